From an optimization exercise on the open Yosys and OpenROAD flow, aimed at small area; shortcuts taken in it are not production practice.
The RTL was checked by simulation tests, not by an equivalence proof against the original design.
Order is by start time. A run may have started before the one above it ended, and the first run may already hold edits.
The series may have gaps, and a smaller design here may also do less where the tests do not look.
Power figures rest on the tool's default switching activity, not on a simulated workload.

<file path="design/flow/design.v">
module eve_pe
#(
parameter WORD_SZ = 32,
parameter GENE_SZ = 64,
parameter ATTR_SZ = 8
)(
input clk,
input rst,
input setup,
input state,
input [GENE_SZ - 1: 0]  data_in1,
input [GENE_SZ - 1: 0]  data_in2,
input [GENE_SZ - 1: 0]  gene_in1,
input [GENE_SZ - 1: 0]  gene_in2,
input [GENE_SZ - 1: 0]  random_num_pack,
output [GENE_SZ - 1: 0]  gene_out1,
output [GENE_SZ - 1: 0]  gene_out2,
output [GENE_SZ - 1: 0]  gene_out3,
output [2 : 0]  out_valid
);
reg  [ATTR_SZ - 1: 0]   node_del_prob_reg;
reg  [ATTR_SZ - 1: 0]   conn_del_prob_reg;
reg  [ATTR_SZ - 1: 0]   node_add_prob_reg;
reg  [ATTR_SZ - 1: 0]   conn_add_prob_reg;
reg setup_stage1;     
reg setup_stage2;     
reg setup_d1;
reg setup_d2;
reg setup_d3;
reg setup_d4;
wire stage2_bypass_n;
wire setup_stage0_out;
wire inst_node_max_rst;
wire [GENE_SZ - 1: 0]   stage1_gene_in;
wire [GENE_SZ - 1: 0]   stage2_gene_in;
wire [ATTR_SZ - 1: 0]   genome_id;
wire [ATTR_SZ - 1: 0]   hidden_node_max_state0;
wire [ATTR_SZ - 1: 0]   hidden_node_max_state1;
wire [ATTR_SZ - 1: 0]   hidden_node_max_reg;
wire [64 - 1: 0]   tie_low;
wire [64 - 1: 0]   tie_high;
assign tie_low  = 64'b0;
assign tie_high = 64'hFFFF_FFFF_FFFF_FFFF;
assign hidden_node_max_reg = (state == 1'b0) ? hidden_node_max_state0 : hidden_node_max_state1;
always @(posedge clk, posedge rst)
begin
    if(rst == 1'b1)
    begin
        node_del_prob_reg <= tie_low[ATTR_SZ - 1: 0];
        node_add_prob_reg <= tie_low[ATTR_SZ - 1: 0];
        conn_del_prob_reg <= tie_low[ATTR_SZ - 1: 0];
        conn_add_prob_reg <= tie_low[ATTR_SZ - 1: 0];
    end
    else
    begin
        if(setup == 1'b1)
        begin
            node_add_prob_reg <= data_in2[2* ATTR_SZ - 1: ATTR_SZ];
            node_del_prob_reg <= data_in2[3* ATTR_SZ - 1: 2* ATTR_SZ];
            conn_add_prob_reg <= data_in2[4* ATTR_SZ - 1: 3* ATTR_SZ];
            conn_del_prob_reg <= data_in2[5* ATTR_SZ - 1: 4* ATTR_SZ];
        end
    end
end
always @(posedge clk, posedge rst)
begin
    if(rst == 1'b1)
    begin
        setup_stage1 <= 1'b0;
        setup_stage2 <= 1'b0;
        setup_d1 <= 1'b0;
        setup_d2 <= 1'b0;
        setup_d3 <= 1'b0;
        setup_d4 <= 1'b0;
    end
    else
    begin
        setup_stage1 <= setup_stage0_out;
        setup_stage2 <= setup_stage1;
        setup_d1 <= setup;
        setup_d2 <= setup_d1;
        setup_d3 <= setup_d2;
        setup_d4 <= setup_d3;
    end
end
wire bubble;
wire bias_ext;
wire [GENE_SZ - 1: 0] gene1_stg0;
wire [GENE_SZ - 1: 0] gene2_stg0;
pe_front_end #(
    .GENE_SZ(GENE_SZ),
    .ATTR_SZ(ATTR_SZ)
) front_end(
    .clk(clk),
    .rst(rst),
    .gene1_in(gene_in1),
    .gene2_in(gene_in2),
    .bubble(bubble),
    .bias(bias_ext),
    .gene1_out(gene1_stg0),
    .gene2_out(gene2_stg0)
);
crossover_perturb #(
    .WORD_SZ(WORD_SZ),
    .GENE_SZ(GENE_SZ),
    .ATTR_SZ(ATTR_SZ)
) stage0(
    .clk(clk),
    .rst(rst),
    .setup(setup),
    .bubble(bubble),
    .bias_ext(bias_ext),
    .data_in1(data_in1),
    .data_in2(data_in2),
    .gene1_in(gene1_stg0),
    .gene2_in(gene2_stg0),
    .random_num_pack(random_num_pack[WORD_SZ -1 : 0]),
    .setup_out(setup_stage0_out),
    .child_genome_id(genome_id),
    .child_gene(stage1_gene_in)
);
assign inst_node_max_rst = setup;
lane_stage0 #(
    .GENE_SZ(GENE_SZ),
    .ATTR_SZ(ATTR_SZ)
) inst_node_max(
    .clk(clk),
    .rst(rst),
    .clear(inst_node_max_rst),
    .state(state),
    .gene_in(stage1_gene_in),
    .hidden_node_max(hidden_node_max_state0)
);
del_node_conn #(
    .GENE_SZ(GENE_SZ),
    .ATTR_SZ(ATTR_SZ),
    .LIM_DEL_NODE(GENE_SZ / ATTR_SZ)
) stage1(
    .clk(clk),
    .rst(rst),
    .state(state),
    .setup(setup_d3),
    .bubble(setup_stage1),
    .gene_in(stage1_gene_in),
    .node_del_prob(node_del_prob_reg),
    .conn_del_prob(conn_del_prob_reg),
    .random(random_num_pack[(WORD_SZ + ATTR_SZ) - 1: WORD_SZ]),
    .gene_out(stage2_gene_in),
    .out_valid(stage2_bypass_n)
);
add_node_conn #(
    .GENE_SZ(GENE_SZ),
    .ATTR_SZ(ATTR_SZ)
) stage2(
    .clk(clk),
    .rst(rst),
    .state(state),
    .setup(setup_d4),
    .bubble(~stage2_bypass_n),
    .gene_in(stage2_gene_in),
    .node_add_prob(node_add_prob_reg),
    .conn_add_prob(conn_add_prob_reg),
    .random(random_num_pack[(2 * ATTR_SZ + WORD_SZ) - 1: (ATTR_SZ + WORD_SZ)]),
    .genome_id(genome_id),
    .global_hidden_node_max(hidden_node_max_reg),
    .hidden_node_max(hidden_node_max_state1),
    .gene_out1(gene_out1),
    .gene_out2(gene_out2),
    .gene_out3(gene_out3),
    .out_valid(out_valid)
);
endmodule
module pe_front_end
#(
parameter GENE_SZ = 64,
parameter ATTR_SZ = 8
)(
input clk,
input rst,
output reg bubble,
output reg bias,
input [GENE_SZ -1: 0] gene1_in,
input [GENE_SZ -1: 0] gene2_in,
output reg [GENE_SZ -1: 0] gene1_out,
output reg [GENE_SZ -1: 0] gene2_out
);
wire [GENE_SZ - 1: 0] tie_low;
reg gene1_rd;
wire gene1_wr;
wire [GENE_SZ -1: 0] gene1_q_out;
reg gene2_rd;
wire gene2_wr;
wire [GENE_SZ -1: 0] gene2_q_out;
wire [ATTR_SZ -1: 0] gene1_src1;
wire [ATTR_SZ -1: 0] gene1_src2;
wire [ATTR_SZ -1: 0] gene2_src1;
wire [ATTR_SZ -1: 0] gene2_src2;
assign tie_low = 0;
assign gene1_wr = 1'b1;          
circ_q #(
    .WORD_SZ(GENE_SZ)
) 
gene1_q(
    .clk(clk),
    .rst(rst),
    .rd(gene1_rd),
    .wr(gene1_wr),
    .data_in(gene1_in),
    .data_out(gene1_q_out)
    );
assign gene2_wr = 1'b1;          
circ_q #(
    .WORD_SZ(GENE_SZ)
) 
gene2_q(
    .clk(clk),
    .rst(rst),
    .rd(gene2_rd),
    .wr(gene2_wr),
    .data_in(gene2_in),
    .data_out(gene2_q_out)
    );
assign gene1_src1 = gene1_q_out[6 * ATTR_SZ - 1 : 5 * ATTR_SZ];
assign gene1_src2 = gene1_q_out[5 * ATTR_SZ - 1 : 4 * ATTR_SZ];
assign gene2_src1 = gene2_q_out[6 * ATTR_SZ - 1 : 5 * ATTR_SZ];
assign gene2_src2 = gene2_q_out[5 * ATTR_SZ - 1 : 4 * ATTR_SZ];
always @(posedge clk)
begin 
    if(rst == 1'b1)
    begin
        gene1_out <= tie_low;
        gene2_out <= tie_low;
        gene1_rd <= 1'b1;
        gene2_rd <= 1'b1;
        bubble <= 1'b1;
        bias <= 1'b0;
    end
    begin
        if (gene1_src1 == gene2_src1)
        begin
            if (gene1_src2 == gene2_src2)
            begin
                gene1_out <= gene1_q_out;
                gene2_out <= gene2_q_out;
                bubble <= 1'b0;
                bias <= 1'b0;
                gene1_rd <= 1'b1;
                gene2_rd <= 1'b1;
            end
            else if (gene1_src2 < gene2_src2)
            begin
                gene1_out <= gene1_q_out;
                gene2_out <= tie_low;
                bubble <= 1'b0;
                bias <= 1'b1;
                gene1_rd <= 1'b1;
                gene2_rd <= 1'b0;
            end
            else
            begin
                gene2_out <= tie_low;
                gene1_out <= tie_low;
                bubble <= 1'b1;
                bias <= 1'b0;
                gene2_rd <= 1'b1;
                gene1_rd <= 1'b0;
            end
        end
        else if (gene1_src1 < gene2_src1)
        begin
            gene1_out <= gene1_q_out;
            gene2_out <= tie_low;
            bubble <= 1'b0;
            bias <= 1'b1;
            gene1_rd <= 1'b1;
            gene2_rd <= 1'b0;
        end
        else
        begin
            gene1_out <= tie_low;
            gene2_out <= tie_low;
            bubble <= 1'b1;
            bias <= 1'b0;
            gene1_rd <= 1'b0;
            gene2_rd <= 1'b1;
        end
    end
end
endmodule
module circ_q
#(
parameter DEPTH = 2,   
parameter WORD_SZ = 32
)(
input clk,
input rst,
input rd,
input wr,
output reg full,
output reg empty,
input [WORD_SZ - 1: 0] data_in,
output reg [WORD_SZ - 1: 0] data_out
);
always @(posedge clk, posedge rst)
begin
    if(rst == 1'b1)
    begin
        full     <= 1'b0;
        empty    <= 1'b1;
        data_out <= {WORD_SZ{1'b0}};
    end
    else
    begin
        full  <= 1'b0;
        empty <= ~wr;
        if(wr == 1'b1)
            data_out <= data_in;
    end
end
endmodule
module crossover_perturb
#(
parameter WORD_SZ = 32,
parameter GENE_SZ = 64,
parameter ATTR_SZ = 8
)(
input clk,
input rst,
input setup,
input bubble,
input bias_ext,
input [GENE_SZ - 1: 0] data_in1,
input [GENE_SZ - 1: 0] data_in2,
input [GENE_SZ - 1: 0] gene1_in,
input [GENE_SZ - 1: 0] gene2_in,
input [WORD_SZ - 1: 0] random_num_pack,      
output setup_out,
output reg [ATTR_SZ - 1: 0] child_genome_id,
output reg [GENE_SZ - 1: 0] child_gene
);
reg [GENE_SZ  -1 : 0]   gene1;                   
reg [GENE_SZ  -1 : 0]   gene2;                   
reg [4*ATTR_SZ - 1 : 0] res_crossover;           
reg skip_crossover;
reg bias_reg;                                    
reg gene_type_reg;                               
reg [3*ATTR_SZ - 1 : 0] res_key;                 
reg skip_mutate;
reg [7:0] parent1_fitness;
reg [7:0] parent2_fitness;
reg [7:0] mutation_prob_node_bias;
reg [7:0] mutation_prob_node_response;
reg [7:0] mutation_prob_node_activation;
reg [7:0] mutation_prob_node_aggregation;
reg [7:0] mutation_prob_conn_weight;
reg [7:0] mutation_prob_conn_enable;
reg [7:0] random0;
reg [7:0] random1;
reg [7:0] random2;
reg [7:0] random3;
wire gene_type;
wire crossover_sel_bias;                            
wire sel_attr0;
wire sel_attr1;
wire sel_attr2;
wire sel_attr3;
wire mutation_sel0;
wire mutation_sel1;
wire mutation_sel2;
wire mutation_sel3;
wire [7:0] mutation_prob_attr0;
wire [7:0] mutation_prob_attr1;
wire [7:0] mutation_prob_attr2;
wire [7:0] mutation_prob_attr3;
wire [7:0] mutated_val_attr0;
wire [7:0] mutated_val_attr1;
wire [7:0] mutated_val_attr2;
wire [7:0] mutated_val_attr3;
wire [127:0] tie_low;
assign tie_low = 128'b0;
always @(posedge clk, posedge rst)
begin
    if(rst == 1'b1)
    begin
        parent1_fitness         <= tie_low[ATTR_SZ - 1: 0];
        parent2_fitness         <= tie_low[ATTR_SZ - 1: 0];
        child_genome_id         <= tie_low[ATTR_SZ - 1: 0];
        mutation_prob_node_bias         <= tie_low[ATTR_SZ - 1: 0];
        mutation_prob_node_response     <= tie_low[ATTR_SZ - 1: 0];
        mutation_prob_node_activation   <= tie_low[ATTR_SZ - 1: 0];
        mutation_prob_node_aggregation  <= tie_low[ATTR_SZ - 1: 0];
        mutation_prob_conn_weight       <= tie_low[ATTR_SZ - 1: 0];
        mutation_prob_conn_enable       <= tie_low[ATTR_SZ - 1: 0];
        gene1   <= tie_low[GENE_SZ - 1: 0];
        gene2   <= tie_low[GENE_SZ - 1: 0];
        bias_reg <= 1'b0;
    end
    else
    begin
        if(setup == 1'b1)
        begin
            parent1_fitness                 <= data_in1[8*ATTR_SZ - 1: 7*ATTR_SZ];
            parent2_fitness                 <= data_in1[7*ATTR_SZ - 1: 6*ATTR_SZ];
            mutation_prob_node_bias         <= data_in1[6*ATTR_SZ - 1: 5*ATTR_SZ];
            mutation_prob_node_response     <= data_in1[5*ATTR_SZ - 1: 4*ATTR_SZ];
            mutation_prob_node_activation   <= data_in1[4*ATTR_SZ - 1: 3*ATTR_SZ];
            mutation_prob_node_aggregation  <= data_in1[3*ATTR_SZ - 1: 2*ATTR_SZ];
            mutation_prob_conn_weight       <= data_in1[2*ATTR_SZ - 1: ATTR_SZ];
            mutation_prob_conn_enable       <= data_in1[ATTR_SZ - 1 : 0];
            child_genome_id                 <= data_in2[ATTR_SZ - 1 : 0];
        end
        else
        begin
            gene1 <= gene1_in;
            gene2 <= gene2_in;
            bias_reg <= bias_ext;
        end
    end
end
wire bubble_insertion;
assign bubble_insertion = setup | bubble;
always @(posedge clk, posedge rst)
begin
    if(rst == 1'b1)
    begin
        skip_crossover  <= 1'b1;
        skip_mutate     <= 1'b1;
    end
    else
    begin
        skip_crossover <= bubble_insertion;
        skip_mutate    <= skip_crossover;
    end
end
assign setup_out = skip_mutate;
always @(posedge clk, posedge rst)
begin
    if(rst == 1'b1)
    begin
        random0 <= tie_low[ATTR_SZ - 1: 0];
        random1 <= tie_low[ATTR_SZ - 1: 0];
        random2 <= tie_low[ATTR_SZ - 1: 0];
        random3 <= tie_low[ATTR_SZ - 1: 0];
    end
    else
    begin
        random0 <= random_num_pack[ATTR_SZ - 1: 0]; 
        random1 <= random_num_pack[2* ATTR_SZ - 1: ATTR_SZ]; 
        random2 <= random_num_pack[3* ATTR_SZ - 1: 2* ATTR_SZ]; 
        random3 <= random_num_pack[4* ATTR_SZ - 1: 3* ATTR_SZ]; 
    end
end
assign crossover_sel_bias = (bias_reg == 1'b0) && (parent2_fitness > parent1_fitness);
crossover_sel_gen sel0_gen( .bias(bias_reg),
                            .random(random0),
                            .gene1_key(gene1[7*ATTR_SZ - 1: 5*ATTR_SZ]),
                            .gene2_key(gene2[7*ATTR_SZ - 1: 5*ATTR_SZ]),
                            .sel(sel_attr0));
crossover_sel_gen sel1_gen( .bias(bias_reg),
                            .random(random1),
                            .gene1_key(gene1[7*ATTR_SZ - 1: 5*ATTR_SZ]),
                            .gene2_key(gene2[7*ATTR_SZ - 1: 5*ATTR_SZ]),
                            .sel(sel_attr1));
crossover_sel_gen sel2_gen( .bias(bias_reg),
                            .random(random2),
                            .gene1_key(gene1[7*ATTR_SZ - 1: 5*ATTR_SZ]),
                            .gene2_key(gene2[7*ATTR_SZ - 1: 5*ATTR_SZ]),
                            .sel(sel_attr2));
crossover_sel_gen sel3_gen( .bias(bias_reg),
                            .random(random3),
                            .gene1_key(gene1[7*ATTR_SZ - 1: 5*ATTR_SZ]),
                            .gene2_key(gene2[7*ATTR_SZ - 1: 5*ATTR_SZ]),
                            .sel(sel_attr3));
always@(posedge clk, posedge rst)
begin
    if(rst == 1'b1)
    begin
        res_crossover[4*ATTR_SZ - 1: 0] <= tie_low[4 * ATTR_SZ - 1 : 0];
        res_key       <= tie_low[3 * ATTR_SZ - 1 : 0];
        gene_type_reg <= 1'b0;
    end
    else
    begin
        if(skip_crossover == 1'b1)
        begin
            res_crossover[4*ATTR_SZ - 1: 0] <= tie_low[4 * ATTR_SZ - 1 : 0];
            res_key       <= tie_low[3 * ATTR_SZ - 1 : 0];
            gene_type_reg <= 1'b0;
        end
        else
        begin
            gene_type_reg <= gene_type;
            if(crossover_sel_bias == 1'b0)
                res_key <= gene1[7*ATTR_SZ - 1: 4*ATTR_SZ];
            else
                res_key <= gene2[7*ATTR_SZ - 1: 4*ATTR_SZ];
            if(sel_attr0 == 1'b0)
                res_crossover[ATTR_SZ - 1: 0] <= gene1[ATTR_SZ - 1: 0];
            else
                res_crossover[ATTR_SZ - 1: 0] <= gene2[ATTR_SZ - 1: 0];
            if(sel_attr1 == 1'b0)
                res_crossover[2*ATTR_SZ - 1: ATTR_SZ] <= gene1[2*ATTR_SZ - 1: ATTR_SZ];
            else
                res_crossover[2*ATTR_SZ - 1: ATTR_SZ] <= gene2[2*ATTR_SZ - 1: ATTR_SZ];
            if(sel_attr2 == 1'b0)
                res_crossover[3*ATTR_SZ - 1: 2* ATTR_SZ] <= gene1[3*ATTR_SZ - 1: 2* ATTR_SZ];
            else
                res_crossover[3*ATTR_SZ - 1: 2* ATTR_SZ] <= gene2[3*ATTR_SZ - 1: 2* ATTR_SZ];
            if(sel_attr3 == 1'b0)
                res_crossover[4*ATTR_SZ - 1: 3* ATTR_SZ] <= gene1[4*ATTR_SZ - 1: 3* ATTR_SZ];
            else
                res_crossover[4*ATTR_SZ - 1: 3* ATTR_SZ] <= gene2[4*ATTR_SZ - 1: 3* ATTR_SZ];
        end
    end
end
assign gene_type = (crossover_sel_bias == 1'b0)? gene1[GENE_SZ - ATTR_SZ -1] :gene2[GENE_SZ - ATTR_SZ -1];  
assign mutation_prob_attr0 = (gene_type_reg == 1'b0)? mutation_prob_node_bias : mutation_prob_conn_weight;
assign mutation_prob_attr1 = (gene_type_reg == 1'b0)? mutation_prob_node_response : mutation_prob_conn_enable;
assign mutation_prob_attr2 = (gene_type_reg == 1'b0)? mutation_prob_node_activation : tie_low[ATTR_SZ -1];
assign mutation_prob_attr3 = (gene_type_reg == 1'b0)? mutation_prob_node_aggregation: tie_low[ATTR_SZ -1];
mutation_sel_gen mutation_sel_gen0( .random(random0),
                                    .mutation_prob(mutation_prob_attr0),
                                    .sel(mutation_sel0));
mutation_sel_gen mutation_sel_gen1( .random(random1),
                                    .mutation_prob(mutation_prob_attr1),
                                    .sel(mutation_sel1));
mutation_sel_gen mutation_sel_gen2( .random(random2),
                                    .mutation_prob(mutation_prob_attr2),
                                    .sel(mutation_sel2));
mutation_sel_gen mutation_sel_gen3( .random(random3),
                                    .mutation_prob(mutation_prob_attr3),
                                    .sel(mutation_sel3));
assign mutated_val_attr0 = random0;
mutate_val_gen_attr1 mval_gen1( .random(random1),
                                .gene_type(gene_type_reg),
                                .mutated_val(mutated_val_attr1)
);
mutate_val_gen_attr2 mval_gen2( .random(random2),
                                .gene_type(gene_type_reg),
                                .mutated_val(mutated_val_attr2)
);
mutate_val_gen_attr3 mval_gen3( .random(random3),
                                .gene_type(gene_type_reg),
                                .mutated_val(mutated_val_attr3)
);
always @(posedge clk, posedge rst)
begin
    if(rst == 1'b1)
    begin 
        child_gene <= tie_low[8*ATTR_SZ - 1 : 0];
    end
    else
    begin
        if(skip_mutate == 1'b1)
        begin
            child_gene <= tie_low[8*ATTR_SZ - 1 : 0];
        end
        else
        begin
            if(mutation_sel0 == 1'b1)
                child_gene[ATTR_SZ - 1 : 0] <= mutated_val_attr0;
            else
                child_gene[ATTR_SZ - 1 : 0] <= res_crossover[ATTR_SZ - 1: 0];
            if(mutation_sel1 == 1'b1)
                child_gene[2*ATTR_SZ - 1 : ATTR_SZ] <= mutated_val_attr1;
            else
                child_gene[2*ATTR_SZ - 1 : ATTR_SZ] <= res_crossover[2*ATTR_SZ - 1: ATTR_SZ];
            if(mutation_sel2 == 1'b1)
                child_gene[3*ATTR_SZ - 1 : 2* ATTR_SZ] <= mutated_val_attr2;
            else
                child_gene[3*ATTR_SZ - 1 : 2* ATTR_SZ] <= res_crossover[3*ATTR_SZ - 1: 2* ATTR_SZ];
            if(mutation_sel3 == 1'b1)
                child_gene[4*ATTR_SZ - 1 : 3* ATTR_SZ] <= mutated_val_attr3;
            else
                child_gene[4*ATTR_SZ - 1 : 3* ATTR_SZ] <= res_crossover[4*ATTR_SZ - 1: 3* ATTR_SZ];
            child_gene[7*ATTR_SZ - 1: 4*ATTR_SZ] <= res_key;
            child_gene[8*ATTR_SZ - 1: 7*ATTR_SZ] <= child_genome_id;
        end
    end
end
endmodule
module crossover_sel_gen(
    input bias,
    input [7:0]  random,
    input [15:0] gene1_key,
    input [15:0] gene2_key,
    output reg sel
);
    wire [7:0] half;
    assign half = 8'b0100_0000;      
    always @(*)
    begin
        if(bias == 1'b0)
        begin 
            if(random > half)
                sel = 1'b1;
            else
                sel = 1'b0;
        end
        else
            sel = 1'b0;
    end
endmodule
module mutation_sel_gen(
    input [7:0] random,
    input [7:0] mutation_prob,
    output reg sel
);
    always @(*)
    begin
        if(random > mutation_prob)
            sel = 1'b1;
        else
            sel = 1'b0;
    end
endmodule
module mutate_val_gen_attr1(
    input   [7:0]   random,
    input           gene_type,
    output reg [7:0]   mutated_val
);
    always @*
    begin
        if(gene_type == 1'b0)                        
            mutated_val = random;                    
        else                                         
            mutated_val = 8'b0000_0001 & random;     
    end
endmodule
module mutate_val_gen_attr2(
    input       [7:0]   random,
    input               gene_type,
    output reg  [7:0]   mutated_val
);
    always @*
    begin
        if(gene_type == 1'b0)                        
            mutated_val = 8'b0000_1111 & random;     
        else                                         
            mutated_val = 8'b0000_0000;              
    end
endmodule
module mutate_val_gen_attr3(
    input       [7:0]   random,
    input               gene_type,
    output reg  [7:0]   mutated_val
);
    always @*
    begin
        if(gene_type == 1'b0)                        
            mutated_val = 8'b0000_0111 & random;     
        else                                         
            mutated_val = 8'b0000_0000;              
    end
endmodule
module lane_stage0
#(
parameter GENE_SZ = 64,
parameter ATTR_SZ = 8
)(
input clk,
input rst,
input clear,
input state,
input [GENE_SZ - 1 : 0] gene_in,
output reg [ATTR_SZ - 1 : 0] hidden_node_max
);
wire [63 : 0] tie_low;
wire [63 : 0] tie_high;
wire [ATTR_SZ - 1 : 0] node_id;
wire [1:0] layer;         
assign tie_high = 64'hFFFF_FFFF_FFFF_FFFF;
assign tie_low  = 64'b0;
assign node_id = gene_in[6* ATTR_SZ - 1: 5* ATTR_SZ];
assign layer   = gene_in[7* ATTR_SZ - 2: 7* ATTR_SZ - 3];
always @(posedge clk, posedge rst)
begin
    if(rst == 1'b1)
    begin 
        hidden_node_max <= tie_low[ATTR_SZ - 1: 0];
    end
    else if(clear == 1'b1)
    begin 
        hidden_node_max <= tie_low[ATTR_SZ - 1: 0];
    end
    else
    begin
        if(state == 1'b0)
        begin
            if(layer == 2'b00)
            begin
                if(node_id > hidden_node_max)
                    hidden_node_max <= node_id; 
            end
        end
    end
end
endmodule
module del_node_conn
#(
parameter GENE_SZ = 64,
parameter ATTR_SZ = 8,
parameter LIM_DEL_NODE = 8  
)(
input clk,
input rst,
input state,
input setup,
input bubble,
input [GENE_SZ - 1 : 0] gene_in,
input [ATTR_SZ - 1 : 0] node_del_prob,
input [ATTR_SZ - 1 : 0] conn_del_prob,
input [ATTR_SZ - 1 : 0] random,
output reg [GENE_SZ - 1 : 0] gene_out,
output reg out_valid
);
wire [63 : 0] tie_low;
wire [63 : 0] tie_high;
assign tie_low  = 64'b0;
assign tie_high = 64'hFFFF_FFFF_FFFF_FFFF;
wire del_node_match;
wire [1:0] node_type;
wire [ATTR_SZ - 1 : 0] node_id;          
wire [ATTR_SZ - 1 : 0] src_node_id;      
wire [ATTR_SZ - 1 : 0] dest_node_id;     
reg [ATTR_SZ - 1: 0] node_del_prob_reg;
reg [ATTR_SZ - 1: 0] conn_del_prob_reg;
reg [ATTR_SZ - 1: 0] del_node_ctr;
reg [GENE_SZ - 1: 0] del_node_list;
assign src_node_id  = gene_in[6* ATTR_SZ - 1: 5* ATTR_SZ];
assign dest_node_id = gene_in[5* ATTR_SZ - 1: 4* ATTR_SZ];
assign node_id      = gene_in[6* ATTR_SZ - 1: 5* ATTR_SZ];
assign node_type    = gene_in[7* ATTR_SZ - 2: 7* ATTR_SZ - 3];
del_list_node_match#(.GENE_SZ(GENE_SZ),
                     .ATTR_SZ(ATTR_SZ)
                   )
                    match_logic(.src_node(src_node_id),
                                .dest_node(dest_node_id),
                                .del_node_list(del_node_list),
                                .del_node_ctr(del_node_ctr),
                                .match(del_node_match)
                    );
always @(posedge clk, posedge rst)
begin
    if(rst == 1'b1)
    begin
        node_del_prob_reg <= tie_low[ATTR_SZ - 1: 0];
        conn_del_prob_reg <= tie_low[ATTR_SZ - 1: 0];
    end
    else
    begin
        if(setup == 1'b1)
        begin
            node_del_prob_reg <= node_del_prob;
            conn_del_prob_reg <= conn_del_prob;
        end
    end
end
always @(posedge clk, posedge rst)
begin
    if(rst == 1'b1)
    begin
        gene_out        <= tie_low[GENE_SZ - 1: 0];
        del_node_list   <= tie_low[GENE_SZ - 1: 0];
        del_node_ctr    <= tie_low[ATTR_SZ - 1: 0];
        out_valid       <= tie_low[0];
    end
    else if(setup == 1'b1)
    begin
        gene_out        <= tie_low[GENE_SZ - 1: 0];
        del_node_list   <= tie_low[GENE_SZ - 1: 0];
        del_node_ctr    <= tie_low[ATTR_SZ - 1: 0];
        out_valid       <= tie_low[0];
    end
    else if(bubble == 1'b1)
    begin
        gene_out        <= tie_low[GENE_SZ - 1: 0];
        out_valid       <= tie_low[0];
    end
    else
    begin
        if(state == 1'b0)
        begin
            if((random > node_del_prob_reg) && (del_node_ctr < LIM_DEL_NODE) && (node_type == 2'b00))
            begin
                gene_out    <= tie_low[GENE_SZ - 1: 0];
                out_valid   <= tie_low[0];
                del_node_ctr <= del_node_ctr + 1;
                case(del_node_ctr)
                    8'h7: del_node_list[8* ATTR_SZ - 1: 7* ATTR_SZ] <= node_id;   
                    8'h6: del_node_list[7* ATTR_SZ - 1: 6* ATTR_SZ] <= node_id;   
                    8'h5: del_node_list[6* ATTR_SZ - 1: 5* ATTR_SZ] <= node_id;   
                    8'h4: del_node_list[5* ATTR_SZ - 1: 4* ATTR_SZ] <= node_id;   
                    8'h3: del_node_list[4* ATTR_SZ - 1: 3* ATTR_SZ] <= node_id;   
                    8'h2: del_node_list[3* ATTR_SZ - 1: 2* ATTR_SZ] <= node_id;   
                    8'h1: del_node_list[2* ATTR_SZ - 1: 1* ATTR_SZ] <= node_id;   
                    8'h0: del_node_list[   ATTR_SZ - 1:          0] <= node_id;   
                endcase
            end
            else
            begin
                gene_out <= gene_in;
                out_valid <= tie_high[0];
            end
        end
        else if(state == 1'b1)
        begin
            if((del_node_match == 1'b1) || (random > conn_del_prob_reg))
            begin
                gene_out    <= tie_low[GENE_SZ - 1: 0];
                out_valid   <= tie_low[0];
            end
            else
            begin
                gene_out <= gene_in;
                out_valid <= tie_high[0];
            end
        end
    end
end
endmodule
module add_node_conn
#(
parameter GENE_SZ = 64,
parameter ATTR_SZ = 8
)(
input clk,
input rst,
input state,
input setup,
input bubble,
input [GENE_SZ - 1 : 0] gene_in,
input [ATTR_SZ - 1 : 0] node_add_prob,
input [ATTR_SZ - 1 : 0] conn_add_prob,
input [ATTR_SZ - 1 : 0] random,
input [ATTR_SZ - 1 : 0] genome_id,
input [ATTR_SZ - 1 : 0] global_hidden_node_max,
output reg [ATTR_SZ - 1 : 0] hidden_node_max,
output reg [GENE_SZ - 1 : 0] gene_out1,
output reg [GENE_SZ - 1 : 0] gene_out2,
output reg [GENE_SZ - 1 : 0] gene_out3,
output reg [2 : 0] out_valid
);
reg next_flag;
reg [ATTR_SZ - 1: 0] src_reg;
reg [ATTR_SZ - 1: 0] node_add_prob_reg;
reg [ATTR_SZ - 1: 0] conn_add_prob_reg;
wire [63 : 0] tie_low;
wire [63 : 0] tie_high;
wire [GENE_SZ - 1 : 0] new_node_gene;
wire [GENE_SZ - 1 : 0] new_conn1_gene;
wire [GENE_SZ - 1 : 0] new_conn2_gene;
wire [GENE_SZ - 1 : 0] new_conn_gene;
wire [ATTR_SZ - 1 : 0] src;
wire [ATTR_SZ - 1 : 0] dest;
assign tie_high = 64'hFFFF_FFFF_FFFF_FFFF;
assign tie_low  = 64'b0;
add_node_mutation #(.GENE_SZ(GENE_SZ),
                    .ATTR_SZ(ATTR_SZ)
                    )
                    add_node_block(.max_node_id(global_hidden_node_max),
                                   .gene_in(gene_in),
                                   .node_gene_out(new_node_gene),
                                   .conn1_gene_out(new_conn1_gene),
                                   .conn2_gene_out(new_conn2_gene)
                    );
assign src  = gene_in[6* ATTR_SZ - 1: 5* ATTR_SZ];
assign dest = gene_in[5* ATTR_SZ - 1: 4* ATTR_SZ];
assign new_conn_gene[8* ATTR_SZ - 1: 7* ATTR_SZ] = genome_id;
assign new_conn_gene[7* ATTR_SZ - 1: 6* ATTR_SZ] = {1'b1, tie_low[ATTR_SZ -2: 0]};
assign new_conn_gene[6* ATTR_SZ - 1: 5* ATTR_SZ] = src_reg; 
assign new_conn_gene[5* ATTR_SZ - 1: 4* ATTR_SZ] = dest; 
assign new_conn_gene[4* ATTR_SZ - 1: 3* ATTR_SZ] = {tie_low[ATTR_SZ -2:0], 1'b1}; 
assign new_conn_gene[3* ATTR_SZ - 1: 2* ATTR_SZ] = {tie_low[ATTR_SZ -2:0], 1'b1}; 
assign new_conn_gene[2* ATTR_SZ - 1:    ATTR_SZ] = tie_low[ATTR_SZ -1:0]; 
assign new_conn_gene[   ATTR_SZ - 1:          0] = tie_low[ATTR_SZ -1:0]; 
always @(posedge clk, posedge rst)
begin
    if(rst == 1'b1)
    begin
        node_add_prob_reg <= tie_low[ATTR_SZ - 1: 0];
        conn_add_prob_reg <= tie_low[ATTR_SZ - 1: 0];
    end
    else
    begin
        if(setup == 1'b1)
        begin
            node_add_prob_reg <= node_add_prob;
            conn_add_prob_reg <= conn_add_prob;
        end
    end
end
always @(posedge clk, posedge rst)
begin
    if(rst == 1'b1)
    begin
        out_valid       <= tie_low[2:0];
        gene_out1       <= tie_low[GENE_SZ - 1: 0];
        gene_out2       <= tie_low[GENE_SZ - 1: 0];
        gene_out3       <= tie_low[GENE_SZ - 1: 0];
        src_reg         <= tie_low[ATTR_SZ - 1: 0];
        hidden_node_max <= tie_low[ATTR_SZ - 1: 0];
        next_flag       <= 1'b0;
    end
    else if(setup == 1'b1)
    begin
        out_valid       <= tie_low[2:0];
        gene_out1       <= tie_low[GENE_SZ - 1: 0];
        gene_out2       <= tie_low[GENE_SZ - 1: 0];
        gene_out3       <= tie_low[GENE_SZ - 1: 0];
        src_reg         <= tie_low[ATTR_SZ - 1: 0];
        hidden_node_max <= tie_low[ATTR_SZ - 1: 0];
        next_flag       <= 1'b0;
    end
    else if(bubble == 1'b1)
    begin
        out_valid       <= tie_low[2:0];
        gene_out1       <= tie_low[GENE_SZ - 1: 0];
        gene_out2       <= tie_low[GENE_SZ - 1: 0];
        gene_out3       <= tie_low[GENE_SZ - 1: 0];
    end
    else
    begin
        if(state == 1'b0)
        begin
            hidden_node_max <= global_hidden_node_max;
            gene_out1       <= gene_in;
            gene_out2       <= tie_low[GENE_SZ - 1: 0];
            gene_out3       <= tie_low[GENE_SZ - 1: 0];
            out_valid       <= 3'b001;
        end
        else if(state == 1'b1)
        begin
            if(random > node_add_prob_reg)
            begin
                hidden_node_max <= new_node_gene[6* ATTR_SZ - 1: 5* ATTR_SZ];
                gene_out1       <= new_node_gene;
                gene_out2       <= new_conn1_gene;
                gene_out3       <= new_conn2_gene;
                out_valid       <= 3'b111;
            end
            else if((random > conn_add_prob_reg) && (next_flag == 1'b0))
            begin
                hidden_node_max <= global_hidden_node_max;
                gene_out1       <= gene_in;
                gene_out2       <= tie_low[GENE_SZ - 1: 0];
                out_valid       <= 3'b001;
                src_reg         <= src;
                next_flag       <= 1'b1; 
            end
            else
            begin
                hidden_node_max <= global_hidden_node_max;
                gene_out1       <= gene_in;
                if(next_flag == 1'b1)
                begin
                    gene_out2   <= new_conn_gene;
                    out_valid   <= 3'b011;
                    next_flag   <= 1'b0;
                end
                else
                begin
                    gene_out2       <= tie_low[GENE_SZ - 1: 0];
                    out_valid       <= 3'b001;
                end
                gene_out3       <= tie_low[GENE_SZ - 1: 0];
            end
        end
    end
end
endmodule
module add_node_mutation
#(
parameter ATTR_SZ = 8,
parameter GENE_SZ = 64
)(
input [ATTR_SZ - 1 : 0] max_node_id,
input [GENE_SZ - 1 : 0] gene_in,
output reg [GENE_SZ - 1 : 0] node_gene_out,
output reg [GENE_SZ - 1 : 0] conn1_gene_out,
output reg [GENE_SZ - 1 : 0] conn2_gene_out
);
wire [63 : 0] tie_low;
wire [ATTR_SZ - 1 : 0] genome_id;
wire [ATTR_SZ - 1 : 0] default_bias;
wire [ATTR_SZ - 1 : 0] default_response;
wire [ATTR_SZ - 1 : 0] default_activation;
wire [ATTR_SZ - 1 : 0] default_aggregation;
wire [ATTR_SZ - 1 : 0] default_weight;
wire [ATTR_SZ - 1 : 0] default_enable;
wire [ATTR_SZ  -1 : 0] node_id; 
wire [ATTR_SZ  -1 : 0] node_gene_identifier;
wire [ATTR_SZ  -1 : 0] conn_gene_identifier;
assign tie_low = 64'b0;
assign genome_id            = gene_in[GENE_SZ - 1: (GENE_SZ - ATTR_SZ)];
assign node_gene_identifier = tie_low[ATTR_SZ - 1:0];
assign conn_gene_identifier = {1'b1, tie_low[ATTR_SZ - 2 : 0]};
assign  node_id              = max_node_id + 1;   
assign  default_bias         = 8'b0000_0001;
assign  default_response     = 8'b0000_0001;
assign  default_activation   = 8'b0000_0001;
assign  default_aggregation  = 8'b0000_0001;
assign  default_weight       = 8'b0000_0001;
assign  default_enable       = 8'b0000_0001;
always @(*)
begin
    node_gene_out[GENE_SZ - 1: (GENE_SZ - ATTR_SZ)] = genome_id;
    node_gene_out[7* ATTR_SZ - 1: 6* ATTR_SZ]       = node_gene_identifier;
    node_gene_out[6* ATTR_SZ - 1: 5* ATTR_SZ]       = node_id;
    node_gene_out[5* ATTR_SZ - 1: 4* ATTR_SZ]       = tie_low[ATTR_SZ -1: 0];
    node_gene_out[4* ATTR_SZ - 1: 3* ATTR_SZ]       = default_bias;
    node_gene_out[3* ATTR_SZ - 1: 2* ATTR_SZ]       = default_response;
    node_gene_out[2* ATTR_SZ - 1:    ATTR_SZ]       = default_activation;
    node_gene_out[   ATTR_SZ - 1:          0]       = default_aggregation;
    conn1_gene_out[GENE_SZ - 1: (GENE_SZ - ATTR_SZ)]    = genome_id;
    conn1_gene_out[7* ATTR_SZ - 1: 6* ATTR_SZ]          = conn_gene_identifier;
    conn1_gene_out[6* ATTR_SZ - 1: 5* ATTR_SZ]          = gene_in[6* ATTR_SZ - 1: 5* ATTR_SZ];
    conn1_gene_out[5* ATTR_SZ - 1: 4* ATTR_SZ]          = node_id;
    conn1_gene_out[4* ATTR_SZ - 1: 3* ATTR_SZ]          = gene_in[4* ATTR_SZ - 1: 3* ATTR_SZ];
    conn1_gene_out[3* ATTR_SZ - 1: 2* ATTR_SZ]          = gene_in[3* ATTR_SZ - 1: 2* ATTR_SZ];
    conn1_gene_out[2* ATTR_SZ - 1: 1* ATTR_SZ]          = gene_in[2* ATTR_SZ - 1: 1* ATTR_SZ];
    conn1_gene_out[   ATTR_SZ - 1:          0]          = gene_in[   ATTR_SZ - 1:          0];
    conn2_gene_out[GENE_SZ - 1: (GENE_SZ - ATTR_SZ)]    = genome_id;
    conn2_gene_out[7* ATTR_SZ - 1: 6* ATTR_SZ]          = conn_gene_identifier;
    conn2_gene_out[6* ATTR_SZ - 1: 5* ATTR_SZ]          = node_id;
    conn2_gene_out[5* ATTR_SZ - 1: 4* ATTR_SZ]          = gene_in[5* ATTR_SZ - 1: 4* ATTR_SZ];
    conn2_gene_out[4* ATTR_SZ - 1: 3* ATTR_SZ]          = default_weight;
    conn2_gene_out[3* ATTR_SZ - 1: 2* ATTR_SZ]          = default_enable;
    conn2_gene_out[2* ATTR_SZ - 1: 1* ATTR_SZ]          = tie_low[ATTR_SZ - 1: 0];
    conn2_gene_out[   ATTR_SZ - 1:          0]          = tie_low[ATTR_SZ - 1: 0];
end
endmodule
module del_list_node_match
#(
parameter GENE_SZ = 64,
parameter ATTR_SZ = 8
)(
input [ATTR_SZ - 1: 0] src_node,
input [ATTR_SZ - 1: 0] dest_node,
input [GENE_SZ - 1: 0] del_node_list,
input [ATTR_SZ - 1: 0] del_node_ctr,
output match
);
wire [(GENE_SZ / ATTR_SZ) - 1: 0] match_bits_src;
wire [(GENE_SZ / ATTR_SZ) - 1: 0] match_bits_dest;
genvar i;
generate
    for(i = 0; i < (GENE_SZ / ATTR_SZ); i = i+1)
    begin
        assign match_bits_src[i] = (del_node_ctr > i) && (src_node == del_node_list[(i+1) * ATTR_SZ - 1: i* ATTR_SZ]);
    end
endgenerate
genvar j;
generate
    for(j = 0; j < (GENE_SZ / ATTR_SZ); j = j+1)
    begin
        assign match_bits_dest[j] = (del_node_ctr > j) && (dest_node == del_node_list[(j+1) * ATTR_SZ - 1: j* ATTR_SZ]);
    end
endgenerate
assign match = |{match_bits_src, match_bits_dest};
endmodule
module add_conn_mutation
#(
parameter GENE_SZ = 64,
parameter ATTR_SZ = 8
)(
input [ATTR_SZ - 1 : 0] genome_id,
output reg [GENE_SZ - 1 : 0] new_node_gene,
output reg [GENE_SZ - 1 : 0] new_conn1_gene,
output reg [GENE_SZ - 1 : 0] new_conn2_gene
);
wire [ATTR_SZ - 1: 0] src;
wire [ATTR_SZ - 1: 0] dest;
endmodule
</file>
<file path="design/flow/config.mk">
export PLATFORM = sky130hd
export DESIGN_NAME = eve_pe
export DESIGN_NICKNAME = eve_pe
export VERILOG_FILES = /design/flow/design.v
export SDC_FILE = /design/flow/constraint.sdc
export NUM_CORES = 4
export LEC_CHECK = 0
export CAP_MARGIN = 20
export CORE_MARGIN = 2
export CORE_UTILIZATION = 40
export SLEW_MARGIN = 20
</file>
<file path="design/flow/constraint.sdc">
create_clock -name core_clock -period 4.5 [get_ports {clk}]
set_input_delay 0.9000 -clock core_clock [delete_from_list [all_inputs] [get_ports {clk}]]
set_output_delay 0.9000 -clock core_clock [all_outputs]
set_load 0.01 [all_outputs]
</file>
<file path="design/flow/run.sh">
#!/bin/bash
# synth_recipe.tcl (not shown) runs the flow's synth.tcl, then flattens the netlist and writes it again
# the make line also repeats each setting of config.mk as NAME=value (left out here)
make -C /OpenROAD-flow-scripts/flow DESIGN_CONFIG=/design/flow/config.mk WORK_HOME=/design/flow/orfs CLKGATE_MAP_FILE= SYNTH_SCRIPT=/design/flow/synth_recipe.tcl finish
</file>
==> results of run 1 <==
==> worst paths after layout <==
path | end | depth (start not counted)
hold / removal | setup_d3 | 0
setup reg to reg | stage1.gene_out[13] | 8
min in group asynchronous | stage0.parent2_fitness[0] | 2
hold reg to reg | setup_d3 | 0
setup / recovery | stage1.gene_out[13] | 10
max in group asynchronous | stage2.gene_out1[17] | 4
==> cell usage in the layout (no fill, tap or decap), types with 7 or more instances in the layout <==
cell	Yosys	routed
and2_1	256	256
nand3_1	9	9
nand4_1	38	38
dfxtp_1	114	114
nor2_1	193	193
nand3b_1	19	19
clkbuf_8	0	29
nand2_1	83	83
a21o_1	34	34
xnor2_1	85	85
xor2_1	50	50
o21a_1	10	10
conb_1	1	44
nor2b_1	54	53
nor4_1	16	16
mux2i_1	158	158
ha_1	103	103
inv_1	84	83
a22o_1	35	35
o21ai_0	53	53
nand2b_1	35	35
buf_4	50	41
bufinv_16	0	7
buf_12	0	16
dfrtp_1	828	826
clkbuf_1	93	25
mux2_2	216	216
clkbuf_16	0	104
a21oi_1	54	53
clkinv_2	0	16
clkdlybuf4s50_1	0	417
==> stage by stage <==
stage          hold WS (ns)  std cells  area, um^2  TNS (ns)  total power, W
2_1_floorplan         0.331       2832       36500  -6466.44          0.0102
3_3_place_gp          0.334       4299       41900         0          0.0108
3_5_place_dp          0.338       4299       41900         0          0.0109
4_1_cts               0.343       4486       45400         0          0.0194
5_1_grt               0.352       4489       45400         0          0.0199
6_report              0.342       4489       45400         0          0.0191
==> where the power goes <==
group          switching (W)  total, W  internal (W)
Clock                0.00328   0.00840       0.00512
Sequential          0.000224   0.00909       0.00886
Combinational       0.000832   0.00160      0.000770
Total                0.00434    0.0191        0.0148
==> layout make-up <==
class,count,area (um^2),area share [%]
sequential,944,23100,50.8
multi-input combinational,1620,12200,27.0
timing repair buffer,475,4820,10.6
clock buffer,158,3100,6.82
tap,1176,1470,3.24
clock inverter,29,375,0.827
inverter,84,319,0.703
antenna,3,7.51,0.0165
==> per-layer routing <==
metal | track usage [%] | wire, um | part of all wire [%] | vias to the layer above
li1 | - | - | - | 10100
met1 | 24.7 | 37700 | 43 | 10900
met2 | 31.6 | 42500 | 49 | 476
met3 | 3.73 | 4300 | 4.9 | 137
met4 | 6.19 | 2400 | 2.8 | 10
met5 | 0 | 61 | 0.070 | -
==> logic make-up after synthesis <==
group / Yosys count / share of synthesized area, %
DFF: 944 / 63.5
and+or+nand+nor: 728 / 10.8
muxes: 374 / 11.1
buffers and inverters: 268 / 3.40
AOI/OAI and AO/OA: 236 / 4.42
xor gates and xnor gates: 135 / 3.26
adders and majority gates: 103 / 3.55
other: 1 / 0.0103
==> run notes, run 1 <==
nets 3651; DR vias approximately 22000; required time worst endpoint 5.07 ns; Tmin final roughly 3.4 ns; clk buf depth 3; final worst slack 1.09 ns; largest net degree at the start of global routing between 100 and 150; clk root buf clkbuf_16; Cell Pwr Density 421 nW/um^2; CP delay by family, top compound AO/OA/AOI/OAI gates; chip height 305 um; R2R Setup Slk about 1.4 ns; Max-cap violations 0; CTS buffer count 99; drt first pass iters 5; #FFs+latches synth 944; Synth Cell Area 36300 um^2; Least-Margin Pin Slew 1.09 ns; clk sinks 944; DP Worst Slack 0.419 ns; leakage 21.1 nW; maximum vdd drop 0.298 mV; asr flop ratio synth between 80 and 90%; slowest stage cell on the critical path o31ai_4; Iter 0 DRT Violations 1063; Die W 305 um; grt ovf 0; r2r startpoint stage0.child_gene[47]; dominant cells by area after synthesis dfrtp_1, mux2_2, dfxtp_1; post-layout utilization of the core 50.4%; antenna-violating nets left 0; Max Freq 0.293 GHz; fin crit share approximately 76%; Final Max Slew Viols 0; I/O pin cnt 519; Wirelength per Cell 19.4 um; Post-DP HPWL 61700 um; core area about 90000 um^2; launch point of the worst path random_num_pack[34]; Yosys top cell area share 57.1%; Via-to-Cell Ratio ~4.8; DRC viols 0; kind of critical path input port to flip-flop; RePlAce Congestion 0.863; area delta synth->final 25.0%; Worst Clk Skew 0.0251 ns; CP peak stage delay 0.50 ns; vias in the first global route 23100; PortBufs between 400 and 500; Worst Setup End Kind flip-flop; # rows 110; setup violators final 0; final WL approximately 87000 um; unrepaired setup endpoints after global routing false; register area share after synthesis 63.5%; Hold WC Path Type flip-flop to flip-flop; synthesized instance count 2789; clock transition at the registers of the reported paths 0.06 ns; CTS tree done; die area 93200 um^2; GRT Util Overall 18.9%; Worst-Skew Late Latency between 0.6 and 0.7 ns; Worst Hold Launch setup_d2; YS warnings 13; Worst slew margin 27.5%; Yosys top cell by area dfrtp_1; Synth Flop Type dfrtp_1; status timing/DRC/antenna clean; worst-path fanout max 58; # hold bufs at CTS 0; buffers plus inverters on the worst setup path 2; Critical Path AT 3.98 ns; initial antenna violation count 13; CP cell instances clkdlybuf4s50_1, ha_1, a21o_1, a2bb2oi_1, a21oi_1, o31ai_1, o2111ai_1, o31ai_4, buf_12, and2_1; post_cts resized 0; synthesized area per cell 13.0 um^2; Setup crit start kind input port; Hold Fails Final Rpt 0; top cells by count, synth dfrtp_1, and2_1, mux2_2; Starting Density 40.3%; FILL cells 7872; number of synthesized flops with an enable pin 0; Synth cell types 63; Post-CTS Setup Inserts 0; htree depth 3; cell with the most instances after synthesis dfrtp_1; first-pass GRT wire length 136000 um; share of cells above drive strength 1 13.9%
==> run 2, diff against run 1 <==
==> design/flow/design.v (replaced) <==
module eve_pe
#(
parameter WORD_SZ = 32,
parameter GENE_SZ = 64,
parameter ATTR_SZ = 8
)(
input clk,
input rst,
input setup,
input state,
input [GENE_SZ - 1: 0]  data_in1,
input [GENE_SZ - 1: 0]  data_in2,
input [GENE_SZ - 1: 0]  gene_in1,
input [GENE_SZ - 1: 0]  gene_in2,
input [GENE_SZ - 1: 0]  random_num_pack,
output [GENE_SZ - 1: 0]  gene_out1,
output [GENE_SZ - 1: 0]  gene_out2,
output [GENE_SZ - 1: 0]  gene_out3,
output reg [2 : 0]  out_valid
);
reg        fit_gt;           
reg  [7:0] mp_node_bias;
reg  [7:0] mp_node_resp;
reg  [7:0] mp_node_act;
reg  [7:0] mp_node_agg;
reg  [7:0] mp_conn_weight;
reg  [7:0] mp_conn_enable;
reg  [7:0] child_genome_id;
reg  [7:0] node_add_prob;
reg  [7:0] node_del_prob;
reg  [7:0] conn_add_prob;
reg  [7:0] conn_del_prob;
reg  [7:0] del_node_prob;    
reg  [7:0] del_conn_prob;
reg  [7:0] add_node_prob;    
reg  [7:0] add_conn_prob;
reg setup_d1, setup_d2, setup_d3, setup_d4;
wire fit_gt_in = data_in1[55:48] > data_in1[63:56];
wire fit_gt_nx = setup ? fit_gt_in : fit_gt;
wire [7:0] mp_node_bias_nx   = setup ? data_in1[47:40] : mp_node_bias;
wire [7:0] mp_node_resp_nx   = setup ? data_in1[39:32] : mp_node_resp;
wire [7:0] mp_node_act_nx    = setup ? data_in1[31:24] : mp_node_act;
wire [7:0] mp_node_agg_nx    = setup ? data_in1[23:16] : mp_node_agg;
wire [7:0] mp_conn_weight_nx = setup ? data_in1[15:8]  : mp_conn_weight;
wire [7:0] mp_conn_enable_nx = setup ? data_in1[7:0]   : mp_conn_enable;
always @(posedge clk, posedge rst)
begin
    if (rst) begin
        fit_gt          <= 1'b0;
        mp_node_bias    <= 8'd0;
        mp_node_resp    <= 8'd0;
        mp_node_act     <= 8'd0;
        mp_node_agg     <= 8'd0;
        mp_conn_weight  <= 8'd0;
        mp_conn_enable  <= 8'd0;
        child_genome_id <= 8'd0;
        node_add_prob   <= 8'd0;
        node_del_prob   <= 8'd0;
        conn_add_prob   <= 8'd0;
        conn_del_prob   <= 8'd0;
    end else begin
        fit_gt         <= fit_gt_nx;
        mp_node_bias   <= mp_node_bias_nx;
        mp_node_resp   <= mp_node_resp_nx;
        mp_node_act    <= mp_node_act_nx;
        mp_node_agg    <= mp_node_agg_nx;
        mp_conn_weight <= mp_conn_weight_nx;
        mp_conn_enable <= mp_conn_enable_nx;
        if (setup) begin
            child_genome_id <= data_in2[7:0];
            node_add_prob   <= data_in2[15:8];
            node_del_prob   <= data_in2[23:16];
            conn_add_prob   <= data_in2[31:24];
            conn_del_prob   <= data_in2[39:32];
        end
    end
end
always @(posedge clk, posedge rst)
begin
    if (rst) begin
        setup_d1 <= 1'b0;
        setup_d2 <= 1'b0;
        setup_d3 <= 1'b0;
        setup_d4 <= 1'b0;
        del_node_prob <= 8'd0;
        del_conn_prob <= 8'd0;
        add_node_prob <= 8'd0;
        add_conn_prob <= 8'd0;
    end else begin
        setup_d1 <= setup;
        setup_d2 <= setup_d1;
        setup_d3 <= setup_d2;
        setup_d4 <= setup_d3;
        if (setup_d3) begin
            del_node_prob <= node_del_prob;
            del_conn_prob <= conn_del_prob;
        end
        if (setup_d4) begin
            add_node_prob <= node_add_prob;
            add_conn_prob <= conn_add_prob;
        end
    end
end
wire [15:0] key1 = gene_in1[47:32];
wire [15:0] key2 = gene_in2[47:32];
reg  [55:0] a_g1;            
reg  [7:0]  a_g2_type;       
reg  [31:0] a_g2_attr;       
reg         a_bubble;        
reg         a_bias;          
always @(posedge clk, posedge rst)
begin
    if (rst) begin
        a_g1      <= 56'd0;
        a_g2_type <= 8'd0;
        a_g2_attr <= 32'd0;
        a_bubble  <= 1'b0;
        a_bias    <= 1'b0;
    end else begin
        a_g1      <= gene_in1[55:0];
        a_g2_type <= gene_in2[55:48];
        a_g2_attr <= gene_in2[31:0];
        a_bubble  <= key1 > key2;
        a_bias    <= key1 < key2;
    end
end
reg  [15:0] b_key;
reg  [7:0]  b_type;
reg  [31:0] b_g1_attr;
reg  [31:0] b_g2_attr;
reg         b_bubble;
reg         b_bias;
always @(posedge clk)
begin
    b_key     <= a_g1[47:32];
    b_type    <= (!a_bias && fit_gt_nx) ? a_g2_type : a_g1[55:48];
    b_g1_attr <= a_g1[31:0];
    b_g2_attr <= a_g2_attr;
    b_bubble  <= a_bubble;
    b_bias    <= a_bias;
end
reg         c_skip;
reg  [15:0] c_key;
reg  [7:0]  c_type;
reg  [31:0] c_attr;
wire [3:0] xsel;
genvar gi;
generate
    for (gi = 0; gi < 4; gi = gi + 1) begin : g_xsel
        assign xsel[gi] = !b_bias && (random_num_pack[8*gi+7:8*gi] > 8'h40);
    end
endgenerate
always @(posedge clk, posedge rst)
begin
    if (rst)
        c_skip <= 1'b1;
    else
        c_skip <= setup | b_bubble;
end
always @(posedge clk)
begin
    c_key  <= b_key;
    c_type <= b_type;
    c_attr[7:0]   <= xsel[0] ? b_g2_attr[7:0]   : b_g1_attr[7:0];
    c_attr[15:8]  <= xsel[1] ? b_g2_attr[15:8]  : b_g1_attr[15:8];
    c_attr[23:16] <= xsel[2] ? b_g2_attr[23:16] : b_g1_attr[23:16];
    c_attr[31:24] <= xsel[3] ? b_g2_attr[31:24] : b_g1_attr[31:24];
end
reg         d_skip;
reg  [15:0] d_key;
reg  [7:0]  d_type;
reg  [31:0] d_attr;
wire       gtype = c_type[7];
wire [7:0] r0 = random_num_pack[7:0];
wire [7:0] r1 = random_num_pack[15:8];
wire [7:0] r2 = random_num_pack[23:16];
wire [7:0] r3 = random_num_pack[31:24];
wire [7:0] th0 = gtype ? mp_conn_weight_nx : mp_node_bias_nx;
wire [7:0] th1 = gtype ? mp_conn_enable_nx : mp_node_resp_nx;
wire [7:0] th2 = gtype ? 8'd0 : mp_node_act_nx;
wire [7:0] th3 = gtype ? 8'd0 : mp_node_agg_nx;
wire [7:0] mv1 = gtype ? {7'd0, r1[0]} : r1;
wire [7:0] mv2 = gtype ? 8'd0 : {4'd0, r2[3:0]};
wire [7:0] mv3 = gtype ? 8'd0 : {5'd0, r3[2:0]};
always @(posedge clk, posedge rst)
begin
    if (rst)
        d_skip <= 1'b1;
    else
        d_skip <= c_skip;
end
always @(posedge clk)
begin
    d_key  <= c_key;
    d_type <= c_type;
    d_attr[7:0]   <= (r0 > th0) ? r0  : c_attr[7:0];
    d_attr[15:8]  <= (r1 > th1) ? mv1 : c_attr[15:8];
    d_attr[23:16] <= (r2 > th2) ? mv2 : c_attr[23:16];
    d_attr[31:24] <= (r3 > th3) ? mv3 : c_attr[31:24];
end
reg  [63:0] e_gene;
reg         e_bubble;
always @(posedge clk, posedge rst)
begin
    if (rst) begin
        e_gene   <= 64'd0;
        e_bubble <= 1'b0;
    end else begin
        e_gene   <= {child_genome_id, d_type, d_key, d_attr};
        e_bubble <= d_skip;
    end
end
wire [7:0] e_src  = e_gene[47:40];
wire [7:0] e_dst  = e_gene[39:32];
wire       e_hidden = (e_gene[54:53] == 2'b00);
reg  [7:0] hidden_max0;
always @(posedge clk, posedge rst)
begin
    if (rst)
        hidden_max0 <= 8'd0;
    else if (setup)
        hidden_max0 <= 8'd0;
    else if (!state && !e_bubble && e_hidden && (e_src > hidden_max0))
        hidden_max0 <= e_src;
end
wire [7:0] r5 = random_num_pack[39:32];
reg  [63:0] f_gene;
reg         f_valid;
reg  [3:0]  del_ctr;
reg  [63:0] del_list;            
wire [7:0] del_hit;
generate
    for (gi = 0; gi < 8; gi = gi + 1) begin : g_match
        assign del_hit[gi] = (del_ctr > gi) && ((e_src == del_list[8*gi+7:8*gi]) || (e_dst == del_list[8*gi+7:8*gi]));
    end
endgenerate
wire del_node = !setup_d3 && !e_bubble && !state && (r5 > del_node_prob) && !del_ctr[3] && e_hidden;
always @(posedge clk, posedge rst)
begin
    if (rst) begin
        f_valid <= 1'b0;
        del_ctr <= 4'd0;
    end else if (setup_d3) begin
        f_valid <= 1'b0;
        del_ctr <= 4'd0;
    end else if (e_bubble) begin
        f_valid <= 1'b0;
    end else if (!state) begin
        if (del_node) begin
            f_valid <= 1'b0;
            del_ctr <= del_ctr + 4'd1;
        end else begin
            f_valid <= 1'b1;
        end
    end else begin
        f_valid <= !((|del_hit) || (r5 > del_conn_prob));
    end
end
always @(posedge clk)
begin
    f_gene <= e_gene;
    if (del_node)
        del_list <= {del_list[55:0], e_src};
end
wire [7:0] r6 = random_num_pack[47:40];
reg  [63:0] g_gene;
reg  [7:0]  g_genome_id;
reg  [7:0]  src_reg;
reg  [7:0]  hidden_max1;
reg         next_flag;
always @(posedge clk, posedge rst)
begin
    if (rst) begin
        out_valid   <= 3'b000;
        hidden_max1 <= 8'd0;
        next_flag   <= 1'b0;
    end else if (setup_d4) begin
        out_valid   <= 3'b000;
        hidden_max1 <= 8'd0;
        next_flag   <= 1'b0;
    end else if (!f_valid) begin
        out_valid   <= 3'b000;
    end else if (!state) begin
        hidden_max1 <= hidden_max0;
        out_valid   <= 3'b001;
    end else if (r6 > add_node_prob) begin
        hidden_max1 <= hidden_max1 + 8'd1;
        out_valid   <= 3'b111;
    end else if ((r6 > add_conn_prob) && !next_flag) begin
        out_valid   <= 3'b001;
        next_flag   <= 1'b1;
    end else if (next_flag) begin
        out_valid   <= 3'b011;
        next_flag   <= 1'b0;
    end else begin
        out_valid   <= 3'b001;
    end
end
wire rec_src = !setup_d4 && f_valid && state && !(r6 > add_node_prob) && (r6 > add_conn_prob) && !next_flag;
always @(posedge clk)
begin
    g_gene      <= f_gene;
    g_genome_id <= child_genome_id;
    if (rec_src)
        src_reg <= f_gene[47:40];
end
wire split = out_valid[2];
assign gene_out1 = split ? {g_gene[63:56], 8'h00, hidden_max1, 8'h00, 32'h01010101}
                         : g_gene;
assign gene_out2 = split ? {g_gene[63:56], 8'h80, g_gene[47:40], hidden_max1, g_gene[31:0]}
                         : {g_genome_id, 8'h80, src_reg, g_gene[39:32], 32'h01010000};
assign gene_out3 = {g_gene[63:56], 8'h80, hidden_max1, g_gene[39:32], 32'h01010000};
endmodule
==> run notes, run 2 <==
status timing/DRC/antenna clean (unchanged); Hold Fails Final Rpt 0 (unchanged); #FFs+latches synth 725 (was 944); drt first pass iters 4 (was 5); most frequent cells in the layout clkdlybuf4s50_1, dfxtp_1, dfrtp_1 (was dfrtp_1, clkdlybuf4s50_1, and2_1); nets 2706 (was 3651); Tmin final 3.67 ns (was 3.41 ns); core area 63000 um^2 (was 90000 um^2); Max-cap violations 0 (unchanged); initial antenna violation count 11 (was 13); combinational share of power 9.5% (was 8.4%); Synth Flop Type dfxtp_1 (was dfrtp_1); clk buf depth 3 (unchanged); CTS tree done (unchanged); post-layout utilization of the core 52.2% (was 50.4%); Setup crit start kind flip-flop (was input port); worst-path fanout max 65 (was 58); DR vias 14600 (was 21600); Worst slew margin 43.7% (was 27.5%); required time worst endpoint 3.60 ns (was 5.07 ns); leading cell type in the layout, fill and taps excluded clkdlybuf4s50_1 (was dfrtp_1); chip height 256 um (was 305 um); vias in the first global route 15800 (was 23100); RePlAce Congestion 0.827 (was 0.863); Worst Clk Skew 0.0189 ns (was 0.0251 ns); cell with the most instances after synthesis dfxtp_1 (was dfrtp_1); net switching share of the total power 22.2% (was 22.7%); share of cells above drive strength 1 14.4% (was 13.9%); synthesized instance count 1861 (was 2789); post_cts resized 0 (unchanged); Least-Margin Pin Slew 0.844 ns (was 1.09 ns); kind of critical path flip-flop to output port (was input port to flip-flop); setup violators final 0 (unchanged); Post-DP Area 30200 um^2 (was 41900 um^2); Die W 256 um (was 305 um); Synth cell types 56 (was 63); dominant cells by area after synthesis dfrtp_1, dfxtp_1, edfxtp_1 (was dfrtp_1, mux2_2, dfxtp_1); synthesized area per cell 13.7 um^2 (was 13.0 um^2); first-pass GRT wire length 90800 um (was 136000 um); Cell Pwr Density 468 nW/um^2 (was 421 nW/um^2); unrepaired setup endpoints after global routing false (unchanged); FILL cells 5304 (was 7872); Worst Setup End Kind output port (was flip-flop); maximum vdd drop 0.286 mV (was 0.298 mV); CTS buffer count 74 (was 99); DRC viols 0 (unchanged); Hold WC Path Type flip-flop to flip-flop (unchanged); Synth Cell Area 25400 um^2 (was 36300 um^2); clk sinks 725 (was 944); Final Max Slew Viols 0 (unchanged); Int Power 0.0120 W (was 0.0148 W); YS warnings 1 (was 13); Max Freq 0.273 GHz (was 0.293 GHz); asr flop ratio synth 43.4% (was 87.9%); largest net degree at the start of global routing 120 (was 105); register area share after synthesis 66.1% (was 63.5%); Wirelength per Cell 18.6 um (was 19.4 um); Via-to-Cell Ratio 4.58 (was 4.81); GRT Util Overall 18.1% (was 18.9%); Starting Density 40.4% (was 40.3%); Clock Power Share 42.4% (was 44.0%); # hold bufs at CTS 0 (unchanged); die area 65600 um^2 (was 93200 um^2); htree depth 3 (unchanged); # rows 92 (was 110); top cells by count, synth dfxtp_1, dfrtp_1, mux2_2 (was dfrtp_1, and2_1, mux2_2); Post-DP HPWL 43100 um (was 61700 um); Iter 0 DRT Violations 544 (was 1063); PortBufs 414 (was 418); grt ovf 0 (unchanged); final WL 59200 um (was 86900 um); Yosys top cell by area dfrtp_1 (unchanged); I/O pin cnt 519 (unchanged); number of synthesized flops with an enable pin 72 (was 0); fin crit share 81.5% (was 75.7%); Psw 0.00341 W (was 0.00434 W); Post-CTS Setup Inserts 0 (unchanged); sequential share of power 48.1% (was 47.6%); leakage 13.7 nW (was 21.1 nW); antenna-violating nets left 0 (unchanged); clock transition at the registers of the reported paths 0.06 ns (about the same); area delta synth->final 29.2% (was 25.0%); Yosys top cell area share 30.8% (was 57.1%); Critical Path AT 2.77 ns (was 3.98 ns); Post-Layout Inst Area 32900 um^2 (was 45400 um^2); clk root buf clkbuf_16 (unchanged); Worst-Skew Late Latency 0.61 ns (was 0.65 ns)
run 2: cell types whose count changed in the layout (fill, tap and decap cells not counted), moves of 18 or more:
cell / change
nor2b_1: +30
a22o_1: -35
edfxtp_1: +72
nand3b_1: -18
nor2_1: -159
clkbuf_16: -26
dfrtp_1: -514
nand2_1: -25
and2_1: -226
mux2i_1: -131
a21oi_1: -21
dfxtp_1: +223
buf_4: -28
mux2_2: -50
run 2: worst max-delay path, cell delays in order, from the launching register on:
cell	delay, ns
dfrtp_4	0.95
buf_12	0.31
mux2_2	0.36
clkdlybuf4s50_1	0.50
run 2: cells by family (layout without fill, tap and decap cells):
kind of cell | after synthesis | count (layout) | share of synthesized area, %
flops | 725 | 725 | 66.1
compound gates | 159 | 159 | 3.83
simple gates | 324 | 324 | 7.10
xor+xnor | 130 | 130 | 4.48
other cells | 2 | 52 | 0.0295
fa+ha+maj | 102 | 102 | 5.02
buf+inv | 218 | 653 | 4.58
mux | 201 | 201 | 8.88
run 2: per-layer routing:
| layer | share of wire (%) | global-route usage, % |
|---|---|---|
| met5 | 0.14 | 0 |
| met4 | 2.5 | 5.91 |
| met3 | 5.5 | 4.90 |
| met2 | 49 | 30.8 |
| met1 | 43 | 22.3 |
run 2: cell type report:
| class | count | area [um^2] | area share (%) |
|---|---|---|---|
| Antenna cell | 4 | 10.0 | 0.0305 |
| Clock buffer | 106 | 2240 | 6.81 |
| Clock inverter | 32 | 443 | 1.35 |
| Inverter | 84 | 319 | 0.971 |
| Multi-Input combinational cell | 964 | 7650 | 23.3 |
| Sequential cell | 725 | 16800 | 51.2 |
| Tap cell | 846 | 1060 | 3.22 |
| Timing Repair Buffer | 431 | 4330 | 13.2 |
run 2: final timing paths:
path                               from                  to  slack, ns  cells after the start
setup reg to reg              c_type[7]          d_attr[16]       1.61                      9
max in group asynchronous           rst              c_skip       2.59                      4
hold / removal                f_gene[8]           g_gene[8]       0.31                      0
min in group asynchronous           rst  child_genome_id[3]       0.76                      2
hold reg to reg               f_gene[8]           g_gene[8]       0.31                      0
setup / recovery           out_valid[2]       gene_out2[57]       0.83                      3
run 2: power groups by stage:
| stage | logic [W] | registers [W] | clock network [W] |
|---|---|---|---|
| after floorplan | 0.000899 | 0.00737 | 0 |
| after detailed placement | 0.00147 | 0.00754 | 0 |
| final | 0.00146 | 0.00740 | 0.00652 |
| after global placement | 0.00145 | 0.00752 | 0 |
| after CTS | 0.00148 | 0.00741 | 0.00670 |
| after global routing | 0.00161 | 0.00746 | 0.00696 |
run 2: metrics by stage:
stage	worst slack (ns)	setup TNS (ns)	power (W)	std cells	hold slack [ns]
floorplan	-0.595	-186.31	0.00827	1907	0.310
global placement	0.727	0	0.00896	3050	0.310
detailed placement	0.715	0	0.00901	3050	0.312
CTS	0.714	0	0.0156	3188	0.310
global route	0.643	0	0.0160	3191	0.318
finish	0.831	0	0.0154	3192	0.311
==> run 3, diff against run 2 <==
--- a/design/flow/config.mk
+++ b/design/flow/config.mk
@@ -5,6 +5,7 @@
 export SDC_FILE = /design/flow/constraint.sdc
 export NUM_CORES = 4
 export LEC_CHECK = 0
+export ABC_AREA = 1
 export CAP_MARGIN = 20
 export CORE_MARGIN = 2
 export CORE_UTILIZATION = 40
==> run notes, run 3 <==
placed cell count 3643 (was 3050); chip height 258 um (was 256 um); Iter 0 DRT Violations 879 (was 544); clk buf depth 3 (unchanged); Die W 258 um (was 256 um); DR vias 17000 (was 14600); sequential share of power 49.3% (was 48.1%); R2R Setup Slk 1.23 ns (was 1.61 ns); r2r worst-path depth 8 (was 9); fin crit share 83.6% (was 81.5%); # hold bufs at CTS 0 (unchanged); Max-cap violations 0 (unchanged); WHS Path Cells 0 (unchanged); synthesized area per cell 10.5 um^2 (was 13.7 um^2); Cell Pwr Density 456 nW/um^2 (was 468 nW/um^2); grt ovf 0 (unchanged); antenna-violating nets left 0 (unchanged); top cells by count, synth nand2_1, dfxtp_1, dfrtp_1 (was dfxtp_1, dfrtp_1, mux2_2); Final Max Slew Viols 0 (unchanged); synthesized instance count 2450 (was 1861); net switching share of the total power 23.4% (was 22.2%); maximum vdd drop 0.287 mV (was 0.286 mV); fin cells 3789 (was 3192); area delta synth->final 27.9% (was 29.2%); # rows 93 (was 92); number of synthesized flops with an enable pin 72 (unchanged); share of cells above drive strength 1 6.80% (was 14.4%); asr flop ratio synth 43.4% (unchanged); clock transition at the registers of the reported paths 0.06 ns (about the same); r2r startpoint c_type[7] (unchanged); final WL 60300 um (was 59200 um); combinational share of power 10.1% (was 9.5%); vias in the first global route 17400 (was 15800); dominant cells by area after synthesis dfrtp_1, dfxtp_1, nand2_1 (was dfrtp_1, dfxtp_1, edfxtp_1); Yosys top cell area share 30.3% (was 30.8%); CTS buffer count 75 (was 74); Setup crit start kind flip-flop (unchanged); Tmin final 3.76 ns (was 3.67 ns); R2R Path End d_attr[0] (was d_attr[16]); largest net degree at the start of global routing 94 (was 120); Yosys top cell by area dfrtp_1 (unchanged); #FFs+latches synth 725 (unchanged); CTS tree done (unchanged); DRC viols 0 (unchanged); Post-Layout Inst Area 33100 um^2 (was 32900 um^2); Max Freq 0.266 GHz (was 0.273 GHz); I/O pin cnt 519 (unchanged); Synth Flop Type dfxtp_1 (unchanged); Tot Pwr 0.0151 W (was 0.0154 W); htree depth 3 (unchanged); initial antenna violation count 14 (was 11); Post-DP Area 30500 um^2 (was 30200 um^2); setup violators final 0 (unchanged); Synth Cell Area 25800 um^2 (was 25400 um^2); GRT Util Overall 18.1% (about the same); Wirelength per Cell 15.9 um (was 18.6 um); leading cell type in the layout, fill and taps excluded nand2_1 (was clkdlybuf4s50_1); worst-path fanout max 79 (was 65); RePlAce Congestion 0.851 (was 0.827); Hold WC Path Type flip-flop to flip-flop (unchanged); Critical Path AT 2.86 ns (was 2.77 ns); YS warnings 1 (unchanged); register area share after synthesis 65.1% (was 66.1%); status timing/DRC/antenna clean (unchanged); Worst-Skew Late Latency 0.61 ns (about the same); Worst Clk Skew 0.0259 ns (was 0.0189 ns); required time worst endpoint 3.60 ns (about the same); Least-Margin Pin Slew 1.02 ns (was 0.844 ns); Worst slew margin 31.6% (was 43.7%); cell with the most instances after synthesis nand2_1 (was dfxtp_1); die area 66600 um^2 (was 65600 um^2); PortBufs 414 (unchanged); Int Power 0.0116 W (was 0.0120 W); Psw 0.00353 W (was 0.00341 W); most frequent cells in the layout nand2_1, clkdlybuf4s50_1, dfxtp_1 (was clkdlybuf4s50_1, dfxtp_1, dfrtp_1); first-pass GRT wire length 93600 um (was 90800 um); kind of critical path flip-flop to output port (unchanged); Hold Fails Final Rpt 0 (unchanged); hold path endpoint e_gene[39] (was g_gene[8]); launch point of the worst path out_valid[2] (unchanged); Post-DP HPWL 44800 um (was 43100 um); Starting Density 40.3% (was 40.4%); unrepaired setup endpoints after global routing false (unchanged); Post-CTS Setup Inserts 0 (unchanged); nets 3291 (was 2706); clk root buf clkbuf_16 (unchanged); clk sinks 725 (unchanged); leakage 15.1 nW (was 13.7 nW); post_cts resized 0 (unchanged); Synth cell types 47 (was 56); Via-to-Cell Ratio 4.49 (was 4.58); core area 64100 um^2 (was 63000 um^2); Worst Setup End Kind output port (unchanged); Clock Power Share 40.6% (was 42.4%); drt first pass iters 5 (was 4); Worst Hold Launch d_key[7] (was f_gene[8])
-- run 3: cell count changes after synthesis, moves of 27 or more --
| cell | before | now |
|---|---|---|
| and2_1 | 30 | 0 |
| inv_1 | 84 | 239 |
| mux2_2 | 166 | 32 |
| mux2i_1 | 27 | 0 |
| nand2_1 | 58 | 676 |
| nand2b_1 | 36 | 0 |
| nand3_1 | 5 | 58 |
| nand4_1 | 45 | 8 |
| nor2_1 | 34 | 123 |
| nor2b_1 | 83 | 0 |
| o21ai_0 | 63 | 122 |
| xor2_1 | 33 | 3 |
-- run 3: cells by family after synthesis --
group / after synthesis / synth area share, %
XOR/XNOR: 98 / 3.32
other: 2 / 0.0291
AO/OA/AOI/OAI: 223 / 4.83
buffers and inverters: 382 / 6.96
flip-flops: 725 / 65.1
multiplexers: 32 / 1.39
AND/OR/NAND/NOR: 886 / 13.5
adder cells (fa/ha/maj): 102 / 4.94
-- run 3: metal layers --
layer  track usage [%]  vias up  part of all wire (%)
li1                  -     8430                     -
met1              21.2     8023                    40
met4              7.19       14                   3.3
met5                 0        -                  0.15
met2              31.7      421                    50
met3              4.79      131                   5.8
-- run 3: area by class of cell --
cell class	count	area, um^2
clock buffer	109	2200
tap	855	1070
timing repair buffer	430	4320
clock inverter	30	310
antenna	7	17.5
inverter	244	921
fill	5640	31100
multi-input combinational	1389	7400
sequential	725	16800
-- run 3: how the worst max path moves through the flow --
stage	cells after the start	slack (ns)	to
after floorplan	1	-0.60	a_bias
after global placement	12	0.84	d_attr[5]
after detailed placement	12	0.80	d_attr[5]
after CTS	4	0.68	gene_out2[59]
after global routing	4	0.48	gene_out2[59]
final	4	0.74	gene_out2[59]
-- run 3: metrics by stage --
step | setup TNS [ns] | hold WS [ns] | setup WS [ns] | utilization (%)
after floorplan | -186.31 | 0.310 | -0.595 | -
after global placement | 0 | 0.310 | 0.841 | 47.6
after detailed placement | 0 | 0.312 | 0.804 | 47.6
after CTS | 0 | 0.303 | 0.680 | 51.5
after global routing | 0 | 0.317 | 0.483 | 51.6
final | 0 | 0.307 | 0.739 | 51.6
-- run 3: power by group through the flow --
stage | combinational, W | clock [W] | sequential (W)
after floorplan | 0.000893 | 0 | 0.00743
after detailed placement | 0.00153 | 0 | 0.00757
after global placement | 0.00150 | 0 | 0.00755
after global routing | 0.00170 | 0.00658 | 0.00750
after CTS | 0.00154 | 0.00630 | 0.00745
final | 0.00152 | 0.00613 | 0.00744
-- run 3: critical path: stages (launching register included) --
cell             delay (ns)
dfrtp_4                0.61
buf_4                  0.76
nand2_1                0.10
nand2_1                0.19
clkdlybuf4s50_1        0.57
==> run 4, diff against run 3 <==
--- a/design/flow/design.v
+++ b/design/flow/design.v
@@ -54,10 +54,6 @@
         mp_conn_weight  <= 8'd0;
         mp_conn_enable  <= 8'd0;
         child_genome_id <= 8'd0;
-        node_add_prob   <= 8'd0;
-        node_del_prob   <= 8'd0;
-        conn_add_prob   <= 8'd0;
-        conn_del_prob   <= 8'd0;
     end else begin
         fit_gt         <= fit_gt_nx;
         mp_node_bias   <= mp_node_bias_nx;
@@ -66,13 +62,17 @@
         mp_node_agg    <= mp_node_agg_nx;
         mp_conn_weight <= mp_conn_weight_nx;
         mp_conn_enable <= mp_conn_enable_nx;
-        if (setup) begin
+        if (setup)
             child_genome_id <= data_in2[7:0];
-            node_add_prob   <= data_in2[15:8];
-            node_del_prob   <= data_in2[23:16];
-            conn_add_prob   <= data_in2[31:24];
-            conn_del_prob   <= data_in2[39:32];
-        end
+    end
+end
+always @(posedge clk)
+begin
+    if (setup) begin
+        node_add_prob <= data_in2[15:8];
+        node_del_prob <= data_in2[23:16];
+        conn_add_prob <= data_in2[31:24];
+        conn_del_prob <= data_in2[39:32];
     end
 end
 always @(posedge clk, posedge rst)
@@ -108,28 +108,32 @@
 reg  [31:0] a_g2_attr;       
 reg         a_bubble;        
 reg         a_bias;          
+reg         a_zero;          
 always @(posedge clk, posedge rst)
 begin
     if (rst) begin
-        a_g1      <= 56'd0;
-        a_g2_type <= 8'd0;
-        a_g2_attr <= 32'd0;
         a_bubble  <= 1'b0;
         a_bias    <= 1'b0;
+        a_zero    <= 1'b1;
     end else begin
-        a_g1      <= gene_in1[55:0];
-        a_g2_type <= gene_in2[55:48];
-        a_g2_attr <= gene_in2[31:0];
         a_bubble  <= key1 > key2;
         a_bias    <= key1 < key2;
+        a_zero    <= 1'b0;
     end
 end
+always @(posedge clk)
+begin
+    a_g1      <= gene_in1[55:0];
+    a_g2_type <= gene_in2[55:48];
+    a_g2_attr <= gene_in2[31:0];
+end
 reg  [15:0] b_key;
 reg  [7:0]  b_type;
 reg  [31:0] b_g1_attr;
 reg  [31:0] b_g2_attr;
 reg         b_bubble;
 reg         b_bias;
+reg         b_zero;
 always @(posedge clk)
 begin
     b_key     <= a_g1[47:32];
@@ -138,6 +142,7 @@
     b_g2_attr <= a_g2_attr;
     b_bubble  <= a_bubble;
     b_bias    <= a_bias;
+    b_zero    <= a_zero;
 end
 reg         c_skip;
 reg  [15:0] c_key;
@@ -159,12 +164,12 @@
 end
 always @(posedge clk)
 begin
-    c_key  <= b_key;
-    c_type <= b_type;
-    c_attr[7:0]   <= xsel[0] ? b_g2_attr[7:0]   : b_g1_attr[7:0];
-    c_attr[15:8]  <= xsel[1] ? b_g2_attr[15:8]  : b_g1_attr[15:8];
-    c_attr[23:16] <= xsel[2] ? b_g2_attr[23:16] : b_g1_attr[23:16];
-    c_attr[31:24] <= xsel[3] ? b_g2_attr[31:24] : b_g1_attr[31:24];
+    c_key  <= b_zero ? 16'd0 : b_key;
+    c_type <= b_zero ? 8'd0  : b_type;
+    c_attr[7:0]   <= b_zero ? 8'd0 : xsel[0] ? b_g2_attr[7:0]   : b_g1_attr[7:0];
+    c_attr[15:8]  <= b_zero ? 8'd0 : xsel[1] ? b_g2_attr[15:8]  : b_g1_attr[15:8];
+    c_attr[23:16] <= b_zero ? 8'd0 : xsel[2] ? b_g2_attr[23:16] : b_g1_attr[23:16];
+    c_attr[31:24] <= b_zero ? 8'd0 : xsel[3] ? b_g2_attr[31:24] : b_g1_attr[31:24];
 end
 reg         d_skip;
 reg  [15:0] d_key;
--- a/design/flow/config.mk
+++ b/design/flow/config.mk
@@ -5,7 +5,6 @@
 export SDC_FILE = /design/flow/constraint.sdc
 export NUM_CORES = 4
 export LEC_CHECK = 0
-export ABC_AREA = 1
 export CAP_MARGIN = 20
 export CORE_MARGIN = 2
 export CORE_UTILIZATION = 40
==> run notes, run 4 <==
post_cts resized 0 (unchanged); dominant cells by area after synthesis dfxtp_1, dfrtp_1, edfxtp_1 (was dfrtp_1, dfxtp_1, nand2_1); Tmin final 3.83 ns (was 3.76 ns); antenna-violating nets left 0 (unchanged); Yosys top cell area share 34.8% (was 30.3%); largest net degree at the start of global routing 88 (was 94); top cells by count, synth dfxtp_1, dfrtp_1, xnor2_1 (was nand2_1, dfxtp_1, dfrtp_1); R2R Setup Slk 1.65 ns (was 1.23 ns); DR vias 14400 (was 17000); final setup TNS 0 ns (unchanged); Critical Path AT 2.93 ns (was 2.86 ns); Worst slew margin 36.6% (was 31.6%); htree depth 3 (unchanged); # hold bufs at CTS 0 (unchanged); synthesized area per cell 13.3 um^2 (was 10.5 um^2); maximum vdd drop 0.275 mV (was 0.287 mV); R2R Path End d_attr[26] (was d_attr[0]); Synth cell types 56 (was 47); CP endpoint gene_out2[12] (was gene_out2[59]); Worst Clk Skew 0.0289 ns (was 0.0259 ns); most frequent cells in the layout dfxtp_1, clkdlybuf4s50_1, dfrtp_1 (was nand2_1, clkdlybuf4s50_1, dfxtp_1); Wirelength per Cell 17.2 um (was 15.9 um); CTS buffer count 78 (was 75); Hold WC Path Type flip-flop to flip-flop (unchanged); Starting Density 40.5% (was 40.3%); leading cell type in the layout, fill and taps excluded dfxtp_1 (was nand2_1); grt ovf 0 (unchanged); kind of critical path flip-flop to output port (unchanged); PortBufs 414 (unchanged); GRT Util Overall 17.0% (was 18.1%); synthesized instance count 1888 (was 2450); required time worst endpoint 3.60 ns (about the same); Setup crit start kind flip-flop (unchanged); area delta synth->final 29.4% (was 27.9%); launch point of the worst path out_valid[2] (unchanged); drt first pass iters 5 (unchanged); Max-cap violations 0 (unchanged); initial antenna violation count 18 (was 14); fin crit share 85.1% (was 83.6%); Synth Flop Type dfxtp_1 (unchanged); Synth Cell Area 25100 um^2 (was 25800 um^2); RePlAce Congestion 0.859 (was 0.851); Least-Margin Pin Slew 0.947 ns (was 1.02 ns); CTS tree done (unchanged); setup violators final 0 (unchanged); clk buf depth 3 (unchanged); leakage 13.3 nW (was 15.1 nW); combinational share of power 8.8% (was 10.1%); Worst Setup End Kind output port (unchanged); Post-DP HPWL 40100 um (was 44800 um); Worst-Skew Late Latency 0.61 ns (about the same); Die W 254 um (was 258 um); asr flop ratio synth 25.9% (was 43.4%); Yosys top cell by area dfxtp_1 (was dfrtp_1); cell with the most instances after synthesis dfxtp_1 (was nand2_1); #FFs+latches synth 727 (was 725); die area 64600 um^2 (was 66600 um^2); register area share after synthesis 66.0% (was 65.1%); worst-path fanout max 67 (was 79); YS warnings 1 (unchanged); Hold Fails Final Rpt 0 (unchanged); chip height 254 um (was 258 um); Iter 0 DRT Violations 638 (was 879); Int Power 0.0118 W (was 0.0116 W); share of cells above drive strength 1 11.5% (was 6.80%); Cell Pwr Density 467 nW/um^2 (was 456 nW/um^2); Tot Pwr 0.0152 W (was 0.0151 W); core area 61800 um^2 (was 64100 um^2); unrepaired setup endpoints after global routing false (unchanged); Final Max Slew Viols 0 (unchanged); Hold WS 0.314 ns (was 0.307 ns); vias in the first global route 15000 (was 17400); sequential share of power 48.5% (was 49.3%); Clock Power Share 42.7% (was 40.6%); nets 2736 (was 3291); final WL 55300 um (was 60300 um); FILL cells 5279 (was 5640); Max Freq 0.261 GHz (was 0.266 GHz); # rows 91 (was 93); Post-CTS Setup Inserts 0 (unchanged); number of synthesized flops with an enable pin 104 (was 72); I/O pin cnt 519 (unchanged); clock transition at the registers of the reported paths 0.06 ns (about the same); Psw 0.00338 W (was 0.00353 W); clk sinks 727 (was 725); first-pass GRT wire length 83400 um (was 93600 um); DRC viols 0 (unchanged); status timing/DRC/antenna clean (unchanged); Via-to-Cell Ratio 4.49 (about the same); r2r startpoint c_type[7] (unchanged); clk root buf clkbuf_16 (unchanged); net switching share of the total power 22.3% (was 23.4%); r2r worst-path depth 9 (was 8)
-- run 4: cell count changes after synthesis, moves of 32 or more --
cell	delta
nor2_1	-54
mux2_2	+78
nand4_1	+42
dfxtp_1	+97
nand2_1	-617
mux2i_1	+58
edfxtp_1	+32
nor2b_1	+104
inv_1	-156
dfrtp_1	-128
nand3_1	-52
o21ai_0	-65
-- run 4: metal layers --
layer	track usage (%)	routed length [um]	up-vias
li1	-	-	7098
met1	19.2	21500	6858
met3	6.26	4120	123
met5	0	149	-
met2	29.4	28100	336
met4	6.00	1480	26
-- run 4: critical path, cell delays in order (launching register included) --
cell             delay [ns]
dfrtp_4                0.95
buf_4                  0.50
and2_1                 0.21
clkdlybuf4s50_1        0.53
-- run 4: metrics by stage --
stage	instance area [um^2]	util (%)	worst slack [ns]	std cells
global placement	29700	48.1	0.763	3067
CTS	32400	52.4	0.613	3209
finish	32400	52.4	0.669	3214
floorplan	25200	-	0.428	1935
global route	32400	52.4	0.492	3211
detailed placement	29700	48.1	0.736	3067
-- run 4: how the worst min path moves through the flow --
stage	startpoint	end	slack [ns]	cells past startpoint
finish	f_gene[3]	g_gene[3]	0.31	0
global route	f_gene[3]	g_gene[3]	0.32	0
CTS	f_gene[3]	g_gene[3]	0.32	0
detailed placement	f_gene[1]	g_gene[1]	0.31	0
global placement	a_g1[24]	b_g1_attr[24]	0.31	0
floorplan	a_g1[0]	b_g1_attr[0]	0.31	0
-- run 4: power by group through the flow --
stage,clock [W],combinational [W],sequential (W)
global route,0.00692,0.00148,0.00740
global placement,0,0.00132,0.00748
CTS,0.00666,0.00136,0.00736
finish,0.00647,0.00133,0.00735
detailed placement,0,0.00135,0.00749
floorplan,0,0.000830,0.00736
-- run 4: cell families after synthesis --
family | after synthesis | synth area share, %
muxes | 168 | 7.26
xor gates and xnor gates | 129 | 4.51
and+or+nand+nor | 374 | 8.10
DFF | 727 | 66.0
other | 2 | 0.0300
AOI/OAI and AO/OA | 167 | 4.24
adders and majority gates | 102 | 5.09
buffers and inverters | 219 | 4.75
-- run 4: final cells by class --
cell class              count  area [um^2]  area share, %
diodes                      5         12.5         0.0386
clock buffers             114         2310           7.13
clock inverters            28          364           1.12
inverters                  83          315          0.973
multi-input cells         989         7510           23.2
flip-flops and latches    727        16500           51.0
well taps                 837         1050           3.23
repair buffers            431         4310           13.3
==> run 5, diff against run 4 <==
--- a/design/flow/design.v
+++ b/design/flow/design.v
@@ -18,6 +18,30 @@
 output [GENE_SZ - 1: 0]  gene_out3,
 output reg [2 : 0]  out_valid
 );
+function gt8;
+    input [7:0] a;
+    input [7:0] b;
+    integer i;
+    reg g;
+    begin
+        g = 1'b0;
+        for (i = 0; i < 8; i = i + 1)
+            g = (a[i] & ~b[i]) | ((a[i] | ~b[i]) & g);
+        gt8 = g;
+    end
+endfunction
+function gt16;
+    input [15:0] a;
+    input [15:0] b;
+    integer i;
+    reg g;
+    begin
+        g = 1'b0;
+        for (i = 0; i < 16; i = i + 1)
+            g = (a[i] & ~b[i]) | ((a[i] | ~b[i]) & g);
+        gt16 = g;
+    end
+endfunction
 reg        fit_gt;           
 reg  [7:0] mp_node_bias;
 reg  [7:0] mp_node_resp;
@@ -35,7 +59,7 @@
 reg  [7:0] add_node_prob;    
 reg  [7:0] add_conn_prob;
 reg setup_d1, setup_d2, setup_d3, setup_d4;
-wire fit_gt_in = data_in1[55:48] > data_in1[63:56];
+wire fit_gt_in = gt8(data_in1[55:48], data_in1[63:56]);
 wire fit_gt_nx = setup ? fit_gt_in : fit_gt;
 wire [7:0] mp_node_bias_nx   = setup ? data_in1[47:40] : mp_node_bias;
 wire [7:0] mp_node_resp_nx   = setup ? data_in1[39:32] : mp_node_resp;
@@ -116,8 +140,8 @@
         a_bias    <= 1'b0;
         a_zero    <= 1'b1;
     end else begin
-        a_bubble  <= key1 > key2;
-        a_bias    <= key1 < key2;
+        a_bubble  <= gt16(key1, key2);
+        a_bias    <= gt16(key2, key1);
         a_zero    <= 1'b0;
     end
 end
@@ -198,10 +222,10 @@
 begin
     d_key  <= c_key;
     d_type <= c_type;
-    d_attr[7:0]   <= (r0 > th0) ? r0  : c_attr[7:0];
-    d_attr[15:8]  <= (r1 > th1) ? mv1 : c_attr[15:8];
-    d_attr[23:16] <= (r2 > th2) ? mv2 : c_attr[23:16];
-    d_attr[31:24] <= (r3 > th3) ? mv3 : c_attr[31:24];
+    d_attr[7:0]   <= gt8(r0, th0) ? r0  : c_attr[7:0];
+    d_attr[15:8]  <= gt8(r1, th1) ? mv1 : c_attr[15:8];
+    d_attr[23:16] <= gt8(r2, th2) ? mv2 : c_attr[23:16];
+    d_attr[31:24] <= gt8(r3, th3) ? mv3 : c_attr[31:24];
 end
 reg  [63:0] e_gene;
 reg         e_bubble;
@@ -225,7 +249,7 @@
         hidden_max0 <= 8'd0;
     else if (setup)
         hidden_max0 <= 8'd0;
-    else if (!state && !e_bubble && e_hidden && (e_src > hidden_max0))
+    else if (!state && !e_bubble && e_hidden && gt8(e_src, hidden_max0))
         hidden_max0 <= e_src;
 end
 wire [7:0] r5 = random_num_pack[39:32];
@@ -239,7 +263,7 @@
         assign del_hit[gi] = (del_ctr > gi) && ((e_src == del_list[8*gi+7:8*gi]) || (e_dst == del_list[8*gi+7:8*gi]));
     end
 endgenerate
-wire del_node = !setup_d3 && !e_bubble && !state && (r5 > del_node_prob) && !del_ctr[3] && e_hidden;
+wire del_node = !setup_d3 && !e_bubble && !state && gt8(r5, del_node_prob) && !del_ctr[3] && e_hidden;
 always @(posedge clk, posedge rst)
 begin
     if (rst) begin
@@ -258,7 +282,7 @@
             f_valid <= 1'b1;
         end
     end else begin
-        f_valid <= !((|del_hit) || (r5 > del_conn_prob));
+        f_valid <= !((|del_hit) || gt8(r5, del_conn_prob));
     end
 end
 always @(posedge clk)
@@ -288,10 +312,10 @@
     end else if (!state) begin
         hidden_max1 <= hidden_max0;
         out_valid   <= 3'b001;
-    end else if (r6 > add_node_prob) begin
+    end else if (gt8(r6, add_node_prob)) begin
         hidden_max1 <= hidden_max1 + 8'd1;
         out_valid   <= 3'b111;
-    end else if ((r6 > add_conn_prob) && !next_flag) begin
+    end else if (gt8(r6, add_conn_prob) && !next_flag) begin
         out_valid   <= 3'b001;
         next_flag   <= 1'b1;
     end else if (next_flag) begin
@@ -301,7 +325,7 @@
         out_valid   <= 3'b001;
     end
 end
-wire rec_src = !setup_d4 && f_valid && state && !(r6 > add_node_prob) && (r6 > add_conn_prob) && !next_flag;
+wire rec_src = !setup_d4 && f_valid && state && !gt8(r6, add_node_prob) && gt8(r6, add_conn_prob) && !next_flag;
 always @(posedge clk)
 begin
     g_gene      <= f_gene;
--- a/design/flow/config.mk
+++ b/design/flow/config.mk
@@ -8,4 +8,7 @@
 export CAP_MARGIN = 20
 export CORE_MARGIN = 2
 export CORE_UTILIZATION = 40
+export CTS_BUF_LIST = sky130_fd_sc_hd__clkbuf_4 sky130_fd_sc_hd__clkbuf_8
+export CTS_CLUSTER_DIAMETER = 40
+export CTS_CLUSTER_SIZE = 10
 export SLEW_MARGIN = 20
==> run notes, run 5 <==
status timing/DRC/antenna clean (unchanged); Via-to-Cell Ratio 4.69 (was 4.49); number of synthesized flops with an enable pin 104 (unchanged); PortBufs 414 (unchanged); initial antenna violation count 18 (unchanged); area of the multi-input gates 7080 um^2 (was 7510 um^2); Post-DP Area 29300 um^2 (was 29700 um^2); chip height 252 um (was 254 um); maximum vdd drop 0.296 mV (was 0.275 mV); Worst slew margin 24.0% (was 36.6%); Yosys top cell area share 35.5% (was 34.8%); nets 2664 (was 2736); FILL cells 5105 (was 5279); Synth cell types 72 (was 56); clock transition at the registers of the reported paths 0.07 ns (was 0.06 ns); first-pass GRT wire length 88700 um (was 83400 um); post_cts resized 0 (unchanged); Cell Pwr Density 464 nW/um^2 (was 467 nW/um^2); DR vias 15000 (was 14400); #FFs+latches synth 727 (unchanged); kind of critical path input port to flip-flop (was flip-flop to output port); Hold WC Path Type flip-flop to flip-flop (unchanged); Critical Path AT 3.95 ns (was 2.93 ns); Synth Cell Area 24600 um^2 (was 25100 um^2); required time worst endpoint 4.83 ns (was 3.60 ns); share of cells above drive strength 1 14.5% (was 11.5%); largest net degree at the start of global routing 110 (was 88); final setup TNS 0 ns (unchanged); fin crit share 80.3% (was 85.1%); clk sinks 727 (unchanged); Hold Fails Final Rpt 0 (unchanged); leading cell type in the layout, fill and taps excluded dfxtp_1 (unchanged); register area 16500 um^2 (about the same); Wirelength per Cell 18.1 um (was 17.2 um); top cells by count, synth dfxtp_1, dfrtp_1, edfxtp_1 (was dfxtp_1, dfrtp_1, xnor2_1); htree depth 3 (unchanged); synthesized area per cell 13.1 um^2 (was 13.3 um^2); GRT Util Overall 18.3% (was 17.0%); RePlAce Congestion 0.857 (was 0.859); unrepaired setup endpoints after global routing false (unchanged); # hold bufs at CTS 0 (unchanged); # rows 90 (was 91); grt ovf 0 (unchanged); core area 60500 um^2 (was 61800 um^2); die area 63400 um^2 (was 64600 um^2); Post-CTS Setup Inserts 0 (unchanged); cell with the most instances after synthesis dfxtp_1 (unchanged); Tmin final 3.62 ns (was 3.83 ns); Max Freq 0.277 GHz (was 0.261 GHz); Yosys top cell by area dfxtp_1 (unchanged); worst-path fanout max 8 (was 67); Iter 0 DRT Violations 673 (was 638); setup violators final 0 (unchanged); Least-Margin Pin Slew 1.14 ns (was 0.947 ns); most frequent cells in the layout dfxtp_1, clkdlybuf4s50_1, dfrtp_1 (unchanged); Tot Pwr 0.0148 W (was 0.0152 W); Synth Flop Type dfxtp_1 (unchanged); YS warnings 1 (unchanged); Die W 252 um (was 254 um); Setup crit start kind input port (was flip-flop); dominant cells by area after synthesis dfxtp_1, dfrtp_1, edfxtp_1 (unchanged); drt first pass iters 5 (unchanged); Worst-Skew Late Latency 0.71 ns (was 0.61 ns); clk buf depth 3 (unchanged); Post-DP HPWL 42300 um (was 40100 um); Worst Setup End Kind flip-flop (was output port); I/O pin cnt 519 (unchanged); CTS buffer count 104 (was 78); Max-cap violations 0 (unchanged); antenna-violating nets left 0 (unchanged); vias in the first global route 15800 (was 15000); register area share after synthesis 67.4% (was 66.0%); area delta synth->final 29.8% (was 29.4%); Post-Layout Inst Area 31900 um^2 (was 32400 um^2); clk root buf clkbuf_8 (was clkbuf_16); Starting Density 40.6% (was 40.5%); CTS tree done (unchanged); Worst Clk Skew 0.0481 ns (was 0.0289 ns); leakage 13.1 nW (was 13.3 nW); asr flop ratio synth 25.9% (unchanged); Final Max Slew Viols 0 (unchanged); synthesized instance count 1873 (was 1888); DRC viols 0 (unchanged); final WL 58100 um (was 55300 um)
[run 5: cell count changes in the layout (fill, tap and decap cells not counted), sizes merged, moves of 17 or more]
cell / before / now
a21o: 18 / 1
clkbuf: 114 / 151
ha: 102 / 5
maj3: 0 / 37
nand4: 51 / 13
nor4: 9 / 27
xnor2: 112 / 48
xor2: 17 / 80
[run 5: final timing paths]
check	start	endpoint	slack [ns]	cells past startpoint
min in group asynchronous	rst	child_genome_id[1]	0.71	2
setup / recovery	random_num_pack[40]	src_reg[3]	0.88	10
hold reg to reg	f_gene[61]	g_gene[61]	0.31	0
hold / removal	f_gene[61]	g_gene[61]	0.31	0
setup reg to reg	c_type[7]	d_attr[1]	1.04	10
max in group asynchronous	rst	a_bias	2.70	3
[run 5: cells by family after synthesis]
family	count (synthesis)	share of synthesized area, %
multiplexers	164	7.91
other	2	0.0306
adder cells (fa/ha/maj)	42	1.80
flip-flops	727	67.4
AO/OA/AOI/OAI	200	5.34
buffers and inverters	221	4.57
AND/OR/NAND/NOR	389	8.40
XOR/XNOR	128	4.57
[run 5: final cells by class]
cell class / count / area share (%)
Antenna cell: 4 / 0.0314
Clock buffer: 150 / 5.95
Clock inverter: 43 / 2.01
Inverter: 93 / 1.11
Multi-Input combinational cell: 972 / 22.2
Sequential cell: 727 / 51.9
Tap cell: 782 / 3.07
Timing Repair Buffer: 437 / 13.7
[run 5: per-stage QoR]
| stage | cells | worst slack, ns | util [%] | hold slack [ns] |
|---|---|---|---|---|
| after floorplan | 1920 | 0.0857 | - | 0.310 |
| after global placement | 3010 | 0.201 | 48.5 | 0.310 |
| after detailed placement | 3010 | 0.205 | 48.5 | 0.312 |
| after CTS | 3203 | 0.920 | 52.7 | 0.286 |
| after global routing | 3207 | 0.814 | 52.7 | 0.294 |
| final | 3208 | 0.885 | 52.7 | 0.306 |
[run 5: critical path: stages]
cell,delay [ns]
clkdlybuf4s50_1,0.42
nor2b_1,0.14
maj3_1,0.35
maj3_1,0.37
maj3_1,0.37
maj3_1,0.40
maj3_1,0.36
o31a_1,0.27
nand3_1,0.10
inv_1,0.27
[run 5: power breakdown]
group	internal (W)	switching, W	leakage (nW)
clock	0.00352	0.00255	1.29
combinational	0.000745	0.000584	4.86
sequential	0.00712	0.000246	6.93
[run 5: layer usage]
metal / part of all wire [%] / track usage, %
met5: 0.29 / 0
met4: 2.4 / 5.92
met3: 5.9 / 5.21
met2: 51 / 32.5
met1: 40 / 21.1
==> run 6, diff against run 5 <==
--- a/design/flow/config.mk
+++ b/design/flow/config.mk
@@ -8,7 +8,7 @@
 export CAP_MARGIN = 20
 export CORE_MARGIN = 2
 export CORE_UTILIZATION = 40
-export CTS_BUF_LIST = sky130_fd_sc_hd__clkbuf_4 sky130_fd_sc_hd__clkbuf_8
-export CTS_CLUSTER_DIAMETER = 40
-export CTS_CLUSTER_SIZE = 10
+export CTS_BUF_LIST = sky130_fd_sc_hd__clkbuf_8
+export CTS_CLUSTER_DIAMETER = 50
+export CTS_CLUSTER_SIZE = 16
 export SLEW_MARGIN = 20
==> run notes, run 6 <==
number of synthesized flops with an enable pin 104 (unchanged); Hold Fails Final Rpt 0 (unchanged); Worst Setup End Kind flip-flop (unchanged); RePlAce Congestion 0.857 (unchanged); Tot Pwr 0.0131 W (was 0.0148 W); Via-to-Cell Ratio 4.72 (was 4.69); FILL cells 5207 (was 5105); clock transition at the registers of the reported paths 0.09 ns (was 0.07 ns); Met2 Wirelength 29200 um (was 29800 um); share of cells above drive strength 1 11.7% (was 14.5%); #FFs+latches synth 727 (unchanged); top cells by count, synth dfxtp_1, dfrtp_1, edfxtp_1 (unchanged); clk sinks 727 (unchanged); Tmin final 3.63 ns (was 3.62 ns); status timing/DRC/antenna clean (unchanged); worst-path fanout max 8 (unchanged); Iter 0 DRT Violations 768 (was 673); WHS Path Cells 0 (unchanged); Psw 0.00322 W (was 0.00338 W); r2r startpoint c_type[7] (unchanged); leakage 12.6 nW (was 13.1 nW); Least-Margin Pin Slew 1.15 ns (was 1.14 ns); register area share after synthesis 67.4% (unchanged); core area 60500 um^2 (unchanged); kind of critical path input port to flip-flop (unchanged); register area 16500 um^2 (unchanged); placed cell count 3010 (unchanged); Post-DP HPWL 42300 um (unchanged); Setup crit start kind input port (unchanged); GRT Util Overall 18.0% (was 18.3%); dominant cells by area after synthesis dfxtp_1, dfrtp_1, edfxtp_1 (unchanged); r2r worst-path depth 10 (unchanged); combinational share of power 10.2% (was 9.0%); met3 WL 3590 um (was 3450 um); Cell Pwr Density 423 nW/um^2 (was 464 nW/um^2); DR vias 14900 (was 15000); Worst Clk Skew 0.0350 ns (was 0.0481 ns); chip height 252 um (unchanged); Hold WC Path Type flip-flop to flip-flop (unchanged); leading cell type in the layout, fill and taps excluded dfxtp_1 (unchanged); antenna-violating nets left 0 (unchanged); Synth cell types 72 (unchanged); Worst Hold Launch d_key[8] (was f_gene[61]); Synth Flop Type dfxtp_1 (unchanged); final WL 57200 um (was 58100 um); Max-cap violations 0 (unchanged); vias in the first global route 15400 (was 15800); Int Power 0.00986 W (was 0.0114 W); grt ovf 0 (unchanged); Synth Cell Area 24600 um^2 (unchanged); R2R Setup Slk 0.99 ns (was 1.04 ns); post_cts resized 0 (unchanged); CTS buffer count 71 (was 104); # rows 90 (unchanged); drt first pass iters 5 (unchanged); Wirelength per Cell 18.2 um (was 18.1 um); most frequent cells in the layout dfxtp_1, clkdlybuf4s50_1, dfrtp_1 (unchanged); area of the multi-input gates 7080 um^2 (unchanged); cell with the most instances after synthesis dfxtp_1 (unchanged); # hold bufs at CTS 0 (unchanged); Clock Power Share 33.6% (was 41.1%); area delta synth->final 25.9% (was 29.8%); nets 2631 (was 2664); clk root buf clkbuf_8 (unchanged); Post-CTS Setup Inserts 0 (unchanged); fin cells 3144 (was 3208); Worst slew margin 23.6% (was 24.0%); maximum vdd drop 0.267 mV (was 0.296 mV); Die W 252 um (unchanged); sequential share of power 56.3% (was 49.9%); htree depth 3 (unchanged); unrepaired setup endpoints after global routing false (unchanged); synthesized instance count 1873 (unchanged); I/O pin cnt 519 (unchanged); Post-DP Area 29300 um^2 (unchanged); fin crit share 80.6% (was 80.3%); Worst-Skew Late Latency 0.66 ns (was 0.71 ns); synthesized area per cell 13.1 um^2 (unchanged); setup violators final 0 (unchanged); first-pass GRT wire length 87300 um (was 88700 um); YS warnings 1 (unchanged); die area 63400 um^2 (unchanged); DRC viols 0 (unchanged); R2R Path End d_attr[1] (unchanged); uppermost layer routed met5 (unchanged); clk buf depth 3 (unchanged); M1 WL 23000 um (was 23300 um); Final Max Slew Viols 0 (unchanged); CTS tree done (unchanged); initial antenna violation count 17 (was 18); asr flop ratio synth 25.9% (unchanged); required time worst endpoint 4.81 ns (was 4.83 ns); largest net degree at the start of global routing 110 (unchanged); PortBufs 414 (unchanged); Post-Layout Inst Area 30900 um^2 (was 31900 um^2); final setup TNS 0 ns (unchanged); Yosys top cell area share 35.5% (unchanged); net switching share of the total power 24.6% (was 22.9%); Starting Density 40.6% (unchanged); Yosys top cell by area dfxtp_1 (unchanged); hold path endpoint e_gene[40] (was g_gene[61]); Max Freq 0.276 GHz (was 0.277 GHz); Critical Path AT 3.94 ns (was 3.95 ns)
## run 6: layout make-up
class,instances,share of cell area [%]
well taps,782,3.17
diodes,5,0.0405
multi-input cells,972,22.9
inverters,93,1.14
repair buffers,437,14.1
flip-flops and latches,727,53.5
clock buffers,77,3.43
clock inverters,51,1.66
## run 6: critical path, cell delays in order
cell	delay, ns
clkdlybuf4s50_1	0.42
nor2b_1	0.14
maj3_1	0.36
maj3_1	0.36
maj3_1	0.36
maj3_1	0.39
maj3_1	0.36
o31a_1	0.27
nand3_1	0.10
inv_1	0.26
## run 6: power groups by stage
stage          Sequential, W  Combinational, W  Clock, W
4_1_cts              0.00737           0.00134   0.00456
3_3_place_gp         0.00750           0.00131         0
5_1_grt              0.00742           0.00144   0.00483
6_report             0.00736           0.00133   0.00439
2_1_floorplan        0.00737          0.000796         0
3_5_place_dp         0.00751           0.00134         0
## run 6: stage by stage
step	setup slack [ns]	hold WS [ns]	utilization, %
6_report	0.872	0.314	51.1
5_1_grt	0.787	0.307	51.1
4_1_cts	0.917	0.315	51.1
3_5_place_dp	0.205	0.312	48.5
3_3_place_gp	0.201	0.310	48.5
2_1_floorplan	0.0857	0.310	-
## run 6: logic make-up after synthesis
logic type      Yosys count  share of synthesized area, %
flops                   727                          67.4
mux                     164                          7.91
compound gates          200                          5.34
buf+inv                 221                          4.57
other cells               2                        0.0306
xor+xnor                128                          4.57
fa+ha+maj                42                          1.80
simple gates            389                          8.40
## run 6: worst max-delay path by stage
stage / from / endpoint / cells after the start
final: random_num_pack[40] / src_reg[3] / 10
after global routing: c_type[7] / d_attr[0] / 10
after CTS: random_num_pack[40] / src_reg[5] / 10
after detailed placement: random_num_pack[40] / src_reg[2] / 10
after global placement: random_num_pack[40] / src_reg[2] / 10
after floorplan: random_num_pack[34] / del_ctr[2] / 9
## run 6: metal layers
layer / vias up / GRT usage [%]
met5: - / 0
met4: 24 / 5.49
met3: 111 / 4.99
met2: 397 / 31.8
met1: 7220 / 21.4
li1: 7098 / -
==> run 7, diff against run 6 <==
--- a/design/flow/config.mk
+++ b/design/flow/config.mk
@@ -7,7 +7,7 @@
 export LEC_CHECK = 0
 export CAP_MARGIN = 20
 export CORE_MARGIN = 2
-export CORE_UTILIZATION = 40
+export CORE_UTILIZATION = 60
 export CTS_BUF_LIST = sky130_fd_sc_hd__clkbuf_8
 export CTS_CLUSTER_DIAMETER = 50
 export CTS_CLUSTER_SIZE = 16
==> run notes, run 7 <==
Yosys top cell by area dfxtp_1 (unchanged); Psw 0.00285 W (was 0.00322 W); Post-DP Area 29000 um^2 (was 29300 um^2); final WL 50900 um (was 57200 um); net switching share of the total power 23.4% (was 24.6%); number of synthesized flops with an enable pin 104 (unchanged); Cell Pwr Density 405 nW/um^2 (was 423 nW/um^2); leakage 12.4 nW (was 12.6 nW); area delta synth->final 22.6% (was 25.9%); worst-path fanout max 68 (was 8); clk sinks 727 (unchanged); clock transition at the registers of the reported paths 0.10 ns (was 0.09 ns); combinational share of power 10.7% (was 10.2%); die area 42600 um^2 (was 63400 um^2); share of cells above drive strength 1 9.97% (was 11.7%); Worst Setup End Kind output port (was flip-flop); initial antenna violation count 11 (was 17); CTS buffer count 56 (was 71); nets 2609 (was 2631); antenna-violating nets left 0 (unchanged); required time worst endpoint 3.60 ns (was 4.81 ns); Worst Clk Skew 0.0264 ns (was 0.0350 ns); top cells by count, synth dfxtp_1, dfrtp_1, edfxtp_1 (unchanged); Iter 0 DRT Violations 760 (was 768); fin crit share 82.2% (was 80.6%); Post-CTS Setup Inserts 0 (unchanged); Critical Path AT 2.80 ns (was 3.94 ns); Worst-Skew Late Latency 0.67 ns (was 0.66 ns); Die W 206 um (was 252 um); sequential share of power 60.4% (was 56.3%); unrepaired setup endpoints after global routing false (unchanged); R2R Setup Slk 1.37 ns (was 0.99 ns); DRC viols 0 (unchanged); drt first pass iters 5 (unchanged); Least-Margin Pin Slew 1.09 ns (was 1.15 ns); dominant cells by area after synthesis dfxtp_1, dfrtp_1, edfxtp_1 (unchanged); # hold bufs at CTS 0 (unchanged); clk root buf clkbuf_8 (unchanged); Yosys top cell area share 35.5% (unchanged); DR vias 14700 (was 14900); final setup TNS 0 ns (unchanged); first-pass GRT wire length 77200 um (was 87300 um); core area 40600 um^2 (was 60500 um^2); Hold WC Path Type flip-flop to flip-flop (unchanged); status timing/DRC/antenna clean (unchanged); r2r worst-path depth 9 (was 10); launch point of the worst path out_valid[2] (was random_num_pack[40]); Max-cap violations 0 (unchanged); R2R Path End src_reg[5] (was d_attr[1]); PortBufs 414 (unchanged); RePlAce Congestion 0.861 (was 0.857); vias in the first global route 14600 (was 15400); largest net degree at the start of global routing 80 (was 110); htree depth 2 (was 3); Post-Layout Inst Area 30100 um^2 (was 30900 um^2); chip height 206 um (was 252 um); Hold Fails Final Rpt 0 (unchanged); most frequent cells in the layout dfxtp_1, clkdlybuf4s50_1, dfrtp_1 (unchanged); #FFs+latches synth 727 (unchanged); Max Freq 0.270 GHz (was 0.276 GHz); post_cts resized 0 (unchanged); I/O pin cnt 519 (unchanged); synthesized area per cell 13.1 um^2 (unchanged); kind of critical path flip-flop to output port (was input port to flip-flop); area of the multi-input gates 7080 um^2 (unchanged); cell with the most instances after synthesis dfxtp_1 (unchanged); Via-to-Cell Ratio 5.14 (was 4.72); register area share after synthesis 67.4% (unchanged); Worst slew margin 27.1% (was 23.6%); asr flop ratio synth 25.9% (unchanged); grt ovf 0 (unchanged); synthesized instance count 1873 (unchanged); Wirelength per Cell 17.8 um (was 18.2 um); CP endpoint gene_out2[27] (was src_reg[3]); Final Max Slew Viols 0 (unchanged); Synth Cell Area 24600 um^2 (unchanged); setup violators final 0 (unchanged); Clock Power Share 29.0% (was 33.6%); Setup crit start kind flip-flop (was input port); Tmin final 3.70 ns (was 3.63 ns); Synth Flop Type dfxtp_1 (unchanged); CTS tree done (unchanged); FILL cells 2737 (was 5207); leading cell type in the layout, fill and taps excluded dfxtp_1 (unchanged); # rows 74 (was 90); Worst Hold Launch c_type[0] (was d_key[8]); maximum vdd drop 0.314 mV (was 0.267 mV); Starting Density 60.4% (was 40.6%); Int Power 0.00933 W (was 0.00986 W); post-layout utilization of the core 74.1% (was 51.1%); register area 16500 um^2 (about the same); Post-DP HPWL 37000 um (was 42300 um); GRT Util Overall 23.8% (was 18.0%); clk buf depth 3 (unchanged); r2r startpoint add_conn_prob[0] (was c_type[7]); Synth cell types 72 (unchanged); YS warnings 1 (unchanged)
-- run 7: cell counts after synthesis --
Identical to the previous run, type by type.
-- run 7: per-stage QoR --
stage	hold WS [ns]	total power [W]	cells	setup slack, ns
final	0.313	0.0122	2861	0.800
after global routing	0.315	0.0127	2859	0.647
after CTS	0.311	0.0123	2858	0.713
after detailed placement	0.312	0.00880	2754	0.325
after global placement	0.310	0.00875	2754	0.327
after floorplan	0.310	0.00817	1920	0.0857
-- run 7: cells by family (layout without fill, tap and decap cells) --
kind of cell    Yosys count  in the layout  share of synthesized area (%)
flops                   727            727                           67.4
simple gates            389            389                           8.40
buf+inv                 221            627                           4.57
compound gates          200            200                           5.34
mux                     164            164                           7.91
xor+xnor                128            128                           4.57
fa+ha+maj                42             42                           1.80
other cells               2             52                         0.0306
-- run 7: power by group through the flow --
| stage | logic [W] | registers [W] | clock network [W] |
|---|---|---|---|
| floorplan | 0.000796 | 0.00737 | 0 |
| global placement | 0.00127 | 0.00748 | 0 |
| detailed placement | 0.00130 | 0.00751 | 0 |
| CTS | 0.00131 | 0.00736 | 0.00363 |
| global route | 0.00141 | 0.00741 | 0.00387 |
| finish | 0.00130 | 0.00735 | 0.00353 |
-- run 7: cell type report --
type / instances / share of cell area (%)
tap: 532 / 2.21
clock buffer: 62 / 2.83
inverter: 93 / 1.17
multi-input combinational: 972 / 23.5
antenna: 3 / 0.0249
timing repair buffer: 430 / 14.3
sequential: 727 / 55.0
clock inverter: 42 / 0.968
-- run 7: worst max-delay path, stage by stage (launching register included) --
cell,delay [ns]
dfrtp_4,0.96
buf_4,0.42
and2_1,0.18
clkdlybuf4s50_1,0.53
-- run 7: routing by layer --
metal / up-vias / global-route usage, % / part of all wire (%)
met4: 12 / 7.65 / 2.4
met2: 454 / 41.4 / 50
met3: 102 / 6.05 / 7.2
met5: - / 0 / 0.16
met1: 7103 / 28.9 / 40
li1: 7025 / - / -
-- run 7: how the worst min path moves through the flow --
stage | to | cells past startpoint | slack, ns
floorplan | b_g1_attr[0] | 0 | 0.31
global placement | g_gene[49] | 0 | 0.31
detailed placement | b_g1_attr[13] | 0 | 0.31
CTS | d_type[0] | 0 | 0.31
global route | b_g2_attr[18] | 0 | 0.32
finish | d_type[0] | 0 | 0.31
==> run 8, diff against run 7 <==
==> design/flow/flow/run.sh (new file) <==
#!/bin/bash
# The standard layout (standard.sh: standard synthesis, floorplan,
# placement, CTS, routing), with two changes:
#  - the port buffers that placement puts on every input and output are the
#    platform's smallest buffer, sky130_fd_sc_hd__buf_1;
#  - CTS inserts no dummy loads.
# make's full output goes to standard.log in the folder this runs in.
set -euo pipefail
export BUFFER_PORTS_ARGS="-buffer_cell sky130_fd_sc_hd__buf_1"
export CTS_ARGS="-sink_clustering_enable -repair_clock_nets -sink_clustering_size 16 -sink_clustering_max_diameter 50 -buf_list sky130_fd_sc_hd__clkbuf_8 -dont_use_dummy_load"
bash standard.sh > standard.log 2>&1
==> design/flow/standard.sh (new file) <==
#!/bin/bash
# synth_recipe.tcl (not shown) runs the flow's synth.tcl, then flattens the netlist and writes it again
# the make line also repeats each setting of config.mk as NAME=value (left out here)
make -C /OpenROAD-flow-scripts/flow DESIGN_CONFIG=/design/flow/config.mk WORK_HOME=/design/flow/orfs CLKGATE_MAP_FILE= SYNTH_SCRIPT=/design/flow/synth_recipe.tcl "${@:-finish}"
--- a/design/flow/config.mk
+++ b/design/flow/config.mk
@@ -7,7 +7,7 @@
 export LEC_CHECK = 0
 export CAP_MARGIN = 20
 export CORE_MARGIN = 2
-export CORE_UTILIZATION = 60
+export CORE_UTILIZATION = 40
 export CTS_BUF_LIST = sky130_fd_sc_hd__clkbuf_8
 export CTS_CLUSTER_DIAMETER = 50
 export CTS_CLUSTER_SIZE = 16
removed: design/flow/run.sh
==> run notes, run 8 <==
Starting Density 40.6% (was 60.4%); Synth Area in Simple Gates 8.40% (unchanged); Hold Fails Final Rpt 0 (unchanged); Setup crit start kind flip-flop (unchanged); kind of critical path flip-flop to flip-flop (was flip-flop to output port); number of synthesized flops with an enable pin 104 (unchanged); Worst slew margin 30.8% (was 27.1%); register area share after synthesis 67.4% (unchanged); CTS buffer count 69 (was 56); fin cells 3083 (was 2861); clk root buf clkbuf_8 (unchanged); Critical Path AT 4.04 ns (was 2.80 ns); area of the multi-input gates 7080 um^2 (unchanged); dominant cells by area after synthesis dfxtp_1, dfrtp_1, edfxtp_1 (unchanged); Post-DP HPWL 39700 um (was 37000 um); placed cell count 3009 (was 2754); synthesized area per cell 13.1 um^2 (unchanged); fraction of synthesized area in multiplexers 7.91% (unchanged); clk buf depth 3 (unchanged); drt first pass iters 4 (was 5); clock transition at the registers of the reported paths 0.09 ns (was 0.10 ns); leakage 11.2 nW (was 12.4 nW); Least-Margin Pin Slew 1.04 ns (was 1.09 ns); Post-Layout Inst Area 27700 um^2 (was 30100 um^2); synthesized instance count 1873 (unchanged); initial antenna violation count 17 (was 11); Worst Clk Skew 0.0580 ns (was 0.0264 ns); asr flop ratio synth 25.9% (unchanged); Synth Cell Area 24600 um^2 (unchanged); leading cell type in the layout, fill and taps excluded dfxtp_1 (unchanged); DRC viols 0 (unchanged); Post-CTS Setup Inserts 0 (unchanged); largest net degree at the start of global routing 89 (was 80); unrepaired setup endpoints after global routing false (unchanged); fin crit share 78.9% (was 82.2%); #FFs+latches synth 727 (unchanged); die area 63400 um^2 (was 42600 um^2); top cells by count, synth dfxtp_1, dfrtp_1, edfxtp_1 (unchanged); YS warnings 1 (unchanged); Hold WS 0.291 ns (was 0.313 ns); xor and xnor area share after synthesis 4.57% (unchanged); Cell Pwr Density 423 nW/um^2 (was 405 nW/um^2); share of cells above drive strength 1 9.89% (was 9.97%); Die W 252 um (was 206 um); htree depth 3 (was 2); Max Freq 0.282 GHz (was 0.270 GHz); Via-to-Cell Ratio 4.73 (was 5.14); Wirelength per Cell 17.4 um (was 17.8 um); first-pass GRT wire length 80700 um (was 77200 um); Post-DP Area 26700 um^2 (was 29000 um^2); adder-cell share of the synthesized area 1.80% (unchanged); DR vias 14600 (was 14700); slowest stage cell on the critical path dfxtp_1 (was dfrtp_4); Yosys top cell area share 35.5% (unchanged); status timing/DRC/antenna clean (unchanged); clk sinks 727 (unchanged); vias in the first global route 14500 (was 14600); required time worst endpoint 4.99 ns (was 3.60 ns); RePlAce Congestion 0.855 (was 0.861); Synth cell types 72 (unchanged); FILL cells 5511 (was 2737); grt ovf 0 (unchanged); nets 2627 (was 2609); CP peak stage delay 0.79 ns (was 0.96 ns); Worst-Skew Late Latency 0.65 ns (was 0.67 ns); I/O pin cnt 519 (unchanged); maximum vdd drop 0.311 mV (was 0.314 mV); CTS tree done (unchanged); most frequent cells in the layout dfxtp_1, buf_1, dfrtp_1 (was dfxtp_1, clkdlybuf4s50_1, dfrtp_1); chip height 252 um (was 206 um); compound-cell area share of the yosys netlist 5.34% (unchanged); Hold WC Path Type flip-flop to flip-flop (unchanged); antenna-violating nets left 0 (unchanged); # hold bufs at CTS 0 (unchanged); register area 16500 um^2 (about the same); setup violators final 0 (unchanged); largest family of logic cells by synthesized area simple AND/OR/NAND/NOR gates (unchanged); Synth Flop Type dfxtp_1 (unchanged); final setup TNS 0 ns (unchanged); Worst Setup End Kind flip-flop (was output port); Yosys top cell by area dfxtp_1 (unchanged); Final Max Slew Viols 0 (unchanged); core area 60500 um^2 (was 40600 um^2); Tmin final 3.55 ns (was 3.70 ns); worst-path fanout max 17 (was 68); CP cell instances buf_4, mux4_1, a211oi_1, o21ai_0, a22oi_1, maj3_1, o21ai_1, a21oi_1, maj3_2, mux2_2 (was buf_4, and2_1, clkdlybuf4s50_1); Max-cap violations 0 (unchanged); area delta synth->final 12.7% (was 22.6%); final WL 53700 um (was 50900 um); post_cts resized 0 (unchanged); GRT Util Overall 16.8% (was 23.8%); cell with the most instances after synthesis dfxtp_1 (unchanged); # rows 90 (was 74); PortBufs 414 (unchanged); Iter 0 DRT Violations 960 (was 760)
[run 8: cell counts after synthesis]
No cell type changed its count.
[run 8: power by group]
group / total (W) / switching [W] / internal [W] / leakage [nW]
combinational: 0.00105 / 0.000575 / 0.000479 / 3.76
sequential: 0.00735 / 0.000237 / 0.00712 / 6.93
clock: 0.00331 / 0.00194 / 0.00137 / 0.496
[run 8: critical path: cells and delay by family (launching register included)]
| kind | cells | cell delay (ns) |
|---|---|---|
| AOI/OAI and AO/OA | 5 | 0.97 |
| adders and majority gates | 2 | 0.58 |
| buffers and inverters | 1 | 0.33 |
| DFF | 1 | 0.79 |
| muxes | 2 | 0.73 |
[run 8: per-layer routing]
metal	track usage, %	part of all wire [%]	vias to the layer above
met3	4.58	6.4	125
met5	0	0.33	-
met1	20.0	41	7010
li1	-	-	7026
met4	6.58	2.9	28
met2	28.7	50	380
[run 8: layout make-up]
class                           instances  area share, %
Clock buffer                           69           3.43
Tap cell                              782           3.53
Multi-Input combinational cell        972           25.6
Timing Repair Buffer                  435           6.38
Inverter                               93           1.27
Antenna cell                            5         0.0452
Sequential cell                       727           59.8
[run 8: path summary, 6_finish.rpt]
kind | cells past startpoint | from | slack, ns | to
worst min-delay path | 0 | c_key[6] | 0.29 | d_key[6]
worst max register to register | 10 | c_type[7] | 0.95 | d_attr[4]
min in group asynchronous | 2 | rst | 0.39 | del_conn_prob[5]
worst min register to register | 0 | c_key[6] | 0.29 | d_key[6]
max in group asynchronous | 3 | rst | 3.13 | mp_node_act[0]
worst max-delay path | 10 | c_type[7] | 0.95 | d_attr[4]
[run 8: cells by family after synthesis]
family                     count (synthesis)
xor gates and xnor gates                 128
adders and majority gates                 42
and+or+nand+nor                          389
muxes                                    164
DFF                                      727
AOI/OAI and AO/OA                        200
buffers and inverters                    221
other                                      2
[run 8: stage by stage]
stage	worst slack, ns	power [W]	util (%)
after floorplan	0.0857	0.00817	-
after global placement	0.480	0.00853	44.2
after detailed placement	0.411	0.00857	44.2
after CTS	0.925	0.0119	45.8
after global routing	0.665	0.0123	45.8
final	0.950	0.0117	45.8
==> run 9, diff against run 8 <==
==> design/flow/run.sh (new file) <==
#!/bin/bash
# synth_recipe.tcl (not shown) runs the flow's synth.tcl, then flattens the netlist and writes it again
# the make line also repeats each setting of config.mk as NAME=value (left out here)
make -C /OpenROAD-flow-scripts/flow DESIGN_CONFIG=/design/flow/config.mk WORK_HOME=/design/flow/orfs CLKGATE_MAP_FILE= SYNTH_SCRIPT=/design/flow/synth_recipe.tcl finish
--- a/design/flow/config.mk
+++ b/design/flow/config.mk
@@ -7,8 +7,8 @@
 export LEC_CHECK = 0
 export CAP_MARGIN = 20
 export CORE_MARGIN = 2
-export CORE_UTILIZATION = 40
+export CORE_UTILIZATION = 70
 export CTS_BUF_LIST = sky130_fd_sc_hd__clkbuf_8
 export CTS_CLUSTER_DIAMETER = 50
-export CTS_CLUSTER_SIZE = 16
+export CTS_CLUSTER_SIZE = 18
 export SLEW_MARGIN = 20
removed: design/flow/flow/run.sh
removed: design/flow/standard.sh
==> run notes, run 9 <==
status timing/DRC/antenna clean (unchanged); hold path endpoint d_key[8] (was d_key[6]); Worst Clk Skew 0.0339 ns (was 0.0580 ns); Least-Margin Pin Slew 1.06 ns (was 1.04 ns); CP most frequent cell maj3_1; Worst Setup End Kind flip-flop (unchanged); GRT Util Overall 27.7% (was 16.8%); antenna-violating nets left 0 (unchanged); register area 16500 um^2 (about the same); Synth cell types 72 (unchanged); post_cts resized 0 (unchanged); Psw 0.00277 W (was 0.00275 W); Post-DP Area 28800 um^2 (was 26700 um^2); most frequent cells in the layout dfxtp_1, clkdlybuf4s50_1, dfrtp_1 (was dfxtp_1, buf_1, dfrtp_1); WHS Path Cells 0 (unchanged); sequential share of power 62.4% (was 62.8%); Synth Cell Area 24600 um^2 (unchanged); final WL 51600 um (was 53700 um); buffers plus inverters on the worst setup path 2 (was 1); asr flop ratio synth 25.9% (unchanged); CP cell instances clkdlybuf4s50_1, nor2b_1, maj3_1, maj3_1, maj3_1, maj3_1, maj3_1, o31a_1, nand3_1, inv_1 (was buf_4, mux4_1, a211oi_1, o21ai_0, a22oi_1, maj3_1, o21ai_1, a21oi_1, maj3_2, mux2_2); Worst-Skew Late Latency 0.61 ns (was 0.65 ns); top cells by count, synth dfxtp_1, dfrtp_1, edfxtp_1 (unchanged); leading cell type in the layout, fill and taps excluded dfxtp_1 (unchanged); Post-DP HPWL 37000 um (was 39700 um); M2 GR Usage 50.3% (was 28.7%); r2r worst-path depth 9 (was 10); register area share after synthesis 67.4% (unchanged); met3 Track Usage GR 4.44% (was 4.58%); die area 36600 um^2 (was 63400 um^2); area of the multi-input gates 7080 um^2 (about the same); launch point of the worst path random_num_pack[40] (was c_type[7]); Tmin final 3.67 ns (was 3.55 ns); vias in the first global route 15300 (was 14500); kind of critical path input port to flip-flop (was flip-flop to flip-flop); Iter 0 DRT Violations 1034 (was 960); clk root buf clkbuf_8 (unchanged); Setup crit start kind input port (was flip-flop); initial antenna violation count 0 (was 17); Max-cap violations 0 (unchanged); net switching share of the total power 23.4% (was 23.5%); slowest stage cell on the critical path clkdlybuf4s50_1 (was dfxtp_1); # hold bufs at CTS 0 (unchanged); Cell Pwr Density 396 nW/um^2 (was 423 nW/um^2); Tot Pwr 0.0118 W (was 0.0117 W); clock transition at the registers of the reported paths 0.10 ns (was 0.09 ns); number of synthesized flops with an enable pin 104 (unchanged); fin crit share 81.5% (was 78.9%); Worst slew margin 29.3% (was 30.8%); I/O pin cnt 519 (unchanged); DRC viols 0 (unchanged); leakage 12.3 nW (was 11.2 nW); Critical Path AT 3.98 ns (was 4.04 ns); Hold Fails Final Rpt 0 (unchanged); Wirelength per Cell 18.6 um (was 17.4 um); Clock Power Share 26.6% (was 28.3%); Yosys top cell area share 35.5% (unchanged); synthesized area per cell 13.1 um^2 (unchanged); share of cells above drive strength 1 9.32% (was 9.89%); CTS buffer count 49 (was 69); worst-path fanout max 8 (was 17); chip height 191 um (was 252 um); area delta synth->final 21.4% (was 12.7%); htree depth 2 (was 3); final setup TNS 0 ns (unchanged); Starting Density 71.1% (was 40.6%); R2R Setup Slk 1.04 ns (was 0.95 ns); clk buf depth 3 (unchanged); RePlAce Congestion 0.830 (was 0.855); CP peak stage delay 0.41 ns (was 0.79 ns); Post-CTS Setup Inserts 0 (unchanged); PortBufs 414 (unchanged); CTS tree done (unchanged); synthesized instance count 1873 (unchanged); Hold WC Path Type flip-flop to flip-flop (unchanged); grt ovf 0 (unchanged); combinational share of power 11.0% (was 9.0%); core area 34500 um^2 (was 60500 um^2); nets 2598 (was 2627); Via-to-Cell Ratio 5.39 (was 4.73); DR vias 14900 (was 14600); #FFs+latches synth 727 (unchanged); r2r startpoint c_type[7] (unchanged); YS warnings 1 (unchanged); Final Max Slew Viols 0 (unchanged); maximum vdd drop 0.326 mV (was 0.311 mV); required time worst endpoint 4.81 ns (was 4.99 ns); clk sinks 727 (unchanged); Post-Layout Inst Area 29800 um^2 (was 27700 um^2); GR Util met1 33.4% (was 20.0%); # rows 68 (was 90); dominant cells by area after synthesis dfxtp_1, dfrtp_1, edfxtp_1 (unchanged); critical path depth in cells 10 (unchanged); CP delay by family, top adder cells (was compound AO/OA/AOI/OAI gates); Synth Flop Type dfxtp_1 (unchanged); FILL cells 1687 (was 5511); GR peak layer met2 (unchanged); Max Freq 0.273 GHz (was 0.282 GHz); Worst Hold Launch c_key[8] (was c_key[6]); setup violators final 0 (unchanged); first-pass GRT wire length 78400 um (was 80700 um); cell with the most instances after synthesis dfxtp_1 (unchanged); Int Power 0.00905 W (was 0.00896 W); largest net degree at the start of global routing 108 (was 89); post-layout utilization of the core 86.3% (was 45.8%); R2R Path End d_attr[13] (was d_attr[4]); unrepaired setup endpoints after global routing false (unchanged); Die W 191 um (was 252 um); Yosys top cell by area dfxtp_1 (unchanged); drt first pass iters 7 (was 4)
run 9: cell counts after synthesis:
No cell type changed its count.
run 9: power by group through the flow:
stage | Clock (W) | Sequential, W | Combinational (W)
4_1_cts | 0.00319 | 0.00738 | 0.00130
5_1_grt | 0.00344 | 0.00742 | 0.00140
6_report | 0.00314 | 0.00738 | 0.00130
3_5_place_dp | 0 | 0.00752 | 0.00129
2_1_floorplan | 0 | 0.00737 | 0.000796
3_3_place_gp | 0 | 0.00748 | 0.00123
run 9: kinds of logic after synthesis:
group	count (synthesis)	share of synthesized area (%)
AO/OA/AOI/OAI	200	5.34
XOR/XNOR	128	4.57
adder cells (fa/ha/maj)	42	1.80
buffers and inverters	221	4.57
flip-flops	727	67.4
multiplexers	164	7.91
other	2	0.0306
AND/OR/NAND/NOR	389	8.40
run 9: cell type report:
| class | instances | area share (%) |
|---|---|---|
| flip-flops and latches | 727 | 55.5 |
| multi-input cells | 972 | 23.8 |
| repair buffers | 426 | 14.4 |
| clock buffers | 54 | 2.49 |
| well taps | 455 | 1.91 |
| inverters | 93 | 1.18 |
| clock inverters | 36 | 0.663 |
| diodes | 5 | 0.0420 |
run 9: worst reg2reg max path: cells and delay by family (launching register included):
| family | cells | cell delay, ns |
|---|---|---|
| compound gates | 1 | 0.24 |
| fa+ha+maj | 3 | 1.06 |
| buf+inv | 1 | 0.44 |
| flops | 1 | 0.87 |
| mux | 2 | 0.60 |
| simple gates | 2 | 0.15 |
run 9: metrics by stage:
stage               std cells  worst slack (ns)  hold slack (ns)
CTS                      2762             0.775            0.314
finish                   2768             0.831            0.309
floorplan                1920            0.0857            0.310
detailed placement       2672             0.275            0.312
global route             2763             0.800            0.322
global placement         2672             0.317            0.311
run 9: worst max path at each step:
stage                     to  slack [ns]
2_1_floorplan     del_ctr[2]        0.09
3_3_place_gp      src_reg[5]        0.32
3_5_place_dp      src_reg[4]        0.28
4_1_cts        gene_out2[40]        0.78
5_1_grt           src_reg[3]        0.80
6_report          src_reg[6]        0.83
run 9: metal layers:
layer	part of all wire, %	wire length, um	up-vias
met3	6.1	3140	97
met4	2.8	1430	0
met1	38	19600	7244
li1	-	-	7010
met2	53	27400	563
met5	0	0	-
==> run 10, diff against run 9 <==
--- a/design/flow/design.v
+++ b/design/flow/design.v
@@ -213,32 +213,32 @@
 wire [7:0] mv3 = gtype ? 8'd0 : {5'd0, r3[2:0]};
 always @(posedge clk, posedge rst)
 begin
-    if (rst)
+    if (rst) begin
         d_skip <= 1'b1;
-    else
+        d_key  <= 16'd0;
+        d_type <= 8'd0;
+        d_attr <= 32'd0;
+    end else begin
         d_skip <= c_skip;
-end
-always @(posedge clk)
-begin
-    d_key  <= c_key;
-    d_type <= c_type;
-    d_attr[7:0]   <= gt8(r0, th0) ? r0  : c_attr[7:0];
-    d_attr[15:8]  <= gt8(r1, th1) ? mv1 : c_attr[15:8];
-    d_attr[23:16] <= gt8(r2, th2) ? mv2 : c_attr[23:16];
-    d_attr[31:24] <= gt8(r3, th3) ? mv3 : c_attr[31:24];
+        d_key  <= c_key;
+        d_type <= c_type;
+        d_attr[7:0]   <= gt8(r0, th0) ? r0  : c_attr[7:0];
+        d_attr[15:8]  <= gt8(r1, th1) ? mv1 : c_attr[15:8];
+        d_attr[23:16] <= gt8(r2, th2) ? mv2 : c_attr[23:16];
+        d_attr[31:24] <= gt8(r3, th3) ? mv3 : c_attr[31:24];
+    end
 end
 reg  [63:0] e_gene;
 reg         e_bubble;
 always @(posedge clk, posedge rst)
 begin
-    if (rst) begin
-        e_gene   <= 64'd0;
+    if (rst)
         e_bubble <= 1'b0;
-    end else begin
-        e_gene   <= {child_genome_id, d_type, d_key, d_attr};
+    else
         e_bubble <= d_skip;
-    end
 end
+always @(posedge clk)
+    e_gene <= {child_genome_id, d_type, d_key, d_attr};
 wire [7:0] e_src  = e_gene[47:40];
 wire [7:0] e_dst  = e_gene[39:32];
 wire       e_hidden = (e_gene[54:53] == 2'b00);
==> design/flow/flow/run.sh (new file) <==
#!/bin/bash
# The standard layout (standard.sh: standard synthesis, floorplan,
# placement, CTS, routing), with two changes:
#  - the port buffers that placement puts on every input and output are the
#    platform's smallest buffer, sky130_fd_sc_hd__buf_1;
#  - CTS inserts no dummy loads.
# make's full output goes to standard.log in the folder this runs in.
set -euo pipefail
export BUFFER_PORTS_ARGS="-buffer_cell sky130_fd_sc_hd__buf_1"
export CTS_ARGS="-sink_clustering_enable -repair_clock_nets -sink_clustering_size 10 -sink_clustering_max_diameter 35 -buf_list sky130_fd_sc_hd__clkbuf_4 -dont_use_dummy_load"
bash standard.sh > standard.log 2>&1
==> design/flow/standard.sh (new file) <==
#!/bin/bash
# synth_recipe.tcl (not shown) runs the flow's synth.tcl, then flattens the netlist and writes it again
# the make line also repeats each setting of config.mk as NAME=value (left out here)
make -C /OpenROAD-flow-scripts/flow DESIGN_CONFIG=/design/flow/config.mk WORK_HOME=/design/flow/orfs CLKGATE_MAP_FILE= SYNTH_SCRIPT=/design/flow/synth_recipe.tcl "${@:-finish}"
--- a/design/flow/config.mk
+++ b/design/flow/config.mk
@@ -8,7 +8,4 @@
 export CAP_MARGIN = 20
 export CORE_MARGIN = 2
 export CORE_UTILIZATION = 70
-export CTS_BUF_LIST = sky130_fd_sc_hd__clkbuf_8
-export CTS_CLUSTER_DIAMETER = 50
-export CTS_CLUSTER_SIZE = 18
 export SLEW_MARGIN = 20
removed: design/flow/run.sh
==> run notes, run 10 <==
area delta synth->final 9.96% (was 21.4%); CP delay by family, top flip-flops (was adder cells); Final Max Slew Viols 0 (unchanged); met3 Track Usage GR 6.65% (was 4.44%); largest net degree at the start of global routing 120 (was 108); Synth Flop Type dfxtp_1 (unchanged); die area 36500 um^2 (was 36600 um^2); antenna-violating nets left 0 (unchanged); biggest regs del_list (64), f_gene (64), g_gene (64); DRC viols 0 (unchanged); fraction of synthesized area in multiplexers 8.09% (was 7.91%); post-layout utilization of the core 78.1% (was 86.3%); PortBufs 414 (unchanged); Post-DP HPWL 36200 um (was 37000 um); Worst Setup End Kind output port (was flip-flop); I/O pin cnt 519 (unchanged); CTS tree done (unchanged); Yosys top cell by area dfxtp_1 (unchanged); Critical Path AT 2.62 ns (was 3.98 ns); Synth Area in Simple Gates 8.21% (was 8.40%); DR vias 15000 (was 14900); unrepaired setup endpoints after global routing false (unchanged); CTS buffer count 94 (was 49); Wirelength per Cell 17.9 um (was 18.6 um); worst-path fanout max 45 (was 8); nets 2642 (was 2598); core area 34500 um^2 (unchanged); Post-CTS Setup Inserts 0 (unchanged); htree depth 3 (was 2); dominant cells by area after synthesis dfxtp_1, dfrtp_1, edfxtp_1 (unchanged); GR peak layer met2 (unchanged); clock transition at the registers of the reported paths 0.10 ns (about the same); placed cell count 2672 (unchanged); Tmin final 3.52 ns (was 3.67 ns); Post-DP Area 26200 um^2 (was 28800 um^2); asr flop ratio synth 25.0% (was 25.9%); drt first pass iters 7 (unchanged); leakage 10.9 nW (was 12.3 nW); required time worst endpoint 3.60 ns (was 4.81 ns); CP peak stage delay 0.82 ns (was 0.41 ns); RePlAce Congestion 0.893 (was 0.830); Max Freq 0.284 GHz (was 0.273 GHz); grt ovf 0 (unchanged); buffers plus inverters on the worst setup path 2 (unchanged); compound-cell area share of the yosys netlist 5.97% (was 5.34%); Iter 0 DRT Violations 779 (was 1034); largest family of logic cells by synthesized area simple AND/OR/NAND/NOR gates (unchanged); synthesized instance count 1869 (was 1873); Max-cap violations 0 (unchanged); cell with the most instances after synthesis dfxtp_1 (unchanged); Post-Layout Inst Area 27000 um^2 (was 29800 um^2); register area share after synthesis 66.6% (was 67.4%); final setup TNS 0 ns (unchanged); #FFs+latches synth 719 (was 727); xor and xnor area share after synthesis 4.61% (was 4.57%); Via-to-Cell Ratio 5.41 (was 5.39); status timing/DRC/antenna clean (unchanged); Yosys top cell area share 35.5% (about the same); final WL 49600 um (was 51600 um); synthesized area per cell 13.1 um^2 (about the same); Synth Cell Area 24500 um^2 (was 24600 um^2); slowest stage cell on the critical path dfrtp_4 (was clkdlybuf4s50_1); Worst slew margin 29.4% (was 29.3%); adder-cell share of the synthesized area 1.77% (was 1.80%); Cell Pwr Density 415 nW/um^2 (was 396 nW/um^2); Starting Density 71.0% (was 71.1%); Synth cell types 76 (was 72); Hold WC Path Type input port to flip-flop (was flip-flop to flip-flop); chip height 191 um (about the same); M2 GR Usage 45.7% (was 50.3%); clk sinks 719 (was 727); top cells by count, synth dfxtp_1, dfrtp_1, edfxtp_1 (unchanged); setup violators final 0 (unchanged); share of cells above drive strength 1 11.2% (was 9.32%); GR Util met1 33.7% (was 33.4%); # hold bufs at CTS 0 (unchanged); most frequent cells in the layout dfxtp_1, buf_1, dfrtp_1 (was dfxtp_1, clkdlybuf4s50_1, dfrtp_1); Hold Fails Final Rpt 0 (unchanged); clk root buf clkbuf_4 (was clkbuf_8); # rows 68 (unchanged); kind of critical path flip-flop to output port (was input port to flip-flop); first-pass GRT wire length 75700 um (was 78400 um); Worst Clk Skew 0.0678 ns (was 0.0339 ns); GRT Util Overall 27.1% (was 27.7%); CP cell instances buf_4, mux2_2, buf_1 (was clkdlybuf4s50_1, nor2b_1, maj3_1, maj3_1, maj3_1, maj3_1, maj3_1, o31a_1, nand3_1, inv_1); Die W 191 um (about the same); number of synthesized flops with an enable pin 104 (unchanged); clk buf depth 3 (unchanged); fin cells 2770 (was 2768); Worst-Skew Late Latency 0.81 ns (was 0.61 ns); YS warnings 1 (unchanged); fin crit share 78.2% (was 81.5%); initial antenna violation count 5 (was 0); Setup crit start kind flip-flop (was input port); vias in the first global route 14700 (was 15300); leading cell type in the layout, fill and taps excluded dfxtp_1 (unchanged); post_cts resized 0 (unchanged); maximum vdd drop 0.354 mV (was 0.326 mV); Least-Margin Pin Slew 1.06 ns (about the same)
## run 10: changes by cell type after synthesis, sizes merged, moves of 9 or more
cell / previous run / this run
and2: 44 / 35
xnor2: 48 / 65
nor4: 27 / 17
o21ai: 55 / 44
a21oi: 43 / 33
xor2: 80 / 64
nand3b: 1 / 10
nand2: 65 / 52
## run 10: cell families after synthesis
group / Yosys count
compound gates: 210
xor+xnor: 129
fa+ha+maj: 41
buf+inv: 224
flops: 719
mux: 171
other cells: 2
simple gates: 373
## run 10: cell type report
type                    count  area, um^2
repair buffers            432        1740
diodes                      4        10.0
inverters                  93         353
fillers                  2289        7580
flip-flops and latches    719       16300
well taps                 455         569
multi-input cells         973        7240
clock buffers              94         706
## run 10: power by group
group | internal, W | leakage, nW | switching, W
sequential | 0.00705 | 6.83 | 0.000249
clock | 0.000959 | 0.432 | 0.00184
combinational | 0.000505 | 3.65 | 0.000594
total | 0.00851 | 10.9 | 0.00268
## run 10: worst paths after layout
path,from,to,slack (ns),cells past startpoint
setup / recovery,out_valid[2],gene_out2[58],0.98,3
hold / removal,gene_in2[2],a_g2_attr[2],0.17,1
setup reg to reg,add_conn_prob[0],src_reg[7],1.37,8
hold reg to reg,c_key[3],d_key[3],0.30,0
max in group asynchronous,rst,d_key[2],3.63,3
min in group asynchronous,rst,del_node_prob[0],0.24,3
## run 10: per-stage QoR
stage / total power, W / setup slack, ns / hold WS (ns)
floorplan: 0.00814 / 0.346 / 0.310
global placement: 0.00848 / 0.522 / 0.310
detailed placement: 0.00854 / 0.474 / 0.312
CTS: 0.0113 / 0.918 / 0.0950
global route: 0.0117 / 0.827 / 0.0964
finish: 0.0112 / 0.981 / 0.173
## run 10: per-layer routing
layer	wire length, um	part of all wire, %
met1	19900	40
met2	24700	50
met3	3440	6.9
met4	1630	3.3
met5	11	0.022
==> run 11, diff against run 10 <==
--- a/design/flow/flow/run.sh
+++ b/design/flow/flow/run.sh
@@ -7,5 +7,5 @@
 # make's full output goes to standard.log in the folder this runs in.
 set -euo pipefail
 export BUFFER_PORTS_ARGS="-buffer_cell sky130_fd_sc_hd__buf_1"
-export CTS_ARGS="-sink_clustering_enable -repair_clock_nets -sink_clustering_size 10 -sink_clustering_max_diameter 35 -buf_list sky130_fd_sc_hd__clkbuf_4 -dont_use_dummy_load"
+export CTS_ARGS="-sink_clustering_enable -repair_clock_nets -sink_clustering_size 20 -sink_clustering_max_diameter 50 -buf_list sky130_fd_sc_hd__clkbuf_8 -dont_use_dummy_load"
 bash standard.sh > standard.log 2>&1
==> run notes, run 11 <==
status timing/DRC/antenna clean (unchanged); final worst slack 1.12 ns (was 0.981 ns); final WL 49400 um (was 49600 um); area delta synth->final 9.81% (was 9.96%); Yosys top cell by area dfxtp_1 (unchanged); DRC viols 0 (unchanged); core area 34500 um^2 (unchanged); Worst Setup End Kind output port (unchanged); final setup TNS 0 ns (unchanged); drt first pass iters 5 (was 7); Post-CTS Setup Inserts 0 (unchanged); Synth Flop Type dfxtp_1 (unchanged); fin cells 2723 (was 2770); synthesized area per cell 13.1 um^2 (unchanged); asr flop ratio synth 25.0% (unchanged); launch point of the worst path out_valid[2] (unchanged); clk buf depth 3 (unchanged); Critical Path AT 2.48 ns (was 2.62 ns); dominant cells by area after synthesis dfxtp_1, dfrtp_1, edfxtp_1 (unchanged); Least-Margin Pin Slew 1.04 ns (was 1.06 ns); Synth cell types 76 (unchanged); CTS tree done (unchanged); initial antenna violation count 3 (was 5); antenna-violating nets left 0 (unchanged); placed cell count 2672 (unchanged); Via-to-Cell Ratio 5.39 (was 5.41); first-pass GRT wire length 75000 um (was 75700 um); share of cells above drive strength 1 9.40% (was 11.2%); YS warnings 1 (unchanged); Cell Pwr Density 414 nW/um^2 (was 415 nW/um^2); r2r worst-path depth 8 (unchanged); worst-path fanout max 45 (unchanged); number of synthesized flops with an enable pin 104 (unchanged); cell with the most instances after synthesis dfxtp_1 (unchanged); most frequent cells in the layout dfxtp_1, buf_1, dfrtp_1 (unchanged); grt ovf 0 (unchanged); Hold Fails Final Rpt 0 (unchanged); clock transition at the registers of the reported paths 0.11 ns (was 0.10 ns); CP endpoint gene_out2[58] (unchanged); PortBufs 414 (unchanged); # rows 68 (unchanged); Iter 0 DRT Violations 849 (was 779); DP Worst Slack 0.474 ns (unchanged); synthesized instance count 1869 (unchanged); register area share after synthesis 66.6% (unchanged); Max Freq 0.296 GHz (was 0.284 GHz); Post-DP HPWL 36200 um (unchanged); CTS buffer count 49 (was 94); R2R Setup Slk 1.35 ns (was 1.37 ns); unrepaired setup endpoints after global routing false (unchanged); Worst Clk Skew 0.0719 ns (was 0.0678 ns); nets 2597 (was 2642); kind of critical path flip-flop to output port (unchanged); # hold bufs at CTS 0 (unchanged); fin crit share 75.2% (was 78.2%); GRT Util Overall 26.9% (was 27.1%); Post-Layout Inst Area 26900 um^2 (was 27000 um^2); post_cts resized 0 (unchanged); #FFs+latches synth 719 (unchanged); Final Max Slew Viols 0 (unchanged); clk root buf clkbuf_8 (was clkbuf_4); die area 36500 um^2 (unchanged); leading cell type in the layout, fill and taps excluded dfxtp_1 (unchanged); htree depth 2 (was 3); largest net degree at the start of global routing 120 (unchanged); top cells by count, synth dfxtp_1, dfrtp_1, edfxtp_1 (unchanged); RePlAce Congestion 0.893 (unchanged); Hold WC Path Type flip-flop to flip-flop (was input port to flip-flop); Post-DP Area 26200 um^2 (unchanged); biggest regs del_list (64), f_gene (64), g_gene (64) (unchanged); leakage 10.8 nW (was 10.9 nW); DR vias 14700 (was 15000); required time worst endpoint 3.60 ns (about the same); chip height 191 um (unchanged); Worst slew margin 30.6% (was 29.4%); r2r startpoint add_conn_prob[0] (unchanged); clk sinks 719 (unchanged); Setup crit start kind flip-flop (unchanged); Worst-Skew Late Latency 0.65 ns (was 0.81 ns); Synth Cell Area 24500 um^2 (unchanged); setup violators final 0 (unchanged); Die W 191 um (unchanged); maximum vdd drop 0.414 mV (was 0.354 mV); vias in the first global route 14400 (was 14700); Tot Pwr 0.0111 W (was 0.0112 W); Wirelength per Cell 18.1 um (was 17.9 um); Tmin final 3.38 ns (was 3.52 ns); R2R Path End src_reg[7] (unchanged); I/O pin cnt 519 (unchanged); Max-cap violations 0 (unchanged); Starting Density 71.0% (unchanged); Yosys top cell area share 35.5% (unchanged)
[run 11: cell count changes in the layout (fill, tap and decap cells not counted)]
| cell | before | now |
|---|---|---|
| diode_2 | 4 | 2 |
| clkbuf_4 | 95 | 1 |
| clkbuf_8 | 0 | 49 |
[run 11: per-layer routing]
metal | track usage (%) | up-vias | share of wire (%)
met5 | 0 | - | 0.022
met4 | 9.76 | 2 | 3.5
met3 | 5.91 | 115 | 6.7
met2 | 46.0 | 513 | 50
met1 | 33.7 | 7065 | 40
li1 | - | 6994 | -
[run 11: cells by family after synthesis]
family	after synthesis	synth area share, %
DFF	719	66.6
AOI/OAI and AO/OA	210	5.97
buffers and inverters	224	4.69
xor gates and xnor gates	129	4.61
and+or+nand+nor	373	8.21
adders and majority gates	41	1.77
other	2	0.0306
muxes	171	8.09
[run 11: worst max-delay path, stage by stage, from the launching register on]
cell	delay [ns]
dfrtp_4	0.82
buf_4	0.46
mux2_2	0.40
buf_1	0.13
[run 11: worst min path at each step]
stage / start / endpoint / cells after the start
global placement: f_gene[63] / g_gene[63] / 0
global route: gene_in2[26] / a_g2_attr[26] / 1
floorplan: a_g1[0] / b_g1_attr[0] / 0
finish: c_type[3] / d_type[3] / 0
detailed placement: a_g1[18] / b_g1_attr[18] / 0
CTS: gene_in1[26] / a_g1[26] / 1
[run 11: where the power goes]
part / switching [W] / leakage [nW] / internal, W
sequential: 0.000249 / 6.83 / 0.00705
combinational: 0.000593 / 3.65 / 0.000505
clock: 0.00177 / 0.352 / 0.000979
total: 0.00261 / 10.8 / 0.00853
[run 11: layout make-up]
cell class	instances	area (um^2)
multi-input combinational	973	7240
inverter	93	353
antenna	2	5.00
sequential	719	16300
timing repair buffer	432	1740
tap	455	569
fill	2252	7610
clock buffer	49	674
[run 11: per-stage QoR]
step	util, %	hold WS, ns
final	78.0	0.281
after global routing	78.0	0.274
after CTS	77.9	0.278
after detailed placement	76.0	0.312
after global placement	76.0	0.310
after floorplan	-	0.310
==> run 12, diff against run 11 <==
==> design/flow/config.mk (replaced) <==
export PLATFORM = sky130hd
export DESIGN_NAME = eve_pe
export DESIGN_NICKNAME = eve_pe
export VERILOG_FILES = /design/flow/design.v
export SDC_FILE = /design/flow/constraint.sdc
export NUM_CORES = 4
export LEC_CHECK = 0
export CAP_MARGIN = 0
export CORE_MARGIN = 2
export CORE_UTILIZATION = 80
export SLEW_MARGIN = 0
==> run notes, run 12 <==
Post-DP Area 26100 um^2 (was 26200 um^2); Setup crit start kind input port (was flip-flop); Critical Path AT 4.13 ns (was 2.48 ns); DR vias 15300 (was 14700); die area 32100 um^2 (was 36500 um^2); r2r worst-path depth 8 (unchanged); PortBufs 414 (unchanged); Worst Clk Skew 0.0486 ns (was 0.0719 ns); Cell Pwr Density 417 nW/um^2 (was 414 nW/um^2); CTS tree done (unchanged); top cells by count, synth dfxtp_1, dfrtp_1, edfxtp_1 (unchanged); Final Max Slew Viols 0 (unchanged); biggest regs del_list (64), f_gene (64), g_gene (64) (unchanged); kind of critical path input port to flip-flop (was flip-flop to output port); unrepaired setup endpoints after global routing false (unchanged); met3 WL 4280 um (was 3330 um); launch point of the worst path setup (was out_valid[2]); Int Power 0.00849 W (was 0.00853 W); Post-CTS Setup Inserts 0 (unchanged); M1 WL 20000 um (was 19800 um); Worst slew margin 11.0% (was 30.6%); fin crit share 79.4% (was 75.2%); final setup TNS 0 ns (unchanged); Hold Fails Final Rpt 0 (unchanged); clock transition at the registers of the reported paths 0.11 ns (about the same); maximum vdd drop 0.339 mV (was 0.414 mV); cell with the most instances after synthesis dfxtp_1 (unchanged); r2r startpoint add_conn_prob[0] (unchanged); nets 2591 (was 2597); clk sinks 719 (unchanged); dominant cells by area after synthesis dfxtp_1, dfrtp_1, edfxtp_1 (unchanged); synthesized area per cell 13.1 um^2 (unchanged); R2R Setup Slk 1.05 ns (was 1.35 ns); leakage 10.8 nW (about the same); #FFs+latches synth 719 (unchanged); Yosys top cell area share 35.5% (unchanged); worst-path fanout max 34 (was 45); I/O pin cnt 519 (unchanged); final WL 54100 um (was 49400 um); status timing/DRC/antenna clean (unchanged); setup violators final 0 (unchanged); Post-Layout Inst Area 26800 um^2 (was 26900 um^2); Post-DP HPWL 38300 um (was 36200 um); grt ovf 0 (unchanged); vias in the first global route 15300 (was 14400); # hold bufs at CTS 0 (unchanged); number of synthesized flops with an enable pin 104 (unchanged); Met2 Wirelength 27500 um (was 24500 um); uppermost layer routed met5 (unchanged); most frequent cells in the layout dfxtp_1, buf_1, dfrtp_1 (unchanged); # rows 64 (was 68); RePlAce Congestion 0.876 (was 0.893); Wirelength per Cell 20.3 um (was 18.1 um); Hold WC Path Type input port to async pin (was flip-flop to flip-flop); Synth Cell Area 24500 um^2 (unchanged); required time worst endpoint 5.06 ns (was 3.60 ns); Yosys top cell by area dfxtp_1 (unchanged); Starting Density 80.8% (was 71.0%); first-pass GRT wire length 80500 um (was 75000 um); R2R Path End src_reg[3] (was src_reg[7]); clk buf depth 3 (unchanged); Synth Flop Type dfxtp_1 (unchanged); Least-Margin Pin Slew 1.34 ns (was 1.04 ns); Tmin final 3.57 ns (was 3.38 ns); Die W 179 um (was 191 um); clk root buf clkbuf_8 (unchanged); largest net degree at the start of global routing 114 (was 120); area delta synth->final 9.19% (was 9.81%); Clock Power Share 24.3% (was 24.7%); Max-cap violations 0 (unchanged); combinational share of power 10.0% (was 9.9%); Max Freq 0.280 GHz (was 0.296 GHz); leading cell type in the layout, fill and taps excluded dfxtp_1 (unchanged); core area 30300 um^2 (was 34500 um^2); drt first pass iters 6 (was 5); Worst-Skew Late Latency 0.61 ns (was 0.65 ns); asr flop ratio synth 25.0% (unchanged); initial antenna violation count 6 (was 3); Iter 0 DRT Violations 972 (was 849); net switching share of the total power 23.9% (was 23.4%); antenna-violating nets left 0 (unchanged); Synth cell types 76 (unchanged); GRT Util Overall 33.2% (was 26.9%); register area share after synthesis 66.6% (unchanged); YS warnings 1 (unchanged); htree depth 2 (unchanged); Psw 0.00267 W (was 0.00261 W); CP endpoint d_attr[17] (was gene_out2[58]); sequential share of power 65.7% (was 65.5%); share of cells above drive strength 1 9.12% (was 9.40%); DRC viols 0 (unchanged); CTS buffer count 47 (was 49); post_cts resized 0 (unchanged); Worst Setup End Kind flip-flop (was output port); Via-to-Cell Ratio 5.75 (was 5.39); synthesized instance count 1869 (unchanged); chip height 179 um (was 191 um); Tot Pwr 0.0112 W (was 0.0111 W)
run 12: cell counts after synthesis:
Identical to the previous run, type by type.
run 12: worst min path at each step:
stage	from	end
2_1_floorplan	a_g1[0]	b_g1_attr[0]
3_3_place_gp	f_gene[63]	g_gene[63]
3_5_place_dp	a_g1[23]	b_g1_attr[23]
4_1_cts	rst	del_conn_prob[3]
5_1_grt	rst	del_conn_prob[3]
6_report	rst	del_conn_prob[3]
run 12: cell type report:
cell class              instances  area (um^2)
repair buffers                428         1700
flip-flops and latches        719        16300
well taps                     396          495
inverters                      93          353
clock buffers                  47          647
fillers                      1440         3570
multi-input cells             973         7220
diodes                          5         12.5
run 12: per-layer routing:
metal	vias up	GRT usage, %
met3	166	7.57
li1	6991	-
met1	7434	39.9
met5	-	0
met4	4	14.9
met2	703	57.2
run 12: cells by family (layout without fill, tap and decap cells):
logic type / after synthesis / count (layout) / synth area share, %
flops: 719 / 719 / 66.6
simple gates: 373 / 373 / 8.21
buf+inv: 224 / 568 / 4.69
compound gates: 210 / 210 / 5.97
mux: 171 / 171 / 8.09
xor+xnor: 129 / 129 / 4.61
fa+ha+maj: 41 / 41 / 1.77
other cells: 2 / 54 / 0.0306
run 12: power groups by stage:
stage | Sequential [W] | Combinational, W | Clock, W
floorplan | 0.00730 | 0.000841 | 0
global placement | 0.00743 | 0.00104 | 0
detailed placement | 0.00747 | 0.00109 | 0
CTS | 0.00733 | 0.00111 | 0.00274
global route | 0.00738 | 0.00122 | 0.00298
finish | 0.00733 | 0.00112 | 0.00271
run 12: worst max-delay path, stage by stage:
cell and delay [ns]:
clkbuf_4 0.45, buf_4 0.35, mux2i_1 0.31, a31oi_1 0.20, o211ai_1 0.25, a22oi_1 0.14, a41oi_1 0.38, o21a_1 0.17
o221ai_1 0.15, a211oi_1 0.57, a22o_1 0.22
run 12: stage by stage:
step / instances / hold WS (ns) / utilization (%) / worst slack, ns
2_1_floorplan: 1916 / 0.310 / - / 0.346
3_3_place_gp: 2609 / 0.310 / 86.1 / 0.582
3_5_place_dp: 2609 / 0.312 / 86.1 / 0.395
4_1_cts: 2656 / 0.181 / 88.2 / 1.00
5_1_grt: 2660 / 0.176 / 88.2 / 0.596
6_report: 2661 / 0.205 / 88.2 / 0.929
==> run 13, diff against run 12 <==
==> design/flow/run.sh (new file) <==
#!/bin/bash
# synth_recipe.tcl (not shown) runs the flow's synth.tcl, then flattens the netlist and writes it again
# the make line also repeats each setting of config.mk as NAME=value (left out here)
make -C /OpenROAD-flow-scripts/flow DESIGN_CONFIG=/design/flow/config.mk WORK_HOME=/design/flow/orfs CLKGATE_MAP_FILE= SYNTH_SCRIPT=/design/flow/synth_recipe.tcl finish
--- a/design/flow/config.mk
+++ b/design/flow/config.mk
@@ -8,4 +8,7 @@
 export CAP_MARGIN = 0
 export CORE_MARGIN = 2
 export CORE_UTILIZATION = 80
+export CTS_BUF_LIST = sky130_fd_sc_hd__clkbuf_8
+export CTS_CLUSTER_DIAMETER = 50
+export CTS_CLUSTER_SIZE = 18
 export SLEW_MARGIN = 0
removed: design/flow/flow/run.sh
removed: design/flow/standard.sh
==> run notes, run 13 <==
asr flop ratio synth 25.0% (unchanged); Yosys top cell area share 35.5% (unchanged); Die W 179 um (unchanged); Stopped at clock tree synthesis; post_cts resized 0 (unchanged); RePlAce Congestion 0.913 (was 0.876); clk root buf clkbuf_8 (unchanged); register area share after synthesis 66.6% (unchanged); Synth Cell Area 24500 um^2 (unchanged); synthesized area per cell 13.1 um^2 (unchanged); Starting Density 80.8% (unchanged); synthesized instance count 1869 (unchanged); clk buf depth 3 (unchanged); number of synthesized flops with an enable pin 104 (unchanged); YS warnings 1 (unchanged); tool error [ERROR DPL-0033] detailed placement checks failed during check placement.; htree depth 2 (unchanged); Yosys top cell by area dfxtp_1 (unchanged); status aborted with a tool error (was timing/DRC/antenna clean); # hold bufs at CTS 0 (unchanged); #FFs+latches synth 719 (unchanged); clk sinks 719 (unchanged); chip height 179 um (unchanged); I/O pin cnt 519 (unchanged); Synth cell types 76 (unchanged); PortBufs 414 (unchanged); # rows 64 (unchanged); Post-DP HPWL 48800 um (was 38300 um); Post-CTS Setup Inserts 0 (unchanged); dominant cells by area after synthesis dfxtp_1, dfrtp_1, edfxtp_1 (unchanged); cell with the most instances after synthesis dfxtp_1 (unchanged); Synth Flop Type dfxtp_1 (unchanged); CTS buffer count 48 (was 47); top cells by count, synth dfxtp_1, dfrtp_1, edfxtp_1 (unchanged); Post-DP Area 28800 um^2 (was 26100 um^2)
-- run 13: cell counts after synthesis --
Identical to the previous run, type by type.
-- run 13: cell families after synthesis --
group           count (synthesis)  synth area share, %
other cells                     2               0.0306
compound gates                210                 5.97
flops                         719                 66.6
mux                           171                 8.09
xor+xnor                      129                 4.61
simple gates                  373                 8.21
fa+ha+maj                      41                 1.77
buf+inv                       224                 4.69
-- run 13: worst min path at each step --
stage,startpoint,to,depth (start not counted)
3_3_place_gp,e_gene[18],f_gene[18],0
3_5_place_dp,e_gene[26],f_gene[26],0
2_1_floorplan,a_g1[0],b_g1_attr[0],0
-- run 13: stage by stage --
step	cells	worst slack (ns)
floorplan	1916	0.346
global placement	2614	0.216
detailed placement	2614	0.0278
-- run 13: power groups by stage --
| stage | Sequential (W) | Combinational, W | Clock [W] |
|---|---|---|---|
| after floorplan | 0.00730 | 0.000841 | 0 |
| after global placement | 0.00742 | 0.00132 | 0 |
| after detailed placement | 0.00748 | 0.00143 | 0 |
==> run 14, diff against run 13 <==
==> design/flow/flow/run.sh (new file) <==
#!/bin/bash
# The standard layout (standard.sh: ORFS synthesis with the standard flow's
# synthesis script, floorplan, placement, CTS, routing), with three changes:
#  - synthesis maps the logic with ABC's area-oriented mapper (flow/abc_area.script
#    in place of ORFS's abc_speed.script); registers are mapped as before;
#  - the port buffers that placement puts on every input and output are the
#    platform's smallest buffer, sky130_fd_sc_hd__buf_1;
#  - CTS inserts no dummy loads.
# make's full output goes to standard.log in the folder this runs in.
set -euo pipefail
here=$(pwd)
rm -rf "$here/scripts"
cp -r "$FLOW_HOME/scripts" "$here/scripts"
cp "$here/flow/abc_area.script" "$here/scripts/abc_speed.script"
export BUFFER_PORTS_ARGS="-buffer_cell sky130_fd_sc_hd__buf_1"
export CTS_ARGS="-sink_clustering_enable -repair_clock_nets -sink_clustering_size 20 -sink_clustering_max_diameter 50 -buf_list sky130_fd_sc_hd__clkbuf_8 -dont_use_dummy_load"
bash standard.sh SCRIPTS_DIR="$here/scripts" finish > standard.log 2>&1
==> design/flow/flow/abc_area.script (new file) <==
strash
dch -f
map -a
topo
mfs2 -a
strash
dch -f
map -a
topo
buffer -c
upsize -c
dnsize -c
==> design/flow/standard.sh (new file) <==
#!/bin/bash
# synth_recipe.tcl (not shown) runs the flow's synth.tcl, then flattens the netlist and writes it again
# the make line also repeats each setting of config.mk as NAME=value (left out here)
make -C /OpenROAD-flow-scripts/flow DESIGN_CONFIG=/design/flow/config.mk WORK_HOME=/design/flow/orfs CLKGATE_MAP_FILE= SYNTH_SCRIPT=/design/flow/synth_recipe.tcl "${@:-finish}"
--- a/design/flow/config.mk
+++ b/design/flow/config.mk
@@ -8,7 +8,4 @@
 export CAP_MARGIN = 0
 export CORE_MARGIN = 2
 export CORE_UTILIZATION = 80
-export CTS_BUF_LIST = sky130_fd_sc_hd__clkbuf_8
-export CTS_CLUSTER_DIAMETER = 50
-export CTS_CLUSTER_SIZE = 18
 export SLEW_MARGIN = 0
removed: design/flow/run.sh
==> run notes, run 14 <==
first-pass GRT wire length about 97000 um; clock transition at the registers of the reported paths 0.11 ns; CP endpoint d_attr[17]; register area share after synthesis 69.3% (was 66.6%); Iter 0 DRT Violations around 2600; htree depth 2 (unchanged); xor and xnor area share after synthesis 1.37% (was 4.61%); number of synthesized flops with an enable pin 104 (unchanged); chip height 176 um (was 179 um); final WL 63900 um; Post-CTS Setup Inserts 0 (unchanged); Synth Area in Simple Gates 11.0% (was 8.21%); Synth cell types 55 (was 76); grt ovf 0; R2R Setup Slk 1.19 ns; Least-Margin Pin Slew 1.24 ns; synthesized instance count 2196 (was 1869); top cells by count, synth dfxtp_1, nand2_1, inv_1 (was dfxtp_1, dfrtp_1, edfxtp_1); Setup crit start kind input port; worst-path fanout max 24; largest family of logic cells by synthesized area simple AND/OR/NAND/NOR gates (unchanged); Starting Density 81.8% (was 80.8%); post_cts resized 0 (unchanged); status timing/DRC/antenna clean (was aborted with a tool error); Hold WC Path Type input port to async pin; initial antenna violation count 2; asr flop ratio synth 25.0% (unchanged); Hold Fails Final Rpt 0; Max Freq 0.293 GHz; Final Max Slew Viols 0; share of cells above drive strength 1 under 10%; CTS tree done; largest net degree at the start of global routing 133; Yosys top cell by area dfxtp_1 (unchanged); Post-DP HPWL 43800 um (was 48800 um); Tmin final 3.41 ns; final worst slack 1.09 ns; # rows 62 (was 64); kind of critical path input port to flip-flop; Cell Pwr Density roughly 430 nW/um^2; dominant cells by area after synthesis dfxtp_1, dfrtp_1, edfxtp_1 (unchanged); Synth Cell Area 23600 um^2 (was 24500 um^2); DR vias 18200; # hold bufs at CTS 0 (unchanged); PortBufs 414 (unchanged); YS warnings 1 (unchanged); FILL cells 1149; launch point of the worst path setup; cell with the most instances after synthesis dfxtp_1 (unchanged); #FFs+latches synth 719 (unchanged); CP cell instances clkbuf_4, clkinv_2, buf_4, nand2_1, nand2_1, nand2_1, a22oi_1, o21ai_1, maj3_2, maj3_2, maj3_1, maj3_2, nor2_1, a21oi_1; Synth Flop Type dfxtp_1 (unchanged); compound-cell area share of the yosys netlist 9.63% (was 5.97%); CP peak stage delay 0.43 ns; leading cell type in the layout, fill and taps excluded dfxtp_1; Die W 176 um (was 179 um); vias in the first global route 18200; Wirelength per Cell ~22 um; nets 2906; drt first pass iters 14; maximum vdd drop 0.394 mV; fraction of synthesized area in multiplexers 0.620% (was 8.09%); r2r startpoint c_type[7]; required time worst endpoint 5.01 ns; unrepaired setup endpoints after global routing false; GRT Util Overall 41.2%; Worst Setup End Kind flip-flop; biggest regs del_list (64), f_gene (64), g_gene (64); adder-cell share of the synthesized area 0.774% (was 1.77%); clk buf depth 3 (unchanged); die area 30900 um^2; Max-cap violations 0; leakage ~11 nW; DRC viols 0; DP Worst Slack 0.574 ns (was 0.0278 ns); core area between 20000 and 30000 um^2; R2R Path End d_attr[3]; Worst-Skew Late Latency 0.62 ns; clk sinks 719 (unchanged); clk root buf clkbuf_8 (unchanged); fin crit share 75.7%; CTS buffer count 45 (was 48); Via-to-Cell Ratio slightly above 6; antenna-violating nets left 0; final setup TNS 0 ns; RePlAce Congestion 0.926 (was 0.913); synthesized area per cell 10.7 um^2 (was 13.1 um^2); Worst Clk Skew 0.0822 ns; I/O pin cnt 519 (unchanged); Yosys top cell area share 36.9% (was 35.5%); Worst slew margin ~17%; Critical Path AT 3.92 ns; r2r worst-path depth 12; most frequent cells in the layout dfxtp_1, buf_1, nand2_1; slowest stage cell on the critical path maj3_2; area delta synth->final 9.12%; setup violators final 0
==> run 14: changes by cell type after synthesis, sizes merged, moves of 25 or more <==
cell / before / now
nand2: 52 / 396
o22ai: 14 / 64
nor2b: 93 / 0
a21oi: 33 / 100
nor2: 77 / 202
inv: 92 / 235
and2: 35 / 0
mux2i: 52 / 0
maj3: 36 / 11
nand2b: 32 / 0
xor2: 64 / 21
mux2: 111 / 13
o21ai: 44 / 103
xnor2: 65 / 16
==> run 14: worst min path at each step <==
stage | startpoint | to | cells past startpoint
after floorplan | a_g1[0] | b_g1_attr[0] | 0
after global placement | e_gene[6] | f_gene[6] | 0
after detailed placement | a_g1[29] | b_g1_attr[29] | 0
after CTS | rst | add_conn_prob[0] | 2
after global routing | rst | add_conn_prob[0] | 2
final | rst | add_conn_prob[0] | 2
==> run 14: cells by family (layout without fill, tap and decap cells) <==
family | after synthesis | after routing
other | 2 | 51
AO/OA/AOI/OAI | 370 | 370
adder cells (fa/ha/maj) | 16 | 16
flip-flops | 719 | 719
XOR/XNOR | 37 | 37
multiplexers | 13 | 13
buffers and inverters | 382 | 714
AND/OR/NAND/NOR | 657 | 657
==> run 14: area by class of cell <==
cell class / instances / area, um^2 / share of cell area (%)
inverter: 240 / 906 / 3.52
multi-input combinational: 1142 / 5700 / 22.1
clock buffer: 45 / 619 / 2.41
antenna: 2 / 5.00 / 0.0194
tap: 384 / 480 / 1.87
sequential: 719 / 16300 / 63.5
timing repair buffer: 429 / 1700 / 6.59
==> run 14: metrics by stage <==
step | total power, W | instances | area [um^2] | hold slack, ns | utilization, %
5_1_grt | 0.0115 | 2961 | 25700 | 0.203 | 89.2
2_1_floorplan | 0.00805 | 2243 | 23800 | 0.310 | -
3_5_place_dp | 0.00851 | 2914 | 25100 | 0.312 | 87.1
6_report | 0.0112 | 2961 | 25700 | 0.207 | 89.2
3_3_place_gp | 0.00838 | 2914 | 25100 | 0.310 | 87.1
4_1_cts | 0.0111 | 2959 | 25700 | 0.195 | 89.2
==> run 14: layer usage <==
metal | up-vias | global-route usage [%] | routed length (um)
met2 | 1547 | 69.7 | 31300
met5 | - | 0 | 0
met3 | 461 | 9.52 | 7160
met4 | 0 | 26.7 | 4960
li1 | 7751 | - | -
met1 | 8418 | 47.6 | 20400
==> run 14: critical path, delay by kind of cell <==
kind | cells | cell delay (ns)
adders and majority gates | 4 | 1.37
AOI/OAI and AO/OA | 3 | 0.33
and+or+nand+nor | 4 | 0.46
buffers and inverters | 3 | 0.84
==> run 14: where the power goes <==
part           internal [W]  total, W  switching [W]
Clock              0.000904   0.00271        0.00181
Combinational      0.000363   0.00114       0.000781
Sequential          0.00705   0.00731       0.000257
==> run 15, diff against run 14 <==
==> design/flow/flow/abc_area.script (replaced) <==
strash
dch -f
map -a
topo
mfs2 -a
strash
dch -f
map -a
topo
==> run notes, run 15 <==
Worst slew margin 16.6% (was 17.3%); I/O pin cnt 519 (unchanged); register area 16300 um^2 (unchanged); Post-DP Area 25100 um^2 (about the same); uppermost layer routed met4 (unchanged); M1 WL 20600 um (was 20400 um); die area 30500 um^2 (was 30900 um^2); share of cells above drive strength 1 3.65% (was 4.16%); fin crit share 83.5% (was 75.7%); Yosys top cell by area dfxtp_1 (unchanged); kind of critical path flip-flop to flip-flop (was input port to flip-flop); clock transition at the registers of the reported paths 0.11 ns (about the same); final WL 61200 um (was 63900 um); largest net degree at the start of global routing 125 (was 133); Least-Margin Pin Slew 1.24 ns (about the same); RePlAce Congestion 0.936 (was 0.926); met3 WL 5920 um (was 7160 um); Critical Path AT 4.21 ns (was 3.92 ns); Post-Layout Inst Area 25700 um^2 (about the same); cell with the most instances after synthesis dfxtp_1 (unchanged); YS warnings 1 (unchanged); asr flop ratio synth 25.0% (unchanged); final setup TNS 0 ns (unchanged); Synth Cell Area 23300 um^2 (was 23600 um^2); DR vias 17700 (was 18200); Hold Fails Final Rpt 0 (unchanged); top cells by count, synth dfxtp_1, nand2_1, clkinv_1 (was dfxtp_1, nand2_1, inv_1); worst-path fanout max 26 (was 24); leakage 10.6 nW (was 11.2 nW); area delta synth->final 10.6% (was 9.12%); clk root buf clkbuf_8 (unchanged); drt first pass iters 9 (was 14); Hold WS 0.294 ns (was 0.207 ns); CTS tree done (unchanged); vias in the first global route 17500 (was 18200); # rows 62 (unchanged); Post-CTS Setup Inserts 0 (unchanged); Hold WC Path Type flip-flop to flip-flop (was input port to async pin); # hold bufs at CTS 0 (unchanged); Worst Clk Skew 0.0699 ns (was 0.0822 ns); Synth cell types 43 (was 55); chip height 175 um (was 176 um); clk buf depth 3 (unchanged); FILL cells 1179 (was 1149); GRT Util Overall 39.6% (was 41.2%); CTS buffer count 45 (unchanged); Final Max Slew Viols 0 (unchanged); initial antenna violation count 8 (was 2); most frequent cells in the layout dfxtp_1, buf_1, nand2_1 (unchanged); first-pass GRT wire length 92200 um (was 96600 um); area of the multi-input gates 5660 um^2 (was 5700 um^2); Worst Setup End Kind flip-flop (unchanged); register area share after synthesis 70.2% (was 69.3%); Worst-Skew Late Latency 0.60 ns (was 0.62 ns); leading cell type in the layout, fill and taps excluded dfxtp_1 (unchanged); post_cts resized 0 (unchanged); Synth Flop Type dfxtp_1 (unchanged); Setup crit start kind flip-flop (was input port); dominant cells by area after synthesis dfxtp_1, dfrtp_1, edfxtp_1 (unchanged); required time worst endpoint 4.95 ns (was 5.01 ns); DRC viols 0 (unchanged); status timing/DRC/antenna clean (unchanged); core area 28700 um^2 (was 28900 um^2); setup violators final 0 (unchanged); synthesized area per cell 10.9 um^2 (was 10.7 um^2); biggest regs del_list (64), f_gene (64), g_gene (64) (unchanged); Yosys top cell area share 37.4% (was 36.9%); clk sinks 719 (unchanged); Max Freq 0.266 GHz (was 0.293 GHz); number of synthesized flops with an enable pin 104 (unchanged); grt ovf 0 (unchanged); Met2 Wirelength 30400 um (was 31300 um); unrepaired setup endpoints after global routing false (unchanged); Post-DP HPWL 42200 um (was 43800 um); antenna-violating nets left 0 (unchanged); Cell Pwr Density 432 nW/um^2 (was 433 nW/um^2); PortBufs 414 (unchanged); nets 2909 (was 2906); maximum vdd drop 0.521 mV (was 0.394 mV); Starting Density 81.1% (was 81.8%); #FFs+latches synth 719 (unchanged); Iter 0 DRT Violations 2030 (was 2631); Via-to-Cell Ratio 5.94 (was 6.14); Wirelength per Cell 20.6 um (was 21.6 um); htree depth 2 (unchanged); Die W 175 um (was 176 um); Tmin final 3.76 ns (was 3.41 ns); Max-cap violations 0 (unchanged); synthesized instance count 2127 (was 2196)
run 15: area by class of cell:
cell class / instances / share of cell area (%)
diodes: 12 / 0.117
multi-input cells: 1142 / 22.0
clock buffers: 45 / 2.41
well taps: 384 / 1.87
flip-flops and latches: 719 / 63.5
repair buffers: 432 / 6.62
inverters: 240 / 3.53
run 15: through the flow:
step | utilization (%) | setup WS (ns) | instances | power (W)
final | 89.7 | 0.740 | 2974 | 0.0111
after global routing | 89.7 | 0.604 | 2970 | 0.0115
after CTS | 89.6 | 0.786 | 2962 | 0.0111
after detailed placement | 87.4 | 0.307 | 2917 | 0.00849
after global placement | 87.4 | 0.511 | 2917 | 0.00836
after floorplan | - | 0.223 | 2174 | 0.00803
run 15: where the power goes:
part | internal, W | leakage (nW) | switching (W)
Sequential | 0.00705 | 6.85 | 0.000249
Clock | 0.000906 | 0.324 | 0.00180
Combinational | 0.000362 | 3.39 | 0.000767
run 15: metal layers:
layer / track usage, % / vias up
met3: 8.07 / 331
met4: 23.5 / 0
met5: 0 / -
li1: - / 7798
met2: 69.1 / 1286
met1: 45.4 / 8252
run 15: cells by family (layout without fill, tap and decap cells):
family | after synthesis | count (layout) | share of synthesized area (%)
AOI/OAI and AO/OA | 370 | 370 | 9.70
xor gates and xnor gates | 37 | 37 | 1.39
adders and majority gates | 16 | 16 | 0.742
buffers and inverters | 313 | 717 | 6.23
DFF | 719 | 719 | 70.2
muxes | 13 | 13 | 0.629
other | 2 | 61 | 0.0323
and+or+nand+nor | 657 | 657 | 11.1
run 15: critical path: stages, from the launching register on:
cell and delay [ns]:
dfxtp_1 0.49, clkinv_1 0.13, buf_4 0.31, nand2_1 0.17, maj3_1 0.39, maj3_1 0.36, maj3_1 0.35, maj3_1 0.34
a21oi_1 0.14, o21ai_0 0.09, maj3_1 0.53, nor2_1 0.22, a21oi_1 0.07
run 15: final timing paths:
| kind | endpoint | depth (start not counted) | start | slack (ns) |
|---|---|---|---|---|
| max in group asynchronous | child_genome_id[3] | 3 | rst | 3.06 |
| worst max-delay path | d_attr[24] | 12 | c_type[7] | 0.74 |
| min in group asynchronous | mp_node_act[5] | 2 | rst | 0.44 |
| worst min-delay path | e_gene[55] | 0 | d_type[7] | 0.29 |
| worst max register to register | d_attr[24] | 12 | c_type[7] | 0.74 |
| worst min register to register | e_gene[55] | 0 | d_type[7] | 0.29 |
==> run 16, diff against run 15 <==
--- a/design/flow/flow/run.sh
+++ b/design/flow/flow/run.sh
@@ -13,5 +13,5 @@
 cp -r "$FLOW_HOME/scripts" "$here/scripts"
 cp "$here/flow/abc_area.script" "$here/scripts/abc_speed.script"
 export BUFFER_PORTS_ARGS="-buffer_cell sky130_fd_sc_hd__buf_1"
-export CTS_ARGS="-sink_clustering_enable -repair_clock_nets -sink_clustering_size 20 -sink_clustering_max_diameter 50 -buf_list sky130_fd_sc_hd__clkbuf_8 -dont_use_dummy_load"
+export CTS_ARGS="-sink_clustering_enable -repair_clock_nets -sink_clustering_size 16 -sink_clustering_max_diameter 45 -buf_list sky130_fd_sc_hd__clkbuf_8 -dont_use_dummy_load"
 bash standard.sh SCRIPTS_DIR="$here/scripts" finish > standard.log 2>&1
==> run notes, run 16 <==
register area share after synthesis 70.2% (unchanged); clk root buf clkbuf_8 (unchanged); asr flop ratio synth 25.0% (unchanged); Max Freq 0.259 GHz (was 0.266 GHz); setup violators final 0 (unchanged); Setup crit start kind flip-flop (unchanged); leading cell type in the layout, fill and taps excluded dfxtp_1 (unchanged); DR vias 18200 (was 17700); unrepaired setup endpoints after global routing false (unchanged); synthesized instance count 2127 (unchanged); kind of critical path flip-flop to flip-flop (unchanged); r2r startpoint c_type[7] (unchanged); Via-to-Cell Ratio 6.09 (was 5.94); clk buf depth 3 (unchanged); #FFs+latches synth 719 (unchanged); Iter 0 DRT Violations 2308 (was 2030); Max-cap violations 0 (unchanged); synthesized area per cell 10.9 um^2 (unchanged); initial antenna violation count 9 (was 8); drt first pass iters 7 (was 9); Yosys top cell by area dfxtp_1 (unchanged); FILL cells 1148 (was 1179); RePlAce Congestion 0.936 (unchanged); Worst slew margin 9.86% (was 16.6%); Starting Density 81.1% (unchanged); Worst-Skew Late Latency 0.64 ns (was 0.60 ns); I/O pin cnt 519 (unchanged); die area 30500 um^2 (unchanged); Final Max Slew Viols 0 (unchanged); area delta synth->final 11.2% (was 10.6%); dominant cells by area after synthesis dfxtp_1, dfrtp_1, edfxtp_1 (unchanged); fin crit share 85.7% (was 83.5%); clock transition at the registers of the reported paths 0.10 ns (was 0.11 ns); Tot Pwr 0.0115 W (was 0.0111 W); R2R Path End d_attr[18] (was d_attr[24]); post_cts resized 0 (unchanged); Die W 175 um (unchanged); Hold Fails Final Rpt 0 (unchanged); htree depth 2 (unchanged); chip height 175 um (unchanged); GRT Util Overall 41.6% (was 39.6%); maximum vdd drop 0.418 mV (was 0.521 mV); Cell Pwr Density 443 nW/um^2 (was 432 nW/um^2); Synth Flop Type dfxtp_1 (unchanged); Synth cell types 43 (unchanged); core area 28700 um^2 (unchanged); area of the multi-input gates 5660 um^2 (unchanged); number of synthesized flops with an enable pin 104 (unchanged); register area 16300 um^2 (unchanged); Worst Clk Skew 0.130 ns (was 0.0699 ns); most frequent cells in the layout dfxtp_1, buf_1, nand2_1 (unchanged); nets 2919 (was 2909); WHS Path Cells 0 (unchanged); DRC viols 0 (unchanged); Post-DP HPWL 42200 um (unchanged); grt ovf 0 (unchanged); clk sinks 719 (unchanged); Tmin final 3.85 ns (was 3.76 ns); PortBufs 414 (unchanged); Least-Margin Pin Slew 1.34 ns (was 1.24 ns); YS warnings 1 (unchanged); required time worst endpoint 4.97 ns (was 4.95 ns); largest net degree at the start of global routing 125 (unchanged); R2R Setup Slk 0.65 ns (was 0.74 ns); Wirelength per Cell 22.2 um (was 20.6 um); antenna-violating nets left 0 (unchanged); vias in the first global route 18000 (was 17500); share of cells above drive strength 1 4.02% (was 3.65%); Worst Hold Launch f_gene[60] (was d_type[7]); Yosys top cell area share 37.4% (unchanged); Worst Setup End Kind flip-flop (unchanged); CTS tree done (unchanged); CTS buffer count 55 (was 45); Hold WC Path Type flip-flop to flip-flop (unchanged); final WL 66100 um (was 61200 um); final setup TNS 0 ns (unchanged); # hold bufs at CTS 0 (unchanged); Critical Path AT 4.33 ns (was 4.21 ns); biggest regs del_list (64), f_gene (64), g_gene (64) (unchanged); worst-path fanout max 26 (unchanged); Synth Cell Area 23300 um^2 (unchanged); # rows 62 (unchanged); r2r worst-path depth 13 (was 12); top cells by count, synth dfxtp_1, nand2_1, clkinv_1 (unchanged); cell with the most instances after synthesis dfxtp_1 (unchanged); Post-CTS Setup Inserts 0 (unchanged); status timing/DRC/antenna clean (unchanged); leakage 10.6 nW (about the same); hold path endpoint g_gene[60] (was e_gene[55]); first-pass GRT wire length 96200 um (was 92200 um)
==> run 16: layer usage <==
metal	track usage, %	up-vias	part of all wire, %
li1	-	7800	-
met1	46.4	8419	32
met2	71.6	1516	49
met3	10.1	435	11
met4	27.2	4	8.1
met5	0	-	0.042
==> run 16: cell type report <==
type	count	share of cell area, %
inverters	240	3.51
diodes	11	0.106
flip-flops and latches	719	63.1
repair buffers	432	6.59
well taps	384	1.86
clock buffers	55	2.92
multi-input cells	1142	21.9
==> run 16: power by group <==
group / internal (W) / total [W] / switching [W]
clock: 0.00109 / 0.00299 / 0.00190
sequential: 0.00705 / 0.00731 / 0.000258
combinational: 0.000362 / 0.00116 / 0.000801
total: 0.00850 / 0.0115 / 0.00296
==> run 16: cell families (layout without fill, tap and decap cells) <==
| kind of cell | count (synthesis) | count (layout) | synth area share, % |
|---|---|---|---|
| AOI/OAI and AO/OA | 370 | 370 | 9.70 |
| xor gates and xnor gates | 37 | 37 | 1.39 |
| adders and majority gates | 16 | 16 | 0.742 |
| buffers and inverters | 313 | 727 | 6.23 |
| DFF | 719 | 719 | 70.2 |
| muxes | 13 | 13 | 0.629 |
| other | 2 | 60 | 0.0323 |
| and+or+nand+nor | 657 | 657 | 11.1 |
==> run 16: per-stage QoR <==
| stage | hold slack (ns) | area [um^2] | cells | worst slack (ns) | util [%] |
|---|---|---|---|---|---|
| 4_1_cts | 0.273 | 25900 | 2972 | 0.734 | 90.1 |
| 2_1_floorplan | 0.310 | 23500 | 2174 | 0.223 | - |
| 3_3_place_gp | 0.310 | 25100 | 2917 | 0.511 | 87.4 |
| 6_report | 0.280 | 25900 | 2983 | 0.645 | 90.2 |
| 3_5_place_dp | 0.312 | 25100 | 2917 | 0.307 | 87.4 |
| 5_1_grt | 0.275 | 25900 | 2980 | 0.571 | 90.2 |
==> run 16: worst max-delay path by stage <==
stage / start / to / slack, ns
floorplan: out_valid[2] / gene_out2[0] / 0.22
global placement: setup / d_attr[24] / 0.51
detailed placement: setup / d_attr[26] / 0.31
CTS: out_valid[2] / gene_out2[6] / 0.73
global route: c_type[7] / d_attr[26] / 0.57
finish: c_type[7] / d_attr[18] / 0.65
==> run 16: worst max-delay path, stage by stage (launching register included) <==
cell and delay [ns]:
dfxtp_1 0.51, clkinv_1 0.14, buf_4 0.34, nand2_1 0.14, nand2_1 0.08, o21ai_0 0.09
a22oi_1 0.17, o21ai_0 0.11, maj3_1 0.35, maj3_1 0.39, maj3_1 0.39, maj3_1 0.55
nor2_1 0.27, a21oi_1 0.14
==> run 17, diff against run 16 <==
--- a/design/flow/design.v
+++ b/design/flow/design.v
@@ -198,7 +198,7 @@
 reg         d_skip;
 reg  [15:0] d_key;
 reg  [7:0]  d_type;
-reg  [31:0] d_attr;
+reg  [31:0] d_attr_n;         
 wire       gtype = c_type[7];
 wire [7:0] r0 = random_num_pack[7:0];
 wire [7:0] r1 = random_num_pack[15:8];
@@ -217,18 +217,18 @@
         d_skip <= 1'b1;
         d_key  <= 16'd0;
         d_type <= 8'd0;
-        d_attr <= 32'd0;
+        d_attr_n <= 32'hffffffff;
     end else begin
         d_skip <= c_skip;
         d_key  <= c_key;
         d_type <= c_type;
-        d_attr[7:0]   <= gt8(r0, th0) ? r0  : c_attr[7:0];
-        d_attr[15:8]  <= gt8(r1, th1) ? mv1 : c_attr[15:8];
-        d_attr[23:16] <= gt8(r2, th2) ? mv2 : c_attr[23:16];
-        d_attr[31:24] <= gt8(r3, th3) ? mv3 : c_attr[31:24];
+        d_attr_n[7:0]   <= ~(gt8(r0, th0) ? r0  : c_attr[7:0]);
+        d_attr_n[15:8]  <= ~(gt8(r1, th1) ? mv1 : c_attr[15:8]);
+        d_attr_n[23:16] <= ~(gt8(r2, th2) ? mv2 : c_attr[23:16]);
+        d_attr_n[31:24] <= ~(gt8(r3, th3) ? mv3 : c_attr[31:24]);
     end
 end
-reg  [63:0] e_gene;
+reg  [63:0] e_gene;          
 reg         e_bubble;
 always @(posedge clk, posedge rst)
 begin
@@ -238,7 +238,7 @@
         e_bubble <= d_skip;
 end
 always @(posedge clk)
-    e_gene <= {child_genome_id, d_type, d_key, d_attr};
+    e_gene <= {child_genome_id, d_type, d_key, d_attr_n};    
 wire [7:0] e_src  = e_gene[47:40];
 wire [7:0] e_dst  = e_gene[39:32];
 wire       e_hidden = (e_gene[54:53] == 2'b00);
@@ -253,7 +253,7 @@
         hidden_max0 <= e_src;
 end
 wire [7:0] r5 = random_num_pack[39:32];
-reg  [63:0] f_gene;
+reg  [63:0] f_gene;          
 reg         f_valid;
 reg  [3:0]  del_ctr;
 reg  [63:0] del_list;            
@@ -292,7 +292,7 @@
         del_list <= {del_list[55:0], e_src};
 end
 wire [7:0] r6 = random_num_pack[47:40];
-reg  [63:0] g_gene;
+reg  [63:0] g_gene;          
 reg  [7:0]  g_genome_id;
 reg  [7:0]  src_reg;
 reg  [7:0]  hidden_max1;
@@ -335,8 +335,8 @@
 end
 wire split = out_valid[2];
 assign gene_out1 = split ? {g_gene[63:56], 8'h00, hidden_max1, 8'h00, 32'h01010101}
-                         : g_gene;
-assign gene_out2 = split ? {g_gene[63:56], 8'h80, g_gene[47:40], hidden_max1, g_gene[31:0]}
+                         : {g_gene[63:32], ~g_gene[31:0]};
+assign gene_out2 = split ? {g_gene[63:56], 8'h80, g_gene[47:40], hidden_max1, ~g_gene[31:0]}
                          : {g_genome_id, 8'h80, src_reg, g_gene[39:32], 32'h01010000};
 assign gene_out3 = {g_gene[63:56], 8'h80, hidden_max1, g_gene[39:32], 32'h01010000};
 endmodule
==> design/flow/run.sh (new file) <==
#!/bin/bash
# synth_recipe.tcl (not shown) runs the flow's synth.tcl, then flattens the netlist and writes it again
# the make line also repeats each setting of config.mk as NAME=value (left out here)
make -C /OpenROAD-flow-scripts/flow DESIGN_CONFIG=/design/flow/config.mk WORK_HOME=/design/flow/orfs CLKGATE_MAP_FILE= SYNTH_SCRIPT=/design/flow/synth_recipe.tcl finish
--- a/design/flow/config.mk
+++ b/design/flow/config.mk
@@ -7,5 +7,8 @@
 export LEC_CHECK = 0
 export CAP_MARGIN = 0
 export CORE_MARGIN = 2
-export CORE_UTILIZATION = 80
+export CORE_UTILIZATION = 70
+export CTS_BUF_LIST = sky130_fd_sc_hd__clkbuf_8
+export CTS_CLUSTER_DIAMETER = 50
+export CTS_CLUSTER_SIZE = 18
 export SLEW_MARGIN = 0
removed: design/flow/flow/run.sh
removed: design/flow/flow/abc_area.script
removed: design/flow/standard.sh
==> run notes, run 17 <==
status timing/DRC/antenna clean (unchanged); Worst Hold Launch f_gene[3] (was f_gene[60]); Hold Fails Final Rpt 0 (unchanged); leakage 12.0 nW (was 10.6 nW); grt ovf 0 (unchanged); top cells by count, synth dfxtp_1, dfrtp_1, xnor2_1 (was dfxtp_1, nand2_1, clkinv_1); synthesized instance count 1862 (was 2127); Clock Power Share 26.9% (was 26.1%); #FFs+latches synth 719 (unchanged); Synth cell types 77 (was 43); CTS tree done (unchanged); vias in the first global route 15300 (was 18000); leading cell type in the layout, fill and taps excluded dfxtp_1 (unchanged); FILL cells 1764 (was 1148); r2r startpoint c_type[7] (unchanged); Post-DP HPWL 39100 um (was 42200 um); sequential share of power 61.7% (was 63.8%); Wirelength per Cell 19.7 um (was 22.2 um); Final Max Slew Viols 0 (unchanged); combinational share of power 11.4% (was 10.1%); share of cells above drive strength 1 10.6% (was 4.02%); PortBufs 414 (unchanged); Least-Margin Pin Slew 1.03 ns (was 1.34 ns); DR vias 15000 (was 18200); post_cts resized 0 (unchanged); clk root buf clkbuf_8 (unchanged); dominant cells by area after synthesis dfxtp_1, dfrtp_1, edfxtp_1 (unchanged); Hold WS 0.317 ns (was 0.280 ns); Hold WC Path Type flip-flop to flip-flop (unchanged); Worst Clk Skew 0.0255 ns (was 0.130 ns); # rows 68 (was 62); DRC viols 0 (unchanged); Int Power 0.00895 W (was 0.00850 W); chip height 191 um (was 175 um); Cell Pwr Density 401 nW/um^2 (was 443 nW/um^2); I/O pin cnt 519 (unchanged); unrepaired setup endpoints after global routing false (unchanged); first-pass GRT wire length 82400 um (was 96200 um); setup violators final 0 (unchanged); Worst Setup End Kind output port (was flip-flop); clk sinks 719 (unchanged); RePlAce Congestion 0.870 (was 0.936); Iter 0 DRT Violations 952 (was 2308); largest net degree at the start of global routing 177 (was 125); hold path endpoint g_gene[3] (was g_gene[60]); Psw 0.00293 W (was 0.00296 W); Critical Path AT 2.96 ns (was 4.33 ns); Die W 191 um (was 175 um); Yosys top cell by area dfxtp_1 (unchanged); clock transition at the registers of the reported paths 0.10 ns (about the same); Worst slew margin 30.9% (was 9.86%); most frequent cells in the layout dfxtp_1, clkdlybuf4s50_1, dfrtp_1 (was dfxtp_1, buf_1, nand2_1); core area 34500 um^2 (was 28700 um^2); die area 36400 um^2 (was 30500 um^2); register area share after synthesis 67.1% (was 70.2%); R2R Path End d_attr_n[0] (was d_attr[18]); fin crit share 85.7% (about the same); required time worst endpoint 3.60 ns (was 4.97 ns); Post-CTS Setup Inserts 0 (unchanged); Tmin final 3.86 ns (was 3.85 ns); GRT Util Overall 29.9% (was 41.6%); Worst-Skew Late Latency 0.68 ns (was 0.64 ns); Yosys top cell area share 35.7% (was 37.4%); cell with the most instances after synthesis dfxtp_1 (unchanged); Max Freq 0.259 GHz (about the same); WHS Path Cells 0 (unchanged); # hold bufs at CTS 0 (unchanged); antenna-violating nets left 0 (unchanged); synthesized area per cell 13.1 um^2 (was 10.9 um^2); Synth Flop Type dfxtp_1 (unchanged); CTS buffer count 51 (was 55); nets 2591 (was 2919); worst-path fanout max 88 (was 26); initial antenna violation count 9 (unchanged); htree depth 2 (unchanged); net switching share of the total power 24.7% (was 25.8%); asr flop ratio synth 25.0% (unchanged); Synth Cell Area 24400 um^2 (was 23300 um^2); maximum vdd drop 0.333 mV (was 0.418 mV); Max-cap violations 0 (unchanged); drt first pass iters 5 (was 7); final WL 54500 um (was 66100 um); number of synthesized flops with an enable pin 104 (unchanged); YS warnings 1 (unchanged); r2r worst-path depth 8 (was 13); Via-to-Cell Ratio 5.42 (was 6.09); biggest regs del_list (64), f_gene (64), g_gene (64) (unchanged); R2R Setup Slk 1.57 ns (was 0.65 ns); Setup crit start kind flip-flop (unchanged); kind of critical path flip-flop to output port (was flip-flop to flip-flop); area delta synth->final 21.4% (was 11.2%); Starting Density 70.8% (was 81.1%); clk buf depth 3 (unchanged); launch point of the worst path out_valid[2] (was c_type[7]); final setup TNS 0 ns (unchanged)
==> run 17: cell types whose count changed after synthesis, moves of 75 or more <==
cell      change
clkinv_1    -240
inv_1        +91
mux2i_1      +75
nand2_1     -329
nor2_1       -94
nor2b_1     +101
xnor2_1     +113
==> run 17: through the flow <==
stage	setup WS (ns)	instances	utilization, %	cell area [um^2]	total power [W]
after floorplan	0.660	1909	-	24600	0.00816
after global placement	0.643	2664	83.2	28700	0.00874
after detailed placement	0.643	2664	83.2	28700	0.00882
after CTS	0.634	2760	86.0	29600	0.0119
after global routing	0.478	2766	86.0	29600	0.0123
final	0.642	2767	86.0	29600	0.0119
==> run 17: power groups by stage <==
| stage | Sequential [W] | Combinational (W) | Clock, W |
|---|---|---|---|
| after floorplan | 0.00733 | 0.000826 | 0 |
| after global placement | 0.00744 | 0.00129 | 0 |
| after CTS | 0.00734 | 0.00136 | 0.00324 |
| after global routing | 0.00738 | 0.00146 | 0.00350 |
| final | 0.00733 | 0.00135 | 0.00319 |
| after detailed placement | 0.00748 | 0.00134 | 0 |
==> run 17: cell families after synthesis <==
| kind of cell | after synthesis | synth area share (%) |
|---|---|---|
| other | 2 | 0.0308 |
| adder cells (fa/ha/maj) | 38 | 1.67 |
| XOR/XNOR | 131 | 4.70 |
| AO/OA/AOI/OAI | 178 | 5.13 |
| multiplexers | 170 | 8.16 |
| buffers and inverters | 224 | 4.81 |
| flip-flops | 719 | 67.1 |
| AND/OR/NAND/NOR | 400 | 8.40 |
==> run 17: layer usage <==
metal / vias up / track usage, % / routed length, um
li1: 6964 / - / -
met2: 609 / 52.4 / 27900
met5: - / 0 / 23
met4: 4 / 12.4 / 2160
met3: 142 / 8.06 / 4290
met1: 7267 / 34.9 / 20100
==> run 17: final cells by class <==
| cell class | instances | area [um^2] | share of cell area (%) |
|---|---|---|---|
| Inverter | 91 | 345 | 1.17 |
| Sequential cell | 719 | 16400 | 55.3 |
| Antenna cell | 7 | 17.5 | 0.0591 |
| Tap cell | 455 | 569 | 1.92 |
| Timing Repair Buffer | 433 | 4310 | 14.5 |
| Clock inverter | 45 | 267 | 0.899 |
| Clock buffer | 51 | 702 | 2.37 |
| Multi-Input combinational cell | 966 | 7050 | 23.8 |
==> run 17: worst max-delay path by stage <==
stage	to	slack, ns	depth (start not counted)
after CTS	gene_out2[12]	0.63	3
after global placement	next_flag	0.64	11
after detailed placement	d_attr_n[26]	0.64	11
after floorplan	del_list[0]	0.66	8
after global routing	gene_out2[12]	0.48	3
final	gene_out2[12]	0.64	3
==> run 17: critical path, stage by stage (launching register included) <==
cell and delay, ns:
dfrtp_4 1.08, buf_4 0.37, nor2b_1 0.20, clkdlybuf4s50_1 0.60
==> run 18, diff against run 17 <==
==> design/flow/flow/run.sh (new file) <==
#!/bin/bash
# The standard layout (standard.sh: ORFS synthesis with the standard flow's
# synthesis script, floorplan, placement, CTS, routing), with three changes:
#  - synthesis maps the logic with ABC's area-oriented mapper (flow/abc_area.script
#    in place of ORFS's abc_speed.script); registers are mapped as before;
#  - the port buffers that placement puts on every input and output are the
#    platform's smallest buffer, sky130_fd_sc_hd__buf_1;
#  - CTS inserts no dummy loads.
# make's full output goes to standard.log in the folder this runs in.
set -euo pipefail
here=$(pwd)
rm -rf "$here/scripts"
cp -r "$FLOW_HOME/scripts" "$here/scripts"
cp "$here/flow/abc_area.script" "$here/scripts/abc_speed.script"
export BUFFER_PORTS_ARGS="-buffer_cell sky130_fd_sc_hd__buf_1"
export CTS_ARGS="-sink_clustering_enable -repair_clock_nets -sink_clustering_size 16 -sink_clustering_max_diameter 45 -buf_list sky130_fd_sc_hd__clkbuf_8 -dont_use_dummy_load"
bash standard.sh SCRIPTS_DIR="$here/scripts" finish > standard.log 2>&1
==> design/flow/flow/abc_area.script (new file) <==
strash
dch -f
map -a
topo
mfs2 -a
strash
dch -f
map -a
topo
==> design/flow/standard.sh (new file) <==
#!/bin/bash
# synth_recipe.tcl (not shown) runs the flow's synth.tcl, then flattens the netlist and writes it again
# the make line also repeats each setting of config.mk as NAME=value (left out here)
make -C /OpenROAD-flow-scripts/flow DESIGN_CONFIG=/design/flow/config.mk WORK_HOME=/design/flow/orfs CLKGATE_MAP_FILE= SYNTH_SCRIPT=/design/flow/synth_recipe.tcl "${@:-finish}"
==> design/flow/config.mk (replaced) <==
export PLATFORM = sky130hd
export DESIGN_NAME = eve_pe
export DESIGN_NICKNAME = eve_pe
export VERILOG_FILES = /design/flow/design.v
export SDC_FILE = /design/flow/constraint.sdc
export NUM_CORES = 4
export LEC_CHECK = 0
export CAP_MARGIN = 0
export CORE_MARGIN = 2
export CORE_UTILIZATION = 80
export SLEW_MARGIN = 0
removed: design/flow/run.sh
==> run notes, run 18 <==
status timing/DRC/antenna clean (unchanged); r2r startpoint c_type[7] (unchanged); R2R Path End d_attr_n[9] (was d_attr_n[0]); Post-CTS Setup Inserts 0 (unchanged); Synth Flop Type dfxtp_1 (unchanged); DRC viols 0 (unchanged); top cells by count, synth nand2_1, dfxtp_1, clkinv_1 (was dfxtp_1, dfrtp_1, xnor2_1); number of synthesized flops with an enable pin 104 (unchanged); Tmin final 3.99 ns (was 3.86 ns); Setup crit start kind flip-flop (unchanged); fin cells 2920 (was 2767); clock transition at the registers of the reported paths 0.09 ns (was 0.10 ns); Post-Layout Inst Area 25700 um^2 (was 29600 um^2); # rows 62 (was 68); grt ovf 0 (unchanged); CTS tree done (unchanged); Synth cell types 44 (was 77); share of cells above drive strength 1 5.46% (was 10.6%); clk buf depth 3 (unchanged); area delta synth->final 11.4% (was 21.4%); Wirelength per Cell 21.7 um (was 19.7 um); fraction of synthesized area in multiplexers 0.651% (was 8.16%); first-pass GRT wire length 95700 um (was 82400 um); Post-DP Area 24900 um^2 (was 28700 um^2); final WL 63200 um (was 54500 um); PortBufs 414 (unchanged); Post-DP HPWL 43000 um (was 39100 um); Iter 0 DRT Violations 1963 (was 952); CP endpoint d_attr_n[9] (was gene_out2[12]); Max Freq 0.251 GHz (was 0.259 GHz); I/O pin cnt 519 (unchanged); CP cell instances clkinv_1, buf_4, a31oi_1, clkinv_1, maj3_1, maj3_1, maj3_1, maj3_1, maj3_1, a21oi_1, nor2_1, clkinv_1, nor2_1, a22oi_1 (was buf_4, nor2b_1, clkdlybuf4s50_1); sequential share of power 64.7% (was 61.7%); RePlAce Congestion 0.923 (was 0.870); DR vias 17700 (was 15000); Critical Path AT 4.52 ns (was 2.96 ns); dominant cells by area after synthesis dfxtp_1, dfrtp_1, edfxtp_1 (unchanged); CP peak stage delay 0.54 ns (was 1.08 ns); drt first pass iters 18 (was 5); slowest stage cell on the critical path dfxtp_1 (was dfrtp_4); register area share after synthesis 71.0% (was 67.1%); r2r worst-path depth 14 (was 8); Worst-Skew Late Latency 0.63 ns (was 0.68 ns); cell with the most instances after synthesis nand2_1 (was dfxtp_1); GRT Util Overall 41.7% (was 29.9%); leakage 10.6 nW (was 12.0 nW); clk root buf clkbuf_8 (unchanged); maximum vdd drop 0.402 mV (was 0.333 mV); die area 30200 um^2 (was 36400 um^2); initial antenna violation count 9 (unchanged); asr flop ratio synth 25.0% (unchanged); net switching share of the total power 25.2% (was 24.7%); vias in the first global route 17800 (was 15300); antenna-violating nets left 0 (unchanged); Worst slew margin 20.3% (was 30.9%); Starting Density 80.8% (was 70.8%); Hold WC Path Type flip-flop to flip-flop (unchanged); # hold bufs at CTS 0 (unchanged); Worst Setup End Kind flip-flop (was output port); R2R Setup Slk 0.51 ns (was 1.57 ns); unrepaired setup endpoints after global routing false (unchanged); post-layout utilization of the core 90.0% (was 86.0%); launch point of the worst path c_type[7] (was out_valid[2]); Final Max Slew Viols 0 (unchanged); largest net degree at the start of global routing 139 (was 177); Synth Cell Area 23100 um^2 (was 24400 um^2); worst-path fanout max 25 (was 88); combinational share of power 9.4% (was 11.4%); setup violators final 0 (unchanged); Psw 0.00285 W (was 0.00293 W); Worst Clk Skew 0.0840 ns (was 0.0255 ns); Yosys top cell area share 37.8% (was 35.7%); YS warnings 1 (unchanged); required time worst endpoint 5.03 ns (was 3.60 ns); CTS buffer count 54 (was 51); core area 28500 um^2 (was 34500 um^2); kind of critical path flip-flop to flip-flop (was flip-flop to output port); final worst slack 0.508 ns (was 0.642 ns); Int Power 0.00848 W (was 0.00895 W); most frequent cells in the layout nand2_1, dfxtp_1, buf_1 (was dfxtp_1, clkdlybuf4s50_1, dfrtp_1); chip height 174 um (was 191 um); DP Worst Slack -0.0230 ns (was 0.643 ns); fin crit share 88.7% (was 85.7%); WHS Path Cells 0 (unchanged); synthesized area per cell 11.2 um^2 (was 13.1 um^2); Max-cap violations 0 (unchanged); Synth Area in Simple Gates 11.1% (was 8.40%); leading cell type in the layout, fill and taps excluded nand2_1 (was dfxtp_1); Die W 174 um (was 191 um); synthesized instance count 2063 (was 1862); clk sinks 719 (unchanged); placed cell count 2858 (was 2664); nets 2859 (was 2591); post_cts resized 0 (unchanged); Clock Power Share 25.9% (was 26.9%); Hold Fails Final Rpt 0 (unchanged); Yosys top cell by area dfxtp_1 (unchanged); xor and xnor area share after synthesis 1.37% (was 4.70%); #FFs+latches synth 719 (unchanged); Hold WS 0.311 ns (was 0.317 ns); htree depth 2 (unchanged); adder-cell share of the synthesized area 0.706% (was 1.67%); compound-cell area share of the yosys netlist 9.74% (was 5.13%); Cell Pwr Density 441 nW/um^2 (was 401 nW/um^2); CP most frequent cell maj3_1; largest family of logic cells by synthesized area simple AND/OR/NAND/NOR gates (unchanged); Via-to-Cell Ratio 6.07 (was 5.42); Least-Margin Pin Slew 1.19 ns (was 1.03 ns); biggest regs del_list (64), f_gene (64), g_gene (64) (unchanged)
==> run 18: changes by cell type after synthesis, sizes merged, moves of 44 or more <==
cell / before / now
a21oi: 32 / 83
clkinv: 0 / 186
inv: 91 / 0
mux2: 83 / 8
mux2i: 76 / 6
nand2: 67 / 437
nand2b: 44 / 0
nor2: 108 / 166
nor2b: 101 / 0
o21ai: 48 / 105
o22ai: 19 / 74
xnor2: 129 / 11
==> run 18: how the worst min path moves through the flow <==
stage,from,endpoint
2_1_floorplan,a_g1[0],b_g1_attr[0]
3_3_place_gp,a_g2_attr[11],b_g2_attr[11]
3_5_place_dp,a_g1[19],b_g1_attr[19]
4_1_cts,f_gene[45],g_gene[45]
5_1_grt,f_gene[45],g_gene[45]
6_report,f_gene[45],g_gene[45]
==> run 18: area by class of cell <==
type / count / area [um^2]
Tap cell: 384 / 480
Inverter: 186 / 706
Timing Repair Buffer: 437 / 1740
Multi-Input combinational cell: 1132 / 5610
Clock buffer: 54 / 743
Sequential cell: 719 / 16400
Antenna cell: 8 / 20.0
Fill cell: 1155 / 2860
==> run 18: routing by layer <==
metal	vias up	global-route usage [%]	part of all wire, %
met5	-	0	0.022
li1	7677	-	-
met4	2	29.3	8.2
met2	1376	70.9	49
met3	409	9.43	10
met1	8269	46.7	32
==> run 18: power by group through the flow <==
stage / clock network (W) / logic [W] / registers, W
after floorplan: 0 / 0.000634 / 0.00736
after global placement: 0 / 0.000916 / 0.00742
after detailed placement: 0 / 0.000999 / 0.00745
after CTS: 0.00294 / 0.00103 / 0.00732
after global routing: 0.00318 / 0.00115 / 0.00737
final: 0.00294 / 0.00106 / 0.00733
==> run 18: cell families after synthesis <==
group,after synthesis
AO/OA/AOI/OAI,366
XOR/XNOR,36
adder cells (fa/ha/maj),15
buffers and inverters,259
flip-flops,719
multiplexers,14
other,2
AND/OR/NAND/NOR,652
==> run 18: worst max-delay path: cells and delay by family, from the launching register on <==
family | cells | cell delay, ns
simple gates | 2 | 0.22
compound gates | 3 | 0.58
flops | 1 | 0.54
buf+inv | 4 | 0.78
fa+ha+maj | 5 | 1.75
==> run 18: metrics by stage <==
step                power (W)  TNS (ns)
floorplan             0.00799         0
global placement      0.00833         0
detailed placement    0.00845   -0.0230
CTS                    0.0113         0
global route           0.0117         0
finish                 0.0113         0
==> run 19, diff against run 18 <==
==> design/flow/flow/run.sh (replaced) <==
#!/bin/bash
# The standard layout (standard.sh: ORFS synthesis with the standard flow's
# synthesis script, floorplan, placement, CTS, routing), with three changes:
#  - synthesis maps the logic with ABC's area-oriented mapper (flow/abc_area.script
#    in place of ORFS's abc_speed.script); registers are mapped as before;
#  - the port buffers that placement puts on every input and output are the
#    platform's smallest buffer, sky130_fd_sc_hd__buf_1;
#  - CTS inserts no dummy loads;
#  - the constant outputs share one tie cell per value (no tie fanout repair).
# make's full output goes to standard.log in the folder this runs in.
set -euo pipefail
here=$(pwd)
rm -rf "$here/scripts"
cp -r "$FLOW_HOME/scripts" "$here/scripts"
cp "$here/flow/abc_area.script" "$here/scripts/abc_speed.script"
export BUFFER_PORTS_ARGS="-buffer_cell sky130_fd_sc_hd__buf_1"
export SKIP_REPAIR_TIE_FANOUT=1
export CTS_ARGS="-sink_clustering_enable -repair_clock_nets -sink_clustering_size 10 -sink_clustering_max_diameter 35 -buf_list sky130_fd_sc_hd__clkbuf_4 -dont_use_dummy_load"
bash standard.sh SCRIPTS_DIR="$here/scripts" finish > standard.log 2>&1
==> run notes, run 19 <==
status timing/DRC/antenna clean (unchanged); drt first pass iters 9 (was 18); synthesized area per cell 11.2 um^2 (unchanged); compound-cell area share of the yosys netlist 9.74% (unchanged); r2r startpoint c_type[7] (unchanged); leakage 10.4 nW (was 10.6 nW); area of the multi-input gates 5440 um^2 (was 5610 um^2); Synth Flop Type dfxtp_1 (unchanged); post-layout utilization of the core 89.1% (was 90.0%); share of cells above drive strength 1 6.80% (was 5.46%); synthesized instance count 2063 (unchanged); register area 16400 um^2 (unchanged); grt ovf 0 (unchanged); most frequent cells in the layout nand2_1, dfxtp_1, buf_1 (unchanged); Final Max Slew Viols 0 (unchanged); Worst Setup End Kind flip-flop (unchanged); Cell Pwr Density 437 nW/um^2 (was 441 nW/um^2); final WL 58400 um (was 63200 um); Die W 174 um (unchanged); fraction of synthesized area in multiplexers 0.651% (unchanged); Worst slew margin 17.6% (was 20.3%); Synth cell types 44 (unchanged); RePlAce Congestion 0.988 (was 0.923); DRC viols 0 (unchanged); YS warnings 1 (unchanged); I/O pin cnt 519 (unchanged); adder-cell share of the synthesized area 0.706% (unchanged); largest net degree at the start of global routing 144 (was 139); Starting Density 80.8% (unchanged); die area 30200 um^2 (unchanged); worst-path fanout max 24 (was 25); nets 2845 (was 2859); Critical Path AT 4.45 ns (was 4.52 ns); CP peak stage delay 0.37 ns (was 0.54 ns); CTS tree done (unchanged); net switching share of the total power 25.2% (about the same); unrepaired setup endpoints after global routing false (unchanged); #FFs+latches synth 719 (unchanged); Max-cap violations 0 (unchanged); Synth Area in Simple Gates 11.1% (unchanged); cell with the most instances after synthesis nand2_1 (unchanged); Worst-Skew Late Latency 0.73 ns (was 0.63 ns); WHS Path Cells 1 (was 0); vias in the first global route 17500 (was 17800); xor and xnor area share after synthesis 1.37% (unchanged); number of synthesized flops with an enable pin 104 (unchanged); Worst Clk Skew 0.0720 ns (was 0.0840 ns); Synth Cell Area 23100 um^2 (unchanged); hold path endpoint a_g2_attr[17] (was g_gene[45]); Int Power 0.00832 W (was 0.00848 W); Hold Fails Final Rpt 0 (unchanged); GRT Util Overall 39.0% (was 41.7%); fin crit share 84.2% (was 88.7%); clk sinks 719 (unchanged); Setup crit start kind flip-flop (unchanged); CP cell instances buf_4, clkinv_1, buf_4, nor2_1, a31oi_1, clkinv_1, maj3_1, maj3_1, maj3_1, maj3_1, maj3_1, a21oi_1, nor2_1, clkinv_1, nor2_1, a22oi_1 (was clkinv_1, buf_4, a31oi_1, clkinv_1, maj3_1, maj3_1, maj3_1, maj3_1, maj3_1, a21oi_1, nor2_1, clkinv_1, nor2_1, a22oi_1); buffers plus inverters on the worst setup path 5 (was 4); Clock Power Share 24.9% (was 25.9%); largest family of logic cells by synthesized area simple AND/OR/NAND/NOR gates (unchanged); # rows 62 (unchanged); first-pass GRT wire length 89900 um (was 95700 um); Wirelength per Cell 20.1 um (was 21.7 um); initial antenna violation count 10 (was 9); Via-to-Cell Ratio 5.90 (was 6.07); leading cell type in the layout, fill and taps excluded nand2_1 (unchanged); Tmin final 3.79 ns (was 3.99 ns); DR vias 17100 (was 17700); Post-CTS Setup Inserts 0 (unchanged); combinational share of power 9.2% (was 9.4%); CTS buffer count 89 (was 54); dominant cells by area after synthesis dfxtp_1, dfrtp_1, edfxtp_1 (unchanged); asr flop ratio synth 25.0% (unchanged); kind of critical path flip-flop to flip-flop (unchanged); R2R Path End d_attr_n[14] (was d_attr_n[9]); Hold WC Path Type input port to flip-flop (was flip-flop to flip-flop); Yosys top cell by area dfxtp_1 (unchanged); biggest regs del_list (64), f_gene (64), g_gene (64) (unchanged); clock transition at the registers of the reported paths 0.10 ns (was 0.09 ns); area delta synth->final 10.3% (was 11.4%); clk root buf clkbuf_4 (was clkbuf_8); launch point of the worst path c_type[7] (unchanged); Yosys top cell area share 37.8% (unchanged); Iter 0 DRT Violations 1773 (was 1963); Worst Hold Launch gene_in2[17] (was f_gene[45]); Psw 0.00280 W (was 0.00285 W); top cells by count, synth nand2_1, dfxtp_1, clkinv_1 (unchanged); Max Freq 0.264 GHz (was 0.251 GHz); register area share after synthesis 71.0% (unchanged); critical path depth in cells 16 (was 14); setup violators final 0 (unchanged); r2r worst-path depth 16 (was 14); slowest stage cell on the critical path maj3_1 (was dfxtp_1); Least-Margin Pin Slew 1.24 ns (was 1.19 ns); Post-DP HPWL 40500 um (was 43000 um); clk buf depth 3 (unchanged); required time worst endpoint 5.16 ns (was 5.03 ns); core area 28500 um^2 (unchanged); # hold bufs at CTS 0 (unchanged); final setup TNS 0 ns (unchanged); maximum vdd drop 0.471 mV (was 0.402 mV); CP most frequent cell maj3_1 (unchanged); post_cts resized 0 (unchanged); PortBufs 414 (unchanged); R2R Setup Slk 0.71 ns (was 0.51 ns); antenna-violating nets left 0 (unchanged); CP delay by family, top adder cells (unchanged); chip height 174 um (unchanged); sequential share of power 65.8% (was 64.7%); FILL cells 1324 (was 1155); htree depth 3 (was 2)
-- run 19: routing by layer --
layer | track usage [%] | share of wire, %
met3 | 9.25 | 10
met5 | 0 | 0.053
met2 | 65.9 | 49
met4 | 25.4 | 6.8
met1 | 44.7 | 34
-- run 19: worst max path at each step --
| stage | end | slack (ns) |
|---|---|---|
| after floorplan | d_attr_n[10] | 0.05 |
| after global placement | d_attr_n[9] | 0.20 |
| after detailed placement | d_attr_n[14] | 0.009 |
| after CTS | d_attr_n[14] | 0.75 |
| after global routing | d_attr_n[11] | 0.45 |
| final | d_attr_n[14] | 0.71 |
-- run 19: kinds of logic after synthesis --
logic type,count (synthesis)
adder cells (fa/ha/maj),15
AND/OR/NAND/NOR,652
XOR/XNOR,36
multiplexers,14
other,2
buffers and inverters,259
flip-flops,719
AO/OA/AOI/OAI,366
-- run 19: worst reg2reg max path: stages, from the launching register on --
cell	delay (ns)
dfxtp_1	0.34
buf_4	0.18
clkinv_1	0.10
buf_4	0.31
nor2_1	0.09
a31oi_1	0.16
clkinv_1	0.09
maj3_1	0.35
maj3_1	0.35
maj3_1	0.34
maj3_1	0.34
maj3_1	0.37
a21oi_1	0.16
nor2_1	0.09
clkinv_1	0.14
nor2_1	0.14
a22oi_1	0.20
-- run 19: power by group through the flow --
stage	Sequential [W]	Combinational, W	Clock [W]
detailed placement	0.00745	0.000987	0
CTS	0.00732	0.00100	0.00279
finish	0.00732	0.00103	0.00277
global route	0.00736	0.00113	0.00305
global placement	0.00742	0.000927	0
floorplan	0.00736	0.000634	0
-- run 19: stage by stage --
step / setup WS [ns] / cells / area [um^2] / power (W) / hold slack, ns
3_5_place_dp: 0.00885 / 2809 / 24700 / 0.00844 / 0.312
3_3_place_gp: 0.203 / 2809 / 24700 / 0.00834 / 0.310
5_1_grt: 0.451 / 2906 / 25400 / 0.0115 / 0.179
2_1_floorplan: 0.0532 / 2063 / 23100 / 0.00799 / 0.310
4_1_cts: 0.750 / 2898 / 25400 / 0.0111 / 0.180
6_report: 0.710 / 2906 / 25400 / 0.0111 / 0.229
-- run 19: final cells by class --
class	instances	area share [%]
inverter	186	2.77
antenna	8	0.0787
sequential	719	64.4
tap	384	1.89
clock buffer	89	2.63
timing repair buffer	435	6.84
multi-input combinational	1085	21.4
==> run 20, diff against run 19 <==
--- a/design/flow/flow/run.sh
+++ b/design/flow/flow/run.sh
@@ -15,5 +15,5 @@
 cp "$here/flow/abc_area.script" "$here/scripts/abc_speed.script"
 export BUFFER_PORTS_ARGS="-buffer_cell sky130_fd_sc_hd__buf_1"
 export SKIP_REPAIR_TIE_FANOUT=1
-export CTS_ARGS="-sink_clustering_enable -repair_clock_nets -sink_clustering_size 10 -sink_clustering_max_diameter 35 -buf_list sky130_fd_sc_hd__clkbuf_4 -dont_use_dummy_load"
+export CTS_ARGS="-sink_clustering_enable -repair_clock_nets -sink_clustering_size 16 -sink_clustering_max_diameter 45 -buf_list sky130_fd_sc_hd__clkbuf_8 -dont_use_dummy_load"
 bash standard.sh SCRIPTS_DIR="$here/scripts" finish > standard.log 2>&1
==> run notes, run 20 <==
status timing/DRC/antenna clean (unchanged); combinational share of power 9.1% (was 9.2%); #FFs+latches synth 719 (unchanged); initial antenna violation count 12 (was 10); CP cell instances clkbuf_4, inv_2, nand2_1, nand2_1, nand2_1, nand3_1, clkinv_1, maj3_1, maj3_1, maj3_1, maj3_1, maj3_1, maj3_1, a21oi_1, nor2_1, clkinv_1, nor2_1, a22oi_1 (was buf_4, clkinv_1, buf_4, nor2_1, a31oi_1, clkinv_1, maj3_1, maj3_1, maj3_1, maj3_1, maj3_1, a21oi_1, nor2_1, clkinv_1, nor2_1, a22oi_1); htree depth 2 (was 3); Critical Path AT 4.43 ns (was 4.45 ns); CP delay by family, top adder cells (unchanged); # rows 62 (unchanged); final setup TNS 0 ns (unchanged); Worst Setup End Kind flip-flop (unchanged); DR vias 16900 (was 17100); largest net degree at the start of global routing 144 (unchanged); die area 30200 um^2 (unchanged); required time worst endpoint 5.02 ns (was 5.16 ns); area delta synth->final 10.7% (was 10.3%); Post-DP HPWL 40500 um (unchanged); Max Freq 0.256 GHz (was 0.264 GHz); Post-CTS Setup Inserts 0 (unchanged); Final Max Slew Viols 0 (unchanged); clk root buf clkbuf_8 (was clkbuf_4); first-pass GRT wire length 88000 um (was 89900 um); fin crit share 86.9% (was 84.2%); Hold Fails Final Rpt 0 (unchanged); Hold WC Path Type flip-flop to flip-flop (was input port to flip-flop); GRT Util Overall 38.0% (was 39.0%); Setup crit start kind input port (was flip-flop); vias in the first global route 16900 (was 17500); unrepaired setup endpoints after global routing false (unchanged); buffers plus inverters on the worst setup path 4 (was 5); chip height 174 um (unchanged); drt first pass iters 7 (was 9); nets 2810 (was 2845); Tmin final 3.91 ns (was 3.79 ns); Clock Power Share 25.8% (was 24.9%); Via-to-Cell Ratio 5.89 (was 5.90); Worst slew margin 18.1% (was 17.6%); clk buf depth 3 (unchanged); dominant cells by area after synthesis dfxtp_1, dfrtp_1, edfxtp_1 (unchanged); sequential share of power 65.1% (was 65.8%); RePlAce Congestion 0.988 (unchanged); CTS tree done (unchanged); Wirelength per Cell 19.9 um (was 20.1 um); CTS buffer count 54 (was 89); # hold bufs at CTS 0 (unchanged); kind of critical path input port to flip-flop (was flip-flop to flip-flop); Synth Flop Type dfxtp_1 (unchanged); YS warnings 1 (unchanged); core area 28500 um^2 (unchanged); share of cells above drive strength 1 5.49% (was 6.80%); number of synthesized flops with an enable pin 104 (unchanged); CP most frequent cell maj3_1 (unchanged); Cell Pwr Density 441 nW/um^2 (was 437 nW/um^2); Hold WS 0.308 ns (was 0.229 ns); Synth cell types 44 (unchanged); cell with the most instances after synthesis nand2_1 (unchanged); worst-path fanout max 13 (was 24); post_cts resized 0 (unchanged); leading cell type in the layout, fill and taps excluded nand2_1 (unchanged); Tot Pwr 0.0112 W (was 0.0111 W); leakage 10.4 nW (about the same); Max-cap violations 0 (unchanged); clk sinks 719 (unchanged); Worst Clk Skew 0.0466 ns (was 0.0720 ns); Int Power 0.00848 W (was 0.00832 W); most frequent cells in the layout nand2_1, dfxtp_1, buf_1 (unchanged); maximum vdd drop 0.407 mV (was 0.471 mV); asr flop ratio synth 25.0% (unchanged); Least-Margin Pin Slew 1.23 ns (was 1.24 ns); PortBufs 414 (unchanged); biggest regs del_list (64), f_gene (64), g_gene (64) (unchanged); clock transition at the registers of the reported paths 0.09 ns (was 0.10 ns); synthesized instance count 2063 (unchanged); register area share after synthesis 71.0% (unchanged); slowest stage cell on the critical path maj3_1 (unchanged); post-layout utilization of the core 89.4% (was 89.1%); Die W 174 um (unchanged); CP peak stage delay 0.37 ns (about the same); setup violators final 0 (unchanged); grt ovf 0 (unchanged); Starting Density 80.8% (unchanged); DRC viols 0 (unchanged); Yosys top cell area share 37.8% (unchanged); Worst-Skew Late Latency 0.61 ns (was 0.73 ns); Synth Cell Area 23100 um^2 (unchanged); synthesized area per cell 11.2 um^2 (unchanged); net switching share of the total power 24.5% (was 25.2%); Iter 0 DRT Violations 1803 (was 1773); antenna-violating nets left 0 (unchanged); Psw 0.00276 W (was 0.00280 W); Yosys top cell by area dfxtp_1 (unchanged); final WL 57300 um (was 58400 um); I/O pin cnt 519 (unchanged); top cells by count, synth nand2_1, dfxtp_1, clkinv_1 (unchanged)
## run 20: path summary, 6_finish.rpt
path / slack, ns / cells after the start / from / end
min: 0.31 / 0 / a_g1[32] / b_key[0]
max in group asynchronous: 2.99 / 3 / rst / d_attr_n[2]
max: 0.59 / 18 / setup / d_attr_n[14]
min reg2reg: 0.31 / 0 / a_g1[32] / b_key[0]
min in group asynchronous: 0.55 / 2 / rst / mp_node_act[6]
max reg2reg: 0.64 / 16 / c_type[7] / d_attr_n[14]
## run 20: power groups by stage
stage               clock [W]  sequential (W)  combinational [W]
detailed placement          0         0.00745           0.000987
finish                0.00290         0.00732            0.00102
CTS                   0.00290         0.00731            0.00100
global route          0.00314         0.00736            0.00112
global placement            0         0.00742           0.000927
floorplan                   0         0.00736           0.000634
## run 20: cell type report
| class | instances | area, um^2 |
|---|---|---|
| inverters | 186 | 706 |
| clock buffers | 54 | 743 |
| fillers | 1258 | 3030 |
| flip-flops and latches | 719 | 16400 |
| repair buffers | 435 | 1740 |
| multi-input cells | 1085 | 5440 |
| diodes | 10 | 25.0 |
| well taps | 384 | 480 |
## run 20: metal layers
layer  part of all wire, %  vias up  global-route usage, %
met3                   9.1      301                   7.92
met4                   6.7        4                   23.4
met5                 0.061        -                      0
met2                    50     1080                   64.8
li1                      -     7623                      -
met1                    34     7919                   44.4
## run 20: cell families after synthesis
group           synth area share (%)
compound gates                  9.74
xor+xnor                        1.37
fa+ha+maj                      0.706
buf+inv                         5.41
flops                           71.0
mux                            0.651
other cells                   0.0326
simple gates                    11.1
## run 20: through the flow
stage	cell area, um^2	cells	setup WS (ns)
5_1_grt	25500	2873	0.295
6_report	25500	2873	0.589
3_3_place_gp	24700	2809	0.203
4_1_cts	25500	2863	0.632
2_1_floorplan	23100	2063	0.0532
3_5_place_dp	24700	2809	0.00885
==> run 21, diff against run 20 <==
--- a/design/flow/flow/run.sh
+++ b/design/flow/flow/run.sh
@@ -1,6 +1,6 @@
 #!/bin/bash
 # The standard layout (standard.sh: ORFS synthesis with the standard flow's
-# synthesis script, floorplan, placement, CTS, routing), with three changes:
+# synthesis script, floorplan, placement, CTS, routing), with four changes:
 #  - synthesis maps the logic with ABC's area-oriented mapper (flow/abc_area.script
 #    in place of ORFS's abc_speed.script); registers are mapped as before;
 #  - the port buffers that placement puts on every input and output are the
==> run notes, run 21 <==
clk sinks 719 (unchanged); YS warnings 1 (unchanged); Synth Area in Simple Gates 11.1% (unchanged); most frequent cells in the layout nand2_1, dfxtp_1, buf_1 (unchanged); synthesized instance count 2063 (unchanged); CTS buffer count 54 (unchanged); required time worst endpoint 5.02 ns (about the same); chip height 174 um (unchanged); final setup TNS 0 ns (unchanged); first-pass GRT wire length 88000 um (unchanged); Synth cell types 44 (unchanged); largest net degree at the start of global routing 144 (unchanged); Post-DP HPWL 40500 um (unchanged); kind of critical path input port to flip-flop (unchanged); r2r worst-path depth 16 (unchanged); Worst-Skew Late Latency 0.61 ns (about the same); RePlAce Congestion 0.988 (unchanged); FILL cells 1258 (unchanged); leakage 10.4 nW (unchanged); Worst Setup End Kind flip-flop (unchanged); area delta synth->final 10.7% (unchanged); final WL 57300 um (unchanged); Die W 174 um (unchanged); met3 WL 5230 um (unchanged); biggest regs del_list (64), f_gene (64), g_gene (64) (unchanged); final worst slack 0.589 ns (unchanged); top cells by count, synth nand2_1, dfxtp_1, clkinv_1 (unchanged); Yosys top cell area share 37.8% (unchanged); Synth Flop Type dfxtp_1 (unchanged); setup violators final 0 (unchanged); drt first pass iters 7 (unchanged); Setup crit start kind input port (unchanged); post_cts resized 0 (unchanged); post-layout utilization of the core 89.4% (unchanged); number of synthesized flops with an enable pin 104 (unchanged); synthesized area per cell 11.2 um^2 (unchanged); Hold Fails Final Rpt 0 (unchanged); launch point of the worst path setup (unchanged); # rows 62 (unchanged); Hold WC Path Type flip-flop to flip-flop (unchanged); M1 WL 19700 um (unchanged); Tot Pwr 0.0112 W (unchanged); largest family of logic cells by synthesized area simple AND/OR/NAND/NOR gates (unchanged); Least-Margin Pin Slew 1.23 ns (unchanged); Iter 0 DRT Violations 1803 (unchanged); Critical Path AT 4.43 ns (about the same); Via-to-Cell Ratio 5.89 (unchanged); Max Freq 0.256 GHz (unchanged); I/O pin cnt 519 (unchanged); antenna-violating nets left 0 (unchanged); Tmin final 3.91 ns (unchanged); grt ovf 0 (unchanged); uppermost layer routed met5 (unchanged); leading cell type in the layout, fill and taps excluded nand2_1 (unchanged); clk buf depth 3 (unchanged); share of cells above drive strength 1 5.49% (unchanged); DP Worst Slack 0.00885 ns (unchanged); #FFs+latches synth 719 (unchanged); Synth Cell Area 23100 um^2 (unchanged); initial antenna violation count 12 (unchanged); Yosys top cell by area dfxtp_1 (unchanged); CTS tree done (unchanged); Starting Density 80.8% (unchanged); cell with the most instances after synthesis nand2_1 (unchanged); Cell Pwr Density 441 nW/um^2 (unchanged); Wirelength per Cell 19.9 um (unchanged); Post-CTS Setup Inserts 0 (unchanged); R2R Path End d_attr_n[14] (unchanged); Worst Clk Skew 0.0466 ns (unchanged); nets 2810 (unchanged); register area 16400 um^2 (unchanged); compound-cell area share of the yosys netlist 9.74% (unchanged); worst-path fanout max 13 (unchanged); htree depth 2 (unchanged); Max-cap violations 0 (unchanged); status timing/DRC/antenna clean (unchanged); die area 30200 um^2 (unchanged); xor and xnor area share after synthesis 1.37% (unchanged); vias in the first global route 16900 (unchanged); DRC viols 0 (unchanged); Met2 Wirelength 28400 um (unchanged); unrepaired setup endpoints after global routing false (unchanged); CP endpoint d_attr_n[14] (unchanged); Final Max Slew Viols 0 (unchanged); dominant cells by area after synthesis dfxtp_1, dfrtp_1, edfxtp_1 (unchanged); core area 28500 um^2 (unchanged); asr flop ratio synth 25.0% (unchanged); GRT Util Overall 38.0% (unchanged); fin crit share 86.9% (unchanged); clock transition at the registers of the reported paths 0.09 ns (about the same); DR vias 16900 (unchanged); r2r startpoint c_type[7] (unchanged); fraction of synthesized area in multiplexers 0.651% (unchanged); Worst slew margin 18.1% (unchanged); # hold bufs at CTS 0 (unchanged); adder-cell share of the synthesized area 0.706% (unchanged); maximum vdd drop 0.407 mV (unchanged); R2R Setup Slk 0.64 ns (about the same); area of the multi-input gates 5440 um^2 (unchanged); register area share after synthesis 71.0% (unchanged); clk root buf clkbuf_8 (unchanged); PortBufs 414 (unchanged)
-- run 21: cell families after synthesis --
logic type / after synthesis
buffers and inverters: 259
flip-flops: 719
adder cells (fa/ha/maj): 15
AO/OA/AOI/OAI: 366
multiplexers: 14
AND/OR/NAND/NOR: 652
other: 2
XOR/XNOR: 36
-- run 21: report_power, final --
part,switching (W),internal (W)
logic,0.000677,0.000342
registers,0.000250,0.00707
clock network,0.00183,0.00107
-- run 21: area by class of cell --
class,instances,area share [%]
Sequential cell,719,64.2
Clock buffer,54,2.91
Antenna cell,10,0.0981
Timing Repair Buffer,435,6.82
Inverter,186,2.77
Multi-Input combinational cell,1085,21.3
Tap cell,384,1.88
-- run 21: through the flow --
step	hold WS [ns]	cells	instance area (um^2)
2_1_floorplan	0.310	2063	23100
3_3_place_gp	0.310	2809	24700
3_5_place_dp	0.312	2809	24700
4_1_cts	0.297	2863	25500
5_1_grt	0.298	2873	25500
6_report	0.308	2873	25500
-- run 21: worst min-delay path by stage --
stage / start / to / depth (start not counted)
5_1_grt: c_key[10] / d_key[10] / 0
2_1_floorplan: a_g1[0] / b_g1_attr[0] / 0
4_1_cts: c_key[10] / d_key[10] / 0
3_5_place_dp: a_g1[15] / b_g1_attr[15] / 0
6_report: a_g1[32] / b_key[0] / 0
3_3_place_gp: a_g1[37] / b_key[5] / 0
-- run 21: layer usage --
| metal | track usage (%) | up-vias |
|---|---|---|
| li1 | - | 7623 |
| met1 | 44.4 | 7919 |
| met2 | 64.8 | 1080 |
| met3 | 7.92 | 301 |
| met4 | 23.4 | 4 |
| met5 | 0 | - |
-- run 21: critical path, cell delays in order --
cell	delay [ns]
clkbuf_4	0.17
inv_2	0.20
nand2_1	0.09
nand2_1	0.08
nand2_1	0.06
nand3_1	0.08
clkinv_1	0.06
maj3_1	0.33
maj3_1	0.33
maj3_1	0.35
maj3_1	0.35
maj3_1	0.34
maj3_1	0.37
a21oi_1	0.16
nor2_1	0.09
clkinv_1	0.14
nor2_1	0.13
a22oi_1	0.20
==> run 22, diff against run 21 <==
--- a/design/flow/config.mk
+++ b/design/flow/config.mk
@@ -7,5 +7,5 @@
 export LEC_CHECK = 0
 export CAP_MARGIN = 0
 export CORE_MARGIN = 2
-export CORE_UTILIZATION = 80
+export CORE_UTILIZATION = 88
 export SLEW_MARGIN = 0
==> run notes, run 22 <==
clk buf depth 3 (unchanged); chip height 166 um (was 174 um); Yosys top cell area share 37.8% (unchanged); Die W 166 um (was 174 um); CTS buffer count 53 (was 54); # hold bufs at CTS 0 (unchanged); status aborted with a tool error (was timing/DRC/antenna clean); synthesized instance count 2063 (unchanged); tool error [ERROR GRT-0116] Global routing finished with congestion. Check the congestion regions in the DRC Viewer.; clk sinks 719 (unchanged); PortBufs 414 (unchanged); grt ovf 13; first-pass GRT wire length 145000 um; I/O pin cnt 519 (unchanged); largest net degree at the start of global routing 139; Yosys top cell by area dfxtp_1 (unchanged); YS warnings 1 (unchanged); number of synthesized flops with an enable pin 104 (unchanged); Post-DP HPWL 49900 um (was 40500 um); Post-CTS Setup Inserts 0 (unchanged); Synth cell types 44 (unchanged); RePlAce Congestion 0.983 (was 0.988); Starting Density 89.0% (was 80.8%); #FFs+latches synth 719 (unchanged); # rows 59 (was 62); dominant cells by area after synthesis dfxtp_1, dfrtp_1, edfxtp_1 (unchanged); htree depth 2 (unchanged); clk root buf clkbuf_8 (unchanged); asr flop ratio synth 25.0% (unchanged); vias in the first global route ~24000; top cells by count, synth nand2_1, dfxtp_1, clkinv_1 (unchanged); Synth Cell Area 23100 um^2 (unchanged); post_cts resized 0 (unchanged); Synth Flop Type dfxtp_1 (unchanged); register area share after synthesis 71.0% (unchanged); placed cell count 2759 (was 2809); Stopped at global routing; synthesized area per cell 11.2 um^2 (unchanged); cell with the most instances after synthesis nand2_1 (unchanged); GRT Util Overall 71.7%
-- run 22: cell counts after synthesis --
No cell type changed its count.
-- run 22: routing by layer --
metal	GRT usage [%]	GRT overflow
met1	71.0	0
met2	94.3	6
met3	48.5	0
met4	77.7	7
met5	3.83	0
-- run 22: power groups by stage --
stage / sequential [W] / clock, W / combinational, W
2_1_floorplan: 0.00736 / 0 / 0.000634
4_1_cts: 0.00739 / 0.00303 / 0.00114
3_3_place_gp: 0.00742 / 0 / 0.000901
3_5_place_dp: 0.00748 / 0 / 0.00103
-- run 22: worst max-delay path by stage --
stage	from	end	slack (ns)
floorplan	setup	d_attr_n[10]	0.05
global placement	setup	d_attr_n[13]	0.19
detailed placement	setup	d_attr_n[10]	-0.22
CTS	c_type[7]	d_attr_n[10]	0.25
-- run 22: cell families after synthesis --
kind of cell	Yosys count	share of synthesized area, %
DFF	719	71.0
other	2	0.0326
buffers and inverters	259	5.41
muxes	14	0.651
adders and majority gates	15	0.706
AOI/OAI and AO/OA	366	9.74
and+or+nand+nor	652	11.1
xor gates and xnor gates	36	1.37
-- run 22: metrics by stage --
stage | instance area (um^2) | hold slack, ns | utilization [%] | setup TNS [ns] | setup WS, ns
after floorplan | 23100 | 0.310 | - | 0 | 0.0532
after global placement | 24700 | 0.310 | 95.2 | 0 | 0.191
after detailed placement | 24700 | 0.312 | 95.2 | -1.32 | -0.222
after CTS | 25400 | 0.298 | 98.0 | 0 | 0.248
==> run 23, diff against run 22 <==
==> design/flow/flow/abc_area.script (replaced) <==
strash
dch -f
amap
topo
--- a/design/flow/config.mk
+++ b/design/flow/config.mk
@@ -7,5 +7,5 @@
 export LEC_CHECK = 0
 export CAP_MARGIN = 0
 export CORE_MARGIN = 2
-export CORE_UTILIZATION = 88
+export CORE_UTILIZATION = 80
 export SLEW_MARGIN = 0
==> run notes, run 23 <==
#FFs+latches synth 719 (unchanged); Starting Density 81.5% (was 89.0%); vias in the first global route 17200; largest net degree at the start of global routing approximately 110; Worst-Skew Late Latency 0.64 ns; largest family of logic cells by synthesized area compound AO/OA/AOI/OAI gates (was simple AND/OR/NAND/NOR gates); core area 27900 um^2; placed cell count 2561 (was 2759); Clock Power Share 25.7%; CP most frequent cell a21oi_1; status timing/DRC/antenna clean (was aborted with a tool error); Setup crit start kind input port; post_cts resized 0 (unchanged); most frequent cells in the layout dfxtp_1, buf_1, nor2_1; Cell Pwr Density 448 nW/um^2; Post-Layout Inst Area 25300 um^2; Wirelength per Cell 22.1 um; adder-cell share of the synthesized area 0.275% (was 0.706%); fin cells 2618; Max-cap violations 0; Post-DP HPWL 37900 um (was 49900 um); final setup TNS 0 ns; initial antenna violation count 4; fin crit share ~86%; cell with the most instances after synthesis dfxtp_1 (was nand2_1); Hold Fails Final Rpt 0; worst-path fanout max 43; die area 29800 um^2; top cells by count, synth dfxtp_1, nor2_1, clkinv_1 (was nand2_1, dfxtp_1, clkinv_1); net switching share of the total power about 24%; Yosys top cell by area dfxtp_1 (unchanged); buffers plus inverters on the worst setup path 4; DRC viols 0; compound-cell area share of the yosys netlist 15.4% (was 9.74%); Tmin final 3.88 ns; CP delay by family, top compound AO/OA/AOI/OAI gates; leakage 9.60 nW; Post-DP Area 24500 um^2 (was 24700 um^2); CTS buffer count 54 (was 53); Worst Setup End Kind flip-flop; I/O pin cnt 519 (unchanged); Via-to-Cell Ratio between 6 and 7; fraction of synthesized area in multiplexers 0% (was 0.651%); chip height 173 um (was 166 um); # rows 61 (was 59); final WL ~58000 um; CP peak stage delay between 0.4 and 0.5 ns; htree depth 2 (unchanged); clk root buf clkbuf_8 (unchanged); clk buf depth 3 (unchanged); antenna-violating nets left 0; Tot Pwr about 0.011 W; grt ovf 0; xor and xnor area share after synthesis 0% (was 1.37%); # hold bufs at CTS 0 (unchanged); register area share after synthesis 71.9% (was 71.0%); PortBufs 414 (unchanged); Synth Cell Area 22800 um^2 (was 23100 um^2); Die W 173 um (was 166 um); Iter 0 DRT Violations a little under 2000; Hold WC Path Type flip-flop to flip-flop; Final Max Slew Viols 0; combinational share of power 9.5%; clk sinks 719 (unchanged); slowest stage cell on the critical path buf_4; Int Power around 0.0086 W; YS warnings 1 (unchanged); kind of critical path input port to flip-flop; Yosys top cell area share 38.2% (was 37.8%); Critical Path AT between 4 and 5 ns; drt first pass iters 7; Max Freq 0.257 GHz; Worst slew margin 16.2%; setup violators final 0; RePlAce Congestion 0.949 (was 0.983); leading cell type in the layout, fill and taps excluded dfxtp_1; Psw roughly 0.0028 W; required time worst endpoint 5.04 ns; area delta synth->final 10.9%; clock transition at the registers of the reported paths 0.10 ns; share of cells above drive strength 1 5.68%; Worst Clk Skew 0.0658 ns; synthesized area per cell 12.6 um^2 (was 11.2 um^2); Least-Margin Pin Slew 1.24 ns; dominant cells by area after synthesis dfxtp_1, dfrtp_1, edfxtp_1 (unchanged); Post-CTS Setup Inserts 0 (unchanged); number of synthesized flops with an enable pin 104 (unchanged); CP cell instances clkbuf_4, buf_4, o22a_1, o22ai_1, o211ai_1, a21oi_1, a221o_1, o221a_1, a21oi_1, nor2_1, a221o_1, o21ai_0, nor2_1, a21oi_1, buf_4, clkinv_1, o22ai_1; biggest regs del_list (64), f_gene (64), g_gene (64); CTS tree done; first-pass GRT wire length roughly 90000 um; Synth cell types 40 (was 44); DR vias 16900; Synth Flop Type dfxtp_1 (unchanged); synthesized instance count 1811 (was 2063); Synth Area in Simple Gates 7.13% (was 11.1%); asr flop ratio synth 25.0% (unchanged); post-layout utilization of the core between 90% and 100%; GRT Util Overall 38.7%; maximum vdd drop 0.393 mV; sequential share of power about 65%; nets 2568; unrepaired setup endpoints after global routing false
## run 23: power groups by stage
stage	registers, W	clock network [W]	logic, W
2_1_floorplan	0.00738	0	0.000652
3_3_place_gp	0.00743	0	0.000946
3_5_place_dp	0.00747	0	0.00101
4_1_cts	0.00734	0.00291	0.00105
5_1_grt	0.00739	0.00315	0.00115
6_report	0.00734	0.00290	0.00107
## run 23: logic make-up after synthesis
| family | count (synthesis) |
|---|---|
| AOI/OAI and AO/OA | 474 |
| DFF | 719 |
| buffers and inverters | 248 |
| adders and majority gates | 5 |
| and+or+nand+nor | 363 |
| other | 2 |
## run 23: worst paths after layout
| check | start | endpoint | slack (ns) | cells after the start |
|---|---|---|---|---|
| max | setup | d_attr_n[4] | 0.62 | 17 |
| min | d_key[1] | e_gene[33] | 0.30 | 0 |
| max reg2reg | c_type[7] | d_attr_n[4] | 1.11 | 15 |
| min reg2reg | d_key[1] | e_gene[33] | 0.30 | 0 |
| max in group asynchronous | rst | hidden_max0[1] | 2.91 | 3 |
| min in group asynchronous | rst | mp_node_resp[5] | 0.47 | 2 |
## run 23: cell type report
type / instances / area, um^2
well taps: 378 / 473
repair buffers: 445 / 1790
diodes: 3 / 7.51
fillers: 1123 / 2680
inverters: 175 / 664
clock buffers: 54 / 743
multi-input cells: 844 / 5200
flip-flops and latches: 719 / 16400
## run 23: worst register-to-register path, delay by kind of cell, from the launching register on
family                 cells  cell delay (ns)
AO/OA/AOI/OAI             10             2.06
buffers and inverters      3             0.78
flip-flops                 1             0.36
AND/OR/NAND/NOR            2             0.14
## run 23: layer usage
| layer | global-route usage, % | wire length (um) |
|---|---|---|
| met2 | 67.2 | 29200 |
| met5 | 0 | 0 |
| met1 | 44.5 | 18900 |
| met4 | 23.8 | 4010 |
| met3 | 7.56 | 5680 |
## run 23: through the flow
| step | hold slack [ns] | setup slack (ns) |
|---|---|---|
| 2_1_floorplan | 0.310 | 0.124 |
| 3_3_place_gp | 0.310 | 0.620 |
| 3_5_place_dp | 0.312 | 0.354 |
| 4_1_cts | 0.302 | 0.821 |
| 5_1_grt | 0.309 | 0.559 |
| 6_report | 0.302 | 0.615 |
==> run 24, diff against run 23 <==
--- a/design/flow/flow/run.sh
+++ b/design/flow/flow/run.sh
@@ -1,7 +1,7 @@
 #!/bin/bash
 # The standard layout (standard.sh: ORFS synthesis with the standard flow's
 # synthesis script, floorplan, placement, CTS, routing), with four changes:
-#  - synthesis maps the logic with ABC's area-oriented mapper (flow/abc_area.script
+#  - synthesis maps the logic with ABC's area-oriented mappers (flow/abc_area.script
 #    in place of ORFS's abc_speed.script); registers are mapped as before;
 #  - the port buffers that placement puts on every input and output are the
 #    platform's smallest buffer, sky130_fd_sc_hd__buf_1;
==> run notes, run 24 <==
# rows 61 (unchanged); share of cells above drive strength 1 5.68% (unchanged); Post-DP HPWL 37900 um (unchanged); CTS buffer count 54 (unchanged); dominant cells by area after synthesis dfxtp_1, dfrtp_1, edfxtp_1 (unchanged); synthesized instance count 1811 (unchanged); buffers plus inverters on the worst setup path 4 (unchanged); I/O pin cnt 519 (unchanged); clk buf depth 3 (unchanged); Critical Path AT 4.43 ns (about the same); DR vias 16900 (unchanged); die area 29800 um^2 (unchanged); initial antenna violation count 4 (unchanged); asr flop ratio synth 25.0% (unchanged); Worst-Skew Late Latency 0.64 ns (about the same); CP cell instances clkbuf_4, buf_4, o22a_1, o22ai_1, o211ai_1, a21oi_1, a221o_1, o221a_1, a21oi_1, nor2_1, a221o_1, o21ai_0, nor2_1, a21oi_1, buf_4, clkinv_1, o22ai_1 (unchanged); synthesized area per cell 12.6 um^2 (unchanged); antenna-violating nets left 0 (unchanged); Tmin final 3.88 ns (unchanged); drt first pass iters 7 (unchanged); Wirelength per Cell 22.1 um (unchanged); post_cts resized 0 (unchanged); leakage 9.60 nW (unchanged); slowest stage cell on the critical path buf_4 (unchanged); met3 WL 5680 um (unchanged); area delta synth->final 10.9% (unchanged); clk sinks 719 (unchanged); Hold WS 0.302 ns (unchanged); unrepaired setup endpoints after global routing false (unchanged); fin crit share 86.3% (unchanged); clock transition at the registers of the reported paths 0.10 ns (about the same); Via-to-Cell Ratio 6.47 (unchanged); vias in the first global route 17200 (unchanged); core area 27900 um^2 (unchanged); Synth cell types 40 (unchanged); Synth Cell Area 22800 um^2 (unchanged); CTS tree done (unchanged); Setup crit start kind input port (unchanged); status timing/DRC/antenna clean (unchanged); #FFs+latches synth 719 (unchanged); Yosys top cell area share 38.2% (unchanged); GRT Util Overall 38.7% (unchanged); number of synthesized flops with an enable pin 104 (unchanged); CP peak stage delay 0.49 ns (about the same); most frequent cells in the layout dfxtp_1, buf_1, nor2_1 (unchanged); RePlAce Congestion 0.949 (unchanged); Post-CTS Setup Inserts 0 (unchanged); clk root buf clkbuf_8 (unchanged); Worst Setup End Kind flip-flop (unchanged); register area share after synthesis 71.9% (unchanged); cell with the most instances after synthesis dfxtp_1 (unchanged); first-pass GRT wire length 90300 um (unchanged); final worst slack 0.615 ns (unchanged); uppermost layer routed met4 (unchanged); Least-Margin Pin Slew 1.24 ns (unchanged); kind of critical path input port to flip-flop (unchanged); CP delay by family, top compound AO/OA/AOI/OAI gates (unchanged); Iter 0 DRT Violations 1988 (unchanged); Cell Pwr Density 448 nW/um^2 (unchanged); worst-path fanout max 43 (unchanged); placed cell count 2561 (unchanged); PortBufs 414 (unchanged); final setup TNS 0 ns (unchanged); htree depth 2 (unchanged); Synth Flop Type dfxtp_1 (unchanged); CP most frequent cell a21oi_1 (unchanged); Die W 173 um (unchanged); # hold bufs at CTS 0 (unchanged); largest net degree at the start of global routing 106 (unchanged); Met2 Wirelength 29200 um (unchanged); setup violators final 0 (unchanged); Worst Clk Skew 0.0658 ns (unchanged); fin cells 2618 (unchanged); Hold WC Path Type flip-flop to flip-flop (unchanged); DRC viols 0 (unchanged); M1 WL 18900 um (unchanged); chip height 173 um (unchanged); leading cell type in the layout, fill and taps excluded dfxtp_1 (unchanged); Starting Density 81.5% (unchanged); DP Worst Slack 0.354 ns (unchanged); Final Max Slew Viols 0 (unchanged); maximum vdd drop 0.393 mV (unchanged); Tot Pwr 0.0113 W (unchanged); grt ovf 0 (unchanged); FILL cells 1123 (unchanged); biggest regs del_list (64), f_gene (64), g_gene (64) (unchanged); YS warnings 1 (unchanged); Max-cap violations 0 (unchanged); top cells by count, synth dfxtp_1, nor2_1, clkinv_1 (unchanged); Hold Fails Final Rpt 0 (unchanged); Yosys top cell by area dfxtp_1 (unchanged); Worst slew margin 16.2% (unchanged); nets 2568 (unchanged); Max Freq 0.257 GHz (unchanged); required time worst endpoint 5.04 ns (about the same); final WL 57800 um (unchanged)
-- run 24: cell counts in the layout (fill, tap and decap cells not counted) --
No cell type changed its count.
-- run 24: worst paths after layout --
path	start	endpoint	depth (start not counted)	slack, ns
worst max-delay path	setup	d_attr_n[4]	17	0.62
worst min-delay path	d_key[1]	e_gene[33]	0	0.30
worst max register to register	c_type[7]	d_attr_n[4]	15	1.11
worst min register to register	d_key[1]	e_gene[33]	0	0.30
max in group asynchronous	rst	hidden_max0[1]	3	2.91
min in group asynchronous	rst	mp_node_resp[5]	2	0.47
-- run 24: per-stage QoR --
stage | cell area (um^2) | util, %
after global placement | 24500 | 87.7
after detailed placement | 24500 | 87.7
after CTS | 25300 | 90.4
after global routing | 25300 | 90.4
after floorplan | 22800 | -
final | 25300 | 90.4
-- run 24: area by class of cell --
type                    count  area (um^2)  area share [%]
flip-flops and latches    719        16400            64.9
multi-input cells         844         5200            20.6
repair buffers            445         1790            7.09
clock buffers              54          743            2.94
inverters                 175          664            2.63
well taps                 378          473            1.87
diodes                      3         7.51          0.0297
-- run 24: report_power, final --
| part | total (W) | switching, W | internal, W |
|---|---|---|---|
| combinational | 0.00107 | 0.000683 | 0.000390 |
| sequential | 0.00734 | 0.000247 | 0.00710 |
| clock | 0.00290 | 0.00183 | 0.00107 |
| total | 0.0113 | 0.00276 | 0.00856 |
-- run 24: cell families after synthesis --
group | Yosys count | share of synthesized area (%)
AO/OA/AOI/OAI | 474 | 15.4
other | 2 | 0.0330
buffers and inverters | 248 | 5.29
AND/OR/NAND/NOR | 363 | 7.13
flip-flops | 719 | 71.9
adder cells (fa/ha/maj) | 5 | 0.275
-- run 24: worst register-to-register path: cells and delay by family (launching register included) --
family	cells	cell delay [ns]
AOI/OAI and AO/OA	10	2.06
and+or+nand+nor	2	0.14
DFF	1	0.36
buffers and inverters	3	0.78
-- run 24: per-layer routing --
| layer | vias to the layer above | global-route usage, % |
|---|---|---|
| met1 | 7955 | 44.5 |
| met3 | 370 | 7.56 |
| met5 | - | 0 |
| met2 | 1341 | 67.2 |
| li1 | 7266 | - |
| met4 | 0 | 23.8 |
==> run 25, diff against run 24 <==
--- a/design/flow/flow/run.sh
+++ b/design/flow/flow/run.sh
@@ -15,5 +15,5 @@
 cp "$here/flow/abc_area.script" "$here/scripts/abc_speed.script"
 export BUFFER_PORTS_ARGS="-buffer_cell sky130_fd_sc_hd__buf_1"
 export SKIP_REPAIR_TIE_FANOUT=1
-export CTS_ARGS="-sink_clustering_enable -repair_clock_nets -sink_clustering_size 16 -sink_clustering_max_diameter 45 -buf_list sky130_fd_sc_hd__clkbuf_8 -dont_use_dummy_load"
+export CTS_ARGS="-sink_clustering_enable -repair_clock_nets -sink_clustering_size 9 -sink_clustering_max_diameter 30 -buf_list sky130_fd_sc_hd__clkbuf_4 -dont_use_dummy_load"
 bash standard.sh SCRIPTS_DIR="$here/scripts" finish > standard.log 2>&1
==> run notes, run 25 <==
Psw 0.00284 W (was 0.00276 W); synthesized area per cell 12.6 um^2 (unchanged); Hold Fails Final Rpt 0 (unchanged); Worst-Skew Late Latency 0.77 ns (was 0.64 ns); Synth Cell Area 22800 um^2 (unchanged); unrepaired setup endpoints after global routing false (unchanged); biggest regs del_list (64), f_gene (64), g_gene (64) (unchanged); Final Max Slew Viols 0 (unchanged); drt first pass iters 6 (was 7); Iter 0 DRT Violations 1902 (was 1988); CTS buffer count 104 (was 54); asr flop ratio synth 25.0% (unchanged); number of synthesized flops with an enable pin 104 (unchanged); Clock Power Share 26.1% (was 25.7%); final WL 57800 um (about the same); Post-DP HPWL 37900 um (unchanged); clock transition at the registers of the reported paths 0.09 ns (was 0.10 ns); grt ovf 0 (unchanged); Setup crit start kind input port (unchanged); antenna-violating nets left 0 (unchanged); Max-cap violations 0 (unchanged); cell with the most instances after synthesis dfxtp_1 (unchanged); chip height 173 um (unchanged); GRT Util Overall 38.5% (was 38.7%); YS warnings 1 (unchanged); RePlAce Congestion 0.949 (unchanged); area delta synth->final 11.1% (was 10.9%); Synth Flop Type dfxtp_1 (unchanged); CP peak stage delay 0.41 ns (was 0.49 ns); Worst Clk Skew 0.114 ns (was 0.0658 ns); Critical Path AT 4.25 ns (was 4.43 ns); I/O pin cnt 519 (unchanged); vias in the first global route 17600 (was 17200); share of cells above drive strength 1 7.74% (was 5.68%); synthesized instance count 1811 (unchanged); Die W 173 um (unchanged); leakage 9.69 nW (was 9.60 nW); die area 29800 um^2 (unchanged); Yosys top cell area share 38.2% (unchanged); Yosys top cell by area dfxtp_1 (unchanged); kind of critical path input port to flip-flop (unchanged); combinational share of power 9.3% (was 9.5%); initial antenna violation count 5 (was 4); Post-CTS Setup Inserts 0 (unchanged); Hold WC Path Type input port to flip-flop (was flip-flop to flip-flop); #FFs+latches synth 719 (unchanged); Cell Pwr Density 450 nW/um^2 (was 448 nW/um^2); Wirelength per Cell 21.6 um (was 22.1 um); PortBufs 414 (unchanged); core area 27900 um^2 (unchanged); fin crit share 81.0% (was 86.3%); CTS tree done (unchanged); dominant cells by area after synthesis dfxtp_1, dfrtp_1, edfxtp_1 (unchanged); Synth cell types 40 (unchanged); final setup TNS 0 ns (unchanged); Via-to-Cell Ratio 6.44 (was 6.47); required time worst endpoint 5.11 ns (was 5.04 ns); sequential share of power 64.5% (was 64.9%); most frequent cells in the layout dfxtp_1, buf_1, nor2_1 (unchanged); Worst Setup End Kind flip-flop (unchanged); register area share after synthesis 71.9% (unchanged); Tmin final 3.65 ns (was 3.88 ns); # rows 61 (unchanged); htree depth 3 (was 2); net switching share of the total power 24.9% (was 24.4%); Int Power 0.00854 W (was 0.00856 W); CP cell instances clkbuf_4, inv_2, buf_4, o22a_1, nand2_1, a222oi_1, a21oi_1, a21oi_1, a31oi_1, a221o_1, o21ai_0, clkinv_1, a32oi_1 (was clkbuf_4, buf_4, o22a_1, o22ai_1, o211ai_1, a21oi_1, a221o_1, o221a_1, a21oi_1, nor2_1, a221o_1, o21ai_0, nor2_1, a21oi_1, buf_4, clkinv_1, o22ai_1); post_cts resized 0 (unchanged); nets 2618 (was 2568); DRC viols 0 (unchanged); status timing/DRC/antenna clean (unchanged); DR vias 17200 (was 16900); Hold WS 0.211 ns (was 0.302 ns); maximum vdd drop 0.500 mV (was 0.393 mV); FILL cells 1149 (was 1123); Starting Density 81.5% (unchanged); worst-path fanout max 22 (was 43); Least-Margin Pin Slew 1.15 ns (was 1.24 ns); top cells by count, synth dfxtp_1, nor2_1, clkinv_1 (unchanged); leading cell type in the layout, fill and taps excluded dfxtp_1 (unchanged); Worst slew margin 23.6% (was 16.2%); clk sinks 719 (unchanged); # hold bufs at CTS 0 (unchanged); first-pass GRT wire length 90100 um (was 90300 um); Max Freq 0.274 GHz (was 0.257 GHz); largest net degree at the start of global routing 106 (unchanged); setup violators final 0 (unchanged); clk root buf clkbuf_4 (was clkbuf_8); CP most frequent cell a21oi_1 (unchanged); clk buf depth 3 (unchanged); slowest stage cell on the critical path clkinv_1 (was buf_4); Tot Pwr 0.0114 W (was 0.0113 W)
## run 25: cell counts after synthesis
No cell type changed its count.
## run 25: worst paths after layout
kind	slack [ns]	depth (start not counted)	from	endpoint
max	0.85	13	setup	d_attr_n[17]
min	0.21	1	gene_in2[21]	a_g2_attr[21]
max reg2reg	1.10	16	c_type[7]	d_attr_n[10]
min reg2reg	0.23	0	c_key[6]	d_key[6]
max in group asynchronous	3.01	3	rst	d_skip
min in group asynchronous	0.31	2	rst	mp_node_agg[7]
## run 25: kinds of logic (layout without fill, tap and decap cells)
logic type | Yosys count | count (layout) | share of synthesized area [%]
DFF | 719 | 719 | 71.9
AOI/OAI and AO/OA | 474 | 474 | 15.4
and+or+nand+nor | 363 | 363 | 7.13
buffers and inverters | 248 | 724 | 5.29
adders and majority gates | 5 | 5 | 0.275
other | 2 | 6 | 0.0330
## run 25: routing by layer
metal | global-route usage, % | wire length [um]
met4 | 25.7 | 4170
met5 | 0 | 0
met3 | 8.16 | 5740
met1 | 43.1 | 19000
met2 | 66.8 | 28900
## run 25: area by class of cell
cell class | instances | area (um^2) | share of cell area [%]
multi-input combinational | 844 | 5200 | 20.5
timing repair buffer | 445 | 1790 | 7.08
antenna | 4 | 10.0 | 0.0396
tap | 378 | 473 | 1.87
sequential | 719 | 16400 | 64.8
clock buffer | 104 | 781 | 3.09
inverter | 175 | 664 | 2.63
## run 25: per-stage QoR
| step | cells | cell area, um^2 | util [%] | setup slack (ns) |
|---|---|---|---|---|
| finish | 2669 | 25300 | 90.6 | 0.854 |
| global route | 2669 | 25300 | 90.6 | 0.718 |
| CTS | 2665 | 25300 | 90.5 | 1.00 |
| detailed placement | 2561 | 24500 | 87.7 | 0.354 |
| global placement | 2561 | 24500 | 87.7 | 0.620 |
| floorplan | 1811 | 22800 | - | 0.124 |
## run 25: power groups by stage
stage / registers [W] / logic, W / clock network [W]
floorplan: 0.00738 / 0.000652 / 0
global placement: 0.00743 / 0.000946 / 0
detailed placement: 0.00747 / 0.00101 / 0
CTS: 0.00734 / 0.00104 / 0.00300
global route: 0.00739 / 0.00114 / 0.00328
finish: 0.00735 / 0.00106 / 0.00297
## run 25: critical path, delay by kind of cell
kind,cells,cell delay (ns)
and+or+nand+nor,1,0.10
buffers and inverters,4,1.29
AOI/OAI and AO/OA,8,1.95
==> run 26, diff against run 25 <==
--- a/design/flow/flow/run.sh
+++ b/design/flow/flow/run.sh
@@ -15,5 +15,5 @@
 cp "$here/flow/abc_area.script" "$here/scripts/abc_speed.script"
 export BUFFER_PORTS_ARGS="-buffer_cell sky130_fd_sc_hd__buf_1"
 export SKIP_REPAIR_TIE_FANOUT=1
-export CTS_ARGS="-sink_clustering_enable -repair_clock_nets -sink_clustering_size 9 -sink_clustering_max_diameter 30 -buf_list sky130_fd_sc_hd__clkbuf_4 -dont_use_dummy_load"
+export CTS_ARGS="-sink_clustering_enable -repair_clock_nets -sink_clustering_size 16 -sink_clustering_max_diameter 45 -buf_list sky130_fd_sc_hd__clkbuf_8 -dont_use_dummy_load"
 bash standard.sh SCRIPTS_DIR="$here/scripts" finish > standard.log 2>&1
--- a/design/flow/config.mk
+++ b/design/flow/config.mk
@@ -8,4 +8,5 @@
 export CAP_MARGIN = 0
 export CORE_MARGIN = 2
 export CORE_UTILIZATION = 80
+export PLACE_DENSITY = 0.9
 export SLEW_MARGIN = 0
==> run notes, run 26 <==
Worst slew margin 26.2% (was 23.6%); DR vias 16600 (was 17200); kind of critical path input port to flip-flop (unchanged); R2R Setup Slk 1.26 ns (was 1.10 ns); nets 2563 (was 2618); Hold Fails Final Rpt 0 (unchanged); required time worst endpoint 5.01 ns (was 5.11 ns); unrepaired setup endpoints after global routing false (unchanged); Worst Clk Skew 0.0700 ns (was 0.114 ns); most frequent cells in the layout dfxtp_1, buf_1, nor2_1 (unchanged); setup violators final 0 (unchanged); clk root buf clkbuf_8 (was clkbuf_4); Synth Cell Area 22800 um^2 (unchanged); die area 29800 um^2 (unchanged); grt ovf 0 (unchanged); r2r worst-path depth 5 (was 16); Iter 0 DRT Violations 1906 (was 1902); clk buf depth 3 (unchanged); top cells by count, synth dfxtp_1, nor2_1, clkinv_1 (unchanged); sequential share of power 65.0% (was 64.5%); Psw 0.00274 W (was 0.00284 W); Synth Area in Simple Gates 7.13% (unchanged); compound-cell area share of the yosys netlist 15.4% (unchanged); status timing/DRC/antenna clean (unchanged); DRC viols 0 (unchanged); synthesized area per cell 12.6 um^2 (unchanged); fin crit share 85.5% (was 81.0%); worst-path fanout max 28 (was 22); Max Freq 0.260 GHz (was 0.274 GHz); Clock Power Share 25.7% (was 26.1%); Die W 173 um (unchanged); # rows 61 (unchanged); Synth cell types 40 (unchanged); core area 27900 um^2 (unchanged); GR peak layer met2 (unchanged); first-pass GRT wire length 87600 um (was 90100 um); share of cells above drive strength 1 5.51% (was 7.74%); Worst-Skew Late Latency 0.63 ns (was 0.77 ns); Least-Margin Pin Slew 1.11 ns (was 1.15 ns); buffers plus inverters on the worst setup path 5 (was 4); Worst Setup End Kind flip-flop (unchanged); Max-cap violations 0 (unchanged); I/O pin cnt 519 (unchanged); area delta synth->final 10.9% (was 11.1%); R2R Path End src_reg[1] (was d_attr_n[10]); antenna-violating nets left 0 (unchanged); # hold bufs at CTS 0 (unchanged); GRT Util Overall 37.5% (was 38.5%); adder-cell share of the synthesized area 0.275% (unchanged); Post-CTS Setup Inserts 0 (unchanged); largest net degree at the start of global routing 117 (was 106); htree depth 2 (was 3); fraction of synthesized area in multiplexers 0% (unchanged); Starting Density 81.5% (unchanged); clock transition at the registers of the reported paths 0.09 ns (about the same); initial antenna violation count 3 (was 5); biggest regs del_list (64), f_gene (64), g_gene (64) (unchanged); critical path depth in cells 17 (was 13); Wirelength per Cell 21.6 um (about the same); Cell Pwr Density 448 nW/um^2 (was 450 nW/um^2); Via-to-Cell Ratio 6.35 (was 6.44); vias in the first global route 16700 (was 17600); Int Power 0.00856 W (was 0.00854 W); maximum vdd drop 0.433 mV (was 0.500 mV); Post-DP Area 24500 um^2 (about the same); Tmin final 3.85 ns (was 3.65 ns); combinational share of power 9.3% (about the same); r2r startpoint setup_d4 (was c_type[7]); CP delay by family, top compound AO/OA/AOI/OAI gates (unchanged); Worst Hold Launch a_g1[2] (was gene_in2[21]); final WL 56500 um (was 57800 um); CTS buffer count 54 (was 104); fin cells 2613 (was 2669); clk sinks 719 (unchanged); Tot Pwr 0.0113 W (was 0.0114 W); drt first pass iters 6 (unchanged); GR Util met1 43.8% (was 43.1%); CTS tree done (unchanged); Yosys top cell by area dfxtp_1 (unchanged); Final Max Slew Viols 0 (unchanged); WHS Path Cells 0 (was 1); #FFs+latches synth 719 (unchanged); number of synthesized flops with an enable pin 104 (unchanged); CP peak stage delay 0.52 ns (was 0.41 ns); CP cell instances clkbuf_4, inv_2, buf_4, o22a_1, nand2_1, o221a_1, a221o_1, o221a_1, a21oi_1, nor2_1, a221o_1, o21ai_0, nor2_1, a21oi_1, buf_4, clkinv_1, a32oi_1 (was clkbuf_4, inv_2, buf_4, o22a_1, nand2_1, a222oi_1, a21oi_1, a21oi_1, a31oi_1, a221o_1, o21ai_0, clkinv_1, a32oi_1); met3 Track Usage GR 6.20% (was 8.16%); chip height 173 um (unchanged); Hold WC Path Type flip-flop to flip-flop (was input port to flip-flop); xor and xnor area share after synthesis 0% (unchanged); asr flop ratio synth 25.0% (unchanged); Post-Layout Inst Area 25300 um^2 (about the same); largest family of logic cells by synthesized area compound AO/OA/AOI/OAI gates (unchanged); register area share after synthesis 71.9% (unchanged); placed cell count 2556 (was 2561); Yosys top cell area share 38.2% (unchanged); PortBufs 414 (unchanged); Synth Flop Type dfxtp_1 (unchanged); synthesized instance count 1811 (unchanged); slowest stage cell on the critical path inv_2 (was clkinv_1); hold path endpoint b_g1_attr[2] (was a_g2_attr[21]); M2 GR Usage 67.6% (was 66.8%); Hold WS 0.309 ns (was 0.211 ns); Post-DP HPWL 38600 um (was 37900 um); leading cell type in the layout, fill and taps excluded dfxtp_1 (unchanged); YS warnings 1 (unchanged); Setup crit start kind input port (unchanged); post_cts resized 0 (unchanged); cell with the most instances after synthesis dfxtp_1 (unchanged); leakage 9.58 nW (was 9.69 nW); final setup TNS 0 ns (unchanged); dominant cells by area after synthesis dfxtp_1, dfrtp_1, edfxtp_1 (unchanged); Critical Path AT 4.36 ns (was 4.25 ns); RePlAce Congestion 0.931 (was 0.949); net switching share of the total power 24.3% (was 24.9%); FILL cells 1128 (was 1149)
-- run 26: worst max-delay path by stage --
stage	start	end	slack (ns)
floorplan	rst	out_valid[2]	0.12
global placement	setup	d_attr_n[9]	0.52
detailed placement	setup	d_attr_n[25]	0.31
CTS	setup	d_attr_n[25]	0.77
global route	setup	d_attr_n[25]	0.52
finish	setup	d_attr_n[25]	0.65
-- run 26: kinds of logic after synthesis --
logic type	Yosys count
adder cells (fa/ha/maj)	5
AND/OR/NAND/NOR	363
flip-flops	719
AO/OA/AOI/OAI	474
buffers and inverters	248
other	2
-- run 26: metal layers --
| layer | part of all wire [%] | routed length, um |
|---|---|---|
| met2 | 52 | 29300 |
| met5 | 0.016 | 9 |
| met1 | 34 | 19300 |
| met4 | 5.1 | 2900 |
| met3 | 8.9 | 5000 |
-- run 26: cell type report --
class	instances	area, um^2	area share [%]
antenna	3	7.51	0.0297
clock buffer	54	743	2.94
inverter	175	664	2.63
multi-input combinational	844	5200	20.6
sequential	719	16400	64.9
tap	378	473	1.87
timing repair buffer	440	1780	7.04
-- run 26: power by group through the flow --
stage          Combinational (W)  Sequential (W)  Clock (W)
5_1_grt                  0.00114         0.00739    0.00315
6_report                 0.00105         0.00735    0.00290
3_5_place_dp             0.00101         0.00748          0
2_1_floorplan           0.000652         0.00738          0
4_1_cts                  0.00103         0.00735    0.00291
3_3_place_gp            0.000945         0.00743          0
-- run 26: metrics by stage --
stage	util, %	worst slack [ns]
CTS	90.4	0.775
floorplan	-	0.124
global placement	87.7	0.519
global route	90.4	0.518
finish	90.4	0.653
detailed placement	87.7	0.305
==> run 27, diff against run 26 <==
--- a/design/flow/config.mk
+++ b/design/flow/config.mk
@@ -7,6 +7,5 @@
 export LEC_CHECK = 0
 export CAP_MARGIN = 0
 export CORE_MARGIN = 2
-export CORE_UTILIZATION = 80
-export PLACE_DENSITY = 0.9
+export CORE_UTILIZATION = 84
 export SLEW_MARGIN = 0
==> run notes, run 27 <==
PortBufs 414 (unchanged); GRT Util Overall 46.8% (was 37.5%); area of the multi-input gates 5200 um^2 (unchanged); Least-Margin Pin Slew 1.34 ns (was 1.11 ns); Post-DP HPWL 41200 um (was 38600 um); clk root buf clkbuf_8 (unchanged); Starting Density 85.0% (was 81.5%); initial antenna violation count 4 (was 3); chip height 169 um (was 173 um); fin cells 2578 (was 2613); Synth Flop Type dfxtp_1 (unchanged); CTS tree done (unchanged); number of synthesized flops with an enable pin 104 (unchanged); core area 26800 um^2 (was 27900 um^2); Worst Clk Skew 0.0612 ns (was 0.0700 ns); synthesized area per cell 12.6 um^2 (unchanged); leakage 9.59 nW (was 9.58 nW); R2R Path End d_attr_n[5] (was src_reg[1]); Worst-Skew Late Latency 0.61 ns (was 0.63 ns); r2r startpoint c_type[7] (was setup_d4); die area 28400 um^2 (was 29800 um^2); final WL 68000 um (was 56500 um); placed cell count 2520 (was 2556); share of cells above drive strength 1 5.55% (was 5.51%); first-pass GRT wire length 100000 um (was 87600 um); R2R Setup Slk 0.72 ns (was 1.26 ns); YS warnings 1 (unchanged); top cells by count, synth dfxtp_1, nor2_1, clkinv_1 (unchanged); Final Max Slew Viols 0 (unchanged); htree depth 2 (unchanged); DRC viols 0 (unchanged); setup violators final 0 (unchanged); Hold Fails Final Rpt 0 (unchanged); WHS Path Cells 0 (unchanged); clk sinks 719 (unchanged); Iter 0 DRT Violations 3040 (was 1906); Post-DP Area 24500 um^2 (about the same); post_cts resized 0 (unchanged); clock transition at the registers of the reported paths 0.10 ns (was 0.09 ns); maximum vdd drop 0.438 mV (was 0.433 mV); largest net degree at the start of global routing 135 (was 117); grt ovf 0 (unchanged); hold path endpoint g_gene[57] (was b_g1_attr[2]); Cell Pwr Density 457 nW/um^2 (was 448 nW/um^2); I/O pin cnt 519 (unchanged); Wirelength per Cell 26.4 um (was 21.6 um); antenna-violating nets left 0 (unchanged); drt first pass iters 9 (was 6); worst-path fanout max 2 (was 28); Worst Hold Launch f_gene[57] (was a_g1[2]); status timing/DRC/antenna clean (unchanged); Yosys top cell area share 38.2% (unchanged); register area 16400 um^2 (about the same); Synth cell types 40 (unchanged); Worst slew margin 9.95% (was 26.2%); Post-CTS Setup Inserts 0 (unchanged); synthesized instance count 1811 (unchanged); DR vias 18000 (was 16600); Max-cap violations 0 (unchanged); cell with the most instances after synthesis dfxtp_1 (unchanged); r2r worst-path depth 16 (was 5); unrepaired setup endpoints after global routing false (unchanged); # rows 60 (was 61); most frequent cells in the layout dfxtp_1, buf_1, nor2_1 (unchanged); Synth Cell Area 22800 um^2 (unchanged); Max Freq 0.240 GHz (was 0.260 GHz); # hold bufs at CTS 0 (unchanged); Critical Path AT 4.73 ns (was 4.36 ns); DP Worst Slack 0.309 ns (was 0.305 ns); fin crit share 92.6% (was 85.5%); Yosys top cell by area dfxtp_1 (unchanged); register area share after synthesis 71.9% (unchanged); leading cell type in the layout, fill and taps excluded dfxtp_1 (unchanged); FILL cells 733 (was 1128); Setup crit start kind input port (unchanged); kind of critical path input port to flip-flop (unchanged); #FFs+latches synth 719 (unchanged); Die W 169 um (was 173 um); dominant cells by area after synthesis dfxtp_1, dfrtp_1, edfxtp_1 (unchanged); final setup TNS 0 ns (unchanged); CTS buffer count 54 (unchanged); Hold WC Path Type flip-flop to flip-flop (unchanged); final worst slack 0.331 ns (was 0.653 ns); Tmin final 4.17 ns (was 3.85 ns); RePlAce Congestion 0.929 (was 0.931); clk buf depth 3 (unchanged); asr flop ratio synth 25.0% (unchanged); Worst Setup End Kind flip-flop (unchanged); area delta synth->final 10.8% (was 10.9%); Post-Layout Inst Area 25200 um^2 (was 25300 um^2); required time worst endpoint 5.07 ns (was 5.01 ns); Via-to-Cell Ratio 7.00 (was 6.35); biggest regs del_list (64), f_gene (64), g_gene (64) (unchanged); nets 2564 (was 2563); vias in the first global route 18000 (was 16700)
## run 27: cell counts after synthesis
No cell type changed its count.
## run 27: cell type report
cell class | instances | area share, %
sequential | 719 | 64.9
multi-input combinational | 844 | 20.6
timing repair buffer | 441 | 7.13
clock buffer | 54 | 2.95
inverter | 175 | 2.63
tap | 341 | 1.69
antenna | 4 | 0.0397
## run 27: worst max-delay path: stages
cell      delay, ns
buf_1          0.12
clkinv_1       0.16
o311ai_0       0.53
nand2_1        0.14
o21ai_0        0.24
nand2_1        0.10
nand2_1        0.09
nor2_1         0.08
nor3_1         0.30
nor2_1         0.08
nor2_1         0.09
or2_0          0.13
nor2_1         0.06
or2_0          0.21
nor2_1         0.12
nor3_1         0.07
nor3_1         0.40
nor2_1         0.11
nor2_1         0.13
nor3_1         0.09
nor3_1         0.24
nor2_1         0.10
nor2b_1        0.15
a21oi_1        0.12
## run 27: power breakdown
group / switching, W / internal (W) / leakage, nW / total [W]
sequential: 0.000281 / 0.00710 / 6.70 / 0.00738
combinational: 0.000754 / 0.000391 / 2.50 / 0.00115
clock: 0.00192 / 0.00107 / 0.388 / 0.00300
## run 27: worst max-delay path by stage
| stage | startpoint | endpoint | slack, ns |
|---|---|---|---|
| CTS | gene_in1[32] | a_bubble | 0.58 |
| finish | gene_in1[32] | a_bubble | 0.33 |
| global placement | setup | d_attr_n[15] | 0.64 |
| floorplan | rst | out_valid[2] | 0.12 |
| detailed placement | setup | d_attr_n[19] | 0.31 |
| global route | gene_in1[32] | a_bubble | 0.29 |
## run 27: layer usage
metal,global-route usage (%),vias to the layer above,share of wire (%)
li1,-,7245,-
met2,79.1,1898,48
met5,0,-,0
met4,31.9,0,9.3
met1,53.8,8342,31
met3,10.3,563,12
## run 27: logic make-up (layout without fill, tap and decap cells)
group / after synthesis / in the layout / synth area share [%]
flip-flops: 719 / 719 / 71.9
AO/OA/AOI/OAI: 474 / 474 / 15.4
AND/OR/NAND/NOR: 363 / 363 / 7.13
buffers and inverters: 248 / 670 / 5.29
adder cells (fa/ha/maj): 5 / 5 / 0.275
other: 2 / 6 / 0.0330
## run 27: stage by stage
stage               util (%)  hold WS (ns)  power [W]
CTS                     94.1         0.294     0.0114
floorplan                  -         0.310    0.00804
global placement        91.3         0.310    0.00838
detailed placement      91.3         0.312    0.00851
finish                  94.1         0.297     0.0115
global route            94.1         0.317     0.0118

separate check: timing with driven ports:
How much do the figures lean on ideal ports? The routed layouts below were timed once more, with nothing changed but the port constraints.
Step 1: set_driving_cell puts a clkbuf_16 on clk and a buf_2 on each other input, an assumption about the parent block.
Step 2 adds t to the input delays and takes it off the output delays; t is the mean of the earliest and latest rising clock arrival at the registers after step 1. Input paths then give back, and output paths get back, about the clock's delay inside the block.
a / b / c = no drivers / after step 1 / after step 2; a / b = the first two.
run | t, ns | setup slack, ns | slew at the worst register clock pin (ns) | pins driven straight from the clock port
run 1 | 0.702 | 1.091 / 1.133 / 0.430 | 0.06 / 0.06 | 1
run 2 | 0.659 | 0.831 / 0.768 / 0.720 | 0.06 / 0.06 | 1
run 3 | 0.658 | 0.739 / 0.674 / 0.835 | 0.06 / 0.06 | 1
run 4 | 0.657 | 0.669 / 0.611 / 0.780 | 0.06 / 0.06 | 1
run 5 | 0.744 | 0.885 / 0.918 / 0.174 | 0.08 / 0.08 | 1
run 6 | 0.708 | 0.872 / 0.906 / 0.197 | 0.10 / 0.10 | 1
run 7 | 0.710 | 0.800 / 0.747 / 0.331 | 0.10 / 0.10 | 1
run 8 | 0.681 | 0.950 / 0.950 / 0.393 | 0.09 / 0.09 | 1
run 9 | 0.649 | 0.831 / 0.857 / 0.208 | 0.11 / 0.11 | 1
run 10 | 0.820 | 0.981 / 0.927 / 0.343 | 0.10 / 0.10 | 1
run 11 | 0.666 | 1.117 / 1.020 / 0.354 | 0.12 / 0.12 | 1
run 12 | 0.627 | 0.929 / 0.888 / 0.261 | 0.11 / 0.11 | 1
run 14 | 0.635 | 1.092 / 1.119 / 0.484 | 0.12 / 0.12 | 1
run 15 | 0.615 | 0.740 / 0.740 / 0.156 | 0.12 / 0.12 | 1
run 16 | 0.633 | 0.645 / 0.633 / 0.086 | 0.11 / 0.11 | 1
run 17 | 0.714 | 0.642 / 0.588 / 0.618 | 0.11 / 0.11 | 1
run 18 | 0.646 | 0.508 / 0.508 / -0.103 | 0.10 / 0.10 | 1
run 19 | 0.756 | 0.710 / 0.710 / 0.012 | 0.12 / 0.12 | 1
run 20 | 0.641 | 0.589 / 0.617 / -0.024 | 0.11 / 0.11 | 1
run 21 | 0.641 | 0.589 / 0.617 / -0.024 | 0.11 / 0.11 | 1
run 23 | 0.651 | 0.615 / 0.622 / -0.030 | 0.10 / 0.10 | 1
run 24 | 0.651 | 0.615 / 0.622 / -0.030 | 0.10 / 0.10 | 1
run 25 | 0.762 | 0.854 / 0.870 / 0.108 | 0.10 / 0.10 | 1
run 26 | 0.654 | 0.653 / 0.682 / 0.028 | 0.10 / 0.10 | 1
run 27 | 0.644 | 0.331 / 0.354 / -0.290 | 0.11 / 0.11 | 1
Met with ideal ports but missed after step 2: setup timing in 6 of these runs. For run 11, which loses most, drivers alone change the setup slack by -0.097 ns; drivers and shift together by -0.763 ns.
